What follows belongs to an exercise in optimizing a design on an open flow for a short achievable clock period and few clock cycles; a production flow would make more cautious choices.
RTL that was checked went through simulation tests only; none was proved equivalent to the original.
The runs stand in the order in which they began. Some may have run side by side, so a run need not build on the results above it, and the first need not be the original design.
The series may have gaps, and a smaller design here may also do less where the tests do not look.
No functional check of the RTL was part of run 2.
Power is estimated from default activity; no workload was simulated.

### flow/constraint.sdc
create_clock -name core_clock -period 7.5 [get_ports {clk}]
set_input_delay 1.5000 -clock core_clock [delete_from_list [all_inputs] [get_ports {clk}]]
set_output_delay 1.5000 -clock core_clock [all_outputs]
set_load 0.01 [all_outputs]
### flow/design.v
`timescale 1ns/1ns
module ALU(A, B, ALU_control, ALU_out, zero, negative, carry, overflow);
	input [31:0]A, B;
	input [2:0] ALU_control;
	output [31:0] ALU_out;
	output zero, negative, carry, overflow;
	reg zero, negative, carry, overflow;
	reg [31:0] ALU_out;
	reg addop, subop;
	wire [31:0] C;
	always@(*) begin
		case(ALU_control)
			3'd0:ALU_out = A+B;
			3'd1:ALU_out = A-B;
			3'd2:ALU_out = A&B;
			3'd3:ALU_out = 32'd0 - B;
			3'd4:ALU_out = B;
			default:ALU_out = B;
		endcase
	end
	assign carry = 1'b0;
	always@(*) begin
	{addop , subop}=2'b0;
		case(ALU_control)
			3'd0:addop = 1'b1;
			3'd1:subop = 1'b1;
		endcase
	end
	assign C = 32'd0 - B;
	assign overflow = addop ? ( (A[31]&B[31]&(~ALU_out[31]))|(~A[31]&(~B[31])&ALU_out[31]) ) : ( subop ?  ((A[31]&(C[31])&(~ALU_out[31]))|(~A[31]&(~C[31])&ALU_out[31])) : 1'b0 );
	assign negative = ALU_out[31];
	assign zero = (ALU_out==32'b0) ?1'b1:1'b0;
endmodule
module mux2to1_4(A, B, Sel, Out);
	input [3:0] A, B;
	input Sel;
	output [3:0] Out;
	assign Out = (~Sel)?A:
		 (Sel)?B:4'bx;
endmodule
module mux2to1_32(A, B, Sel, Out);
	input [31:0] A, B;
	input Sel;
	output [31:0] Out;
	assign Out = (~Sel)?A:
		 (Sel)?B:32'bx;
endmodule
module Sign_Extend_26(Input, Output);
	input [25:0]Input;
	output [31:0]Output;
	assign Output = (Input[25])?{6'd63, Input}:{6'b0, Input};
endmodule
module Sign_Extend_12(Input, Output);
	input [11:0] Input;
	output [31:0] Output;
	assign Output = (Input[11])?{12'b1, Input}:{12'b0, Input};
endmodule
module Register_File(clk, rst, Read_Reg1, Read_Reg2, Write_Reg, Write_Data, RegWrite, Read1, Read2);
	input [3:0] Read_Reg1, Read_Reg2, Write_Reg;
	input [31:0] Write_Data;
	input RegWrite, clk, rst;
	output [31:0] Read1, Read2;
	reg [0:15][31:0] registers;
	integer n;
	always@(posedge clk)begin
		if(rst)
			for(n=0; n<16; n = n+1)begin
				registers[n] <= 32'b0;
			end
		else if(RegWrite)begin
			registers[Write_Reg][31:0] <= Write_Data;
		end
	end
	assign Read1 = registers[Read_Reg1][31:0];
	assign Read2 = registers[Read_Reg2][31:0];
endmodule
module Register_1(clk, rst, Reg_Write, Input, Output);
	input Input, clk, rst, Reg_Write;
	output Output;
	reg Output;
	always@(posedge clk)begin
		if(rst) 
			Output <= 1'b0;
		else if (Reg_Write)
			Output <= Input;
		else Output <= Output;
	end
endmodule
module Register_ctrl(clk, rst, Reg_Write, Input, Output);
	input [31:0] Input;
	input clk, rst, Reg_Write;
	output [31:0] Output;
	reg [31:0] Output;
	always@(posedge clk)begin
		if(rst) 
			Output <= 32'b0;
		else if (Reg_Write)
			Output <= Input;
		else Output <= Output;
	end
endmodule
module Register(clk, rst, Input, Output);
	input [31:0] Input;
	input clk, rst;
	output [31:0] Output;
	reg [31:0] Output;
	always@(posedge clk)begin
		if(rst) 
			Output <= 32'b0;
		else Output <= Input;
	end
endmodule
`timescale 1ns/1ns
module DataPath(clk, rst, ALU_control, Memory_out, regwrite, PC_Write, IR_Write, ld_V, ld_N, ld_Z, ld_C, I_or_D, WD_sel, MDR_sel, OP_sel, OP2_sel, MUX_sel, Pc_set, Data_sel, rr_sel, wr_sel, condition, Adr, B_out, V_in, C_in, Z_in, N_in, IR_out);
	input [31:0]Memory_out;
	input [2:0]ALU_control;
	input clk, rst, PC_Write, IR_Write, regwrite, ld_V, ld_N, ld_Z, ld_C, I_or_D, WD_sel, MDR_sel, OP_sel, OP2_sel, MUX_sel, Pc_set, Data_sel, rr_sel, wr_sel;
	output [31:0] B_out, Adr;
	output condition, V_in, C_in, Z_in, N_in;
	output [31:0] IR_out;
	wire [3:0] read_data2, Write;
	wire [31:0] ALU_out, PC_out, IR_out ,MDR_out, mux_MDR_out, A_out, data1, data2, ALU_in, Write_Data, OpSel_out, Op2Sel_out, ALU_a, ALU_b, PcSet_out, SE1_out, SE2_out;
	wire V_out, C_out, Z_out, N_out, line1, line2, line3, line4;
	Register_ctrl PC(clk, rst, PC_Write, ALU_in, PC_out);
	Register_ctrl IR(clk, rst, IR_Write, Memory_out, IR_out);
	Register_1 V(clk, rst, ld_V, V_in, V_out);
	Register_1 N(clk, rst, ld_N, N_in, N_out);
	Register_1 Z(clk, rst, ld_Z, Z_in, Z_out);
	Register_1 C(clk, rst, ld_C, C_in, C_out);
	Register MDR(clk, rst, Memory_out, MDR_out);
	Register A(clk, rst, data1, A_out);
	Register B(clk, rst, data2, B_out);
	Register Aluout(clk, rst, ALU_in, ALU_out);
	mux2to1_32 IorD(PC_out, ALU_out, I_or_D, Adr);
	mux2to1_32 MUX_MDR(MDR_out, ALU_out, MDR_sel, mux_MDR_out);
	mux2to1_32 WrData(mux_MDR_out, PC_out, WD_sel, Write_Data);
	mux2to1_32 OpSel(A_out, PC_out, OP_sel, OpSel_out);
	mux2to1_32 Op2Sel(B_out, SE2_out, OP2_sel, Op2Sel_out);
	mux2to1_32 MuxSel(OpSel_out, ALU_out, MUX_sel, ALU_a);
	mux2to1_32 PcSet(32'b1, SE1_out, Pc_set, PcSet_out);
	mux2to1_32 DataSel(Op2Sel_out, PcSet_out, Data_sel, ALU_b);
	mux2to1_4 RrSel(IR_out[3:0], IR_out[15:12], rr_sel, read_data2);
	mux2to1_4 WrSel(IR_out[15:12], 4'd15, wr_sel, Write);
	Register_File RF(clk, rst, IR_out[19:16], read_data2, Write, Write_Data, regwrite, data1, data2);
	Sign_Extend_26 SE1(IR_out[25:0], SE1_out);
	Sign_Extend_12 SE2(IR_out[11:0], SE2_out);
	ALU ALU_(ALU_a, ALU_b, ALU_control, ALU_in, Z_in, N_in, C_in, V_in);
	assign line1 = Z_out&(~(IR_out[30] | IR_out[31]));
	assign line2 = ~Z_out&(V_out~^N_out)&(~(~IR_out[30] | IR_out[31]));
	assign line3 = ~(V_out~^N_out)&(~(~IR_out[31] | IR_out[30]));
	assign line4 = IR_out[30]&IR_out[31];
	assign condition = line1|line2|line3|line4;
endmodule
`timescale 1ns/1ns
module ALU_controller(ALUop, alu_function, ALU_control);
	input [1:0] ALUop;
	input [2:0] alu_function;
	output [2:0] ALU_control;
	reg [2:0] ALU_control;
	always @(*)begin
		if(ALUop == 2'd2)
			case(alu_function)
				3'd0:ALU_control = 3'd0;
				3'd1:ALU_control = 3'd1;
				3'd2:ALU_control = 3'd1;
				3'd3:ALU_control = 3'd2;
				3'd4:ALU_control = 3'd3;
				3'd5:ALU_control = 3'd2;
				3'd6:ALU_control = 3'd1;
				3'd7:ALU_control = 3'd4;
			endcase
		else if(ALUop == 2'd0)
			ALU_control = 3'd0;
		else if(ALUop == 2'd1)
			ALU_control = 3'd1;
		else
			ALU_control = 3'd0;
	end
endmodule
module controller(clk, rst, condition, Memory_out, ALUop, PC_Write, IR_Write, regwrite, ld_V, ld_N, ld_Z, ld_C, I_or_D, WD_sel, MDR_sel, OP_sel, OP2_sel, MUX_sel, Pc_set, Data_sel, rr_sel, wr_sel, MemWrite, MemRead);
	input clk, rst, condition;
	input [31:0] Memory_out;
	output PC_Write, IR_Write, regwrite, ld_V, ld_N, ld_Z, ld_C, I_or_D, WD_sel, MDR_sel, OP_sel, OP2_sel, MUX_sel, Pc_set, Data_sel, rr_sel, wr_sel, MemWrite, MemRead;
	output [1:0]ALUop;
	reg [1:0]ALUop;
	reg PC_Write, IR_Write, regwrite, ld_V, ld_N, ld_Z, ld_C, I_or_D, WD_sel, MDR_sel, OP_sel, OP2_sel, MUX_sel, Pc_set, Data_sel, rr_sel, wr_sel, MemWrite, MemRead;
	reg [4:0] ps,ns;
	wire L1, L2, I, DPI, DTI, BI, ADD, SUB;
	assign L1 = Memory_out[20];
	assign L2 = Memory_out[26];
	assign I = Memory_out[23];
	assign DPI = (Memory_out[29:24] == 6'b0)?1'b1:1'b0;
	assign DTI = (Memory_out[29:21] == 9'b010000000)?1'b1:1'b0;
	assign BI = (Memory_out[29:27] == 3'b101)?1'b1:1'b0;
	always @(posedge clk)begin
		if(rst)
			ps <= 5'd0;
		else
			ps <= ns;
	end
	always @(*)begin
		ns=5'd0;
		case(ps)
			5'd0:ns =5'd1;
			5'd1:if (condition == 1'b1)begin 
				if(DTI == 1'b1)begin 
					if(L1 == 1'b1) ns=5'd2;
					else ns=5'd4;
				end
				else if(DPI == 1'b1)begin
					if(I == 1'b1) ns=5'd11;
					else ns=5'd10;
				end
				else if(BI==1'b1) ns=5'd7;
			end
			else begin
				ns=5'd16;end 
			5'd2:ns = 5'd3;
			5'd3:ns = 5'd16;
			5'd4:ns = 5'd5;
			5'd5:ns = 5'd6;
			5'd6:ns = 5'd16;
			5'd7:ns = L2?5'd9:5'd8;
			5'd8:ns =5'd16;
			5'd9:ns = 5'd16;
			5'd10:ns = (Memory_out[22:20] == 3'd0 | Memory_out[22:20] == 3'd1 | Memory_out[22:20] == 3'd2 | Memory_out[22:20] == 3'd6)?5'd12:5'd14;
			5'd11:ns = (Memory_out[22:20] == 3'd0 | Memory_out[22:20] == 3'd1 | Memory_out[22:20] == 3'd2 | Memory_out[22:20] == 3'd6)?5'd12:5'd14;
			5'd12:ns = 5'd16;
			5'd14:ns = 5'd16;
			5'd16:ns = 5'd0;
			default:ns = 5'd0;
		endcase
	end
	always @(*)begin
		case(ps)
			5'd0: begin {MemRead, IR_Write}=2'b11;ALUop=2'b00;{PC_Write, regwrite, ld_V, ld_N, ld_Z, ld_C, I_or_D, WD_sel, MDR_sel, OP_sel, OP2_sel, MUX_sel, Pc_set, Data_sel, rr_sel, wr_sel, MemWrite}=17'd0;end
			5'd1:{PC_Write, IR_Write, regwrite, ld_V, ld_N, ld_Z, ld_C, I_or_D, WD_sel, MDR_sel, OP_sel, OP2_sel, MUX_sel, Pc_set, Data_sel, rr_sel, wr_sel, MemWrite, MemRead, ALUop}=21'd0;
			5'd2: begin {OP2_sel, rr_sel}=2'b11;{PC_Write, IR_Write, regwrite, ld_V, ld_N, ld_Z, ld_C, I_or_D, WD_sel, MDR_sel, OP_sel, MUX_sel, Pc_set, Data_sel, wr_sel, MemWrite, MemRead, ALUop}=19'd0;end
			5'd3: begin {I_or_D, MemWrite} = 2'b11;rr_sel=1'b1;{PC_Write, IR_Write, regwrite, ld_V, ld_N, ld_Z, ld_C, WD_sel, MDR_sel, OP_sel, OP2_sel, MUX_sel, Pc_set, Data_sel, wr_sel, MemRead, ALUop}=18'd0;end
			5'd4: begin {OP2_sel} = 1'b1;{PC_Write, IR_Write, regwrite, ld_V, ld_N, ld_Z, ld_C, I_or_D, WD_sel, MDR_sel, OP_sel, MUX_sel, Pc_set, Data_sel, rr_sel, wr_sel, MemWrite, MemRead, ALUop}=20'd0;end
			5'd5: begin {I_or_D, MemRead} = 2'b11;{PC_Write, IR_Write, regwrite, ld_V, ld_N, ld_Z, ld_C, WD_sel, MDR_sel, OP_sel, OP2_sel, MUX_sel, Pc_set, Data_sel, rr_sel, wr_sel, MemWrite, ALUop}=19'd0;end
			5'd6: begin regwrite = 1'b1;{PC_Write, IR_Write, ld_V, ld_N, ld_Z, ld_C, I_or_D, WD_sel, MDR_sel, OP_sel, OP2_sel, MUX_sel, Pc_set, Data_sel, rr_sel, wr_sel, MemWrite, MemRead, ALUop}=20'd0;end
			5'd7: begin {Data_sel, Pc_set, OP_sel} = 3'b111;{PC_Write, IR_Write, regwrite, ld_V, ld_N, ld_Z, ld_C, I_or_D, WD_sel, MDR_sel, OP2_sel, MUX_sel, rr_sel, wr_sel, MemWrite, MemRead, ALUop}=18'd0;end
			5'd8: begin {PC_Write}=1'b1;{OP_sel, MUX_sel, Pc_set, Data_sel}=4'b1011;{IR_Write, regwrite, ld_V, ld_N, ld_Z, ld_C, I_or_D, WD_sel, MDR_sel, OP2_sel, rr_sel, wr_sel, MemWrite, MemRead, ALUop}=16'd0;end
			5'd9: begin {Pc_set, MUX_sel, PC_Write, wr_sel, regwrite, WD_sel} = 6'b111111;{IR_Write, ld_V, ld_N, ld_Z, ld_C, I_or_D, MDR_sel, OP_sel, OP2_sel, Data_sel, rr_sel, MemWrite, MemRead, ALUop}=15'd0;end
			5'd10: begin {ALUop} = 2'b10;{PC_Write, IR_Write, regwrite, ld_V, ld_N, ld_Z, ld_C, I_or_D, WD_sel, MDR_sel, OP_sel, OP2_sel, MUX_sel, Pc_set, Data_sel, rr_sel, wr_sel, MemWrite, MemRead}=19'd0;end
			5'd11: begin {OP2_sel, ALUop} = 3'b110;{PC_Write, IR_Write, regwrite, ld_V, ld_N, ld_Z, ld_C, I_or_D, WD_sel, MDR_sel, OP_sel, MUX_sel, Pc_set, Data_sel, rr_sel, wr_sel, MemWrite, MemRead}=18'd0;end
			5'd12: begin {regwrite, MDR_sel, ld_V, ld_N, ld_Z, ld_C}=6'b111111;OP2_sel=I;ALUop=2'b10;{PC_Write, IR_Write, I_or_D, WD_sel, OP_sel, MUX_sel, Pc_set, Data_sel, rr_sel, wr_sel, MemWrite, MemRead}=12'd0;end
			5'd13:{PC_Write, IR_Write, regwrite, ld_V, ld_N, ld_Z, ld_C, I_or_D, WD_sel, MDR_sel, OP_sel, OP2_sel, MUX_sel, Pc_set, Data_sel, rr_sel, wr_sel, MemWrite, MemRead, ALUop}=21'd0;
			5'd14: begin {regwrite, MDR_sel, ld_Z, ld_N}=4'b1111;{PC_Write, IR_Write, ld_V, ld_C, I_or_D, WD_sel, OP2_sel, OP_sel, MUX_sel, Pc_set, Data_sel, rr_sel, wr_sel, MemWrite, MemRead, ALUop}=17'd0;end
		        5'd15:{PC_Write, IR_Write, regwrite, ld_V, ld_N, ld_Z, ld_C, I_or_D, WD_sel, MDR_sel, OP_sel, OP2_sel, MUX_sel, Pc_set, Data_sel, rr_sel, wr_sel, MemWrite, MemRead, ALUop}=21'd0;
			5'd16: begin {PC_Write, Data_sel, OP_sel}=3'b111;{IR_Write, regwrite, ld_V, ld_N, ld_Z, ld_C, I_or_D, WD_sel, MDR_sel, OP2_sel, MUX_sel, Pc_set, rr_sel, wr_sel, MemWrite, MemRead, ALUop}=18'd0;end
			default:{PC_Write, IR_Write, regwrite, ld_V, ld_N, ld_Z, ld_C, I_or_D, WD_sel, MDR_sel, OP_sel, OP2_sel, MUX_sel, Pc_set, Data_sel, rr_sel, wr_sel, MemWrite, MemRead, ALUop}=21'd0;
		endcase
	end
endmodule
`timescale 1ns/1ns
module MIPS_Multi(clk, rst, Memory_out, MemWrite, MemRead, Adr, B_out);
	input clk, rst;
	input [31:0] Memory_out;
	output MemWrite, MemRead;
	wire V_in, C_in, Z_in, N_in;
	wire [31:0] IR_out;
	output [31:0] Adr, B_out;
	wire MemWrite, MemRead, regwrite, PC_Write, IR_Write, ld_V, ld_N, ld_Z, ld_C, I_or_D, WD_sel, MDR_sel, OP_sel, OP2_sel, MUX_sel, Pc_set, Data_sel, rr_sel, wr_sel, condition;
	wire [31:0] Adr, B_out;
	wire [1:0]ALUop;
	wire [2:0] alu_function, ALU_control;
	assign alu_function = IR_out[22:20];
	DataPath DP(clk, rst, ALU_control, Memory_out, regwrite, PC_Write, IR_Write, ld_V, ld_N, ld_Z, ld_C, I_or_D, WD_sel, MDR_sel, OP_sel, OP2_sel, MUX_sel, Pc_set, Data_sel, rr_sel, wr_sel, condition, Adr, B_out, V_in, C_in, Z_in, N_in, IR_out);
	controller CL(clk, rst, condition, IR_out, ALUop, PC_Write, IR_Write, regwrite, ld_V, ld_N, ld_Z, ld_C, I_or_D, WD_sel, MDR_sel, OP_sel, OP2_sel, MUX_sel, Pc_set, Data_sel, rr_sel, wr_sel, MemWrite, MemRead);
	ALU_controller ALUCL(ALUop, alu_function, ALU_control);
endmodule
### flow/config.mk
export PLATFORM = sky130hd
export DESIGN_NAME = MIPS_Multi
export DESIGN_NICKNAME = MIPS_Multi
export VERILOG_FILES = /design/flow/design.v
export SDC_FILE = /design/flow/constraint.sdc
export NUM_CORES = 4
export LEC_CHECK = 0
export CAP_MARGIN = 20
export CORE_MARGIN = 2
export CORE_UTILIZATION = 45
export PLACE_DENSITY = 0.6
export SLEW_MARGIN = 20
### flow/run.sh
#!/bin/bash
# synth_recipe.tcl (not shown) runs the flow's synth.tcl, then flattens the netlist and writes it again
# the make line also repeats each setting of config.mk as NAME=value (left out here)
make -C /OpenROAD-flow-scripts/flow DESIGN_CONFIG=/design/flow/config.mk WORK_HOME=/design/flow/orfs CLKGATE_MAP_FILE= SYNTH_SCRIPT=/design/flow/synth_recipe.tcl finish
==> results by group, run 1 <==
Logic synthesis
  – Synth top area share: a little under two fifths
  – Distinct cells, synth: between 80 and 90
  – Number of synthesized register bits: 715
  – Ys Warns: 11
  – Async set-reset flop share out of synthesis: 0%
  – Synth Flop Type: dfxtp_1
  – Post-Syn Instances: 4320
  – Synth area leader: dfxtp_1
  – Syn avg cell area: 8.822 µm²
  – EDFF count, synth: 0
  – Sequential fraction of the synthesis area: 37.56%
  – Post-synthesis cell area: 38110 µm²
  – Dominant cells by area after synthesis: dfxtp_1, mux4_2, a21oi_1

GRT
  – Number of global-route vias before repair: 32250
  – Global-route wire length before repair: 214.7 mm
  – Largest net degree at the start of global routing: 191
  – Initial antenna violation count: 4
  – GR Overflow Total: 0
  – Tot GR Track Use: 32.98%

Hold path
  – Hold WC Path Type: register to register
  – Hold depth: 2
  – Hold Startpoint: DP.RF.registers[228]
  – WHS Endpoint: DP.RF.registers[228]

Clock tree
  – Clock-pin slew on the worst setup and hold paths: 0.06 ns
  – Num CTS Buffers: 80
  – Worst-Skew Late Latency: 0.67 ns
  – H-tree levels: 3
  – CTS root buf: clkbuf_16
  – Clk buf depth: 3
  – # clock sinks: roughly 720
  – Hold-fix buffers, CTS: 0
  – Post-CTS setup buffers: 0
  – CTS tree: done

Die
  – Rows: about 110
  – Initial core utilization: 45.54%
  – IO Count: 100
  – Die X: 295.0 µm
  – Core Region: about 84000 µm²
  – Die Span Y: 295.0 µm
  – Die area: 87030 µm²

Setup path
  – WS Path Type: register to register
  – CP Buf/Inv Count: 2
  – CP endpoint kind: register
  – CP max FO: 15
  – Critical Path, Cell by Cell: and2b_1, a221o_1, and3_1, a31oi_1, ha_1, inv_1, o41ai_2, buf_4, nand2_1, nor3_1, nor2_1, xnor2_1, ha_1, and3_1, nand2_1, o31ai_1, xnor2_1, nor2_1, a221oi_2, nand4_1, or4_1, nor4_1, nand4b_1, o32ai_1
  – Critical path launch point type: register
  – Cells on worst reg2reg path: 24
  – Crit-path max cell delay: 0.64 ns
  – Stages on the worst setup path: 24
  – Crit. Startpoint: CL.ps[0]
  – Worst r2r dst: DP.Z.Output
  – Internal reg-to-reg setup slack: 0.42 ns
  – Worst path top cell family by delay: simple AND/OR/NAND/NOR gates
  – Worst Path Arrival: 7.64 ns
  – CP required: about 8.1 ns
  – Slowest cell on crit path: dfxtp_1
  – R2R Path Start: CL.ps[0]

Route
  – Total length of routed wires: 145.6 mm
  – Starting DRT DRC Count: 4093
  – DRT Pass-1 Iters: 8
  – Number of vias per cell: 6.311
  – Total number of vias: 34350
  – Drt wl/cell: 26.75 µm
  – Routed Antenna Nets: 0
  – DRC violations left: 0

Layout
  – Share of cells above drive strength 1: 14.92%
  – Layout Utilization: 51.41%
  – Area of the multi-input gates: around 22000 µm²
  – Final net count: 4319
  – ANT cells: 0
  – Layout area overhead: 12.90%
  – Filler Cell Count: 7824
  – Storage cell area: 14330 µm²

Run
  – Max cap viols: 0

Timing
  – Least-Margin Pin Slew: 1.077 ns
  – F_max: around 140 MHz
  – Setup TNS: 0 ns
  – RSZ-0062 raised after global routing: no
  – Min cycle time layout: 7.082 ns
  – Relative slew slack: 27.91%
  – Worst hold slack: ~0.46 ns
  – Final hold vios: 0
  – Final Skew: between 0.03 and 0.04 ns
  – Count of final setup violators: 0
  – Final period util: 94.42%
  – Max Slew Vio Count: 0

Place
  – GP Congestion: 1.028
  – Number of buffers added on ports: 99
  – Post-detail-place hpwl: 96.61 mm

Power and ir drop
  – Max IR drop VDD: 189.8 µV
  – Power Total: between 10 and 15 mW
  – Leak: 15.30 nW
  – P per Cell Area: 256.1 nW/µm²

Status
  – Status: no timing/DRC/antenna violations
[cell type report]
class,count,area share (%)
well taps,1134,3.298
inverters,23,0.2007
flip-flops and latches,715,33.30
repair buffers,222,4.665
clock inverters,29,0.9190
clock buffers,113,5.360
multi-input cells,3207,52.26
[worst register-to-register path: cells and delay by family, from the launching register on]
family / cells / cell delay [ns]
buf+inv: 2 / 0.39
simple gates: 12 / 2.87
flops: 1 / 0.64
fa+ha+maj: 2 / 0.78
compound gates: 6 / 1.99
xor+xnor: 2 / 0.35
[cell usage after synthesis (5+ instances only)]
master	n
dfxtp_1	715
nand2_1	670
nor2_1	660
a21oi_1	516
clkbuf_1	304
mux4_2	288
a22oi_1	144
nor2b_1	113
a211oi_1	108
mux2i_1	94
o21ai_0	61
buf_1	57
nand3_1	42
nor3_1	40
xnor2_1	39
a31oi_1	38
ha_1	35
mux2_2	32
and3_1	27
xor2_1	25
inv_1	23
o21a_1	22
and2_1	19
a21o_1	17
o211ai_1	14
nor4_1	13
nand2b_1	12
a221o_1	10
a22o_1	10
buf_2	10
nand4_1	10
a221oi_1	9
or2_2	9
or3_1	9
o21bai_1	8
o31ai_1	7
o22ai_1	6
o32ai_1	6
or4_1	6
a311oi_1	5
and4_1	5
nor3b_1	5
o221a_2	5
[where the power goes]
group | total, mW | switching (mW) | internal, mW | leakage (nW)
Clock | 4.06 | 1.70 | 2.37 | 1.34
Combinational | 2.77 | 1.77 | 0.999 | 8.17
Sequential | 4.18 | 0.231 | 3.95 | 5.79
[cell usage in the layout, fill, tap and decap left out, types with 8 or more instances in the layout]
cell	count
a31oi_1	37
nor3_1	30
o21bai_1	8
xor2_1	25
nand4_1	10
mux2i_1	91
ha_1	35
or2_2	9
a22o_1	10
inv_1	23
buf_4	116
a22oi_1	144
nand2b_1	12
mux4_2	288
o21a_1	22
nor2b_1	113
dfxtp_1	711
mux2_2	32
clkbuf_8	18
clkbuf_1	15
nor3_2	9
a211oi_1	108
o21ai_0	61
nand2_2	8
clkbuf_16	80
a21o_1	17
clkinv_2	14
nand2_1	661
nor2_1	654
a221o_1	10
xnor2_1	39
nor4_1	12
and2_1	18
a21oi_1	515
clkdlybuf4s50_1	98
nand3_1	37
or3_1	9
o211ai_1	14
a221oi_1	9
and3_1	25
[metal layers]
metal,track usage (%),wire (µm),vias up
li1,-,-,15390
met1,44.93,59460,16830
met2,51.25,65180,1826
met3,5.510,13460,311
met4,15.56,7520,0
met5,0,0,-
[kinds of logic after synthesis]
group / count (synthesis) / share of synthesized area, %
and+or+nand+nor: 1657 / 18.39
muxes: 414 / 20.43
buffers and inverters: 398 / 4.022
AOI/OAI and AO/OA: 1036 / 16.93
adders and majority gates: 36 / 1.202
DFF: 715 / 37.56
xor gates and xnor gates: 64 / 1.471
[how the worst max path moves through the flow]
stage,endpoint
2_1_floorplan,DP.Z.Output
3_3_place_gp,DP.Z.Output
3_5_place_dp,DP.Z.Output
4_1_cts,DP.Z.Output
5_1_grt,DP.Z.Output
6_report,DP.Z.Output
[flip-flops by register name, summed over array words and instances (netlist names), named ones only]
| signal | flops |
|---|---|
| CL.ps | 5 |
| DP.A.Output | 32 |
| DP.Aluout.Output | 32 |
| DP.B.Output | 32 |
| DP.IR.Output | 32 |
| DP.MDR.Output | 32 |
| DP.N.Output | 1 |
| DP.PC.Output | 32 |
| DP.RF.registers | 512 |
| DP.V.Output | 1 |
| DP.Z.Output | 1 |
[per-stage QoR]
step / std cells / setup WS (ns) / instance area, µm²
after floorplan: 4320 / 1.361 / 38110
after global placement: 5301 / 0.5644 / 40310
final: 5443 / 0.4185 / 43020
after CTS: 5443 / 0.3326 / 43010
after global routing: 5443 / 0.05312 / 43020
after detailed placement: 5301 / 0.4085 / 40310
[what timing repair did]
item	CTS	global route
resized for setup	0	1
endpoints found under the hold margin	0	0
endpoints found under the setup margin	0	1
Testbench counts, summed over its fixed seeds: cycles 342,790.
==> inputs of run 2 (changes only) <==
==> flow/design.v (replaced) <==
`timescale 1ns/1ns
module MIPS_Multi(clk, rst, Memory_out, MemWrite, MemRead, Adr, B_out);
	input clk, rst;
	input [31:0] Memory_out;
	output MemWrite, MemRead;
	output [31:0] Adr, B_out;
	reg [31:0] R [0:15];
	reg fZ, fN, fV;
	reg [31:0] adr_q;      
	reg [31:0] adr_n;      
	reg [31:0] bo_q;
	reg        rd_q, wr_q;
	assign Adr = adr_q;
	assign MemRead = rd_q;
	assign MemWrite = wr_q;
	assign B_out = bo_q;
	wire [31:0] adr = ~adr_n;
	reg        mp;         
	reg        mload;      
	reg        mstore;     
	reg [3:0]  mrd;        
	reg        halted;     
	reg        ev;         
	reg [31:0] ir;
	reg [31:0] pce;        
	reg [31:0] fpce;       
	reg [31:0] btgt;       
	reg        pt;         
	reg [31:0] opA;        
	reg [31:0] opM;        
	reg [31:0] opB;        
	reg [31:0] opD;        
	reg        selA, selM, selB, selD;    
	reg [31:0] res_q;      
	reg        c_dti, c_dpi, c_bi, c_inv, c_arith, c_add, c_mov, c_logic_res, c_zx, c_sub;
	function [31:0] ext12(input [11:0] x);
		ext12 = {19'd0, x[11], x};
	endfunction
	function condf(input [1:0] c, input z, input n, input v);
		condf = (c == 2'b00) ? z :
		        (c == 2'b01) ? (~z & (n == v)) :
		        (c == 2'b10) ? (n != v) : 1'b1;
	endfunction
	function [31:0] ksadd(input [31:0] a, input [31:0] b, input ci);
		reg [31:0] g, p, gn, pn;
		integer i, s;
		begin
			g = a & b;
			p = a ^ b;
			g[0] = g[0] | (p[0] & ci);
			for (s = 1; s < 32; s = s * 2) begin
				gn = g; pn = p;
				for (i = s; i < 32; i = i + 1) begin
					gn[i] = g[i] | (p[i] & g[i - s]);
					pn[i] = p[i] & p[i - s];
				end
				g = gn; p = pn;
			end
			ksadd = (a ^ b) ^ {g[30:0], ci};
		end
	endfunction
	wire cond  = condf(ir[31:30], fZ, fN, fV);
	wire ex    = ev & ~mp & cond;
	wire e_dp  = ex & c_dpi;
	wire e_mem = ex & c_dti;
	wire e_bl  = ex & c_bi & ir[26];
	wire e_inv = ex & c_inv;
	wire e_miss = ev & ~mp & c_bi & ~ir[26] & (cond != pt);
	wire [31:0] a_e = selA ? res_q : opA;
	wire [31:0] m_e = selM ? res_q : opM;
	wire [31:0] b_e = selB ? res_q : opB;
	wire [31:0] d_e = selD ? res_q : opD;
	wire [31:0] x_e = c_zx ? 32'd0 : a_e;
	wire [31:0] y_e = c_sub ? ~b_e : b_e;
	wire [31:0] sum1 = ksadd(x_e, y_e, c_sub);
	wire [31:0] sum2 = ksadd(a_e, m_e, 1'b0);
	wire z1 = ((x_e[0] ^ y_e[0]) == c_sub) & ((x_e[31:1] ^ y_e[31:1]) == (x_e[30:0] | y_e[30:0]));
	wire z2 = ~(a_e[0] ^ m_e[0]) & ((a_e[31:1] ^ m_e[31:1]) == (a_e[30:0] | m_e[30:0]));
	wire y31 = c_add ? b_e[31] : (b_e[31] ^ (b_e[30:0] != 31'd0));
	wire v1 = (x_e[31] & y31 & ~sum1[31]) | (~x_e[31] & ~y31 & sum1[31]);
	wire [31:0] lres = c_mov ? b_e : (a_e & b_e);
	wire [31:0] eres = c_logic_res ? lres : sum1;
	wire        we = mp ? mload : (e_dp | e_bl);
	wire [3:0]  wa = mp ? mrd : (e_bl ? 4'd15 : ir[15:12]);
	wire [31:0] wd = mp ? Memory_out : (e_bl ? pce : eres);
	wire [31:0] wf = Memory_out;
	wire keep = ~mp & ~halted & ~e_miss & ~e_bl & ~e_inv;
	wire f_bnl = (wf[29:27] == 3'b101) & ~wf[26];
	wire f_pt = f_bnl & ((wf[31:30] == 2'b11) | e_dp | condf(wf[31:30], fZ, fN, fV));
	wire [31:0] f_tgt = ksadd(adr, {{6{wf[25]}}, wf[25:0]}, 1'b1);
	wire [31:0] f_seq = adr + 32'd1;
	function [127:0] rdops(input [31:0] w);
		reg [31:0] a, m, d;
		begin
			a = (mp && mload && mrd == w[19:16]) ? Memory_out : R[w[19:16]];
			m = (mp && mload && mrd == w[3:0]) ? Memory_out : R[w[3:0]];
			d = (mp && mload && mrd == w[15:12]) ? Memory_out : R[w[15:12]];
			rdops = {a, m, (w[29:24] == 6'd0 && !w[23]) ? m : ext12(w[11:0]), d};
		end
	endfunction
	function [9:0] dec(input [31:0] w);
		reg [2:0] op;
		reg dpi, dti, bi, neg, sub, ar;
		begin
			op = w[22:20];
			dti = (w[29:21] == 9'b010000000);
			dpi = (w[29:24] == 6'd0);
			bi = (w[29:27] == 3'b101);
			neg = (op == 3'd4);
			sub = (op == 3'd1) | (op == 3'd2) | (op == 3'd6) | neg;
			ar = (op == 3'd0) | (op == 3'd1) | (op == 3'd2) | (op == 3'd6);
			dec = {dti, dpi, bi, ~dti & ~dpi & ~bi, ar, op == 3'd0, op == 3'd7,
			       dpi & ~ar & ~neg, dpi & neg, dpi & sub};
		end
	endfunction
	wire [31:0] w_n = mp ? ir : wf;
	wire [127:0] ops_n = rdops(w_n);
	wire [9:0] dec_n = dec(w_n);
	wire [3:0] e_rd = ir[15:12];
	wire f_selA = ~mp & e_dp & (e_rd == wf[19:16]);
	wire f_selM = ~mp & e_dp & (e_rd == wf[3:0]);
	wire f_selB = f_selM & (wf[29:24] == 6'd0) & ~wf[23];
	wire f_selD = ~mp & e_dp & (e_rd == wf[15:12]);
	integer k;
	always @(posedge clk) begin
		if (rst) begin
			for (k = 0; k < 16; k = k + 1) R[k] <= 32'd0;
			fZ <= 1'b0; fN <= 1'b0; fV <= 1'b0;
			adr_q <= 32'd0; adr_n <= 32'hffffffff; bo_q <= 32'd0; rd_q <= 1'b1; wr_q <= 1'b0;
			mp <= 1'b0; mload <= 1'b0; mstore <= 1'b0; mrd <= 4'd0; halted <= 1'b0;
			ev <= 1'b0; ir <= 32'd0; pce <= 32'd0; fpce <= 32'd0; btgt <= 32'd0; pt <= 1'b0;
			opA <= 32'd0; opM <= 32'd0; opB <= 32'd0; opD <= 32'd0; res_q <= 32'd0;
			selA <= 1'b0; selM <= 1'b0; selB <= 1'b0; selD <= 1'b0;
			{c_dti, c_dpi, c_bi, c_inv, c_arith, c_add, c_mov, c_logic_res, c_zx, c_sub} <= 10'd0;
		end else begin
			if (we) R[wa] <= wd;
			if (e_dp) begin
				if (c_arith) begin
					fZ <= z1; fN <= sum1[31]; fV <= v1;
				end else begin
					fZ <= z2; fN <= sum2[31];
				end
			end
			if (e_inv) halted <= 1'b1;
			res_q <= eres;
			mp <= e_mem;
			mload <= e_mem & ~ir[20];
			mstore <= e_mem & ir[20];
			mrd <= ir[15:12];
			bo_q <= d_e;
			wr_q <= e_mem & ir[20];
			rd_q <= ~(e_mem & ir[20]) & ~e_inv & ~halted;
			{opA, opM, opB, opD} <= ops_n;
			{c_dti, c_dpi, c_bi, c_inv, c_arith, c_add, c_mov, c_logic_res, c_zx, c_sub} <= dec_n;
			{selA, selM, selB, selD} <= {f_selA, f_selM, f_selB, f_selD};
			if (!mp) begin
				ir <= wf;
				pce <= adr;
				fpce <= f_seq;
				btgt <= f_tgt;
				pt <= f_pt;
			end
			if (mp) begin
				if (mstore && adr == pce) begin
					ev <= 1'b0;
					adr_q <= pce; adr_n <= ~pce;
				end else begin
					adr_q <= pt ? btgt : fpce; adr_n <= ~(pt ? btgt : fpce);
				end
			end else begin
				ev <= keep;
				if (e_mem) begin
					adr_q <= sum1; adr_n <= ~sum1;
				end else if (e_miss) begin
					adr_q <= cond ? btgt : fpce; adr_n <= ~(cond ? btgt : fpce);
				end else if (e_bl) begin
					adr_q <= ksadd(btgt, m_e, 1'b0); adr_n <= ~ksadd(btgt, m_e, 1'b0);
				end else begin
					adr_q <= f_pt ? f_tgt : f_seq; adr_n <= ~(f_pt ? f_tgt : f_seq);
				end
			end
		end
	end
endmodule
--- a/flow/config.mk
+++ b/flow/config.mk
@@ -6,7 +6,9 @@
 export NUM_CORES = 4
 export LEC_CHECK = 0
+export ABC_CLOCK_PERIOD_IN_PS = 3000
 export CAP_MARGIN = 20
 export CORE_MARGIN = 2
 export CORE_UTILIZATION = 45
 export PLACE_DENSITY = 0.6
+export SETUP_SLACK_MARGIN = 4.0
 export SLEW_MARGIN = 20
==> results by group, run 2 <==
Status
  – Status: no timing/DRC/antenna violations

Layout
  – Design Area, Final: 74560 µm² (+73%)
  – Layout area overhead: 29.50%
  – Share of cells above drive strength 1: 31.31% (+16 points)
  – Filler Cell Count: 10450 (+34%)
  – Final net count: 6193 (+43%)
  – Max FFs per register: 512 (unchanged)
  – Most common cell after layout, fill and taps aside: nor2_1
  – Most frequent cells in the layout: nor2_1, edfxtp_1, nand2_1
  – Largest Register: R

Route
  – Total number of vias: 52790 (+54%)
  – Total length of routed wires: 270.3 mm (+86%)
  – DRC violations left: 0 (unchanged)
  – Routed Antenna Nets: 0 (unchanged)
  – Number of vias per cell: 6.830 (+8.2%)
  – Starting DRT DRC Count: 7872 (+92%)
  – DRT Pass-1 Iters: 9 (+1)
  – Drt wl/cell: 34.98 µm (+31%)

GRT
  – Met3 Use GR: 14.13% (+8.6 points)
  – Met2 Track Usage GR: 59.06% (+7.8 points)
  – Most crowded layer after global routing: met2
  – Global-route wire length before repair: 371.1 mm (+73%)
  – Number of global-route vias before repair: 49990 (+55%)
  – Initial antenna violation count: 14 (+10)
  – Largest net degree at the start of global routing: 80 (-58%)
  – GR Overflow Total: 0 (unchanged)
  – Grt met1 use: 47.82% (+2.9 points)
  – Tot GR Track Use: 39.62% (+6.6 points)

Timing
  – F_max: 238.4 MHz (+69%)
  – Least-Margin Pin Slew: 1.269 ns (+0.1918 ns)
  – Worst hold slack: 0.4788 ns (+0.01511 ns)
  – Count of final setup violators: 0 (unchanged)
  – Setup TNS: 0 ns (unchanged)
  – Min cycle time layout: 4.194 ns (-2.888 ns)
  – Relative slew slack: 15.08% (-13 points)
  – Max Slew Vio Count: 0 (unchanged)
  – Final Skew: 0.05741 ns (+0.02338 ns)
  – Final hold vios: 0 (unchanged)
  – Final period util: 55.92% (-39 points)
  – RSZ-0062 raised after global routing: yes

Clock tree
  – Clk buf depth: 3 (unchanged)
  – Clock-pin slew on the worst setup and hold paths: 0.06 ns (about the same)
  – Worst-Skew Late Latency: 0.78 ns (+0.11 ns)
  – CTS tree: done
  – CTS root buf: clkbuf_16
  – H-tree levels: 3 (unchanged)
  – # clock sinks: 924 (+29%)
  – Num CTS Buffers: 106 (+33%)

Logic synthesis
  – Post-Syn Instances: 5703 (+32%)
  – Top-count cell post-synth: nor2_1
  – Async set-reset flop share out of synthesis: 0% (unchanged)
  – Ys Warns: 1 (-10)
  – Sequential fraction of the synthesis area: 41.03% (+3.5 points)
  – Synth area leader: edfxtp_1
  – Distinct cells, synth: 81 (unchanged)
  – Synth cell count leaders: nor2_1, edfxtp_1, nand2_1
  – Post-synthesis cell area: 57580 µm² (+51%)
  – EDFF count, synth: 512 (+512)
  – Synth top area share: 26.70% (-11 points)
  – Syn avg cell area: 10.10 µm² (+14%)
  – Number of synthesized register bits: 924 (+29%)
  – Synth Flop Type: edfxtp_1
  – Dominant cells by area after synthesis: edfxtp_1, mux4_2, dfxtp_1

Place
  – Post-detail-place hpwl: 164.2 mm (+70%)
  – Area after DPL: 61090 µm² (+52%)
  – GP Congestion: 1.094 (+6.4%)
  – Number of buffers added on ports: 99 (unchanged)

Die
  – Initial core utilization: 45.27% (-0.27 points)
  – Die area: 130800 µm² (+50%)
  – Die Span Y: 361.7 µm (+23%)
  – Die X: 361.7 µm (+23%)
  – Rows: 131 (+24%)
  – IO Count: 100 (unchanged)
  – Core Region: 127200 µm² (+52%)

Power and ir drop
  – Leak: 27.47 nW (+80%)
  – Max IR drop VDD: 186.1 µV (-1.9%)
  – P per Cell Area: 192.6 nW/µm² (-25%)

Setup path
  – Worst Path Arrival: 4.66 ns (-2.98 ns)
  – CP max FO: 8 (-7)
  – Critical path launch point type: register
  – WS Path Type: register to register
  – CP required: 7.96 ns (-0.10 ns)
  – CP endpoint kind: register

Hold path
  – Hold WC Path Type: register to register

Run
  – Max cap viols: 0 (unchanged)
[run 2: changes by cell type after synthesis, moves of 152 or more]
| cell | before | now |
|---|---|---|
| a21oi_1 | 516 | 355 |
| dfxtp_1 | 715 | 412 |
| edfxtp_1 | 0 | 512 |
| ha_1 | 35 | 187 |
| inv_1 | 23 | 197 |
| nand2_1 | 670 | 485 |
| nor2_1 | 660 | 1016 |
[run 2: timing repair]
action / 4_1_cts / 5_1_grt
setup buffers: 235 / 106
hold endpoints to repair: 0 / 0
endpoints found under the setup margin: 1275 / 997
pin swaps: 119 / 127
cloned: 28 / 17
resized for setup: 775 / 562
hold buffers: 0 / 0
[run 2: final cells by class]
class / count / area [µm²] / share of cell area [%]
Antenna cell: 6 / 15.01 / 0.02014
Clock buffer: 142 / 2995 / 4.017
Clock inverter: 58 / 633.1 / 0.8491
Inverter: 197 / 755.7 / 1.014
Multi-Input combinational cell: 4135 / 37500 / 50.29
Sequential cell: 924 / 23650 / 31.72
Tap cell: 1662 / 2079 / 2.789
Timing Repair Buffer: 605 / 6934 / 9.300
[run 2: routing by layer]
layer	routed length (µm)	share of wire [%]
met5	134	0.050
met2	116200	43
met1	93080	34
met3	38250	14
met4	22670	8.4
[run 2: kinds of logic (layout without fill, tap and decap cells)]
family	after synthesis	in the layout	share of synthesized area (%)
xor+xnor	267	267	4.061
simple gates	1968	1971	14.71
mux	637	644	19.46
other cells	0	6	0
buf+inv	662	1002	4.405
compound gates	1055	1063	12.18
fa+ha+maj	190	190	4.168
flops	924	924	41.03
[run 2: report_power, final]
part           internal [mW]  total, mW  switching (mW)  leakage, nW
Sequential              5.54       5.77           0.225         8.67
Combinational           1.24       3.08            1.84         17.0
Clock                   3.13       5.51            2.38         1.76
[run 2: stage by stage]
stage	util [%]	worst slack [ns]	cells	power [mW]
5_1_grt	58.61	3.258	7723	14.62
3_5_place_dp	48.03	1.942	7137	8.087
4_1_cts	55.79	3.489	7600	13.93
3_3_place_gp	48.00	2.005	7136	8.074
6_report	58.62	3.306	7729	14.36
2_1_floorplan	-	3.400	5703	7.203
[run 2: critical path, stage by stage, from the launching register on]
cell and delay [ns]:
dfxtp_4 0.40, buf_12 0.16, mux2i_4 0.26, xnor2_2 0.09, ha_1 0.34, and3_1 0.20
a221o_1 0.40, buf_6 0.15, o21bai_4 0.24, a311oi_4 0.18, or4b_4 0.54, nand4_1 0.14
nand3_1 0.10, a22oi_2 0.29, buf_6 0.18, clkbuf_16 0.15, nor2_1 0.04
[run 2: final timing paths]
kind	to	startpoint	cells after the start	slack [ns]
worst max register to register	R[5][25]	selB	16	3.31
worst min-delay path	bo_q[27]	opD[27]	2	0.48
worst min register to register	bo_q[27]	opD[27]	2	0.48
worst max-delay path	R[5][25]	selB	16	3.31
==> inputs of run 3 (changes only) <==
--- a/flow/design.v
+++ b/flow/design.v
@@ -33,4 +33,6 @@
 	reg        selA, selM, selB, selD;    
 	reg [31:0] res_q;      
+	reg        wb_en;      
+	reg [3:0]  wb_a;
 	reg        c_dti, c_dpi, c_bi, c_inv, c_arith, c_add, c_mov, c_logic_res, c_zx, c_sub;
 	function [31:0] ext12(input [11:0] x);
@@ -90,13 +92,15 @@
 	wire [31:0] f_tgt = ksadd(adr, {{6{wf[25]}}, wf[25:0]}, 1'b1);
 	wire [31:0] f_seq = adr + 32'd1;
-	function [127:0] rdops(input [31:0] w);
-		reg [31:0] a, m, d;
-		begin
-			a = (mp && mload && mrd == w[19:16]) ? Memory_out : R[w[19:16]];
-			m = (mp && mload && mrd == w[3:0]) ? Memory_out : R[w[3:0]];
-			d = (mp && mload && mrd == w[15:12]) ? Memory_out : R[w[15:12]];
-			rdops = {a, m, (w[29:24] == 6'd0 && !w[23]) ? m : ext12(w[11:0]), d};
-		end
+	function [31:0] rdreg(input [3:0] idx);
+		rdreg = (wb_en && wb_a == idx) ? res_q : R[idx];
 	endfunction
+	wire [31:0] f_a = rdreg(wf[19:16]);
+	wire [31:0] f_m = rdreg(wf[3:0]);
+	wire [31:0] f_d = rdreg(wf[15:12]);
+	wire [31:0] f_b = ((wf[29:24] == 6'd0) && !wf[23]) ? f_m : ext12(wf[11:0]);
+	wire p_a = mload && mrd == ir[19:16];
+	wire p_m = mload && mrd == ir[3:0];
+	wire p_b = p_m && c_dpi && !ir[23];
+	wire p_d = mload && mrd == ir[15:12];
 	function [9:0] dec(input [31:0] w);
 		reg [2:0] op;
@@ -114,7 +118,5 @@
 		end
 	endfunction
-	wire [31:0] w_n = mp ? ir : wf;
-	wire [127:0] ops_n = rdops(w_n);
-	wire [9:0] dec_n = dec(w_n);
+	wire [9:0] dec_f = dec(wf);
 	wire [3:0] e_rd = ir[15:12];
 	wire f_selA = ~mp & e_dp & (e_rd == wf[19:16]);
@@ -131,8 +133,12 @@
 			ev <= 1'b0; ir <= 32'd0; pce <= 32'd0; fpce <= 32'd0; btgt <= 32'd0; pt <= 1'b0;
 			opA <= 32'd0; opM <= 32'd0; opB <= 32'd0; opD <= 32'd0; res_q <= 32'd0;
+			wb_en <= 1'b0; wb_a <= 4'd0;
 			selA <= 1'b0; selM <= 1'b0; selB <= 1'b0; selD <= 1'b0;
 			{c_dti, c_dpi, c_bi, c_inv, c_arith, c_add, c_mov, c_logic_res, c_zx, c_sub} <= 10'd0;
 		end else begin
-			if (we) R[wa] <= wd;
+			if (wb_en) R[wb_a] <= res_q;
+			wb_en <= we;
+			wb_a <= wa;
+			res_q <= wd;
 			if (e_dp) begin
 				if (c_arith) begin
@@ -143,5 +149,4 @@
 			end
 			if (e_inv) halted <= 1'b1;
-			res_q <= eres;
 			mp <= e_mem;
 			mload <= e_mem & ~ir[20];
@@ -151,6 +156,13 @@
 			wr_q <= e_mem & ir[20];
 			rd_q <= ~(e_mem & ir[20]) & ~e_inv & ~halted;
-			{opA, opM, opB, opD} <= ops_n;
-			{c_dti, c_dpi, c_bi, c_inv, c_arith, c_add, c_mov, c_logic_res, c_zx, c_sub} <= dec_n;
+			if (mp) begin
+				if (p_a) opA <= Memory_out;
+				if (p_m) opM <= Memory_out;
+				if (p_b) opB <= Memory_out;
+				if (p_d) opD <= Memory_out;
+			end else begin
+				opA <= f_a; opM <= f_m; opB <= f_b; opD <= f_d;
+				{c_dti, c_dpi, c_bi, c_inv, c_arith, c_add, c_mov, c_logic_res, c_zx, c_sub} <= dec_f;
+			end
 			{selA, selM, selB, selD} <= {f_selA, f_selM, f_selB, f_selD};
 			if (!mp) begin
--- a/flow/config.mk
+++ b/flow/config.mk
@@ -6,9 +6,9 @@
 export NUM_CORES = 4
 export LEC_CHECK = 0
-export ABC_CLOCK_PERIOD_IN_PS = 3000
+export ABC_CLOCK_PERIOD_IN_PS = 1500
 export CAP_MARGIN = 20
 export CORE_MARGIN = 2
 export CORE_UTILIZATION = 45
 export PLACE_DENSITY = 0.6
-export SETUP_SLACK_MARGIN = 4.0
+export SETUP_SLACK_MARGIN = 5.0
 export SLEW_MARGIN = 20
==> results by group, run 3 <==
Status
  – Status: no timing/DRC/antenna violations

Power and ir drop
  – Max IR drop VDD: 192.7 µV (+3.5%)
  – Sw frac: 29.09% (-1.9 points)
  – Clock Power Share: 39.3% (+0.9 points)
  – P per Cell Area: 179.3 nW/µm² (-6.9%)
  – Leak: 29.83 nW (+8.6%)
  – Net Switching: 4.135 mW (-7.0%)
  – Pint: 10.08 mW (+1.7%)
  – Logic pwr share: 19.9% (-1.6 points)
  – Sequential Power Share: 40.8% (+0.6 points)

Timing
  – Max Slew Vio Count: 0 (unchanged)
  – Relative slew slack: 32.73% (+18 points)
  – Min cycle time layout: 3.868 ns (-0.3262 ns)
  – F_max: 258.6 MHz (+8.4%)
  – Final period util: 51.57% (-4.3 points)
  – Least-Margin Pin Slew: 0.9998 ns (-0.2693 ns)
  – Count of final setup violators: 0 (unchanged)
  – Final WS setup: 3.632 ns (+0.3262 ns)
  – Setup TNS: 0 ns (unchanged)
  – Worst hold slack: 0.4813 ns (+0.002452 ns)
  – RSZ-0062 raised after global routing: yes
  – Final Skew: 0.04700 ns (-0.01041 ns)
  – Final hold vios: 0 (unchanged)

GRT
  – Number of global-route vias before repair: 48080 (-3.8%)
  – Largest net degree at the start of global routing: 161 (+100%)
  – GR Overflow Total: 0 (unchanged)
  – Initial antenna violation count: 7 (-7)
  – Tot GR Track Use: 36.60% (-3.0 points)
  – Global-route wire length before repair: 355.2 mm (-4.3%)

Logic synthesis
  – Dominant cells by area after synthesis: edfxtp_1, mux4_2, dfxtp_1
  – Main combinational cell family by area after synthesis: multiplexers
  – Top-count cell post-synth: and2_1
  – Async set-reset flop share out of synthesis: 0% (unchanged)
  – Post-Syn Instances: 5443 (-4.6%)
  – Area fraction in compound gates after synthesis: 10.29% (-1.9 points)
  – Post-synthesis cell area: 59630 µm² (+3.6%)
  – Synth area leader: edfxtp_1
  – Post-Synth XOR/XNOR Area: 4.155% (+0.093 points)
  – EDFF count, synth: 512 (unchanged)
  – Synth Flop Type: edfxtp_1
  – Post-Synth Adder-Cell Area: 4.025% (-0.14 points)
  – Synth cell count leaders: and2_1, edfxtp_1, mux4_2
  – Sequential fraction of the synthesis area: 39.28% (-1.7 points)
  – Distinct cells, synth: 97 (+20%)
  – Number of synthesized register bits: 914 (-1.1%)
  – Mux cell area share after synthesis: 23.74% (+4.3 points)
  – Synth top area share: 25.78% (-0.92 points)
  – Ys Warns: 1 (unchanged)
  – Syn avg cell area: 10.96 µm² (+8.5%)
  – Simple-gate share of the synthesized area: 14.14% (-0.56 points)

Clock tree
  – Hold-fix buffers, CTS: 0 (unchanged)
  – CTS root buf: clkbuf_16
  – Num CTS Buffers: 104 (-1.9%)
  – Worst-Skew Late Latency: 0.77 ns (about the same)
  – # clock sinks: 914 (-1.1%)
  – Clock-pin slew on the worst setup and hold paths: 0.07 ns (about the same)
  – Clk buf depth: 3 (unchanged)
  – CTS tree: done
  – H-tree levels: 3 (unchanged)

Place
  – Number of buffers added on ports: 99 (unchanged)
  – Post-detail-place hpwl: 140.1 mm (-15%)
  – Dpl ws: 2.190 ns (+0.2479 ns)
  – GP Congestion: 0.9676 (-12%)

Die
  – Die Span Y: 368.0 µm (+1.7%)
  – Rows: 133 (+1.5%)
  – Die X: 368.0 µm (+1.7%)
  – IO Count: 100 (unchanged)
  – Core Region: 131500 µm² (+3.4%)
  – Die area: 135400 µm² (+3.5%)
  – Initial core utilization: 45.36% (+0.088 points)

Setup path
  – Critical path launch point type: input pin
  – Critical Path, Cell by Cell: buf_16, clkinv_8, ha_4, inv_2, fa_2, a21o_4, a211o_4, a211oi_4, o21ai_4, a22oi_2, a2111oi_2, a21oi_1, nand3_1, a221o_1, a32o_1
  – CP endpoint kind: register
  – Worst path top cell family by delay: compound AO/OA/AOI/OAI gates
  – Cells on worst reg2reg path: 15 (-1)
  – CP max FO: 3 (-5)
  – CP required: 8.14 ns (+0.18 ns)
  – CP Buf/Inv Count: 3 (-1)
  – Internal reg-to-reg setup slack: 3.66 ns (+0.35 ns)
  – WS Path Type: input pin to register
  – Worst Path Arrival: 4.51 ns (-0.15 ns)
  – Stages on the worst setup path: 15 (-1)
  – Slowest cell on crit path: fa_2
  – Crit-path max cell delay: 0.40 ns (-0.14 ns)

Route
  – Number of vias per cell: 6.606 (-3.3%)
  – DRC violations left: 0 (unchanged)
  – DRT Pass-1 Iters: 6 (-3)
  – Total number of vias: 50230 (-4.8%)
  – Drt wl/cell: 34.16 µm (-2.3%)
  – Total length of routed wires: 259.8 mm (-3.9%)
  – Routed Antenna Nets: 0 (unchanged)
  – Starting DRT DRC Count: 6273 (-20%)

Layout
  – Layout area overhead: 32.97%
  – Share of cells above drive strength 1: 37.83% (+6.5 points)
  – Most frequent cells in the layout: and2_1, edfxtp_1, mux4_2
  – Largest Register: R
  – Max FFs per register: 512 (unchanged)
  – Final net count: 5977 (-3.5%)
  – Most common cell after layout, fill and taps aside: and2_1

Hold path
  – Hold WC Path Type: register to register
  – Hold depth: 2 (unchanged)

Run
  – Max cap viols: 0 (unchanged)
-- run 3: cells by family after synthesis --
| family | count (synthesis) |
|---|---|
| fa+ha+maj | 190 |
| simple gates | 1646 |
| flops | 914 |
| compound gates | 928 |
| mux | 812 |
| xor+xnor | 282 |
| buf+inv | 671 |
-- run 3: timing repair --
item | 4_1_cts | 5_1_grt
gates cloned | 96 | 15
resized for setup | 1360 | 486
pin swaps | 202 | 262
buffers inserted | 265 | 117
endpoints found under the setup margin | 1354 | 1071
-- run 3: layer usage --
layer,vias up,track usage [%],wire length (µm)
met4,2,25.27,23170
li1,20850,-,-
met3,1012,8.198,29820
met1,24920,45.31,90460
met5,-,0,10
met2,3447,57.05,116300
-- run 3: cell type report --
cell class	count	area [µm²]
clock inverter	58	758.2
multi-input combinational	3862	39250
tap	1755	2196
antenna	5	12.51
clock buffer	139	2940
sequential	914	23630
timing repair buffer	687	9773
timing repair inverter	1	8.758
inverter	183	724.4
fill	10100	52180
-- run 3: power by group through the flow --
stage	clock network, mW	logic [mW]	registers [mW]
after CTS	5.61	2.51	5.77
after global placement	0	1.99	5.84
after detailed placement	0	2.00	5.85
after global routing	5.80	2.91	5.82
after floorplan	0	1.46	5.71
final	5.59	2.82	5.80
-- run 3: worst paths after layout --
check / startpoint / end
min: fpce[23] / fpce[23]
min reg2reg: fpce[23] / fpce[23]
max: Memory_out[0] / adr_q[28]
max reg2reg: selM / adr_q[28]
-- run 3: stage by stage --
stage               power [mW]  cell area (µm²)  std cells  util [%]
finish                   14.21            79290       7604     60.31
global route             14.54            79280       7601     60.31
CTS                      13.89            75510       7466     57.44
detailed placement       7.847            62540       6908     47.57
global placement         7.828            62540       6908     47.57
floorplan                7.161            61550       5443         -
-- run 3: worst min-delay path, delay by kind of cell, from the launching register on --
family,cells,cell delay (ns)
AOI/OAI and AO/OA,1,0.05
DFF,1,0.32
and+or+nand+nor,1,0.06
Testbench counts for the RTL of run 3, summed over its fixed seeds: cycles 97,001.
==> inputs of run 4 (changes only) <==
==> flow/design.v (replaced) <==
`timescale 1ns/1ns
module MIPS_Multi(clk, rst, Memory_out, MemWrite, MemRead, Adr, B_out);
	input clk, rst;
	input [31:0] Memory_out;
	output MemWrite, MemRead;
	output [31:0] Adr, B_out;
	reg [31:0] R [0:15];
	reg fZ, fN, fV;
	reg [31:0] adr_q;      
	reg [31:0] adr_n;      
	reg [31:0] bo_q;
	reg        rd_q, wr_q;
	assign Adr = adr_q;
	assign MemRead = rd_q;
	assign MemWrite = wr_q;
	assign B_out = bo_q;
	wire [31:0] adr = ~adr_n;
	reg        mp;         
	reg        mload;      
	reg        mstore;     
	reg [3:0]  mrd;        
	reg        stl;        
	reg        big;        
	reg        bigl;       
	reg [31:0] blm;        
	reg        halted;     
	reg        ev;         
	reg [31:0] ir;
	reg [31:0] pce;        
	reg [31:0] fpce;       
	reg [31:0] btgt;       
	reg        pt;         
	reg        c_small;    
	reg [31:0] opX;        
	reg [31:0] opY;        
	reg [31:0] opA;        
	reg [31:0] opM;        
	reg [31:0] opB;        
	reg [31:0] opD;        
	reg [31:0] lres;       
	reg [31:0] res_q;      
	reg        wb_en;      
	reg [3:0]  wb_a;
	reg        c_dti, c_dpi, c_bi, c_inv, c_arith, c_add, c_logic_res, c_sub;
	function [31:0] ext12(input [11:0] x);
		ext12 = {19'd0, x[11], x};
	endfunction
	function condf(input [1:0] c, input z, input n, input v);
		condf = (c == 2'b00) ? z :
		        (c == 2'b01) ? (~z & (n == v)) :
		        (c == 2'b10) ? (n != v) : 1'b1;
	endfunction
	function zsum(input [31:0] a, input [31:0] b, input ci);
		zsum = ((a[0] ^ b[0]) == ci) & ((a[31:1] ^ b[31:1]) == (a[30:0] | b[30:0]));
	endfunction
	wire idle  = mp | stl | big;
	wire cond  = condf(ir[31:30], fZ, fN, fV);
	wire ex    = ev & ~idle & cond;
	wire e_dp  = ex & c_dpi;
	wire e_mem = ex & c_dti;
	wire e_bl  = ex & c_bi & ir[26];
	wire e_bls = e_bl & c_small;
	wire e_big = ex & c_bi & ~(ir[26] ? c_small : pt);
	wire e_inv = ex & c_inv;
	wire e_miss = ev & ~idle & c_bi & ~ir[26] & pt & ~cond;
	wire [31:0] sum1, sum2;
	add32 u_sum1(.a(opX), .b(opY), .ci(c_sub), .s(sum1));
	add32 u_sum2(.a(opA), .b(opM), .ci(1'b0), .s(sum2));
	wire z1 = zsum(opX, opY, c_sub);
	wire z2 = zsum(opA, opM, 1'b0);
	wire y31 = c_add ? opB[31] : (opB[31] ^ (opB[30:0] != 31'd0));
	wire v1 = (opX[31] & y31 & ~sum1[31]) | (~opX[31] & ~y31 & sum1[31]);
	wire [31:0] eres = c_logic_res ? lres : sum1;
	wire [31:0] e_tgt, bl_tgt, big_tgt;
	add32 u_etgt(.a(pce), .b({{6{ir[25]}}, ir[25:0]}), .ci(1'b1), .s(e_tgt));
	add32 u_bltgt(.a(btgt), .b(opM), .ci(1'b0), .s(bl_tgt));
	add32 u_bigtgt(.a(btgt), .b(blm), .ci(1'b0), .s(big_tgt));
	wire        we = mp ? mload : (e_dp | e_bl);
	wire [3:0]  wa = mp ? mrd : (e_bl ? 4'd15 : ir[15:12]);
	wire [31:0] wd = mp ? Memory_out : (e_bl ? pce : eres);
	wire [31:0] wf = Memory_out;
	wire keep = ~idle & ~halted & ~e_miss & ~e_bl & ~e_big & ~e_inv;
	wire f_small = (wf[25:7] == 19'd0) | (wf[25:7] == 19'h7ffff);
	wire f_bnl = (wf[29:27] == 3'b101) & ~wf[26] & f_small;
	wire f_pt = f_bnl & ((wf[31:30] == 2'b11) | e_dp | condf(wf[31:30], fZ, fN, fV));
	wire [31:0] f_seq = adr + 32'd1;
	wire [31:0] f_tgt;
	tgt8 u_tgt(.adr(adr), .off(wf[7:0]), .tgt(f_tgt));
	wire [511:0] rfv = {R[15], R[14], R[13], R[12], R[11], R[10], R[9], R[8],
	                    R[7], R[6], R[5], R[4], R[3], R[2], R[1], R[0]};
	wire [223:0] p_f, p_i;
	wire [9:0] dec_f;
	opsf u_opsf(.w(wf), .rf(rfv), .b_en(wb_en), .b_a(wb_a), .b_d(res_q), .ops(p_f), .dc(dec_f));
	opsi u_opsi(.w(ir), .rf(rfv), .b_en(wb_en), .b_a(wb_a), .b_d(res_q),
	            .l_en(mp & mload), .l_a(mrd), .l_d(Memory_out), .ops(p_i));
	wire [3:0] e_rd = ir[15:12];
	wire f_dti = (wf[29:21] == 9'b010000000);
	wire f_dpi = (wf[29:24] == 6'd0);
	wire f_logic = (wf[22:20] == 3'd3) | (wf[22:20] == 3'd4) | (wf[22:20] == 3'd5) | (wf[22:20] == 3'd7);
	wire f_dep = e_dp & (((e_rd == wf[19:16]) & (f_dti | f_dpi)) |
	                     ((e_rd == wf[3:0]) & ((f_dpi & (~wf[23] | f_logic)) | ((wf[29:27] == 3'b101) & wf[26]))) |
	                     ((e_rd == wf[15:12]) & f_dti & wf[20]));
	wire m_hit = mstore & (adr == pce);
	wire a_oth = e_mem | e_miss | e_bls;
	wire [31:0] a_o = e_mem ? sum1 : (e_miss ? fpce : bl_tgt);
	wire [31:0] a_early = rst ? 32'd0 :
	                      mp ? (m_hit ? pce : (pt ? btgt : fpce)) :
	                      stl ? adr :
	                      big ? (bigl ? big_tgt : btgt) :
	                      e_miss ? fpce : e_bls ? bl_tgt : f_seq;
	wire plain = ~rst & ~mp & ~stl & ~big;
	wire use_sum1 = plain & e_mem;
	wire use_tgt = plain & ~a_oth & f_pt;
	wire use_early = ~use_sum1 & ~use_tgt;
	wire [31:0] a_nxt = (f_tgt & {32{use_tgt}}) | (sum1 & {32{use_sum1}}) | (a_early & {32{use_early}});
	wire use_sum = ~mp & ~e_bl & ~c_logic_res;
	wire [31:0] r_oth = mp ? Memory_out : (e_bl ? pce : lres);
	wire [31:0] r_nxt = (sum1 & {32{use_sum}}) | (r_oth & {32{~use_sum}});
	always @(posedge clk) begin
		adr_q <= a_nxt;
		adr_n <= ~a_nxt;
		res_q <= r_nxt;
		bo_q <= opD;
		blm <= opM;
		{opX, opY, opA, opM, opB, opD, lres} <= (mp | stl) ? p_i : p_f;
		if (!mp && !stl && !big) begin
			ir <= wf;
			pce <= adr;
			fpce <= f_seq;
			btgt <= f_tgt;
		end
		if (e_big) btgt <= e_tgt;
	end
	integer k;
	always @(posedge clk) begin
		if (rst) begin
			for (k = 0; k < 16; k = k + 1) R[k] <= 32'd0;
			fZ <= 1'b0; fN <= 1'b0; fV <= 1'b0;
			rd_q <= 1'b1; wr_q <= 1'b0;
			mp <= 1'b0; mload <= 1'b0; mstore <= 1'b0; mrd <= 4'd0;
			stl <= 1'b0; big <= 1'b0; bigl <= 1'b0; halted <= 1'b0;
			ev <= 1'b0; pt <= 1'b0; c_small <= 1'b0;
			wb_en <= 1'b0; wb_a <= 4'd0;
			{c_dti, c_dpi, c_bi, c_inv, c_arith, c_add, c_logic_res, c_sub} <= 8'd0;
		end else begin
			if (wb_en) R[wb_a] <= res_q;
			wb_en <= we;
			wb_a <= wa;
			if (e_dp) begin
				if (c_arith) begin
					fZ <= z1; fN <= sum1[31]; fV <= v1;
				end else begin
					fZ <= z2; fN <= sum2[31];
				end
			end
			if (e_inv) halted <= 1'b1;
			mp <= e_mem;
			mload <= e_mem & ~ir[20];
			mstore <= e_mem & ir[20];
			mrd <= ir[15:12];
			wr_q <= e_mem & ir[20];
			rd_q <= ~(e_mem & ir[20]) & ~e_inv & ~halted;
			stl <= keep & f_dep;
			big <= e_big;
			bigl <= ir[26];
			if (!mp && !stl && !big) begin
				{c_dti, c_dpi, c_bi, c_inv, c_arith, c_add, c_logic_res, c_sub} <= dec_f[9:2];
				pt <= f_pt;
				c_small <= f_small;
			end
			if (mp) begin
				if (m_hit) ev <= 1'b0;    
			end else if (big)
				ev <= 1'b0;
			else if (!stl)
				ev <= keep;
		end
	end
endmodule
module add32(a, b, ci, s);
	input [31:0] a, b;
	input ci;
	output [31:0] s;
	function [31:0] ksadd(input [31:0] a, input [31:0] b, input ci);
		reg [31:0] g, p, gg, pp, gn, pn, c;
		integer i, s;
		begin
			g = a & b;
			p = a ^ b;
			gg = g; pp = p;
			for (i = 1; i < 32; i = i + 1) begin
				gg[i] = g[i] | ((p[i] & a[i - 1]) & b[i - 1]);
				pp[i] = p[i] & p[i - 1];
			end
			for (s = 2; s < 32; s = s * 2) begin
				gn = gg; pn = pp;
				for (i = s; i < 32; i = i + 1) begin
					gn[i] = gg[i] | (pp[i] & gg[i - s]);
					pn[i] = pp[i] & pp[i - s];
				end
				gg = gn; pp = pn;
			end
			c = {gg[30:0] | (pp[30:0] & {31{ci}}), ci};
			ksadd = p ^ c;
		end
	endfunction
	assign s = ksadd(a, b, ci);
endmodule
module tgt8(adr, off, tgt);
	input [31:0] adr;
	input [7:0] off;
	output [31:0] tgt;
	wire [31:0] lo;
	add32 u_lo(.a({24'd0, adr[7:0]}), .b({24'd0, off}), .ci(1'b1), .s(lo));
	wire [23:0] hi0 = adr[31:8];
	wire [23:0] hip = adr[31:8] + 24'd1;
	wire [23:0] him = adr[31:8] - 24'd1;
	wire up = lo[8] & ~off[7];
	wire dn = ~lo[8] & off[7];
	assign tgt = {(hip & {24{up}}) | (him & {24{dn}}) | (hi0 & {24{~up & ~dn}}), lo[7:0]};
endmodule
module opsf(w, rf, b_en, b_a, b_d, ops, dc);
	input [31:0] w;
	input [511:0] rf;
	input b_en;
	input [3:0] b_a;
	input [31:0] b_d;
	output [223:0] ops;
	output [9:0] dc;
	function [31:0] ext12(input [11:0] x);
		ext12 = {19'd0, x[11], x};
	endfunction
	function [9:0] dec(input [31:0] w);
		reg [2:0] op;
		reg dpi, dti, bi, neg, sub, ar;
		begin
			op = w[22:20];
			dti = (w[29:21] == 9'b010000000);
			dpi = (w[29:24] == 6'd0);
			bi = (w[29:27] == 3'b101);
			neg = (op == 3'd4);
			sub = (op == 3'd1) | (op == 3'd2) | (op == 3'd6) | neg;
			ar = (op == 3'd0) | (op == 3'd1) | (op == 3'd2) | (op == 3'd6);
			dec = {dti, dpi, bi, ~dti & ~dpi & ~bi, ar, op == 3'd0,
			       dpi & ~ar & ~neg, dpi & sub, dpi & neg, op == 3'd7};
		end
	endfunction
	function [223:0] prep(input [31:0] w, input [31:0] a, input [31:0] m, input [31:0] d);
		reg [9:0] dc;
		reg [31:0] b, x, y;
		begin
			dc = dec(w);
			b = ((w[29:24] == 6'd0) && !w[23]) ? m : ext12(w[11:0]);
			x = dc[1] ? 32'd0 : a;
			y = (w[29:24] != 6'd0) ? ext12(w[11:0]) : (dc[2] ? ~b : b);
			prep = {x, y, a, m, b, d, dc[0] ? b : (a & b)};
		end
	endfunction
	function [31:0] rd(input [3:0] idx);
		reg [31:0] v;
		integer r;
		begin
			v = 32'd0;
			for (r = 0; r < 16; r = r + 1)
				v = v | (rf[r * 32 +: 32] & {32{idx == r}});
			rd = (b_en && b_a == idx) ? b_d : v;
		end
	endfunction
	assign ops = prep(w, rd(w[19:16]), rd(w[3:0]), rd(w[15:12]));
	assign dc = dec(w);
endmodule
module opsi(w, rf, b_en, b_a, b_d, l_en, l_a, l_d, ops);
	input [31:0] w;
	input [511:0] rf;
	input b_en, l_en;
	input [3:0] b_a, l_a;
	input [31:0] b_d, l_d;
	output [223:0] ops;
	function [31:0] ext12(input [11:0] x);
		ext12 = {19'd0, x[11], x};
	endfunction
	function [9:0] dec(input [31:0] w);
		reg [2:0] op;
		reg dpi, dti, bi, neg, sub, ar;
		begin
			op = w[22:20];
			dti = (w[29:21] == 9'b010000000);
			dpi = (w[29:24] == 6'd0);
			bi = (w[29:27] == 3'b101);
			neg = (op == 3'd4);
			sub = (op == 3'd1) | (op == 3'd2) | (op == 3'd6) | neg;
			ar = (op == 3'd0) | (op == 3'd1) | (op == 3'd2) | (op == 3'd6);
			dec = {dti, dpi, bi, ~dti & ~dpi & ~bi, ar, op == 3'd0,
			       dpi & ~ar & ~neg, dpi & sub, dpi & neg, op == 3'd7};
		end
	endfunction
	function [223:0] prep(input [31:0] w, input [31:0] a, input [31:0] m, input [31:0] d);
		reg [9:0] dc;
		reg [31:0] b, x, y;
		begin
			dc = dec(w);
			b = ((w[29:24] == 6'd0) && !w[23]) ? m : ext12(w[11:0]);
			x = dc[1] ? 32'd0 : a;
			y = (w[29:24] != 6'd0) ? ext12(w[11:0]) : (dc[2] ? ~b : b);
			prep = {x, y, a, m, b, d, dc[0] ? b : (a & b)};
		end
	endfunction
	function [31:0] rd(input [3:0] idx);
		reg [31:0] v;
		integer r;
		begin
			v = 32'd0;
			for (r = 0; r < 16; r = r + 1)
				v = v | (rf[r * 32 +: 32] & {32{idx == r}});
			rd = (l_en && l_a == idx) ? l_d : (b_en && b_a == idx) ? b_d : v;
		end
	endfunction
	assign ops = prep(w, rd(w[19:16]), rd(w[3:0]), rd(w[15:12]));
endmodule
--- a/flow/config.mk
+++ b/flow/config.mk
@@ -9,6 +9,8 @@
 export CAP_MARGIN = 20
 export CORE_MARGIN = 2
-export CORE_UTILIZATION = 45
+export CORE_UTILIZATION = 40
 export PLACE_DENSITY = 0.6
 export SETUP_SLACK_MARGIN = 5.0
 export SLEW_MARGIN = 20
+export SYNTH_HIERARCHICAL = 1
+export SYNTH_MINIMUM_KEEP_SIZE = 0
==> results by group, run 4 <==
Place
  – Number of buffers added on ports: 99 (unchanged)
  – GP Congestion: 1.320 (+36%)
  – Placed Cells: 12340 (+79%)
  – Post-detail-place hpwl: 524.4 mm (+270%)
  – Dpl ws: 1.882 ns (-0.3075 ns)
  – Area after DPL: 92840 µm² (+48%)

GRT
  – GR Overflow Total: about 4600
  – Tot GR Track Use: 89.09%
  – Largest net degree at the start of global routing: 89
  – Number of global-route vias before repair: between 100k and 150k
  – Global-route wire length before repair: between 1000 and 1500 mm

Die
  – Die X: 466.0 µm (+27%)
  – Initial core utilization: 40.25% (-5.1 points)
  – Rows: 169 (+27%)
  – Die Span Y: 466.0 µm (+27%)
  – IO Count: 100 (unchanged)

Clock tree
  – Num CTS Buffers: 131 (+26%)
  – CTS root buf: clkbuf_16
  – H-tree levels: 4 (+1)
  – Clk buf depth: 3 (unchanged)

Logic synthesis
  – Ys Warns: 10 (+9)
  – Post-synthesis cell area: 85370 µm² (+43%)
  – Post-Syn Instances: 9741 (+79%)
  – Syn avg cell area: 8.764 µm² (-20%)

Status
  – Stopped at: global routing
  – Status: did not finish
  – Stop err: [ERROR GRT-0116] Global routing finished with congestion. Check the congestion regions in the DRC Viewer.
[run 4: how the worst max path moves through the flow]
stage          slack [ns]   endpoint           from  depth (start not counted)
4_1_cts              4.00  adr_n[24]       btgt[16]                         13
3_5_place_dp         1.88   btgt[30]  Memory_out[5]                         15
3_3_place_gp         1.75   btgt[30]  Memory_out[5]                         15
2_1_floorplan        3.69   btgt[22]  Memory_out[1]                         13
[run 4: layer usage]
layer / global-route usage [%] / overflow
met2: 99.62 / 2626
met3: 80.08 / 350
met4: 88.46 / 1323
met5: 58.41 / 54
met1: 88.87 / 291
[run 4: power groups by stage]
stage / logic, mW / registers (mW) / clock network (mW)
floorplan: 2.83 / 6.97 / 0
global placement: 5.43 / 7.25 / 0
detailed placement: 5.49 / 7.24 / 0
CTS: 7.52 / 7.14 / 6.75
[run 4: repair_timing]
item,in CTS
hold buffers,0
gates resized for setup,2963
cloned,140
pin swaps,682
buffers inserted,1208
setup endpoints to repair,1459
Testbench counts for the RTL of run 4, summed over its fixed seeds: cycles 99,136.
==> inputs of run 5 (changes only) <==
--- a/flow/design.v
+++ b/flow/design.v
@@ -32,15 +32,12 @@
 	reg        pt;         
 	reg        c_small;    
-	reg [31:0] opX;        
-	reg [31:0] opY;        
 	reg [31:0] opA;        
 	reg [31:0] opM;        
 	reg [31:0] opB;        
 	reg [31:0] opD;        
-	reg [31:0] lres;       
 	reg [31:0] res_q;      
 	reg        wb_en;      
 	reg [3:0]  wb_a;
-	reg        c_dti, c_dpi, c_bi, c_inv, c_arith, c_add, c_logic_res, c_sub;
+	reg        c_dti, c_dpi, c_bi, c_inv, c_arith, c_add, c_logic_res, c_sub, c_zx, c_mov;
 	function [31:0] ext12(input [11:0] x);
 		ext12 = {19'd0, x[11], x};
@@ -65,4 +62,6 @@
 	wire e_miss = ev & ~idle & c_bi & ~ir[26] & pt & ~cond;
 	wire [31:0] sum1, sum2;
+	wire [31:0] opX = c_zx ? 32'd0 : opA;
+	wire [31:0] opY = c_sub ? ~opB : opB;
 	add32 u_sum1(.a(opX), .b(opY), .ci(c_sub), .s(sum1));
 	add32 u_sum2(.a(opA), .b(opM), .ci(1'b0), .s(sum2));
@@ -71,4 +70,5 @@
 	wire y31 = c_add ? opB[31] : (opB[31] ^ (opB[30:0] != 31'd0));
 	wire v1 = (opX[31] & y31 & ~sum1[31]) | (~opX[31] & ~y31 & sum1[31]);
+	wire [31:0] lres = c_mov ? opB : (opA & opB);
 	wire [31:0] eres = c_logic_res ? lres : sum1;
 	wire [31:0] e_tgt, bl_tgt, big_tgt;
@@ -89,5 +89,5 @@
 	wire [511:0] rfv = {R[15], R[14], R[13], R[12], R[11], R[10], R[9], R[8],
 	                    R[7], R[6], R[5], R[4], R[3], R[2], R[1], R[0]};
-	wire [223:0] p_f, p_i;
+	wire [127:0] p_f, p_i;
 	wire [9:0] dec_f;
 	opsf u_opsf(.w(wf), .rf(rfv), .b_en(wb_en), .b_a(wb_a), .b_d(res_q), .ops(p_f), .dc(dec_f));
@@ -107,11 +107,13 @@
 	                      mp ? (m_hit ? pce : (pt ? btgt : fpce)) :
 	                      stl ? adr :
-	                      big ? (bigl ? big_tgt : btgt) :
-	                      e_miss ? fpce : e_bls ? bl_tgt : f_seq;
+	                      big ? btgt :
+	                      e_miss ? fpce : f_seq;
 	wire plain = ~rst & ~mp & ~stl & ~big;
 	wire use_sum1 = plain & e_mem;
+	wire use_bl = plain & e_bls;
 	wire use_tgt = plain & ~a_oth & f_pt;
-	wire use_early = ~use_sum1 & ~use_tgt;
-	wire [31:0] a_nxt = (f_tgt & {32{use_tgt}}) | (sum1 & {32{use_sum1}}) | (a_early & {32{use_early}});
+	wire use_early = ~use_sum1 & ~use_bl & ~use_tgt;
+	wire [31:0] a_nxt = (f_tgt & {32{use_tgt}}) | (sum1 & {32{use_sum1}}) |
+	                    (bl_tgt & {32{use_bl}}) | (a_early & {32{use_early}});
 	wire use_sum = ~mp & ~e_bl & ~c_logic_res;
 	wire [31:0] r_oth = mp ? Memory_out : (e_bl ? pce : lres);
@@ -123,5 +125,5 @@
 		bo_q <= opD;
 		blm <= opM;
-		{opX, opY, opA, opM, opB, opD, lres} <= (mp | stl) ? p_i : p_f;
+		{opA, opM, opB, opD} <= (mp | stl) ? p_i : p_f;
 		if (!mp && !stl && !big) begin
 			ir <= wf;
@@ -131,4 +133,5 @@
 		end
 		if (e_big) btgt <= e_tgt;
+		if (big && bigl) btgt <= big_tgt;
 	end
 	integer k;
@@ -142,5 +145,5 @@
 			ev <= 1'b0; pt <= 1'b0; c_small <= 1'b0;
 			wb_en <= 1'b0; wb_a <= 4'd0;
-			{c_dti, c_dpi, c_bi, c_inv, c_arith, c_add, c_logic_res, c_sub} <= 8'd0;
+			{c_dti, c_dpi, c_bi, c_inv, c_arith, c_add, c_logic_res, c_sub, c_zx, c_mov} <= 10'd0;
 		end else begin
 			if (wb_en) R[wb_a] <= res_q;
@@ -162,8 +165,8 @@
 			rd_q <= ~(e_mem & ir[20]) & ~e_inv & ~halted;
 			stl <= keep & f_dep;
-			big <= e_big;
-			bigl <= ir[26];
+			big <= e_big | (big & bigl);
+			bigl <= e_big & ir[26];
 			if (!mp && !stl && !big) begin
-				{c_dti, c_dpi, c_bi, c_inv, c_arith, c_add, c_logic_res, c_sub} <= dec_f[9:2];
+				{c_dti, c_dpi, c_bi, c_inv, c_arith, c_add, c_logic_res, c_sub, c_zx, c_mov} <= dec_f;
 				pt <= f_pt;
 				c_small <= f_small;
@@ -226,5 +229,5 @@
 	input [3:0] b_a;
 	input [31:0] b_d;
-	output [223:0] ops;
+	output [127:0] ops;
 	output [9:0] dc;
 	function [31:0] ext12(input [11:0] x);
@@ -246,13 +249,9 @@
 		end
 	endfunction
-	function [223:0] prep(input [31:0] w, input [31:0] a, input [31:0] m, input [31:0] d);
-		reg [9:0] dc;
-		reg [31:0] b, x, y;
+	function [127:0] prep(input [31:0] w, input [31:0] a, input [31:0] m, input [31:0] d);
+		reg [31:0] b;
 		begin
-			dc = dec(w);
 			b = ((w[29:24] == 6'd0) && !w[23]) ? m : ext12(w[11:0]);
-			x = dc[1] ? 32'd0 : a;
-			y = (w[29:24] != 6'd0) ? ext12(w[11:0]) : (dc[2] ? ~b : b);
-			prep = {x, y, a, m, b, d, dc[0] ? b : (a & b)};
+			prep = {a, m, b, d};
 		end
 	endfunction
@@ -276,5 +275,5 @@
 	input [3:0] b_a, l_a;
 	input [31:0] b_d, l_d;
-	output [223:0] ops;
+	output [127:0] ops;
 	function [31:0] ext12(input [11:0] x);
 		ext12 = {19'd0, x[11], x};
@@ -295,13 +294,9 @@
 		end
 	endfunction
-	function [223:0] prep(input [31:0] w, input [31:0] a, input [31:0] m, input [31:0] d);
-		reg [9:0] dc;
-		reg [31:0] b, x, y;
+	function [127:0] prep(input [31:0] w, input [31:0] a, input [31:0] m, input [31:0] d);
+		reg [31:0] b;
 		begin
-			dc = dec(w);
 			b = ((w[29:24] == 6'd0) && !w[23]) ? m : ext12(w[11:0]);
-			x = dc[1] ? 32'd0 : a;
-			y = (w[29:24] != 6'd0) ? ext12(w[11:0]) : (dc[2] ? ~b : b);
-			prep = {x, y, a, m, b, d, dc[0] ? b : (a & b)};
+			prep = {a, m, b, d};
 		end
 	endfunction
--- a/flow/config.mk
+++ b/flow/config.mk
@@ -9,6 +9,6 @@
 export CAP_MARGIN = 20
 export CORE_MARGIN = 2
-export CORE_UTILIZATION = 40
-export PLACE_DENSITY = 0.6
+export CORE_UTILIZATION = 30
+export PLACE_DENSITY = 0.55
 export SETUP_SLACK_MARGIN = 5.0
 export SLEW_MARGIN = 20
==> results by group, run 5 <==
Die
  – Initial core utilization: 30.12% (-10 points)
  – IO Count: 100 (unchanged)
  – Die X: 522.2 µm (+12%)
  – Rows: 190 (+12%)
  – Die Span Y: 522.2 µm (+12%)

Clock tree
  – Num CTS Buffers: 125 (-4.6%)
  – H-tree levels: 3 (-1)
  – CTS root buf: clkbuf_16
  – Clk buf depth: 4 (+1)

Place
  – Dpl ws: 1.706 ns (-0.1756 ns)
  – Number of buffers added on ports: 99 (unchanged)
  – Placed Cells: 12360 (+0.13%)
  – GP Congestion: 1.235 (-6.4%)
  – Post-detail-place hpwl: 573.4 mm (+9.4%)

Logic synthesis
  – Syn avg cell area: 9.001 µm² (+2.7%)
  – Ys Warns: 10 (unchanged)
  – Post-synthesis cell area: 80560 µm² (-5.6%)
  – Post-Syn Instances: 8950 (-8.1%)

GRT
  – Tot GR Track Use: about 70%
  – GR Overflow Total: 4
  – Largest net degree at the start of global routing: roughly 70

Status
  – Status: did not finish
  – Stopped at: global routing
  – Stop err: [ERROR GRT-0232] Routing congestion too high. Check the congestion heatmap in the GUI.
[run 5: power groups by stage]
stage	Clock, mW	Sequential (mW)	Combinational [mW]
2_1_floorplan	0	6.39	2.71
3_3_place_gp	0	6.77	5.56
3_5_place_dp	0	6.76	5.59
4_1_cts	6.47	6.65	7.26
[run 5: worst max-delay path by stage]
stage,startpoint,to,slack [ns],cells past startpoint
CTS,c_sub,adr_q[30],3.91,13
detailed placement,Memory_out[6],btgt[22],1.71,15
global placement,Memory_out[6],btgt[22],1.49,15
floorplan,Memory_out[1],btgt[17],3.65,14
[run 5: metal layers]
layer	GRT usage, %	GRT overflow
met1	72.13	1
met2	84.86	2
met3	58.91	0
met4	69.93	1
met5	39.91	0
[run 5: timing repair]
| action | in CTS |
|---|---|
| setup endpoints to repair | 1439 |
| pin swaps | 466 |
| hold buffers | 0 |
| hold endpoints to repair | 0 |
| resized for setup | 2531 |
| setup buffers | 964 |
| gates cloned | 118 |
[run 5: metrics by stage]
step                hold WS (ns)  total power, mW  area (µm²)
floorplan                 0.3096            9.097       83380
global placement          0.3118            12.33       88980
detailed placement        0.3135            12.35       89050
CTS                       0.2672            20.38      115400
Testbench counts for the RTL of run 5, summed over its fixed seeds: cycles 99,136.
==> inputs of run 6 (changes only) <==
--- a/flow/design.v
+++ b/flow/design.v
@@ -64,5 +64,5 @@
 	wire [31:0] opX = c_zx ? 32'd0 : opA;
 	wire [31:0] opY = c_sub ? ~opB : opB;
-	add32 u_sum1(.a(opX), .b(opY), .ci(c_sub), .s(sum1));
+	add32cs u_sum1(.a(opX), .b(opY), .ci(c_sub), .s(sum1));
 	add32 u_sum2(.a(opA), .b(opM), .ci(1'b0), .s(sum2));
 	wire z1 = zsum(opX, opY, c_sub);
@@ -74,5 +74,5 @@
 	wire [31:0] e_tgt, bl_tgt, big_tgt;
 	add32 u_etgt(.a(pce), .b({{6{ir[25]}}, ir[25:0]}), .ci(1'b1), .s(e_tgt));
-	add32 u_bltgt(.a(btgt), .b(opM), .ci(1'b0), .s(bl_tgt));
+	add32cs u_bltgt(.a(btgt), .b(opM), .ci(1'b0), .s(bl_tgt));
 	add32 u_bigtgt(.a(btgt), .b(blm), .ci(1'b0), .s(big_tgt));
 	wire        we = mp ? mload : (e_dp | e_bl);
@@ -89,9 +89,9 @@
 	wire [511:0] rfv = {R[15], R[14], R[13], R[12], R[11], R[10], R[9], R[8],
 	                    R[7], R[6], R[5], R[4], R[3], R[2], R[1], R[0]};
-	wire [127:0] p_f, p_i;
+	wire [31:0] w_rd = (mp | stl) ? ir : wf;
+	wire [127:0] p_n;
 	wire [9:0] dec_f;
-	opsf u_opsf(.w(wf), .rf(rfv), .b_en(wb_en), .b_a(wb_a), .b_d(res_q), .ops(p_f), .dc(dec_f));
-	opsi u_opsi(.w(ir), .rf(rfv), .b_en(wb_en), .b_a(wb_a), .b_d(res_q),
-	            .l_en(mp & mload), .l_a(mrd), .l_d(Memory_out), .ops(p_i));
+	opsi u_ops(.w(w_rd), .rf(rfv), .b_en(wb_en), .b_a(wb_a), .b_d(res_q),
+	           .l_en(mp & mload), .l_a(mrd), .l_d(Memory_out), .ops(p_n), .dc(dec_f));
 	wire [3:0] e_rd = ir[15:12];
 	wire f_dti = (wf[29:21] == 9'b010000000);
@@ -125,5 +125,5 @@
 		bo_q <= opD;
 		blm <= opM;
-		{opA, opM, opB, opD} <= (mp | stl) ? p_i : p_f;
+		{opA, opM, opB, opD} <= p_n;
 		if (!mp && !stl && !big) begin
 			ir <= wf;
@@ -210,10 +210,64 @@
 	assign s = ksadd(a, b, ci);
 endmodule
+module add32cs(a, b, ci, s);
+	input [31:0] a, b;
+	input ci;
+	output [31:0] s;
+	wire [16:0] lo, h0, h1;
+	add16 u_lo(.a(a[15:0]), .b(b[15:0]), .ci(ci), .s(lo));
+	add16 u_h0(.a(a[31:16]), .b(b[31:16]), .ci(1'b0), .s(h0));
+	add16 u_h1(.a(a[31:16]), .b(b[31:16]), .ci(1'b1), .s(h1));
+	assign s = {lo[16] ? h1[15:0] : h0[15:0], lo[15:0]};
+endmodule
+module add16(a, b, ci, s);
+	input [15:0] a, b;
+	input ci;
+	output [16:0] s;
+	reg [15:0] g, p, gg, pp, gn, pn, c;
+	reg co;
+	integer i, k;
+	always @(*) begin
+		g = a & b;
+		p = a ^ b;
+		gg = g; pp = p;
+		for (i = 1; i < 16; i = i + 1) begin
+			gg[i] = g[i] | ((p[i] & a[i - 1]) & b[i - 1]);
+			pp[i] = p[i] & p[i - 1];
+		end
+		for (k = 2; k < 16; k = k * 2) begin
+			gn = gg; pn = pp;
+			for (i = k; i < 16; i = i + 1) begin
+				gn[i] = gg[i] | (pp[i] & gg[i - k]);
+				pn[i] = pp[i] & pp[i - k];
+			end
+			gg = gn; pp = pn;
+		end
+		c = {gg[14:0] | (pp[14:0] & {15{ci}}), ci};
+		co = gg[15] | (pp[15] & ci);
+	end
+	assign s = {co, p ^ c};
+endmodule
 module tgt8(adr, off, tgt);
 	input [31:0] adr;
 	input [7:0] off;
 	output [31:0] tgt;
-	wire [31:0] lo;
-	add32 u_lo(.a({24'd0, adr[7:0]}), .b({24'd0, off}), .ci(1'b1), .s(lo));
+	function [8:0] add8(input [7:0] a, input [7:0] b);
+		reg [7:0] g, p, gn, pn;
+		integer i, s;
+		begin
+			g = a & b;
+			p = a ^ b;
+			for (s = 1; s < 8; s = s * 2) begin
+				gn = g; pn = p;
+				for (i = s; i < 8; i = i + 1) begin
+					gn[i] = g[i] | (p[i] & g[i - s]);
+					pn[i] = p[i] & p[i - s];
+				end
+				g = gn; p = pn;
+			end
+			add8 = {g[7] | p[7], (a ^ b) ^ {g[6:0] | p[6:0], 1'b1}};
+		end
+	endfunction
+	wire [8:0] lo = add8(adr[7:0], off);
 	wire [23:0] hi0 = adr[31:8];
 	wire [23:0] hip = adr[31:8] + 24'd1;
@@ -223,51 +277,5 @@
 	assign tgt = {(hip & {24{up}}) | (him & {24{dn}}) | (hi0 & {24{~up & ~dn}}), lo[7:0]};
 endmodule
-module opsf(w, rf, b_en, b_a, b_d, ops, dc);
-	input [31:0] w;
-	input [511:0] rf;
-	input b_en;
-	input [3:0] b_a;
-	input [31:0] b_d;
-	output [127:0] ops;
-	output [9:0] dc;
-	function [31:0] ext12(input [11:0] x);
-		ext12 = {19'd0, x[11], x};
-	endfunction
-	function [9:0] dec(input [31:0] w);
-		reg [2:0] op;
-		reg dpi, dti, bi, neg, sub, ar;
-		begin
-			op = w[22:20];
-			dti = (w[29:21] == 9'b010000000);
-			dpi = (w[29:24] == 6'd0);
-			bi = (w[29:27] == 3'b101);
-			neg = (op == 3'd4);
-			sub = (op == 3'd1) | (op == 3'd2) | (op == 3'd6) | neg;
-			ar = (op == 3'd0) | (op == 3'd1) | (op == 3'd2) | (op == 3'd6);
-			dec = {dti, dpi, bi, ~dti & ~dpi & ~bi, ar, op == 3'd0,
-			       dpi & ~ar & ~neg, dpi & sub, dpi & neg, op == 3'd7};
-		end
-	endfunction
-	function [127:0] prep(input [31:0] w, input [31:0] a, input [31:0] m, input [31:0] d);
-		reg [31:0] b;
-		begin
-			b = ((w[29:24] == 6'd0) && !w[23]) ? m : ext12(w[11:0]);
-			prep = {a, m, b, d};
-		end
-	endfunction
-	function [31:0] rd(input [3:0] idx);
-		reg [31:0] v;
-		integer r;
-		begin
-			v = 32'd0;
-			for (r = 0; r < 16; r = r + 1)
-				v = v | (rf[r * 32 +: 32] & {32{idx == r}});
-			rd = (b_en && b_a == idx) ? b_d : v;
-		end
-	endfunction
-	assign ops = prep(w, rd(w[19:16]), rd(w[3:0]), rd(w[15:12]));
-	assign dc = dec(w);
-endmodule
-module opsi(w, rf, b_en, b_a, b_d, l_en, l_a, l_d, ops);
+module opsi(w, rf, b_en, b_a, b_d, l_en, l_a, l_d, ops, dc);
 	input [31:0] w;
 	input [511:0] rf;
@@ -276,4 +284,5 @@
 	input [31:0] b_d, l_d;
 	output [127:0] ops;
+	output [9:0] dc;
 	function [31:0] ext12(input [11:0] x);
 		ext12 = {19'd0, x[11], x};
@@ -302,13 +311,7 @@
 	endfunction
 	function [31:0] rd(input [3:0] idx);
-		reg [31:0] v;
-		integer r;
-		begin
-			v = 32'd0;
-			for (r = 0; r < 16; r = r + 1)
-				v = v | (rf[r * 32 +: 32] & {32{idx == r}});
-			rd = (l_en && l_a == idx) ? l_d : (b_en && b_a == idx) ? b_d : v;
-		end
+		rd = (l_en && l_a == idx) ? l_d : (b_en && b_a == idx) ? b_d : rf[idx * 32 +: 32];
 	endfunction
 	assign ops = prep(w, rd(w[19:16]), rd(w[3:0]), rd(w[15:12]));
+	assign dc = dec(w);
 endmodule
--- a/flow/config.mk
+++ b/flow/config.mk
@@ -9,5 +9,5 @@
 export CAP_MARGIN = 20
 export CORE_MARGIN = 2
-export CORE_UTILIZATION = 30
+export CORE_UTILIZATION = 35
 export PLACE_DENSITY = 0.55
 export SETUP_SLACK_MARGIN = 5.0
==> results by group, run 6 <==
Status
  – Status: no timing/DRC/antenna violations

Clock tree
  – H-tree levels: 3 (unchanged)
  – CTS root buf: clkbuf_16
  – Worst-Skew Late Latency: 0.81 ns
  – Hold-fix buffers, CTS: 0 (unchanged)
  – Clock-pin slew on the worst setup and hold paths: 0.06 ns
  – Clk buf depth: 3 (-1)
  – CTS tree: done
  – # clock sinks: 961
  – Num CTS Buffers: 110 (-12%)

Die
  – Die Span Y: 436.4 µm (-16%)
  – Initial core utilization: 35.25% (+5.1 points)
  – Rows: 158 (-17%)
  – Die area: 190500 µm²
  – Core Region: 185600 µm²
  – IO Count: 100 (unchanged)
  – Die X: 436.4 µm (-16%)

Route
  – DRC violations left: 0
  – Total length of routed wires: 307.0 mm
  – Routed Antenna Nets: 0
  – Number of vias per cell: about 6.3
  – Drt wl/cell: 33.94 µm
  – Starting DRT DRC Count: 8022
  – DRT Pass-1 Iters: 6
  – Total number of vias: 57360

Timing
  – RSZ-0062 raised after global routing: yes
  – Final period util: 49.93%
  – Final Skew: 0.06911 ns
  – Count of final setup violators: 0
  – Relative slew slack: 22.03%
  – Max Slew Vio Count: 0
  – Least-Margin Pin Slew: 1.165 ns
  – Setup TNS: 0 ns
  – Min cycle time layout: 3.745 ns
  – F_max: 267.0 MHz
  – Final WS setup: 3.755 ns
  – Final hold vios: 0

Hold path
  – Hold WC Path Type: register to register

Layout
  – Most common cell after layout, fill and taps aside: edfxtp_1
  – Layout Utilization: 47.58%
  – Max FFs per register: 512
  – Share of cells above drive strength 1: between 30% and 40%
  – Most frequent cells in the layout: edfxtp_1, and2_1, mux4_2
  – Layout area overhead: 34.97%
  – Filler Cell Count: 16040
  – Final net count: 6763
  – Largest Register: R
  – Design Area, Final: 88330 µm²

Place
  – Number of buffers added on ports: 99 (unchanged)
  – Post-detail-place hpwl: 167.3 mm (-71%)
  – GP Congestion: 0.9424 (-24%)
  – Dpl ws: 1.617 ns (-0.08962 ns)
  – Area after DPL: 69680 µm² (-22%)

Power and ir drop
  – P per Cell Area: between 150 and 200 nW/µm²
  – Max IR drop VDD: just over 200 µV
  – Power Total: 17.05 mW
  – Leak: approximately 34 nW

Setup path
  – Worst Path Arrival: 4.24 ns
  – CP required: ~8.0 ns
  – WS Path Type: input pin to register
  – CP endpoint kind: register
  – CP max FO: 5
  – Critical path launch point type: input pin

Logic synthesis
  – Ys Warns: 11 (+1)
  – Syn avg cell area: 11.21 µm² (+25%)
  – Post-synthesis cell area: 65440 µm² (-19%)
  – Post-Syn Instances: 5839 (-35%)

GRT
  – GR Overflow Total: 0
  – Largest net degree at the start of global routing: 116
  – Tot GR Track Use: between 30 and 40%
  – Global-route wire length before repair: 411.2 mm
  – Initial antenna violation count: 24
  – Number of global-route vias before repair: 53890

Run
  – Max cap viols: 0
run 6: metrics by stage:
stage	instances	hold slack (ns)
after CTS	8831	0.3301
after global routing	9034	0.3377
after detailed placement	8122	0.3179
final	9046	0.3296
after global placement	8122	0.3218
after floorplan	5855	0.3096
run 6: timing repair:
item,CTS,global route
pin swaps,165,185
setup endpoints to repair,1412,850
gates cloned,107,40
setup buffers,396,158
gates resized for setup,1266,484
run 6: area by class of cell:
cell class / instances / area [µm²] / area share [%]
well taps: 2480 / 3103 / 3.513
repair buffers: 843 / 11640 / 13.18
multi-input cells: 4276 / 42830 / 48.49
flip-flops and latches: 961 / 25770 / 29.18
inverters: 262 / 1061 / 1.201
diodes: 16 / 40.04 / 0.04533
clock buffers: 150 / 3129 / 3.543
repair inverters: 2 / 27.53 / 0.03116
clock inverters: 56 / 724.4 / 0.8201
run 6: power breakdown:
part | switching (mW) | total (mW) | internal, mW
clock | 2.51 | 5.86 | 3.35
sequential | 0.667 | 6.62 | 5.95
combinational | 2.52 | 4.57 | 2.05
total | 5.69 | 17.1 | 11.4
run 6: final timing paths:
check / start / to / slack (ns) / depth (start not counted)
setup / recovery: Memory_out[0] / btgt[28] / 3.76 / 18
hold / removal: opD[25] / bo_q[25] / 0.33 / 0
setup reg to reg: c_zx / adr_q[23] / 3.87 / 15
hold reg to reg: opD[25] / bo_q[25] / 0.33 / 0
run 6: routing by layer:
layer  GRT usage, %  up-vias  part of all wire (%)
met3          7.341     1104                    12
li1               -    23570                     -
met4          20.69       10                   8.8
met1          37.49    28660                    36
met2          45.93     4014                    44
met5              0        -                 0.025
run 6: critical path, stage by stage:
cell      delay [ns]
buf_8           0.10
buf_8           0.13
clkinv_8        0.04
ha_4            0.19
o21ai_4         0.14
a211oi_2        0.10
and4_4          0.17
o31ai_4         0.32
nand2b_1        0.19
ha_4            0.33
nor2_4          0.15
buf_4           0.14
buf_6           0.08
nand4_1         0.12
nand3_2         0.14
o221ai_4        0.14
mux2i_1         0.18
o21ai_1         0.07
Testbench counts for the RTL of run 6, summed over its fixed seeds: cycles 99,136.
==> inputs of run 7 (changes only) <==
--- a/flow/config.mk
+++ b/flow/config.mk
@@ -13,4 +13,2 @@
 export SETUP_SLACK_MARGIN = 5.0
 export SLEW_MARGIN = 20
-export SYNTH_HIERARCHICAL = 1
-export SYNTH_MINIMUM_KEEP_SIZE = 0
==> results by group, run 7 <==
Status
  – Status: no timing/DRC/antenna violations

GRT
  – GR Overflow Total: 0 (unchanged)
  – Number of global-route vias before repair: 53060 (-1.6%)
  – Tot GR Track Use: 32.26% (+2.2 points)
  – Global-route wire length before repair: 409.7 mm (-0.35%)
  – Largest net degree at the start of global routing: 64 (-45%)
  – Initial antenna violation count: 27 (+13%)

Logic synthesis
  – Simple-gate share of the synthesized area: 15.62%
  – EDFF count, synth: 640
  – Async set-reset flop share out of synthesis: 0%
  – Post-synthesis cell area: 61810 µm² (-5.6%)
  – Post-Synth Adder-Cell Area: 4.413%
  – Syn avg cell area: 10.59 µm² (-5.5%)
  – Top-count cell post-synth: edfxtp_1
  – Mux cell area share after synthesis: 15.58%
  – Area fraction in compound gates after synthesis: 13.81%
  – Post-Syn Instances: 5837 (-0.034%)
  – Ys Warns: 5 (-6)
  – Synth area leader: edfxtp_1
  – Synth Flop Type: edfxtp_1
  – Synth cell count leaders: edfxtp_1, and2_1, nand2_1
  – Dominant cells by area after synthesis: edfxtp_1, mux4_2, dfxtp_1
  – Main combinational cell family by area after synthesis: simple AND/OR/NAND/NOR gates
  – Distinct cells, synth: 90
  – Sequential fraction of the synthesis area: 41.49%
  – Number of synthesized register bits: 961
  – Post-Synth XOR/XNOR Area: 4.591%
  – Synth top area share: a little under a third

Timing
  – Relative slew slack: 23.59% (+1.6 points)
  – Final Skew: 0.05656 ns (-0.01255 ns)
  – Count of final setup violators: 0 (unchanged)
  – Max Slew Vio Count: 0 (unchanged)
  – Setup TNS: 0 ns (unchanged)
  – Least-Margin Pin Slew: 1.142 ns (-0.02323 ns)
  – Min cycle time layout: 4.210 ns (+0.4649 ns)
  – F_max: 237.5 MHz (-11%)
  – Final hold vios: 0 (unchanged)
  – RSZ-0062 raised after global routing: yes
  – Final period util: 56.13% (+6.2 points)

Clock tree
  – CTS root buf: clkbuf_16
  – # clock sinks: 961 (unchanged)
  – Worst-Skew Late Latency: 0.79 ns (-0.02 ns)
  – Hold-fix buffers, CTS: 0 (unchanged)
  – Clk buf depth: 3 (unchanged)
  – Num CTS Buffers: 113 (+2.7%)
  – CTS tree: done
  – H-tree levels: 3 (unchanged)
  – Clock-pin slew on the worst setup and hold paths: 0.07 ns (about the same)

Setup path
  – CP Buf/Inv Count: 4 (-1)
  – CP max FO: 3 (-2)
  – CP endpoint kind: register
  – Critical path launch point type: input pin
  – Most common cell on crit path: o21a_1
  – CP required: 8.14 ns (+0.15 ns)
  – Slowest cell on crit path: or3_4
  – Critical Path, Cell by Cell: buf_12, clkinvlp_4, ha_4, o21a_1, o21a_1, o21a_1, o21a_1, o21a_1, o211a_1, or3_4, inv_2, ha_4, buf_12, nand3_2, nor2_2, nor2_1, o22ai_2, o21ai_1, nand4_1, and3_1
  – WS Path Type: input pin to register
  – Crit-path max cell delay: 0.41 ns (+0.08 ns)
  – Worst path top cell family by delay: compound AO/OA/AOI/OAI gates
  – Worst Path Arrival: 4.85 ns (+0.61 ns)

Layout
  – Layout area overhead: 39.74%
  – Storage cell area: 25790 µm² (about the same)
  – Most frequent cells in the layout: edfxtp_1, and2_1, nand2_1
  – Largest Register: R
  – Area of the multi-input gates: 39420 µm² (-8.0%)
  – Filler Cell Count: 15110 (-5.8%)
  – Final net count: 6726 (-0.55%)
  – Share of cells above drive strength 1: 38.53% (+2.5 points)
  – Layout Utilization: 49.15% (+1.6 points)
  – Max FFs per register: 512 (unchanged)
  – Most common cell after layout, fill and taps aside: edfxtp_1

Route
  – Total number of vias: 57110 (-0.44%)
  – Number of vias per cell: 6.388 (+0.75%)
  – Starting DRT DRC Count: 8089 (+0.84%)
  – Drt wl/cell: 35.17 µm (+3.6%)
  – Routed Antenna Nets: 0 (unchanged)
  – Total length of routed wires: 314.4 mm (+2.4%)
  – DRT Pass-1 Iters: 8 (+2)
  – DRC violations left: 0 (unchanged)

Place
  – Post-detail-place hpwl: 164.2 mm (-1.9%)
  – Number of buffers added on ports: 99 (unchanged)
  – GP Congestion: 0.9453 (+0.31%)

Power and ir drop
  – P per Cell Area: 189.3 nW/µm² (-2.0%)
  – Max IR drop VDD: 227.0 µV (+9.9%)
  – Leak: 33.03 nW (-3.7%)

Die
  – Die Span Y: 424.2 µm (-2.8%)
  – Die area: 180000 µm² (-5.5%)
  – IO Count: 100 (unchanged)
  – Initial core utilization: 35.17% (-0.083 points)
  – Die X: 424.2 µm (-2.8%)
  – Core Region: 175700 µm² (-5.3%)
  – Rows: 154 (-2.5%)

Run
  – Max cap viols: 0 (unchanged)

Hold path
  – Hold WC Path Type: register to register
run 7: changes by cell type in the layout (fill, tap and decap cells not counted), sizes merged, moves of 78 or more:
cell / before / now
o21ai: 190 / 288
a21oi: 175 / 318
a311oi: 9 / 108
buf: 793 / 933
nand2: 456 / 550
a211oi: 50 / 162
a221o: 104 / 13
and2: 547 / 625
run 7: final timing paths:
kind                 start        to  slack [ns]  cells past startpoint
min                 opD[0]   bo_q[0]        0.32                      0
min reg2reg         opD[0]   bo_q[0]        0.32                      0
max          Memory_out[0]  btgt[28]        3.29                     20
max reg2reg         ir[14]  btgt[29]        3.41                     10
run 7: layout make-up:
class	instances	share of cell area, %
antenna	25	0.07243
clock buffer	176	4.023
clock inverter	39	0.5346
inverter	206	0.9634
multi-input combinational	4203	45.64
sequential	961	29.86
tap	2340	3.390
timing repair buffer	989	15.52
run 7: stage by stage:
stage,setup WS (ns),hold slack [ns],area [µm²],cells,total power [mW]
final,3.290,0.3200,86370,8939,16.35
after global routing,3.184,0.3285,86330,8924,16.66
after CTS,3.203,0.3203,81260,8660,15.81
after detailed placement,1.299,0.3121,65940,7916,9.224
after global placement,1.395,0.3139,65940,7916,9.201
after floorplan,2.813,0.3096,63740,5837,8.131
run 7: worst register-to-register path, delay by kind of cell (launching register included):
family          cells  cell delay [ns]
fa+ha+maj           1             0.47
mux                 1             0.15
compound gates      6             1.32
simple gates        2             0.90
flops               1             1.00
run 7: repair_timing:
action                      CTS  global route
gates resized for setup    1465           528
hold endpoints to repair      0             0
pin swaps                   247           322
cloned                       93            24
setup endpoints to repair  1460           690
setup buffers               436           230
run 7: cells by family after synthesis:
kind of cell	after synthesis
xor gates and xnor gates	324
DFF	961
AOI/OAI and AO/OA	1296
buffers and inverters	694
adders and majority gates	218
and+or+nand+nor	1864
muxes	480
run 7: where the power goes:
part	switching, mW	internal, mW
Combinational	2.19	1.72
Clock	2.54	3.40
Sequential	0.561	5.93
Total	5.29	11.1
run 7: layer usage:
metal | share of wire (%) | wire [µm] | vias up | global-route usage, %
met5 | 0.11 | 357 | - | 0
met4 | 9.9 | 31170 | 14 | 24.08
met3 | 13 | 40570 | 1410 | 7.554
met2 | 43 | 135600 | 4545 | 49.90
met1 | 34 | 106700 | 28030 | 39.22
li1 | - | - | 23110 | -
==> inputs of run 8 (changes only) <==
--- a/flow/design.v
+++ b/flow/design.v
@@ -32,4 +32,6 @@
 	reg        pt;         
 	reg        c_small;    
+	reg [31:0] opX;        
+	reg [31:0] opY;        
 	reg [31:0] opA;        
 	reg [31:0] opM;        
@@ -62,6 +64,4 @@
 	wire e_miss = ev & ~idle & c_bi & ~ir[26] & pt & ~cond;
 	wire [31:0] sum1, sum2;
-	wire [31:0] opX = c_zx ? 32'd0 : opA;
-	wire [31:0] opY = c_sub ? ~opB : opB;
 	add32cs u_sum1(.a(opX), .b(opY), .ci(c_sub), .s(sum1));
 	add32 u_sum2(.a(opA), .b(opM), .ci(1'b0), .s(sum2));
@@ -90,5 +90,5 @@
 	                    R[7], R[6], R[5], R[4], R[3], R[2], R[1], R[0]};
 	wire [31:0] w_rd = (mp | stl) ? ir : wf;
-	wire [127:0] p_n;
+	wire [191:0] p_n;
 	wire [9:0] dec_f;
 	opsi u_ops(.w(w_rd), .rf(rfv), .b_en(wb_en), .b_a(wb_a), .b_d(res_q),
@@ -113,7 +113,7 @@
 	wire use_bl = plain & e_bls;
 	wire use_tgt = plain & ~a_oth & f_pt;
-	wire use_early = ~use_sum1 & ~use_bl & ~use_tgt;
-	wire [31:0] a_nxt = (f_tgt & {32{use_tgt}}) | (sum1 & {32{use_sum1}}) |
-	                    (bl_tgt & {32{use_bl}}) | (a_early & {32{use_early}});
+	wire use_early = ~use_sum1 & ~use_bl;
+	wire [31:0] a_rest = (sum1 & {32{use_sum1}}) | (bl_tgt & {32{use_bl}}) | (a_early & {32{use_early}});
+	wire [31:0] a_nxt = use_tgt ? f_tgt : a_rest;
 	wire use_sum = ~mp & ~e_bl & ~c_logic_res;
 	wire [31:0] r_oth = mp ? Memory_out : (e_bl ? pce : lres);
@@ -125,5 +125,5 @@
 		bo_q <= opD;
 		blm <= opM;
-		{opA, opM, opB, opD} <= p_n;
+		{opX, opY, opA, opM, opB, opD} <= p_n;
 		if (!mp && !stl && !big) begin
 			ir <= wf;
@@ -273,7 +273,7 @@
 	wire [23:0] hip = adr[31:8] + 24'd1;
 	wire [23:0] him = adr[31:8] - 24'd1;
-	wire up = lo[8] & ~off[7];
-	wire dn = ~lo[8] & off[7];
-	assign tgt = {(hip & {24{up}}) | (him & {24{dn}}) | (hi0 & {24{~up & ~dn}}), lo[7:0]};
+	wire [23:0] hi_c1 = off[7] ? hi0 : hip;
+	wire [23:0] hi_c0 = off[7] ? him : hi0;
+	assign tgt = {lo[8] ? hi_c1 : hi_c0, lo[7:0]};
 endmodule
 module opsi(w, rf, b_en, b_a, b_d, l_en, l_a, l_d, ops, dc);
@@ -283,5 +283,5 @@
 	input [3:0] b_a, l_a;
 	input [31:0] b_d, l_d;
-	output [127:0] ops;
+	output [191:0] ops;
 	output [9:0] dc;
 	function [31:0] ext12(input [11:0] x);
@@ -303,9 +303,11 @@
 		end
 	endfunction
-	function [127:0] prep(input [31:0] w, input [31:0] a, input [31:0] m, input [31:0] d);
+	function [191:0] prep(input [31:0] w, input [31:0] a, input [31:0] m, input [31:0] d);
+		reg [9:0] dc;
 		reg [31:0] b;
 		begin
+			dc = dec(w);
 			b = ((w[29:24] == 6'd0) && !w[23]) ? m : ext12(w[11:0]);
-			prep = {a, m, b, d};
+			prep = {dc[1] ? 32'd0 : a, dc[2] ? ~b : b, a, m, b, d};
 		end
 	endfunction
--- a/flow/config.mk
+++ b/flow/config.mk
@@ -13,2 +13,4 @@
 export SETUP_SLACK_MARGIN = 5.0
 export SLEW_MARGIN = 20
+export SYNTH_HIERARCHICAL = 1
+export SYNTH_MINIMUM_KEEP_SIZE = 0
==> results by group, run 8 <==
Route
  – Top Layer Used: met5
  – Met3 Wirelength: 35.83 mm (-12%)
  – Number of vias per cell: 6.331 (-0.89%)
  – Metal-1 WL: 109.4 mm (+2.6%)
  – Routed Antenna Nets: 0 (unchanged)
  – Drt wl/cell: 33.53 µm (-4.7%)
  – Met2 WL: 134.6 mm (-0.79%)
  – Total length of routed wires: 308.4 mm (-1.9%)
  – Total number of vias: 58230 (+2.0%)
  – DRC violations left: 0 (unchanged)
  – Starting DRT DRC Count: 8276 (+2.3%)
  – DRT Pass-1 Iters: 9 (+1)

Power and ir drop
  – P per Cell Area: 201.5 nW/µm² (+6.4%)
  – Max IR drop VDD: 191.6 µV (-16%)
  – Leak: 34.40 nW (+4.2%)

Die
  – Rows: 159 (+3.2%)
  – IO Count: 100 (unchanged)
  – Die area: 193100 µm² (+7.3%)
  – Core Region: 188000 µm² (+7.0%)
  – Die Span Y: 439.5 µm (+3.6%)
  – Die X: 439.5 µm (+3.6%)
  – Initial core utilization: 35.30% (+0.13 points)

Clock tree
  – # clock sinks: 1024 (+6.6%)
  – H-tree levels: 3 (unchanged)
  – Worst-Skew Late Latency: 0.80 ns (about the same)
  – CTS tree: done
  – Num CTS Buffers: 115 (+1.8%)
  – Clk buf depth: 3 (unchanged)
  – CTS root buf: clkbuf_16
  – Clock-pin slew on the worst setup and hold paths: 0.06 ns (about the same)

Place
  – Number of buffers added on ports: 99 (unchanged)
  – Area after DPL: 70760 µm² (+7.3%)
  – Post-detail-place hpwl: 168.1 mm (+2.4%)
  – GP Congestion: 0.9588 (+1.4%)

Logic synthesis
  – Ys Warns: 11 (+6)
  – Post-Syn Instances: 5960 (+2.1%)
  – Post-synthesis cell area: 66370 µm² (+7.4%)
  – Syn avg cell area: 11.14 µm² (+5.2%)

Hold path
  – Hold Startpoint: opD[27]
  – Hold WC Path Type: register to register

GRT
  – Global-route wire length before repair: 422.9 mm (+3.2%)
  – Largest net degree at the start of global routing: 72 (+13%)
  – Initial antenna violation count: 17 (-37%)
  – GR Overflow Total: 0 (unchanged)
  – Number of global-route vias before repair: 56310 (+6.1%)
  – Tot GR Track Use: 30.63% (-1.6 points)

Setup path
  – R2R Path Start: opX[0]
  – Critical Path, Cell by Cell: buf_16, mux2_8, buf_12, buf_8, buf_8, mux4_2, mux4_2, nor3b_2, a221o_1, nor2b_1
  – WS Path Type: input pin to register
  – CP Buf/Inv Count: 4 (unchanged)
  – Critical path launch point type: input pin
  – Worst path top cell family by delay: multiplexers
  – CP required: 8.15 ns (about the same)
  – Crit. Startpoint: Memory_out[16]
  – Crit-path max cell delay: 0.58 ns (+0.17 ns)
  – CP endpoint kind: register
  – Worst Path Arrival: 4.01 ns (-0.84 ns)
  – Slowest cell on crit path: mux4_2
  – CP max FO: 5 (+2)

Timing
  – Count of final setup violators: 0 (unchanged)
  – Final period util: 44.71% (-11 points)
  – Final Skew: 0.06116 ns (+0.004604 ns)
  – Relative slew slack: 26.66% (+3.1 points)
  – F_max: 298.2 MHz (+26%)
  – Min cycle time layout: 3.353 ns (-0.8565 ns)
  – RSZ-0062 raised after global routing: yes
  – Final hold vios: 0 (unchanged)
  – Least-Margin Pin Slew: 1.099 ns (-0.04346 ns)
  – Max Slew Vio Count: 0 (unchanged)
  – Setup TNS: 0 ns (unchanged)

Run
  – Max cap viols: 0 (unchanged)

Layout
  – Layout Utilization: 47.24% (-1.9 points)
  – Most common cell after layout, fill and taps aside: edfxtp_1
  – Final net count: 6898 (+2.6%)
  – Most frequent cells in the layout: edfxtp_1, and2_1, mux4_2
  – Design Area, Final: 88810 µm² (+2.8%)
  – Max FFs per register: 512 (unchanged)
  – Share of cells above drive strength 1: 36.05% (-2.5 points)
  – Layout area overhead: 33.82%
  – Largest Register: R

Status
  – Status: no timing/DRC/antenna violations
## run 8: area by class of cell
cell class | count | area, µm²
Fill cell | 16310 | 99190
Multi-Input combinational cell | 4315 | 42630
Sequential cell | 1024 | 27040
Timing Repair Buffer | 846 | 10710
Clock buffer | 149 | 3437
Tap cell | 2495 | 3122
Inverter | 289 | 1167
Clock inverter | 68 | 664.4
Antenna cell | 9 | 22.52
Timing Repair inverter | 2 | 17.52
## run 8: final timing paths
path               endpoint  slack [ns]  depth (start not counted)
hold / removal     bo_q[27]        0.33                          0
hold reg to reg    bo_q[27]        0.33                          0
setup reg to reg  adr_q[17]        4.16                         11
setup / recovery    opX[24]        4.15                         10
## run 8: repair_timing
action                     4_1_cts  5_1_grt
buffers inserted               458      120
cloned                         120       23
hold buffers                     0        0
setup endpoints to repair     1443      921
resized for setup             1277      371
pin swaps                      205      173
## run 8: power by group
group | switching, mW | internal (mW) | total (mW)
registers | 0.745 | 6.33 | 7.07
logic | 2.51 | 2.13 | 4.64
clock network | 2.65 | 3.53 | 6.18
## run 8: through the flow
stage	hold slack [ns]	power [mW]	std cells	setup WS, ns
2_1_floorplan	0.3096	9.262	5976	3.818
3_3_place_gp	0.3134	10.54	8249	1.826
3_5_place_dp	0.3121	10.59	8249	1.806
4_1_cts	0.3263	17.43	9044	4.232
5_1_grt	0.3339	18.32	9192	4.107
6_report	0.3260	17.89	9197	4.147
## run 8: per-layer routing
metal / GRT usage (%) / up-vias
met1: 37.10 / 28870
met3: 8.111 / 1204
met5: 0.1489 / -
li1: - / 23900
met2: 46.50 / 4245
met4: 23.39 / 12
Testbench counts for the RTL of run 8, summed over its fixed seeds: cycles 99,136.
==> inputs of run 9 (changes only) <==
--- a/flow/config.mk
+++ b/flow/config.mk
@@ -11,5 +11,5 @@
 export CORE_UTILIZATION = 35
 export PLACE_DENSITY = 0.55
-export SETUP_SLACK_MARGIN = 5.0
+export SETUP_SLACK_MARGIN = 4.4
 export SLEW_MARGIN = 20
 export SYNTH_HIERARCHICAL = 1
==> results by group, run 9 <==
Status
  – Status: no timing/DRC/antenna violations

Setup path
  – Critical path launch point type: input pin
  – Worst r2r dst: opX[14]
  – CP endpoint kind: register
  – CP max FO: 7 (+2)
  – CP required: 8.20 ns (+0.05 ns)
  – Worst Path Arrival: 4.09 ns (+0.08 ns)
  – R2R Path Start: ir[16]
  – WS Path Type: input pin to register
  – Internal reg-to-reg setup slack: 4.14 ns (-0.02 ns)
  – Cells on worst reg2reg path: 10 (-1)

Layout
  – Storage cell area: 26970 µm² (-0.29%)
  – Share of cells above drive strength 1: 28.39% (-7.7 points)
  – Most frequent cells in the layout: edfxtp_1, and2_1, nand2_1
  – Layout Utilization: 44.06% (-3.2 points)
  – Largest Register: R
  – Layout area overhead: 24.81%
  – Max FFs per register: 512 (unchanged)
  – Most common cell after layout, fill and taps aside: edfxtp_1
  – Area of the multi-input gates: 40570 µm² (-4.8%)
  – Post-route insts no fill: 8954 (-2.6%)
  – Design Area, Final: 82830 µm² (-6.7%)
  – Final net count: 6660 (-3.5%)
  – Filler Cell Count: 17160 (+5.2%)

Logic synthesis
  – Post-Syn Instances: 5960 (unchanged)
  – Syn avg cell area: 11.14 µm² (unchanged)
  – Post-synthesis cell area: 66370 µm² (unchanged)
  – Ys Warns: 11 (unchanged)

Route
  – Total length of routed wires: 287.0 mm (-7.0%)
  – Number of vias per cell: 6.232 (-1.6%)
  – DRT Pass-1 Iters: 7 (-2)
  – Routed Antenna Nets: 0 (unchanged)
  – DRC violations left: 0 (unchanged)
  – Total number of vias: 55800 (-4.2%)
  – Starting DRT DRC Count: 7443 (-10%)
  – Drt wl/cell: 32.05 µm (-4.4%)

Clock tree
  – Num CTS Buffers: 115 (unchanged)
  – H-tree levels: 3 (unchanged)
  – CTS root buf: clkbuf_16
  – Worst-Skew Late Latency: 0.82 ns (+0.02 ns)
  – # clock sinks: 1024 (unchanged)
  – CTS tree: done
  – Hold-fix buffers, CTS: 0 (unchanged)
  – Clock-pin slew on the worst setup and hold paths: 0.06 ns (about the same)
  – Clk buf depth: 3 (unchanged)

Timing
  – Least-Margin Pin Slew: 1.137 ns (+0.03833 ns)
  – Max Slew Vio Count: 0 (unchanged)
  – Min cycle time layout: 3.392 ns (+0.03907 ns)
  – Final Skew: 0.06610 ns (+0.004940 ns)
  – F_max: 294.8 MHz (-1.2%)
  – Setup TNS: 0 ns (unchanged)
  – Relative slew slack: 23.66% (-3.0 points)
  – Final hold vios: 0 (unchanged)
  – Final period util: 45.23% (+0.52 points)
  – RSZ-0062 raised after global routing: yes
  – Count of final setup violators: 0 (unchanged)

Hold path
  – Hold depth: 0 (unchanged)
  – Hold WC Path Type: register to register
  – WHS Endpoint: bo_q[23]
  – Hold Startpoint: opD[23]

Power and ir drop
  – P per Cell Area: 210.0 nW/µm² (+4.2%)
  – Logic pwr share: 24.0% (-1.9 points)
  – Sequential Power Share: 40.5% (+1.0 points)
  – Leak: 32.21 nW (-6.4%)
  – Sw frac: 32.37% (-0.62 points)
  – Power Total: 17.40 mW (-2.8%)
  – Clock Power Share: 35.5% (+1.0 points)
  – Pint: 11.76 mW (-1.9%)
  – Max IR drop VDD: 205.4 µV (+7.2%)
  – Net Switching: 5.632 mW (-4.6%)

GRT
  – Global-route wire length before repair: 400.1 mm (-5.4%)
  – Initial antenna violation count: 16 (-1)
  – Number of global-route vias before repair: 53890 (-4.3%)
  – GR Overflow Total: 0 (unchanged)
  – Largest net degree at the start of global routing: 72 (unchanged)
  – Tot GR Track Use: 28.75% (-1.9 points)

Place
  – Area after DPL: 70600 µm² (-0.23%)
  – Number of buffers added on ports: 99 (unchanged)
  – Post-detail-place hpwl: 172.7 mm (+2.7%)
  – Placed Cells: 8278 (+0.35%)
  – GP Congestion: 0.9267 (-3.3%)

Die
  – Rows: 159 (unchanged)
  – Initial core utilization: 35.30% (unchanged)
  – Die Span Y: 439.5 µm (unchanged)
  – IO Count: 100 (unchanged)
  – Die area: 193100 µm² (unchanged)
  – Die X: 439.5 µm (unchanged)
  – Core Region: 188000 µm² (unchanged)

Run
  – Max cap viols: 0 (unchanged)
-- run 9: what timing repair did --
action	4_1_cts	5_1_grt
pin swaps	86	57
setup buffers	267	100
endpoints found under the hold margin	0	0
endpoints found under the setup margin	798	357
gates resized for setup	638	219
gates cloned	74	14
-- run 9: worst max path at each step --
| stage | from | end | slack (ns) | cells past startpoint |
|---|---|---|---|---|
| 2_1_floorplan | Memory_out[16] | opX[4] | 3.81 | 9 |
| 3_3_place_gp | Memory_out[16] | opX[2] | 1.82 | 8 |
| 3_5_place_dp | Memory_out[16] | opX[2] | 1.78 | 8 |
| 4_1_cts | btgt[3] | adr_q[26] | 4.22 | 11 |
| 5_1_grt | Memory_out[16] | opX[14] | 4.16 | 10 |
| 6_report | Memory_out[16] | opX[14] | 4.11 | 10 |
-- run 9: metal layers --
layer	share of wire, %	GRT usage, %
met4	8.3	19.42
met5	0.0052	0
met3	10	5.866
met1	37	35.91
met2	45	44.88
-- run 9: layout make-up --
type | instances | share of cell area, %
tap | 2495 | 3.769
sequential | 1024 | 32.55
antenna | 5 | 0.01511
clock inverter | 52 | 0.8444
inverter | 289 | 1.387
multi-input combinational | 4298 | 48.97
timing repair buffer | 627 | 8.352
clock buffer | 164 | 4.107
-- run 9: through the flow --
| stage | worst slack [ns] | hold slack, ns |
|---|---|---|
| 2_1_floorplan | 3.810 | 0.3096 |
| 3_3_place_gp | 1.821 | 0.3221 |
| 3_5_place_dp | 1.781 | 0.3143 |
| 4_1_cts | 4.224 | 0.3175 |
| 5_1_grt | 4.159 | 0.3200 |
| 6_report | 4.108 | 0.3241 |
-- run 9: power by group through the flow --
| stage | clock network [mW] | logic [mW] | registers, mW |
|---|---|---|---|
| floorplan | 0 | 2.50 | 6.72 |
| global placement | 0 | 3.36 | 7.15 |
| detailed placement | 0 | 3.40 | 7.15 |
| CTS | 6.20 | 3.91 | 7.01 |
| global route | 6.42 | 4.40 | 7.07 |
| finish | 6.18 | 4.17 | 7.04 |
-- run 9: worst max-delay path, cell delays in order --
cell     delay [ns]
buf_16         0.12
mux2_8         0.38
buf_12         0.18
buf_12         0.12
buf_16         0.13
mux4_2         0.41
mux4_2         0.58
nor3b_4        0.20
a221o_1        0.30
nor2b_4        0.14
==> inputs of run 10 (changes only) <==
--- a/flow/design.v
+++ b/flow/design.v
@@ -64,5 +64,5 @@
 	wire e_miss = ev & ~idle & c_bi & ~ir[26] & pt & ~cond;
 	wire [31:0] sum1, sum2;
-	add32cs u_sum1(.a(opX), .b(opY), .ci(c_sub), .s(sum1));
+	add32c4 u_sum1(.a(opX), .b(opY), .ci(c_sub), .s(sum1));
 	add32 u_sum2(.a(opA), .b(opM), .ci(1'b0), .s(sum2));
 	wire z1 = zsum(opX, opY, c_sub);
@@ -74,5 +74,5 @@
 	wire [31:0] e_tgt, bl_tgt, big_tgt;
 	add32 u_etgt(.a(pce), .b({{6{ir[25]}}, ir[25:0]}), .ci(1'b1), .s(e_tgt));
-	add32cs u_bltgt(.a(btgt), .b(opM), .ci(1'b0), .s(bl_tgt));
+	add32c4 u_bltgt(.a(btgt), .b(opM), .ci(1'b0), .s(bl_tgt));
 	add32 u_bigtgt(.a(btgt), .b(blm), .ci(1'b0), .s(big_tgt));
 	wire        we = mp ? mload : (e_dp | e_bl);
@@ -220,4 +220,50 @@
 	assign s = {lo[16] ? h1[15:0] : h0[15:0], lo[15:0]};
 endmodule
+module add32c4(a, b, ci, s);
+	input [31:0] a, b;
+	input ci;
+	output [31:0] s;
+	wire [8:0] b0, b10, b11, b20, b21, b30, b31;
+	add8c u_b0(.a(a[7:0]), .b(b[7:0]), .ci(ci), .s(b0));
+	add8c u_b10(.a(a[15:8]), .b(b[15:8]), .ci(1'b0), .s(b10));
+	add8c u_b11(.a(a[15:8]), .b(b[15:8]), .ci(1'b1), .s(b11));
+	add8c u_b20(.a(a[23:16]), .b(b[23:16]), .ci(1'b0), .s(b20));
+	add8c u_b21(.a(a[23:16]), .b(b[23:16]), .ci(1'b1), .s(b21));
+	add8c u_b30(.a(a[31:24]), .b(b[31:24]), .ci(1'b0), .s(b30));
+	add8c u_b31(.a(a[31:24]), .b(b[31:24]), .ci(1'b1), .s(b31));
+	wire c8 = b0[8];
+	wire c16 = b10[8] | (b11[8] & c8);
+	wire c24 = b20[8] | (b21[8] & b10[8]) | (b21[8] & b11[8] & c8);
+	assign s = {c24 ? b31[7:0] : b30[7:0], c16 ? b21[7:0] : b20[7:0],
+	            c8 ? b11[7:0] : b10[7:0], b0[7:0]};
+endmodule
+module add8c(a, b, ci, s);
+	input [7:0] a, b;
+	input ci;
+	output [8:0] s;
+	reg [7:0] g, p, gg, pp, gn, pn, c;
+	reg co;
+	integer i, k;
+	always @(*) begin
+		g = a & b;
+		p = a ^ b;
+		gg = g; pp = p;
+		for (i = 1; i < 8; i = i + 1) begin
+			gg[i] = g[i] | ((p[i] & a[i - 1]) & b[i - 1]);
+			pp[i] = p[i] & p[i - 1];
+		end
+		for (k = 2; k < 8; k = k * 2) begin
+			gn = gg; pn = pp;
+			for (i = k; i < 8; i = i + 1) begin
+				gn[i] = gg[i] | (pp[i] & gg[i - k]);
+				pn[i] = pp[i] & pp[i - k];
+			end
+			gg = gn; pp = pn;
+		end
+		c = {gg[6:0] | (pp[6:0] & {7{ci}}), ci};
+		co = gg[7] | (pp[7] & ci);
+	end
+	assign s = {co, p ^ c};
+endmodule
 module add16(a, b, ci, s);
 	input [15:0] a, b;
==> results by group, run 10 <==
Timing
  – Count of final setup violators: 0 (unchanged)
  – Final Skew: 0.06831 ns (+0.002213 ns)
  – Max Slew Vio Count: 0 (unchanged)
  – F_max: 300.0 MHz (+1.8%)
  – Relative slew slack: 31.31% (+7.6 points)
  – Final hold vios: 0 (unchanged)
  – Setup TNS: 0 ns (unchanged)
  – Min cycle time layout: 3.333 ns (-0.05913 ns)
  – RSZ-0062 raised after global routing: yes
  – Least-Margin Pin Slew: 1.029 ns (-0.1079 ns)
  – Final period util: 44.44% (-0.79 points)

Layout
  – Final net count: 6837 (+2.7%)
  – Layout Utilization: 43.06% (-1.0 points)
  – Layout area overhead: 22.62%
  – Largest Register: R
  – Storage cell area: 26950 µm² (about the same)
  – Max FFs per register: 512 (unchanged)
  – Most common cell after layout, fill and taps aside: edfxtp_1
  – Most frequent cells in the layout: edfxtp_1, and2_1, nand2_1
  – Filler Cell Count: 17700 (+3.2%)
  – Share of cells above drive strength 1: 25.32% (-3.1 points)
  – Post-route insts no fill: 9146 (+2.1%)
  – Design Area, Final: 82760 µm² (about the same)
  – Area of the multi-input gates: 41030 µm² (+1.2%)

Die
  – Die area: 196400 µm² (+1.7%)
  – IO Count: 100 (unchanged)
  – Die X: 443.1 µm (+0.84%)
  – Core Region: 192200 µm² (+2.2%)
  – Die Span Y: 443.1 µm (+0.84%)
  – Rows: 161 (+1.3%)
  – Initial core utilization: 35.12% (-0.18 points)

Power and ir drop
  – P per Cell Area: 209.7 nW/µm² (-0.16%)
  – Leak: 32.53 nW (+0.98%)
  – Power Total: 17.35 mW (-0.25%)
  – Max IR drop VDD: 194.9 µV (-5.1%)

Route
  – Drt wl/cell: 31.29 µm (-2.4%)
  – Total number of vias: 56280 (+0.85%)
  – Routed Antenna Nets: 0 (unchanged)
  – Total length of routed wires: 286.2 mm (-0.26%)
  – DRT Pass-1 Iters: 6 (-1)
  – Starting DRT DRC Count: 6991 (-6.1%)
  – Number of vias per cell: 6.153 (-1.3%)
  – DRC violations left: 0 (unchanged)

Logic synthesis
  – Ys Warns: 11 (unchanged)
  – Post-synthesis cell area: 67500 µm² (+1.7%)
  – Post-Syn Instances: 6173 (+3.6%)
  – Syn avg cell area: 10.93 µm² (-1.8%)

Run
  – Max cap viols: 0 (unchanged)

Setup path
  – Worst Path Arrival: 3.99 ns (-0.10 ns)
  – Critical path launch point type: register
  – CP max FO: 30 (+23)
  – CP required: 8.16 ns (-0.04 ns)
  – CP endpoint kind: register
  – WS Path Type: register to register

Clock tree
  – H-tree levels: 3 (unchanged)
  – CTS tree: done
  – Clk buf depth: 3 (unchanged)
  – CTS root buf: clkbuf_16
  – Clock-pin slew on the worst setup and hold paths: 0.07 ns (about the same)
  – Hold-fix buffers, CTS: 0 (unchanged)
  – Worst-Skew Late Latency: 0.79 ns (-0.03 ns)
  – # clock sinks: 1024 (unchanged)
  – Num CTS Buffers: 116 (+0.87%)

Hold path
  – Hold WC Path Type: register to register

GRT
  – Largest net degree at the start of global routing: 72 (unchanged)
  – Initial antenna violation count: 21 (+5)
  – Tot GR Track Use: 27.86% (-0.90 points)
  – Global-route wire length before repair: 397.6 mm (-0.62%)
  – Number of global-route vias before repair: 54550 (+1.2%)
  – GR Overflow Total: 0 (unchanged)

Place
  – GP Congestion: 0.9231 (-0.39%)
  – Placed Cells: 8500 (+2.7%)
  – Area after DPL: 71420 µm² (+1.2%)
  – Post-detail-place hpwl: 171.8 mm (-0.54%)
  – Number of buffers added on ports: 99 (unchanged)

Status
  – Status: no timing/DRC/antenna violations
## run 10: worst paths after layout
kind	from	endpoint	slack, ns	depth (start not counted)
min reg2reg	opD[29]	bo_q[29]	0.33	0
min	opD[29]	bo_q[29]	0.33	0
max reg2reg	pce[30]	adr_q[11]	4.17	8
max	pce[30]	adr_q[11]	4.17	8
## run 10: worst max-delay path, cell delays in order (launching register included)
cell	delay [ns]
edfxtp_1	0.46
xor2_2	0.41
nand4_1	0.16
or4_4	0.55
nor4_4	0.39
buf_8	0.28
a2111oi_0	0.12
a311oi_1	0.49
a221o_1	0.32
## run 10: cell type report
cell class,instances,share of cell area (%)
antenna,8,0.02419
clock buffer,162,4.120
clock inverter,60,0.7272
inverter,300,1.433
multi-input combinational,4492,49.58
sequential,1024,32.56
tap,2526,3.819
timing repair buffer,572,7.712
timing repair inverter,2,0.02117
## run 10: per-layer routing
metal / global-route usage [%] / wire length [µm]
met2: 44.09 / 129200
met3: 5.073 / 29090
met5: 0.1221 / 31
met4: 16.99 / 21480
met1: 35.37 / 106400
## run 10: timing repair
action | 4_1_cts | 5_1_grt
gates cloned | 60 | 17
pin swaps | 79 | 73
setup buffers | 235 | 104
resized for setup | 584 | 228
setup endpoints to repair | 760 | 608
## run 10: metrics by stage
step | hold slack, ns | worst slack, ns
global placement | 0.3135 | 1.734
global route | 0.3368 | 4.183
finish | 0.3272 | 4.167
detailed placement | 0.3164 | 1.672
floorplan | 0.3096 | 3.810
CTS | 0.3296 | 4.281
## run 10: where the power goes
part,switching [mW],internal [mW]
sequential,0.756,6.33
clock,2.62,3.41
combinational,2.37,1.87
total,5.75,11.6
Testbench counts for the RTL of run 10, summed over its fixed seeds: cycles 99,136.
==> inputs of run 11 (changes only) <==
--- a/flow/config.mk
+++ b/flow/config.mk
@@ -11,5 +11,5 @@
 export CORE_UTILIZATION = 35
 export PLACE_DENSITY = 0.55
-export SETUP_SLACK_MARGIN = 4.4
+export SETUP_SLACK_MARGIN = 5.0
 export SLEW_MARGIN = 20
 export SYNTH_HIERARCHICAL = 1
==> results by group, run 11 <==
Clock tree
  – Worst-Skew Late Latency: 0.81 ns (+0.02 ns)
  – Hold-fix buffers, CTS: 0 (unchanged)
  – Num CTS Buffers: 117 (+0.86%)
  – H-tree levels: 3 (unchanged)
  – CTS tree: done
  – Clock-pin slew on the worst setup and hold paths: 0.06 ns (about the same)
  – # clock sinks: 1024 (unchanged)
  – CTS root buf: clkbuf_16
  – Clk buf depth: 3 (unchanged)

Layout
  – Design Area, Final: 90540 µm² (+9.4%)
  – Storage cell area: 27060 µm² (+0.42%)
  – Filler Cell Count: 16790 (-5.2%)
  – Largest Register: R
  – Most common cell after layout, fill and taps aside: edfxtp_1
  – Max FFs per register: 512 (unchanged)
  – Area of the multi-input gates: 43130 µm² (+5.1%)
  – Most frequent cells in the layout: edfxtp_1, and2_1, nand2_1
  – Final net count: 7132 (+4.3%)
  – Post-route insts no fill: 9446 (+3.3%)
  – Share of cells above drive strength 1: 34.18% (+8.9 points)
  – Layout area overhead: 34.14%

Place
  – Placed Cells: 8493 (-0.082%)
  – GP Congestion: 0.9378 (+1.6%)
  – Number of buffers added on ports: 99 (unchanged)
  – Post-detail-place hpwl: 171.3 mm (-0.30%)
  – Area after DPL: 71680 µm² (+0.36%)

Setup path
  – CP endpoint kind: register
  – Slowest cell on crit path: mux4_2
  – Critical path launch point type: input pin
  – CP max FO: 8 (-73%)
  – CP required: 8.15 ns (about the same)
  – Critical Path, Cell by Cell: buf_6, buf_12, mux2_4, buf_12, mux4_2, mux4_2, nor3b_4, a221o_1, nor2b_1
  – Worst Path Arrival: 4.05 ns (+0.06 ns)
  – WS Path Type: input pin to register
  – Crit-path max cell delay: 0.57 ns (+0.02 ns)

GRT
  – Global-route wire length before repair: 437.2 mm (+10%)
  – GR Overflow Total: 0 (unchanged)
  – Met3 Use GR: 8.134% (+3.1 points)
  – Tot GR Track Use: 31.03% (+3.2 points)
  – Initial antenna violation count: 25 (+19%)
  – Grt met1 use: 37.07% (+1.7 points)
  – Largest net degree at the start of global routing: 65 (-9.7%)
  – Most crowded layer after global routing: met2
  – Met2 Track Usage GR: 46.85% (+2.8 points)
  – Number of global-route vias before repair: 57920 (+6.2%)

Timing
  – F_max: 294.3 MHz (-1.9%)
  – Least-Margin Pin Slew: 1.168 ns (+0.1387 ns)
  – Worst hold slack: 0.3246 ns (-0.002651 ns)
  – Max Slew Vio Count: 0 (unchanged)
  – Relative slew slack: 22.05% (-9.3 points)
  – Count of final setup violators: 0 (unchanged)
  – Final hold vios: 0 (unchanged)
  – Setup TNS: 0 ns (unchanged)
  – RSZ-0062 raised after global routing: yes
  – Final Skew: 0.07275 ns (+0.004435 ns)
  – Min cycle time layout: 3.398 ns (+0.06513 ns)
  – Final period util: 45.31% (+0.87 points)

Route
  – Routed Antenna Nets: 0 (unchanged)
  – Total length of routed wires: 320.4 mm (+12%)
  – DRT Pass-1 Iters: 8 (+2)
  – Total number of vias: 60020 (+6.7%)
  – DRC violations left: 0 (unchanged)
  – Number of vias per cell: 6.354 (+3.3%)
  – Starting DRT DRC Count: 8046 (+15%)
  – Drt wl/cell: 33.92 µm (+8.4%)

Logic synthesis
  – Syn avg cell area: 10.93 µm² (unchanged)
  – Post-synthesis cell area: 67500 µm² (unchanged)
  – Post-Syn Instances: 6173 (unchanged)
  – Ys Warns: 11 (unchanged)

Power and ir drop
  – Leak: 35.54 nW (+9.3%)
  – Max IR drop VDD: 213.5 µV (+9.5%)
  – P per Cell Area: 200.1 nW/µm² (-4.6%)

Die
  – Die Span Y: 443.1 µm (unchanged)
  – Die area: 196400 µm² (unchanged)
  – Rows: 161 (unchanged)
  – IO Count: 100 (unchanged)
  – Core Region: 192200 µm² (unchanged)
  – Die X: 443.1 µm (unchanged)
  – Initial core utilization: 35.12% (unchanged)

Status
  – Status: no timing/DRC/antenna violations

Hold path
  – Hold WC Path Type: register to register

Run
  – Max cap viols: 0 (unchanged)
## run 11: final timing paths
check / start / to / slack (ns) / cells after the start
setup / recovery: Memory_out[16] / opX[0] / 4.10 / 9
hold / removal: opD[2] / bo_q[2] / 0.32 / 0
setup reg to reg: ir[16] / opX[0] / 4.21 / 8
hold reg to reg: opD[2] / bo_q[2] / 0.32 / 0
## run 11: area by class of cell
| cell class | count | area share [%] |
|---|---|---|
| multi-input cells | 4512 | 47.64 |
| flip-flops and latches | 1024 | 29.89 |
| repair buffers | 846 | 13.01 |
| clock buffers | 163 | 3.919 |
| well taps | 2526 | 3.491 |
| inverters | 300 | 1.303 |
| clock inverters | 60 | 0.6924 |
| diodes | 13 | 0.03593 |
| repair inverters | 2 | 0.01935 |
## run 11: report_power, final
group / switching (mW) / internal [mW] / total, mW
combinational: 2.60 / 2.15 / 4.74
sequential: 0.805 / 6.33 / 7.14
clock: 2.69 / 3.54 / 6.23
## run 11: layer usage
layer	up-vias	wire (µm)
met2	4489	137800
met1	29500	111800
li1	24590	-
met4	16	33600
met3	1433	36840
met5	-	366
## run 11: repair_timing
action	CTS	global route
resized for setup	1292	383
setup endpoints to repair	1403	1094
gates cloned	153	23
buffers inserted	452	89
pin swaps	269	175
## run 11: worst max-delay path: cells and delay by family
kind,cells,cell delay (ns)
AND/OR/NAND/NOR,2,0.32
multiplexers,3,1.47
buffers and inverters,3,0.45
AO/OA/AOI/OAI,1,0.29
## run 11: stage by stage
stage | utilization, % | power (mW) | worst slack (ns)
after floorplan | - | 9.424 | 3.818
after global placement | 37.29 | 10.73 | 2.064
after detailed placement | 37.30 | 10.79 | 1.970
after CTS | 45.60 | 17.69 | 4.179
after global routing | 47.10 | 18.57 | 4.079
final | 47.11 | 18.12 | 4.102
==> inputs of run 12 (changes only) <==
--- a/flow/design.v
+++ b/flow/design.v
@@ -89,9 +89,14 @@
 	wire [511:0] rfv = {R[15], R[14], R[13], R[12], R[11], R[10], R[9], R[8],
 	                    R[7], R[6], R[5], R[4], R[3], R[2], R[1], R[0]};
-	wire [31:0] w_rd = (mp | stl) ? ir : wf;
 	wire [191:0] p_n;
 	wire [9:0] dec_f;
-	opsi u_ops(.w(w_rd), .rf(rfv), .b_en(wb_en), .b_a(wb_a), .b_d(res_q),
-	           .l_en(mp & mload), .l_a(mrd), .l_d(Memory_out), .ops(p_n), .dc(dec_f));
+	opsi u_ops(.w(wf), .rf(rfv), .b_en(wb_en), .b_a(wb_a), .b_d(res_q), .ops(p_n), .dc(dec_f));
+	wire        h_en = mp ? mload : wb_en;
+	wire [3:0]  h_a = mp ? mrd : wb_a;
+	wire [31:0] h_d = mp ? Memory_out : res_q;
+	wire h_hita = h_en & (h_a == ir[19:16]);
+	wire h_hitm = h_en & (h_a == ir[3:0]);
+	wire h_hitb = h_hitm & c_dpi & ~ir[23];
+	wire h_hitd = h_en & (h_a == ir[15:12]);
 	wire [3:0] e_rd = ir[15:12];
 	wire f_dti = (wf[29:21] == 9'b010000000);
@@ -125,5 +130,13 @@
 		bo_q <= opD;
 		blm <= opM;
-		{opX, opY, opA, opM, opB, opD} <= p_n;
+		if (mp | stl) begin
+			if (h_hita) opA <= h_d;
+			if (h_hita & ~c_zx) opX <= h_d;
+			if (h_hitm) opM <= h_d;
+			if (h_hitb) opB <= h_d;
+			if (h_hitb) opY <= c_sub ? ~h_d : h_d;
+			if (h_hitd) opD <= h_d;
+		end else
+			{opX, opY, opA, opM, opB, opD} <= p_n;
 		if (!mp && !stl && !big) begin
 			ir <= wf;
@@ -323,10 +336,10 @@
 	assign tgt = {lo[8] ? hi_c1 : hi_c0, lo[7:0]};
 endmodule
-module opsi(w, rf, b_en, b_a, b_d, l_en, l_a, l_d, ops, dc);
+module opsi(w, rf, b_en, b_a, b_d, ops, dc);
 	input [31:0] w;
 	input [511:0] rf;
-	input b_en, l_en;
-	input [3:0] b_a, l_a;
-	input [31:0] b_d, l_d;
+	input b_en;
+	input [3:0] b_a;
+	input [31:0] b_d;
 	output [191:0] ops;
 	output [9:0] dc;
@@ -359,5 +372,5 @@
 	endfunction
 	function [31:0] rd(input [3:0] idx);
-		rd = (l_en && l_a == idx) ? l_d : (b_en && b_a == idx) ? b_d : rf[idx * 32 +: 32];
+		rd = (b_en && b_a == idx) ? b_d : rf[idx * 32 +: 32];
 	endfunction
 	assign ops = prep(w, rd(w[19:16]), rd(w[3:0]), rd(w[15:12]));
==> results by group, run 12 <==
Power and ir drop
  – Max IR drop VDD: 226.3 µV (+6.0%)
  – P per Cell Area: 192.1 nW/µm² (-4.0%)
  – Leak: 37.56 nW (+5.7%)

Clock tree
  – Num CTS Buffers: 115 (-1.7%)
  – CTS root buf: clkbuf_16
  – # clock sinks: 1022 (-0.20%)
  – CTS tree: done
  – Hold-fix buffers, CTS: 0 (unchanged)
  – Clock-pin slew on the worst setup and hold paths: 0.06 ns (about the same)
  – Worst-Skew Late Latency: 0.81 ns (about the same)
  – Clk buf depth: 3 (unchanged)
  – H-tree levels: 3 (unchanged)

Setup path
  – Slowest cell on crit path: a211o_4
  – Stages on the worst setup path: 12 (+3)
  – Critical Path, Cell by Cell: buf_16, buf_16, buf_12, ha_1, o21ai_4, a22oi_2, a211o_4, buf_12, mux2i_1, xor2_1, a222oi_1, o31ai_1
  – CP Buf/Inv Count: 4 (+1)
  – Crit-path max cell delay: 0.47 ns (-0.10 ns)
  – Internal reg-to-reg setup slack: 4.21 ns (about the same)
  – CP max FO: 7 (-1)
  – Crit. Startpoint: Memory_out[0]
  – Crit path capture: adr_q[25]
  – Worst Path Arrival: 3.97 ns (-0.08 ns)
  – Cells on worst reg2reg path: 10 (+2)
  – Worst path top cell family by delay: compound AO/OA/AOI/OAI gates
  – Critical path launch point type: input pin
  – CP required: 8.15 ns (about the same)
  – WS Path Type: input pin to register
  – CP endpoint kind: register
  – Worst r2r dst: adr_q[25]
  – R2R Path Start: opY[13]

Hold path
  – Hold WC Path Type: register to register

Layout
  – Largest Register: R
  – Storage cell area: 28880 µm² (+6.7%)
  – Most common cell after layout, fill and taps aside: edfxtp_1
  – Max FFs per register: 512 (unchanged)
  – Post-route insts no fill: 9854 (+4.3%)
  – Share of cells above drive strength 1: 32.79% (-1.4 points)
  – Design Area, Final: 93850 µm² (+3.7%)
  – Area of the multi-input gates: 43870 µm² (+1.7%)
  – Layout area overhead: 30.36%
  – Final net count: 7363 (+3.2%)
  – Most frequent cells in the layout: edfxtp_1, and2_1, nand2_1
  – Filler Cell Count: 18090 (+7.8%)

GRT
  – Largest net degree at the start of global routing: 82 (+26%)
  – GR Overflow Total: 0 (unchanged)
  – Number of global-route vias before repair: 59320 (+2.4%)
  – Initial antenna violation count: 24 (-4.0%)
  – Tot GR Track Use: 30.38% (-0.65 points)
  – Global-route wire length before repair: 454.1 mm (+3.9%)

Route
  – Routed Antenna Nets: 0 (unchanged)
  – Total number of vias: 62850 (+4.7%)
  – DRC violations left: 0 (unchanged)
  – Drt wl/cell: 34.28 µm (+1.0%)
  – Total length of routed wires: 337.8 mm (+5.4%)
  – DRT Pass-1 Iters: 6 (-2)
  – Number of vias per cell: 6.378 (+0.37%)
  – Starting DRT DRC Count: 8231 (+2.3%)

Die
  – Die Span Y: 457.5 µm (+3.2%)
  – IO Count: 100 (unchanged)
  – Die X: 457.5 µm (+3.2%)
  – Initial core utilization: 35.19% (+0.067 points)
  – Die area: 209300 µm² (+6.6%)
  – Rows: 166 (+3.1%)
  – Core Region: 204600 µm² (+6.5%)

Timing
  – RSZ-0062 raised after global routing: yes
  – Least-Margin Pin Slew: 1.119 ns (-0.04864 ns)
  – Relative slew slack: 25.29% (+3.2 points)
  – Max Slew Vio Count: 0 (unchanged)
  – F_max: 301.0 MHz (+2.3%)
  – Count of final setup violators: 0 (unchanged)
  – Final WS setup: 4.178 ns (+0.07588 ns)
  – Min cycle time layout: 3.322 ns (-0.07588 ns)
  – Setup TNS: 0 ns (unchanged)
  – Final period util: 44.30% (-1.0 points)
  – Final Skew: 0.03989 ns (-0.03286 ns)
  – Final hold vios: 0 (unchanged)

Place
  – Post-detail-place hpwl: 188.5 mm (+10%)
  – Placed Cells: 8891 (+4.7%)
  – Number of buffers added on ports: 99 (unchanged)
  – GP Congestion: 0.9450 (+0.77%)
  – Dpl ws: 2.032 ns (+0.06116 ns)
  – Area after DPL: 75750 µm² (+5.7%)

Status
  – Status: no timing/DRC/antenna violations

Run
  – Max cap viols: 0 (unchanged)

Logic synthesis
  – Post-Syn Instances: 6439 (+4.3%)
  – Post-synthesis cell area: 71990 µm² (+6.7%)
  – Ys Warns: 11 (unchanged)
  – Syn avg cell area: 11.18 µm² (+2.3%)
## run 12: power breakdown
part / internal (mW) / switching, mW
combinational: 2.24 / 2.70
clock: 3.26 / 2.64
sequential: 6.48 / 0.698
## run 12: timing repair
action | in CTS | in global routing
cloned | 125 | 33
setup buffers | 381 | 175
endpoints found under the hold margin | 0 | 0
endpoints found under the setup margin | 1724 | 903
pin swaps | 269 | 192
gates resized for setup | 1350 | 403
## run 12: worst min path at each step
stage	from	to	slack, ns	cells past startpoint
5_1_grt	opD[22]	bo_q[22]	0.35	0
3_3_place_gp	opD[7]	bo_q[7]	0.33	0
3_5_place_dp	opD[25]	bo_q[25]	0.33	0
2_1_floorplan	opD[0]	bo_q[0]	0.32	0
6_report	opD[22]	bo_q[22]	0.34	0
4_1_cts	opD[22]	bo_q[22]	0.34	0
## run 12: stage by stage
step	hold WS [ns]	util (%)	power, mW
2_1_floorplan	0.3233	-	9.601
3_3_place_gp	0.3269	37.03	10.92
3_5_place_dp	0.3278	37.03	10.98
4_1_cts	0.3413	43.81	17.51
5_1_grt	0.3489	45.84	18.48
6_report	0.3355	45.87	18.03
## run 12: final cells by class
cell class	instances	area share (%)
antenna	29	0.07733
clock buffer	156	3.414
clock inverter	64	0.6746
inverter	254	1.048
multi-input combinational	4727	46.75
sequential	1022	30.78
tap	2688	3.584
timing repair buffer	913	13.67
timing repair inverter	1	0.009333
## run 12: routing by layer
layer,vias to the layer above,routed length (µm),GRT usage (%)
met2,4664,150700,46.99
met5,-,178,0.1837
met4,10,31580,22.85
met1,31150,118200,37.15
li1,25670,-,-
met3,1361,37110,6.614
Testbench counts for the RTL of run 12, summed over its fixed seeds: cycles 99,136.
==> inputs of run 13 (changes only) <==
--- a/flow/config.mk
+++ b/flow/config.mk
@@ -11,5 +11,5 @@
 export CORE_UTILIZATION = 35
 export PLACE_DENSITY = 0.55
-export SETUP_SLACK_MARGIN = 5.0
+export SETUP_SLACK_MARGIN = 4.4
 export SLEW_MARGIN = 20
 export SYNTH_HIERARCHICAL = 1
==> results by group, run 13 <==
Setup path
  – CP endpoint kind: register
  – Critical path launch point type: register
  – CP required: 8.13 ns (-0.02 ns)
  – WS Path Type: register to register
  – Internal reg-to-reg setup slack: 4.29 ns (+0.08 ns)
  – CP max FO: 8 (+1)
  – Worst Path Arrival: 3.84 ns (-0.13 ns)

Route
  – DRT Pass-1 Iters: 6 (unchanged)
  – Top Layer Used: met4
  – Routed Antenna Nets: 0 (unchanged)
  – Met3 Wirelength: 29.29 mm (-21%)
  – Number of vias per cell: 6.219 (-2.5%)
  – Drt wl/cell: 32.03 µm (-6.6%)
  – Starting DRT DRC Count: 7323 (-11%)
  – DRC violations left: 0 (unchanged)
  – Metal-1 WL: 116.3 mm (-1.6%)
  – Total length of routed wires: 306.4 mm (-9.3%)
  – Met2 WL: 137.5 mm (-8.7%)
  – Total number of vias: 59490 (-5.3%)

Power and ir drop
  – P per Cell Area: 202.9 nW/µm² (+5.6%)
  – Leak: 34.89 nW (-7.1%)
  – Max IR drop VDD: 202.7 µV (-10%)
  – Power Total: 17.73 mW (-1.6%)

Timing
  – Min cycle time layout: 3.209 ns (-0.1133 ns)
  – Max Slew Vio Count: 0 (unchanged)
  – Final Skew: 0.06353 ns (+0.02364 ns)
  – Setup TNS: 0 ns (unchanged)
  – RSZ-0062 raised after global routing: yes
  – Count of final setup violators: 0 (unchanged)
  – F_max: 311.6 MHz (+3.5%)
  – Least-Margin Pin Slew: 1.247 ns (+0.1277 ns)
  – Relative slew slack: 16.11% (-9.2 points)
  – Final hold vios: 0 (unchanged)
  – Final period util: 42.79% (-1.5 points)

Logic synthesis
  – Post-Syn Instances: 6439 (unchanged)
  – Syn avg cell area: 11.18 µm² (unchanged)
  – Ys Warns: 11 (unchanged)
  – Post-synthesis cell area: 71990 µm² (unchanged)

Layout
  – Max FFs per register: 512 (unchanged)
  – Layout area overhead: 21.39%
  – Most common cell after layout, fill and taps aside: edfxtp_1
  – Most frequent cells in the layout: edfxtp_1, and2_1, nand2_1
  – Final net count: 7099 (-3.6%)
  – Largest Register: R
  – Filler Cell Count: 18880 (+4.3%)
  – Share of cells above drive strength 1: 26.34% (-6.5 points)

GRT
  – Largest net degree at the start of global routing: 83 (+1.2%)
  – Initial antenna violation count: 13 (-46%)
  – Global-route wire length before repair: 420.1 mm (-7.5%)
  – GR Overflow Total: 0 (unchanged)
  – Tot GR Track Use: 27.73% (-2.7 points)
  – Number of global-route vias before repair: 56470 (-4.8%)

Clock tree
  – Clk buf depth: 3 (unchanged)
  – Num CTS Buffers: 116 (+0.87%)
  – Clock-pin slew on the worst setup and hold paths: 0.06 ns (about the same)
  – CTS root buf: clkbuf_16
  – CTS tree: done
  – H-tree levels: 3 (unchanged)
  – Hold-fix buffers, CTS: 0 (unchanged)
  – # clock sinks: 1022 (unchanged)
  – Worst-Skew Late Latency: 0.80 ns (about the same)

Die
  – Die area: 209300 µm² (unchanged)
  – Initial core utilization: 35.19% (unchanged)
  – Rows: 166 (unchanged)
  – Die X: 457.5 µm (unchanged)
  – IO Count: 100 (unchanged)
  – Die Span Y: 457.5 µm (unchanged)
  – Core Region: 204600 µm² (unchanged)

Place
  – Post-detail-place hpwl: 187.5 mm (-0.51%)
  – Number of buffers added on ports: 99 (unchanged)
  – GP Congestion: 0.9817 (+3.9%)

Status
  – Status: no timing/DRC/antenna violations

Run
  – Max cap viols: 0 (unchanged)

Hold path
  – Hold WC Path Type: register to register
run 13: routing by layer:
metal / track usage [%] / up-vias
met5: 0 / -
met4: 16.97 / 0
met3: 5.343 / 909
met2: 43.66 / 3587
met1: 35.23 / 29940
li1: - / 25060
run 13: path summary, 6_finish.rpt:
kind              startpoint        end  depth (start not counted)
setup / recovery      opX[9]  adr_q[27]                         11
hold / removal       opD[30]   bo_q[30]                          0
setup reg to reg      opX[9]  adr_q[27]                         11
hold reg to reg      opD[30]   bo_q[30]                          0
run 13: cell type report:
class / instances / area, µm² / area share (%)
repair buffers: 658 / 7881 / 9.018
diodes: 10 / 25.02 / 0.02863
clock inverters: 59 / 634.4 / 0.7259
inverters: 254 / 1001 / 1.145
clock buffers: 158 / 3353 / 3.837
repair inverters: 2 / 15.01 / 0.01718
flip-flops and latches: 1022 / 28790 / 32.95
multi-input cells: 4716 / 42330 / 48.43
well taps: 2688 / 3363 / 3.848
run 13: stage by stage:
step           util (%)  setup WS (ns)  hold slack, ns  instances  instance area (µm²)
6_report          42.72          4.291          0.3382       9567                87390
5_1_grt           42.71          4.243          0.3452       9565                87390
4_1_cts           41.17          4.335          0.3422       9382                84230
3_5_place_dp      36.91          2.033          0.3279       8882                75510
3_3_place_gp      36.91          2.150          0.3272       8882                75510
2_1_floorplan         -          2.390          0.3233       6479                72950
run 13: critical path, stage by stage (launching register included):
cell and delay, ns:
edfxtp_1 0.54, ha_2 0.26, a22o_1 0.21, a21oi_2 0.18, a21oi_2 0.08, o221a_2 0.27
a21o_4 0.27, a21oi_4 0.15, buf_12 0.16, mux2_4 0.36, a221o_1 0.33, o22a_1 0.21
run 13: power by group:
group          internal, mW  switching (mW)  total, mW
logic                  1.99            2.50       4.49
registers              6.49           0.735       7.22
clock network          3.37            2.65       6.02
total                  11.8            5.89       17.7
run 13: what timing repair did:
| action | in CTS | in global routing |
|---|---|---|
| cloned | 46 | 30 |
| buffers inserted | 237 | 145 |
| pin swaps | 100 | 132 |
| gates resized for setup | 517 | 295 |
| setup endpoints to repair | 1042 | 352 |
==> inputs of run 14 (changes only) <==
--- a/flow/config.mk
+++ b/flow/config.mk
@@ -9,6 +9,6 @@
 export CAP_MARGIN = 20
 export CORE_MARGIN = 2
-export CORE_UTILIZATION = 35
-export PLACE_DENSITY = 0.55
+export CORE_UTILIZATION = 42
+export PLACE_DENSITY = 0.62
 export SETUP_SLACK_MARGIN = 4.4
 export SLEW_MARGIN = 20
==> results by group, run 14 <==
Timing
  – Relative slew slack: 22.89% (+6.8 points)
  – Setup TNS: 0 ns (unchanged)
  – Final WS setup: 4.285 ns (-0.006210 ns)
  – Final hold vios: 0 (unchanged)
  – Least-Margin Pin Slew: 1.157 ns (-0.09015 ns)
  – Final period util: 42.87% (+0.083 points)
  – RSZ-0062 raised after global routing: yes
  – Min cycle time layout: 3.215 ns (+0.006210 ns)
  – Max Slew Vio Count: 0 (unchanged)
  – F_max: 311.0 MHz (-0.19%)
  – Count of final setup violators: 0 (unchanged)
  – Final Skew: 0.03994 ns (-0.02360 ns)

Setup path
  – Slowest cell on crit path: edfxtp_1
  – CP Buf/Inv Count: 1 (unchanged)
  – CP max FO: 8 (unchanged)
  – CP endpoint kind: register
  – Critical Path, Cell by Cell: ha_4, a22o_4, a21oi_4, a21oi_2, o221a_2, a21o_4, a21oi_4, buf_12, mux2_4, a222oi_1, o31ai_1
  – Critical path launch point type: register
  – Worst Path Arrival: 3.86 ns (+0.02 ns)
  – Worst path top cell family by delay: compound AO/OA/AOI/OAI gates
  – CP required: 8.14 ns (about the same)
  – Most common cell on crit path: a21oi_4
  – WS Path Type: register to register
  – Crit-path max cell delay: 0.54 ns (about the same)

Logic synthesis
  – Post-synthesis cell area: 71990 µm² (unchanged)
  – Syn avg cell area: 11.18 µm² (unchanged)
  – Ys Warns: 11 (unchanged)
  – Post-Syn Instances: 6439 (unchanged)

Clock tree
  – # clock sinks: 1022 (unchanged)
  – Num CTS Buffers: 114 (-1.7%)
  – Worst-Skew Late Latency: 0.79 ns (about the same)
  – Hold-fix buffers, CTS: 0 (unchanged)
  – Clk buf depth: 3 (unchanged)
  – CTS tree: done
  – CTS root buf: clkbuf_16
  – Clock-pin slew on the worst setup and hold paths: 0.07 ns (about the same)
  – H-tree levels: 3 (unchanged)

Power and ir drop
  – P per Cell Area: 206.1 nW/µm² (+1.5%)
  – Leak: 34.54 nW (-1.0%)
  – Max IR drop VDD: 191.1 µV (-5.8%)

Layout
  – Filler Cell Count: 14770 (-22%)
  – Final net count: 7051 (-0.68%)
  – Design Area, Final: 85760 µm² (-1.9%)
  – Layout Utilization: 50.49% (+7.8 points)
  – Share of cells above drive strength 1: 25.16% (-1.2 points)
  – Largest Register: R
  – Most frequent cells in the layout: edfxtp_1, and2_1, nand2_1
  – Storage cell area: 28780 µm² (about the same)
  – Max FFs per register: 512 (unchanged)
  – Layout area overhead: 19.13%
  – Area of the multi-input gates: 42120 µm² (-0.49%)
  – Most common cell after layout, fill and taps aside: edfxtp_1

GRT
  – Initial antenna violation count: 14 (+1)
  – Number of global-route vias before repair: 56180 (-0.52%)
  – GR Overflow Total: 0 (unchanged)
  – Tot GR Track Use: 32.43% (+4.7 points)
  – Largest net degree at the start of global routing: 87 (+4.8%)
  – Global-route wire length before repair: 409.0 mm (-2.6%)

Status
  – Status: no timing/DRC/antenna violations

Die
  – Core Region: 169800 µm² (-17%)
  – Die area: 174700 µm² (-17%)
  – Rows: 151 (-9.0%)
  – Die Span Y: 418.0 µm (-8.6%)
  – Initial core utilization: 42.38% (+7.2 points)
  – IO Count: 100 (unchanged)
  – Die X: 418.0 µm (-8.6%)

Route
  – Starting DRT DRC Count: 8315 (+14%)
  – DRC violations left: 0 (unchanged)
  – Drt wl/cell: 32.63 µm (+1.9%)
  – Number of vias per cell: 6.556 (+5.4%)
  – Routed Antenna Nets: 0 (unchanged)
  – Total number of vias: 59300 (-0.33%)
  – DRT Pass-1 Iters: 8 (+2)
  – Total length of routed wires: 295.1 mm (-3.7%)

Place
  – Dpl ws: 2.113 ns (+0.08030 ns)
  – GP Congestion: 0.9705 (-1.1%)
  – Area after DPL: 74940 µm² (-0.75%)
  – Number of buffers added on ports: 99 (unchanged)
  – Post-detail-place hpwl: 180.3 mm (-3.8%)

Hold path
  – Hold WC Path Type: register to register

Run
  – Max cap viols: 0 (unchanged)
[run 14: what timing repair did]
item	in CTS	in global routing
pin swaps	77	93
gates cloned	48	21
buffers inserted	169	170
setup endpoints to repair	1003	386
gates resized for setup	469	245
[run 14: report_power, final]
part | internal [mW] | switching (mW) | total [mW]
logic | 1.92 | 2.47 | 4.39
registers | 6.49 | 0.691 | 7.18
clock network | 3.50 | 2.60 | 6.10
[run 14: stage by stage]
step	total power, mW	hold WS [ns]	cells
CTS	17.28	0.3411	8847
global route	18.16	0.3400	9043
global placement	10.88	0.3299	8416
finish	17.67	0.3386	9045
detailed placement	10.95	0.3269	8416
floorplan	9.619	0.3233	6479
[run 14: path summary, 6_finish.rpt]
| kind | startpoint | end | slack, ns | depth (start not counted) |
|---|---|---|---|---|
| max reg2reg | opX[10] | adr_q[25] | 4.28 | 11 |
| min reg2reg | opD[23] | bo_q[23] | 0.34 | 0 |
| min | opD[23] | bo_q[23] | 0.34 | 0 |
| max | opX[10] | adr_q[25] | 4.28 | 11 |
[run 14: worst reg2reg max path: stages (launching register included)]
cell      delay, ns
edfxtp_1       0.54
ha_4           0.31
a22o_4         0.24
a21oi_4        0.17
a21oi_2        0.08
o221a_2        0.26
a21o_4         0.25
a21oi_4        0.15
buf_12         0.16
mux2_4         0.37
a222oi_1       0.40
o31ai_1        0.13
[run 14: final cells by class]
| class | count | share of cell area [%] |
|---|---|---|
| clock inverter | 55 | 0.7047 |
| sequential | 1022 | 33.56 |
| antenna | 7 | 0.02043 |
| multi-input combinational | 4713 | 49.11 |
| inverter | 254 | 1.142 |
| timing repair buffer | 617 | 8.252 |
| tap | 2218 | 3.236 |
| clock buffer | 159 | 3.974 |
[run 14: metal layers]
layer,up-vias,routed length [µm],track usage (%)
met5,-,13,0
met4,2,24700,21.25
met3,977,34730,7.401
met2,4075,131200,50.31
met1,29330,104400,40.64
li1,24920,-,-
==> inputs of run 15 (changes only) <==
--- a/flow/design.v
+++ b/flow/design.v
@@ -99,4 +99,6 @@
 	wire h_hitb = h_hitm & c_dpi & ~ir[23];
 	wire h_hitd = h_en & (h_a == ir[15:12]);
+	wire [31:0] h_a_new = h_hita ? h_d : opA;
+	wire [31:0] h_b_new = h_hitb ? h_d : opB;
 	wire [3:0] e_rd = ir[15:12];
 	wire f_dti = (wf[29:21] == 9'b010000000);
@@ -132,11 +134,11 @@
 		if (mp | stl) begin
 			if (h_hita) opA <= h_d;
-			if (h_hita & ~c_zx) opX <= h_d;
 			if (h_hitm) opM <= h_d;
 			if (h_hitb) opB <= h_d;
-			if (h_hitb) opY <= c_sub ? ~h_d : h_d;
 			if (h_hitd) opD <= h_d;
 		end else
-			{opX, opY, opA, opM, opB, opD} <= p_n;
+			{opA, opM, opB, opD} <= p_n[127:0];
+		opX <= (mp | stl) ? (c_zx ? 32'd0 : h_a_new) : p_n[191:160];
+		opY <= (mp | stl) ? (c_sub ? ~h_b_new : h_b_new) : p_n[159:128];
 		if (!mp && !stl && !big) begin
 			ir <= wf;
--- a/flow/config.mk
+++ b/flow/config.mk
@@ -9,6 +9,6 @@
 export CAP_MARGIN = 20
 export CORE_MARGIN = 2
-export CORE_UTILIZATION = 42
-export PLACE_DENSITY = 0.62
+export CORE_UTILIZATION = 35
+export PLACE_DENSITY = 0.55
 export SETUP_SLACK_MARGIN = 4.4
 export SLEW_MARGIN = 20
==> results by group, run 15 <==
Route
  – Number of vias per cell: 6.173 (-5.8%)
  – Routed Antenna Nets: 0 (unchanged)
  – Total number of vias: 58490 (-1.4%)
  – Drt wl/cell: 31.77 µm (-2.6%)
  – Total length of routed wires: 301.1 mm (+2.0%)
  – DRT Pass-1 Iters: 6 (-2)
  – Starting DRT DRC Count: 7347 (-12%)
  – DRC violations left: 0 (unchanged)

GRT
  – Initial antenna violation count: 24 (+10)
  – Largest net degree at the start of global routing: 94 (+8.0%)
  – Global-route wire length before repair: 415.7 mm (+1.6%)
  – GR Overflow Total: 0 (unchanged)
  – Tot GR Track Use: 27.92% (-4.5 points)
  – Number of global-route vias before repair: 56420 (+0.43%)

Logic synthesis
  – Post-synthesis cell area: 71100 µm² (-1.2%)
  – Post-Syn Instances: 6531 (+1.4%)
  – Syn avg cell area: 10.89 µm² (-2.6%)
  – Ys Warns: 11 (unchanged)

Timing
  – Final hold vios: 0 (unchanged)
  – RSZ-0062 raised after global routing: yes
  – Final Skew: 0.05603 ns (+0.01609 ns)
  – Count of final setup violators: 0 (unchanged)
  – Setup TNS: 0 ns (unchanged)
  – Final period util: 42.64% (-0.23 points)
  – Min cycle time layout: 3.198 ns (-0.01749 ns)
  – Max Slew Vio Count: 0 (unchanged)
  – Least-Margin Pin Slew: 1.231 ns (+0.07404 ns)
  – F_max: 312.7 MHz (+0.55%)
  – Worst hold slack: 0.3396 ns (+0.0009260 ns)
  – Relative slew slack: 17.36% (-5.5 points)

Layout
  – Share of cells above drive strength 1: 22.90% (-2.3 points)
  – Largest Register: R
  – Layout area overhead: 18.00%
  – Most common cell after layout, fill and taps aside: edfxtp_1
  – Filler Cell Count: 18950 (+28%)
  – Max FFs per register: 512 (unchanged)
  – Most frequent cells in the layout: edfxtp_1, nand2_1, and2_1
  – Final net count: 7018 (-0.47%)
  – Post-route insts no fill: 9475 (+4.8%)

Setup path
  – Worst Path Arrival: 3.85 ns (about the same)
  – CP max FO: 5 (-3)
  – Worst r2r dst: adr_q[28]
  – Critical Path, Cell by Cell: buf_8, ha_4, a22o_4, a21oi_4, a21oi_2, o221a_4, a21o_4, a21oi_4, buf_6, mux2_4, a22o_4, a221o_1
  – CP endpoint kind: register
  – Internal reg-to-reg setup slack: 4.30 ns (+0.02 ns)
  – CP required: 8.15 ns (about the same)
  – Crit-path max cell delay: 0.43 ns (-0.11 ns)
  – Critical path launch point type: register
  – Cells on worst reg2reg path: 12 (+1)
  – WS Path Type: register to register
  – Slowest cell on crit path: edfxtp_1
  – R2R Path Start: opM[10]

Clock tree
  – Clock-pin slew on the worst setup and hold paths: 0.06 ns (about the same)
  – Num CTS Buffers: 119 (+4.4%)
  – CTS tree: done
  – Hold-fix buffers, CTS: 0 (unchanged)
  – # clock sinks: 1022 (unchanged)
  – H-tree levels: 3 (unchanged)
  – Clk buf depth: 3 (unchanged)
  – CTS root buf: clkbuf_16
  – Worst-Skew Late Latency: 0.80 ns (about the same)

Die
  – Die X: 454.7 µm (+8.8%)
  – Die area: 206800 µm² (+18%)
  – Rows: 165 (+9.3%)
  – Initial core utilization: 35.18% (-7.2 points)
  – Die Span Y: 454.7 µm (+8.8%)
  – IO Count: 100 (unchanged)
  – Core Region: 202100 µm² (+19%)

Power and ir drop
  – Net Switching: 5.874 mW (+1.8%)
  – Clock Power Share: 35.9% (+1.4 points)
  – Sequential Power Share: 39.8% (-0.8 points)
  – Max IR drop VDD: 202.6 µV (+6.1%)
  – Pint: 11.96 mW (+0.48%)
  – Leak: 32.53 nW (-5.8%)
  – Logic pwr share: 24.3% (-0.5 points)
  – Sw frac: 32.94% (+0.29 points)
  – P per Cell Area: 212.6 nW/µm² (+3.2%)

Hold path
  – Hold depth: 0 (unchanged)
  – Hold WC Path Type: register to register
  – WHS Endpoint: bo_q[21]
  – Hold Startpoint: opD[21]

Place
  – Post-detail-place hpwl: 189.0 mm (+4.9%)
  – Number of buffers added on ports: 99 (unchanged)
  – GP Congestion: 0.9226 (-4.9%)
  – Placed Cells: 8968 (+6.6%)

Run
  – Max cap viols: 0 (unchanged)

Status
  – Status: no timing/DRC/antenna violations
## run 15: final cells by class
type	instances	area [µm²]	area share, %
repair inverters	2	17.52	0.02088
multi-input cells	4824	42460	50.61
diodes	8	20.02	0.02386
flip-flops and latches	1022	27530	32.82
repair buffers	467	5309	6.328
clock buffers	160	3336	3.976
inverters	253	987.2	1.177
well taps	2672	3343	3.985
clock inverters	67	893.4	1.065
## run 15: how the worst max path moves through the flow
stage | start | endpoint
floorplan | Memory_out[5] | btgt[22]
global placement | Memory_out[26] | opY[4]
detailed placement | Memory_out[3] | opB[30]
CTS | opM[2] | adr_q[28]
global route | btgt[9] | adr_q[31]
finish | opM[10] | adr_q[28]
## run 15: per-layer routing
metal	GRT usage (%)	routed length [µm]	vias to the layer above
met5	0	61	-
met4	16.52	21090	8
met3	5.113	29760	839
met2	44.13	136100	3366
met1	35.68	114000	29310
li1	-	-	24970
## run 15: through the flow
| stage | area (µm²) | power [mW] | worst slack [ns] | utilization (%) |
|---|---|---|---|---|
| floorplan | 72200 | 9.531 | 3.978 | - |
| global placement | 74780 | 10.92 | 2.246 | 37.00 |
| detailed placement | 74810 | 10.97 | 2.150 | 37.01 |
| CTS | 81960 | 17.58 | 4.328 | 40.55 |
| global route | 83890 | 18.34 | 4.274 | 41.51 |
| finish | 83900 | 17.83 | 4.302 | 41.51 |
## run 15: worst max-delay path, delay by kind of cell, from the launching register on
kind | cells | cell delay [ns]
adders and majority gates | 1 | 0.27
muxes | 1 | 0.30
AOI/OAI and AO/OA | 8 | 1.69
DFF | 1 | 0.43
buffers and inverters | 2 | 0.33
## run 15: power groups by stage
stage	Sequential, mW	Clock, mW	Combinational [mW]
after global placement	7.20	0	3.72
after global routing	7.14	6.64	4.57
after detailed placement	7.21	0	3.75
final	7.10	6.40	4.33
after CTS	7.08	6.43	4.07
after floorplan	6.80	0	2.73
## run 15: timing repair
item,in CTS,in global routing
resized for setup,391,184
pin swaps,57,50
buffers inserted,113,104
gates cloned,38,17
setup endpoints to repair,868,401
Testbench counts for the RTL of run 15, summed over its fixed seeds: cycles 99,136.
==> inputs of run 16 (changes only) <==
--- a/flow/config.mk
+++ b/flow/config.mk
@@ -9,6 +9,6 @@
 export CAP_MARGIN = 20
 export CORE_MARGIN = 2
-export CORE_UTILIZATION = 35
-export PLACE_DENSITY = 0.55
+export CORE_UTILIZATION = 42
+export PLACE_DENSITY = 0.62
 export SETUP_SLACK_MARGIN = 4.4
 export SLEW_MARGIN = 20
==> results by group, run 16 <==
Setup path
  – Slowest cell on crit path: nor4_4
  – Most common cell on crit path: buf_12
  – Critical Path, Cell by Cell: buf_16, and4_1, nand4_1, nor4_4, o221ai_4, buf_6, o21ai_4, buf_12, buf_12, a211oi_1, a211o_1
  – Crit-path max cell delay: 0.40 ns (-0.03 ns)
  – Worst Path Arrival: 3.91 ns (+0.06 ns)
  – WS Path Type: input pin to register
  – CP endpoint kind: register
  – CP required: 8.14 ns (about the same)
  – Cells on worst reg2reg path: 9 (-3)
  – Internal reg-to-reg setup slack: 4.24 ns (-0.06 ns)
  – Worst r2r dst: adr_q[28]
  – CP max FO: 8 (+3)
  – Worst path top cell family by delay: simple AND/OR/NAND/NOR gates
  – CP Buf/Inv Count: 4 (+2)
  – Critical path launch point type: input pin
  – R2R Path Start: opM[19]

Layout
  – Post-route insts no fill: 9003 (-5.0%)
  – Most common cell after layout, fill and taps aside: edfxtp_1
  – Max FFs per register: 512 (unchanged)
  – Area of the multi-input gates: 42450 µm² (about the same)
  – Most frequent cells in the layout: edfxtp_1, nand2_1, and2_1
  – Layout area overhead: 17.03%
  – Filler Cell Count: 14800 (-22%)
  – Storage cell area: 27520 µm² (about the same)
  – Final net count: 7010 (-0.11%)
  – Largest Register: R
  – Share of cells above drive strength 1: 22.86% (-0.042 points)

Route
  – Starting DRT DRC Count: 8111 (+10%)
  – DRC violations left: 0 (unchanged)
  – Drt wl/cell: 31.90 µm (+0.39%)
  – Total number of vias: 58910 (+0.71%)
  – Number of vias per cell: 6.543 (+6.0%)
  – DRT Pass-1 Iters: 8 (+2)
  – Total length of routed wires: 287.2 mm (-4.6%)
  – Routed Antenna Nets: 0 (unchanged)

GRT
  – Initial antenna violation count: 17 (-29%)
  – Number of global-route vias before repair: 56490 (+0.12%)
  – Largest net degree at the start of global routing: 116 (+23%)
  – Global-route wire length before repair: 402.3 mm (-3.2%)
  – Tot GR Track Use: 31.97% (+4.1 points)
  – GR Overflow Total: 0 (unchanged)

Power and ir drop
  – Leak: 32.45 nW (-0.25%)
  – Power Total: 17.50 mW (-1.9%)
  – Max IR drop VDD: 176.3 µV (-13%)
  – P per Cell Area: 210.3 nW/µm² (-1.1%)

Logic synthesis
  – Syn avg cell area: 10.89 µm² (unchanged)
  – Ys Warns: 11 (unchanged)
  – Post-synthesis cell area: 71100 µm² (unchanged)
  – Post-Syn Instances: 6531 (unchanged)

Timing
  – Setup TNS: 0 ns (unchanged)
  – Least-Margin Pin Slew: 1.127 ns (-0.1032 ns)
  – RSZ-0062 raised after global routing: yes
  – Final Skew: 0.04095 ns (-0.01507 ns)
  – Final hold vios: 0 (unchanged)
  – Max Slew Vio Count: 0 (unchanged)
  – Min cycle time layout: 3.271 ns (+0.07358 ns)
  – Count of final setup violators: 0 (unchanged)
  – Final period util: 43.62% (+0.98 points)
  – Relative slew slack: 24.73% (+7.4 points)
  – F_max: 305.7 MHz (-2.2%)

Clock tree
  – Worst-Skew Late Latency: 0.77 ns (-0.03 ns)
  – CTS root buf: clkbuf_16
  – # clock sinks: 1022 (unchanged)
  – Clock-pin slew on the worst setup and hold paths: 0.06 ns (about the same)
  – Clk buf depth: 3 (unchanged)
  – CTS tree: done
  – H-tree levels: 3 (unchanged)
  – Hold-fix buffers, CTS: 0 (unchanged)
  – Num CTS Buffers: 114 (-4.2%)

Hold path
  – Hold WC Path Type: register to register
  – WHS Endpoint: bo_q[1]
  – Hold Startpoint: opD[1]
  – Hold depth: 0 (unchanged)

Run
  – Max cap viols: 0 (unchanged)

Die
  – Die Span Y: 415.4 µm (-8.6%)
  – Die area: 172600 µm² (-17%)
  – Die X: 415.4 µm (-8.6%)
  – Initial core utilization: 42.14% (+7.0 points)
  – Core Region: 168700 µm² (-17%)
  – IO Count: 100 (unchanged)
  – Rows: 151 (-8.5%)

Place
  – GP Congestion: 1.022 (+11%)
  – Placed Cells: 8509 (-5.1%)
  – Number of buffers added on ports: 99 (unchanged)
  – Post-detail-place hpwl: 178.6 mm (-5.5%)

Status
  – Status: no timing/DRC/antenna violations
==> run 16: changes by cell type in the layout (fill, tap and decap cells not counted), sizes merged, moves of 2 or more <==
cell	previous run	this run
clkinv	42	39
clkinvlp	1	10
bufinv	18	21
buf	366	362
clkdlybuf4s50	2	0
or2	27	24
inv	261	255
nand3	136	138
clkbuf	183	165
clkdlybuf4s15	1	5
==> run 16: stage by stage <==
step                hold slack [ns]  cell area [µm²]  util, %  setup WS, ns
floorplan                    0.3233            72200        -         3.978
global placement             0.3276            74170    43.96         1.888
detailed placement           0.3269            74190    43.97         1.977
CTS                          0.3409            81270    48.17         4.242
global route                 0.3472            83200    49.32         4.270
finish                       0.3401            83200    49.32         4.229
==> run 16: report_power, final <==
group | total, mW | internal (mW) | switching, mW
sequential | 7.13 | 6.37 | 0.760
clock | 6.15 | 3.59 | 2.56
combinational | 4.21 | 1.82 | 2.40
==> run 16: worst reg2reg max path, cell delays in order, from the launching register on <==
cell and delay (ns):
edfxtp_1 0.86, ha_1 0.49, a21oi_2 0.20, a21oi_1 0.09, o221a_2 0.27, a21oi_4 0.23
buf_12 0.16, mux2_4 0.31, a22o_4 0.24, a221o_1 0.27
==> run 16: final cells by class <==
class                      instances  area share [%]
timing repair inverter             2         0.01805
clock inverter                    70           1.167
antenna                            8         0.02406
timing repair buffer             467           6.481
sequential                      1022           33.07
multi-input combinational       4821           51.02
inverter                         253           1.192
tap                             2218           3.335
clock buffer                     142           3.689
==> run 16: how the worst max path moves through the flow <==
stage	startpoint	to	slack (ns)	depth (start not counted)
final	Memory_out[12]	adr_q[0]	4.23	11
after global placement	Memory_out[26]	opY[8]	1.89	9
after CTS	Memory_out[12]	adr_q[0]	4.24	11
after detailed placement	Memory_out[21]	adr_q[0]	1.98	9
after global routing	btgt[11]	adr_q[28]	4.27	10
after floorplan	Memory_out[5]	btgt[22]	3.98	9
==> run 16: what timing repair did <==
item	CTS	global route
gates cloned	37	17
setup endpoints to repair	817	343
buffers inserted	136	84
pin swaps	50	50
gates resized for setup	407	185
==> run 16: routing by layer <==
metal	vias to the layer above	routed length, µm	GRT usage, %
li1	24950	-	-
met1	29000	103700	40.34
met2	3968	129000	50.00
met3	981	31840	6.379
met4	6	22630	20.83
met5	-	39	0
==> inputs of run 17 (changes only) <==
--- a/flow/design.v
+++ b/flow/design.v
@@ -60,7 +60,7 @@
 	wire e_bl  = ex & c_bi & ir[26];
 	wire e_bls = e_bl & c_small;
-	wire e_big = ex & c_bi & ~(ir[26] ? c_small : pt);
+	wire e_big = ex & c_bi & ~c_small;
 	wire e_inv = ex & c_inv;
-	wire e_miss = ev & ~idle & c_bi & ~ir[26] & pt & ~cond;
+	wire e_miss = ev & ~idle & c_bi & ~ir[26] & c_small & (cond != pt);
 	wire [31:0] sum1, sum2;
 	add32c4 u_sum1(.a(opX), .b(opY), .ci(c_sub), .s(sum1));
@@ -83,5 +83,7 @@
 	wire f_small = (wf[25:7] == 19'd0) | (wf[25:7] == 19'h7ffff);
 	wire f_bnl = (wf[29:27] == 3'b101) & ~wf[26] & f_small;
-	wire f_pt = f_bnl & ((wf[31:30] == 2'b11) | e_dp | condf(wf[31:30], fZ, fN, fV));
+	wire e_znext = c_arith ? z1 : z2;
+	wire f_guess = (wf[31:30] == 2'b00) ? e_znext : wf[25];
+	wire f_pt = f_bnl & ((wf[31:30] == 2'b11) | (e_dp ? f_guess : condf(wf[31:30], fZ, fN, fV)));
 	wire [31:0] f_seq = adr + 32'd1;
 	wire [31:0] f_tgt;
@@ -115,5 +117,5 @@
 	                      stl ? adr :
 	                      big ? btgt :
-	                      e_miss ? fpce : f_seq;
+	                      e_miss ? (cond ? btgt : fpce) : f_seq;
 	wire plain = ~rst & ~mp & ~stl & ~big;
 	wire use_sum1 = plain & e_mem;
--- a/flow/config.mk
+++ b/flow/config.mk
@@ -9,6 +9,6 @@
 export CAP_MARGIN = 20
 export CORE_MARGIN = 2
-export CORE_UTILIZATION = 42
-export PLACE_DENSITY = 0.62
+export CORE_UTILIZATION = 35
+export PLACE_DENSITY = 0.55
 export SETUP_SLACK_MARGIN = 4.4
 export SLEW_MARGIN = 20
==> results by group, run 17 <==
Route
  – Number of vias per cell: 6.254 (-4.4%)
  – Met2 WL: 142.6 mm (+10%)
  – Total number of vias: 60490 (+2.7%)
  – DRC violations left: 0 (unchanged)
  – Total length of routed wires: 310.5 mm (+8.1%)
  – Drt wl/cell: 32.10 µm (+0.65%)
  – Starting DRT DRC Count: 8190 (+0.97%)
  – DRT Pass-1 Iters: 9 (+1)
  – Top Layer Used: met5
  – Metal-1 WL: 115.8 mm (+12%)
  – Routed Antenna Nets: 0 (unchanged)
  – Met3 Wirelength: 31.45 mm (-1.2%)

Timing
  – Least-Margin Pin Slew: 1.216 ns (+0.08836 ns)
  – F_max: 284.4 MHz (-7.0%)
  – Worst hold slack: 0.3422 ns (+0.002046 ns)
  – Final WS setup: 3.983 ns (-0.2453 ns)
  – Final Skew: 0.06722 ns (+0.02627 ns)
  – Final period util: 46.89% (+3.3 points)
  – Max Slew Vio Count: 0 (unchanged)
  – Setup TNS: 0 ns (unchanged)
  – Relative slew slack: 18.20% (-6.5 points)
  – Min cycle time layout: 3.517 ns (+0.2453 ns)
  – RSZ-0062 raised after global routing: yes
  – Count of final setup violators: 0 (unchanged)
  – Final hold vios: 0 (unchanged)

Die
  – IO Count: 100 (unchanged)
  – Core Region: 202500 µm² (+20%)
  – Initial core utilization: 35.26% (-6.9 points)
  – Die area: 207600 µm² (+20%)
  – Rows: 165 (+9.3%)
  – Die Span Y: 455.7 µm (+9.7%)
  – Die X: 455.7 µm (+9.7%)

Layout
  – Most frequent cells in the layout: edfxtp_1, nand2_1, and2_1
  – Share of cells above drive strength 1: 25.39% (+2.5 points)
  – Final net count: 7208 (+2.8%)
  – Design Area, Final: 85980 µm² (+3.3%)
  – Largest Register: R
  – Layout area overhead: 20.41%
  – Post-route insts no fill: 9672 (+7.4%)
  – Filler Cell Count: 18880 (+28%)
  – Layout Utilization: 42.45% (-6.9 points)
  – Storage cell area: 27550 µm² (+0.10%)
  – Most common cell after layout, fill and taps aside: edfxtp_1
  – Max FFs per register: 512 (unchanged)
  – Area of the multi-input gates: 43470 µm² (+2.4%)

GRT
  – Largest net degree at the start of global routing: 99 (-15%)
  – Number of global-route vias before repair: 57720 (+2.2%)
  – Tot GR Track Use: 28.59% (-3.4 points)
  – Initial antenna violation count: 31 (+14)
  – Global-route wire length before repair: 430.8 mm (+7.1%)
  – GR Overflow Total: 0 (unchanged)

Setup path
  – Critical path launch point type: input pin
  – CP endpoint kind: register
  – CP max FO: 17 (+9)
  – Worst Path Arrival: 4.19 ns (+0.28 ns)
  – CP required: 8.18 ns (+0.04 ns)
  – WS Path Type: input pin to register

Power and ir drop
  – Sw frac: 33.77% (+1.1 points)
  – Clock Power Share: 34.6% (-0.6 points)
  – Leak: 33.27 nW (+2.5%)
  – Pint: 11.77 mW (-0.10%)
  – Logic pwr share: 25.7% (+1.6 points)
  – Max IR drop VDD: 211.2 µV (+20%)
  – Power Total: 17.78 mW (+1.6%)
  – Net Switching: 6.003 mW (+5.1%)
  – P per Cell Area: 206.7 nW/µm² (-1.7%)
  – Sequential Power Share: 39.7% (-1.1 points)

Logic synthesis
  – Ys Warns: 11 (unchanged)
  – Post-Syn Instances: 6602 (+1.1%)
  – Post-synthesis cell area: 71400 µm² (+0.43%)
  – Syn avg cell area: 10.82 µm² (-0.65%)

Clock tree
  – Worst-Skew Late Latency: 0.82 ns (+0.05 ns)
  – # clock sinks: 1022 (unchanged)
  – CTS root buf: clkbuf_16
  – Clock-pin slew on the worst setup and hold paths: 0.06 ns (about the same)
  – Clk buf depth: 3 (unchanged)
  – H-tree levels: 3 (unchanged)
  – Num CTS Buffers: 118 (+3.5%)
  – CTS tree: done

Run
  – Max cap viols: 0 (unchanged)

Place
  – Area after DPL: 75320 µm² (+1.5%)
  – Number of buffers added on ports: 99 (unchanged)
  – Post-detail-place hpwl: 193.1 mm (+8.1%)
  – GP Congestion: 0.9893 (-3.2%)
  – Dpl ws: 2.537 ns (+0.5598 ns)
  – Placed Cells: 9044 (+6.3%)

Status
  – Status: no timing/DRC/antenna violations

Hold path
  – Hold WC Path Type: register to register
[run 17: worst paths after layout]
kind	from	to	slack, ns	depth (start not counted)
hold / removal	opD[12]	bo_q[12]	0.34	0
setup reg to reg	opY[19]	adr_n[5]	3.99	15
setup / recovery	Memory_out[13]	adr_n[5]	3.98	14
hold reg to reg	opD[12]	bo_q[12]	0.34	0
[run 17: repair_timing]
| item | 4_1_cts | 5_1_grt |
|---|---|---|
| cloned | 38 | 14 |
| hold buffers | 0 | 0 |
| endpoints found under the hold margin | 0 | 0 |
| gates resized for setup | 496 | 204 |
| pin swaps | 71 | 68 |
| endpoints found under the setup margin | 1022 | 801 |
| buffers inserted | 227 | 108 |
[run 17: worst max-delay path, cell delays in order]
cell and delay, ns:
buf_12 0.15, or4_4 0.57, nor4_4 0.22, and4_4 0.27, o21ai_4 0.09, a2111oi_4 0.41
o21ai_4 0.10, buf_12 0.16, buf_6 0.11, buf_12 0.14, buf_12 0.14, buf_16 0.15
nand3_4 0.06, o21ai_1 0.06
[run 17: layout make-up]
| cell class | count | share of cell area, % |
|---|---|---|
| multi-input combinational | 4894 | 50.56 |
| sequential | 1022 | 32.04 |
| timing repair buffer | 591 | 7.601 |
| clock buffer | 159 | 3.890 |
| tap | 2672 | 3.888 |
| inverter | 252 | 1.147 |
| clock inverter | 66 | 0.8266 |
| antenna | 16 | 0.04657 |
[run 17: power by group through the flow]
stage / Clock [mW] / Combinational, mW / Sequential (mW)
after floorplan: 0 / 2.73 / 6.80
after global placement: 0 / 3.74 / 7.20
after detailed placement: 0 / 3.79 / 7.21
after CTS: 6.17 / 4.27 / 7.02
after global routing: 6.39 / 4.82 / 7.09
final: 6.16 / 4.57 / 7.05
[run 17: per-layer routing]
layer / up-vias / track usage (%)
met3: 899 / 5.801
met1: 30310 / 35.56
met2: 3769 / 46.17
li1: 25500 / -
met5: - / 0
met4: 8 / 16.41
Testbench counts for the RTL of run 17, summed over its fixed seeds: cycles 98,786.

[port drivers added, routing unchanged]
Ports are ideal in the flow. The routed layouts listed here were re-timed in OpenROAD. Step 1 assumes that a clkbuf_16 drives the clock port and a buf_2 every other input. Step 2 times the ports against the registers' clock, not the clock port: input delays grow and output delays shrink by t, the midpoint of the rising clock arrivals with the driver on. Slacks: no drivers / after step 1 / after step 2; pairs: no drivers / after step 1.
run	t (ns)	setup WS [ns]	latest minus earliest clock arrival (ns)	slew at the worst register clock pin (ns)
run 1	0.714	0.418 / 0.418 / 0.418	0.043 / 0.043	0.06 / 0.06
run 2	0.833	3.306 / 3.306 / 2.971	0.057 / 0.057	0.07 / 0.07
run 3	0.820	3.632 / 3.457 / 2.637	0.052 / 0.052	0.07 / 0.07
run 6	0.865	3.755 / 3.795 / 2.930	0.076 / 0.075	0.07 / 0.07
run 7	0.847	3.290 / 3.213 / 2.366	0.059 / 0.059	0.08 / 0.08
run 8	0.859	4.147 / 4.155 / 3.313	0.062 / 0.062	0.07 / 0.07
run 9	0.881	4.108 / 4.137 / 3.256	0.066 / 0.066	0.07 / 0.07
run 10	0.844	4.167 / 4.167 / 3.373	0.070 / 0.070	0.07 / 0.07
run 11	0.872	4.102 / 4.157 / 3.285	0.074 / 0.074	0.07 / 0.07
run 12	0.887	4.178 / 3.978 / 3.091	0.041 / 0.041	0.07 / 0.07
run 13	0.853	4.291 / 3.973 / 3.121	0.064 / 0.065	0.07 / 0.07
run 14	0.863	4.285 / 3.970 / 3.107	0.040 / 0.040	0.07 / 0.07
run 15	0.867	4.302 / 4.145 / 3.278	0.056 / 0.056	0.07 / 0.07
run 16	0.841	4.229 / 4.078 / 3.237	0.043 / 0.044	0.07 / 0.07
run 17	0.875	3.983 / 3.968 / 3.093	0.068 / 0.068	0.07 / 0.07
After both steps every run listed still meets setup and hold. For run 14, which loses most, drivers alone change the setup slack by -0.315 ns; drivers and shift together by -1.178 ns.
